This is an optimization exercise on Yosys and OpenROAD, whose aim is small area, not a production implementation.
Where RTL was checked, it was by simulation tests only, not by an equivalence proof against the original.
Runs are listed by start time; runs that overlapped did not see each other's results, and the first one shown may already differ from the original design.
Some runs may be left out. An edit can pass the tests and still lose a function that they never use.
Only the layout flow was run in runs 4 to 8; the RTL was not checked for function there.
In runs 25 to 34 the design's own scripts or RTL, not TritonCTS, make the clock network.
The clock port is modelled as an ideal driver, which makes a skipped or thinned clock tree look cheaper than it is; a real chip needs a root buffer or a tree.

--- flow/run.sh ---
#!/bin/bash
# synth_recipe.tcl (not shown) runs the flow's synth.tcl, then flattens the netlist and writes it again
# the make line also repeats each setting of config.mk as NAME=value (left out here)
make -C /OpenROAD-flow-scripts/flow DESIGN_CONFIG=/design/flow/config.mk WORK_HOME=/design/flow/orfs CLKGATE_MAP_FILE= SYNTH_SCRIPT=/design/flow/synth_recipe.tcl finish
--- flow/config.mk ---
export PLATFORM = sky130hd
export DESIGN_NAME = TopModule
export DESIGN_NICKNAME = TopModule
export VERILOG_FILES = /design/flow/design.v
export SDC_FILE = /design/flow/constraint.sdc
export NUM_CORES = 4
export LEC_CHECK = 0
export CAP_MARGIN = 20
export CORE_MARGIN = 2
export CORE_UTILIZATION = 40
export SLEW_MARGIN = 20
--- flow/design.v ---
`timescale 1ns / 1ps
module ClockDivider(
    input clk,
    input reset,
    output reg clk_1Hz,
    output reg clk_2Hz,
	output reg clk_4Hz,
    output reg clk_50Hz,
    output reg clk_500Hz,
    output wire rise_2Hz,
    output wire rise_4Hz,
    output wire rise_500Hz
);
    localparam TH_1HZ   = 20_000;
    localparam TH_2HZ   = 10_000;
    localparam TH_4HZ   = 5_000;
    localparam TH_50HZ  = 400;
    localparam TH_500HZ = 40;
    reg [25:0] counter_1Hz;
	reg [25:0] counter_2Hz;
	reg [25:0] counter_4Hz;
    reg [25:0] counter_50Hz;
    reg [25:0] counter_500Hz;
	  always @(posedge clk or posedge reset) begin
        if (reset) begin
            counter_1Hz <= 0;
            counter_2Hz <= 0;
			counter_4Hz <= 0;
            counter_50Hz <= 0;
            counter_500Hz <= 0;
            clk_1Hz <= 0;
            clk_2Hz <= 0;
            clk_4Hz <= 0;
            clk_50Hz <= 0;
            clk_500Hz <= 0;
        end else begin
            if (counter_1Hz >= TH_1HZ) begin
                clk_1Hz <= ~clk_1Hz;
                counter_1Hz <= 0;
            end else begin
				counter_1Hz <= counter_1Hz + 1;
            end
            if (counter_2Hz >= TH_2HZ) begin
                clk_2Hz <= ~clk_2Hz;
                counter_2Hz <= 0;
            end else begin
                counter_2Hz <= counter_2Hz + 1;
            end
				if (counter_4Hz >= TH_4HZ) begin
					clk_4Hz <= ~clk_4Hz;
					counter_4Hz <= 0;
				end else begin
					counter_4Hz <= counter_4Hz + 1;
					end
            if (counter_50Hz >= TH_50HZ) begin
                clk_50Hz <= ~clk_50Hz;
                counter_50Hz <= 0;
				end else begin
                counter_50Hz <= counter_50Hz + 1;
            end
            if (counter_500Hz >= TH_500HZ) begin
                clk_500Hz <= ~clk_500Hz;
                counter_500Hz <= 0;
            end else begin
                counter_500Hz <= counter_500Hz + 1;
            end
        end
    end
    assign rise_2Hz   = (counter_2Hz   >= TH_2HZ)   & ~clk_2Hz;
    assign rise_4Hz   = (counter_4Hz   >= TH_4HZ)   & ~clk_4Hz;
    assign rise_500Hz = (counter_500Hz >= TH_500HZ) & ~clk_500Hz;
endmodule
`timescale 1ns / 1ps
module Debouncer(
	input clk,
	input reset_n,
	input button,
	output reg debounce
	);
	localparam COUNT_VALUE = 40_000 / 5;  
	reg [1:0] state;
	reg [25:0] count;
	reg button_sync, button_sync_prev;
	always @(posedge clk or negedge reset_n) begin
		if (!reset_n) begin
			state <= 0;
			debounce <= 0;
			count <= 0;
			button_sync <= 0;
			button_sync_prev <= 0;
		end else begin
			button_sync <= button;
			button_sync_prev <= button_sync;
			debounce <= 0;
	case (state)
		0: begin
			if (button_sync && !button_sync_prev) begin  
				state <= 1;
				count <= 0;
			end
		end
		1: begin
			if (count < COUNT_VALUE - 1) begin
				count <= count + 1;
			end else begin
				debounce <= 1;  
				state <= 0;
			end
		end
		endcase
	end
	end
endmodule
`timescale 1ns / 1ps
module refresher250ms (
    input clk,
    input rst,
    input en,
    output measure
);
    localparam PERIOD = 10_000;
    reg [23:0] count;
    always @(posedge clk or posedge rst) begin
        if (rst)
            count <= 24'd0;
        else if (en) begin
            if (count == PERIOD - 1)
                count <= 24'd0;
            else
                count <= count + 24'd1;
        end
    end
    assign measure = en & (count == PERIOD - 1);
endmodule
module UltraSonicSensor#(
    parameter ten_us = 10'd40,   
    parameter threshold_RAW = 22'd696   
)(
    input clk,  
    input rst,
    input measure,
    output reg [1:0] state,
    output ready,
    input echo,   
    output trig,  
    output reg [21:0] distanceRAW,
    output reg exit_car   
);
    localparam IDLE = 2'b00,
              TRIGGER = 2'b01,
              WAIT = 2'b11,
              COUNTECHO = 2'b10;
    wire inIDLE, inTRIGGER, inWAIT, inCOUNTECHO;
    reg [9:0] counter;
    wire trigcountDONE;
    assign ready = inIDLE;
    assign inIDLE = (state == IDLE);
    assign inTRIGGER = (state == TRIGGER);
    assign inWAIT = (state == WAIT);
    assign inCOUNTECHO = (state == COUNTECHO);
    always @(posedge clk or posedge rst)
        begin
            if (rst)
                begin
                    state <= IDLE;
                    exit_car <= 0;   
                end
            else
                begin
                    case (state)
                        IDLE:
                            begin
                                state <= (measure & ready) ? TRIGGER : state;
                            end
                        TRIGGER:
                            begin
                                state <= (trigcountDONE) ? WAIT : state;
                            end
                        WAIT:
                            begin
                                state <= (echo) ? COUNTECHO : state;
                            end
                        COUNTECHO:
                            begin
                                state <= (~echo) ? IDLE : state;
                            end
                    endcase
                    if (inIDLE && ready)
                        begin
                            if (distanceRAW < threshold_RAW)
                                exit_car <= 1;   
                            else
                                exit_car <= 0;   
                        end
                end
        end
    assign trig = (state == TRIGGER);
    always @(posedge clk or posedge rst)
        begin
            if (rst)
                counter <= 10'd0;
            else if (inIDLE)
                counter <= 10'd0;
            else
                counter <= counter + 1;
        end
    assign trigcountDONE = (counter == ten_us);
    always @(posedge clk or posedge rst)
        begin
            if (rst)
                distanceRAW <= 22'd0;
            else if (inWAIT)
                distanceRAW <= 22'd0;
            else if (inCOUNTECHO)
                distanceRAW <= distanceRAW + 1;
            else
                distanceRAW <= distanceRAW;
        end
endmodule
`timescale 1ns / 1ps
module ParkingFSM (
    input wire clk,
    input wire reset,
    input wire enable,
    input wire entry_sensor,
    input wire exit_sensor,
    input wire [1:0] exit_location,
    output reg door_open,
    output reg full_light,
    output reg [3:0] current_state,
    output reg [2:0] capacity,
    output reg [1:0] best_slot
);
    reg [3:0] next_state;
    reg is_valid_car_location;
    always @(*) begin
            case (current_state)
                4'b0000: best_slot = 2'b00;
                4'b0001: best_slot = 2'b01;
                4'b0011: best_slot = 2'b10;
                4'b0111: best_slot = 2'b11;
                default: begin
                    if (~current_state[0]) best_slot = 2'b00;
                    else if (~current_state[1]) best_slot = 2'b01;
                    else if (~current_state[2]) best_slot = 2'b10;
                    else if (~current_state[3]) best_slot = 2'b11;
                    else best_slot = 2'b00;  
                end
            endcase
            next_state = current_state;
            is_valid_car_location = 1'b0;
            if (exit_sensor) begin
                case (exit_location)
                    2'b00: is_valid_car_location = current_state[0];
                    2'b01: is_valid_car_location = current_state[1];
                    2'b10: is_valid_car_location = current_state[2];
                    2'b11: is_valid_car_location = current_state[3];
                    default: is_valid_car_location = 1'b0;
                endcase
                if (is_valid_car_location) begin
                    case (exit_location)
                        2'b00: next_state = current_state & ~4'b0001;
                        2'b01: next_state = current_state & ~4'b0010;
                        2'b10: next_state = current_state & ~4'b0100;
                        2'b11: next_state = current_state & ~4'b1000;
                    endcase
                end
            end
            else if (entry_sensor) begin
                if (current_state != 4'b1111) begin
                    case (best_slot)
                        2'b00: next_state = current_state | 4'b0001;
                        2'b01: next_state = current_state | 4'b0010;
                        2'b10: next_state = current_state | 4'b0100;
                        2'b11: next_state = current_state | 4'b1000;
                        default: next_state = current_state;  
                    endcase
                end
            end
            capacity = (current_state[0] ? 0 : 1) +
                       (current_state[1] ? 0 : 1) +
                       (current_state[2] ? 0 : 1) +
                       (current_state[3] ? 0 : 1);
    end
    always @(posedge clk or posedge reset) begin
        if (reset) begin
            current_state <= 4'b0000;
            door_open <= 1'b0;
            full_light <= 1'b0;
        end else if (enable) begin
            current_state <= next_state;
            door_open <= 1'b0;
            full_light <= 1'b0;
            if (exit_sensor && is_valid_car_location) begin
                door_open <= 1'b1;
            end else if (entry_sensor && current_state != 4'b1111) begin
                door_open <= 1'b1;
            end else if (entry_sensor && current_state == 4'b1111) begin
                full_light <= 1'b1;
            end
        end
    end
endmodule
module SevenSegmentDisplay (
    input clk,                       
    input reset,                     
    input tick,                      
    input [3:0] digit_0,             
    input [3:0] digit_1,             
    input [3:0] digit_2,             
    input [3:0] digit_3,             
    output reg [7:0] seg_out,        
    output reg [4:0] anode           
);
    reg [3:0] current_digit;         
    reg [1:0] mux_index;             
    function [7:0] seven_seg;
    input [3:0] num;
    begin
        case (num)
            4'h0: seven_seg = 8'b00111111;  
            4'h1: seven_seg = 8'b00000110;  
            4'h2: seven_seg = 8'b01011011;  
            4'h3: seven_seg = 8'b01001111;  
            4'h4: seven_seg = 8'b01100110;  
            default: seven_seg = 8'b01000000;  
        endcase
    end
endfunction
    always @(posedge clk or posedge reset) begin
        if (reset)
            mux_index <= 0;
        else if (!tick)
            mux_index <= mux_index;
        else if (mux_index < 2'b11) begin
            mux_index <= mux_index + 1;
		  end else begin
			   mux_index <= 2'b00;
		  end
    end
    always @(*) begin
        case (mux_index)
            2'b00: begin
                current_digit = digit_0;  
                anode = 5'b00001;         
            end
            2'b01: begin
                current_digit = digit_1;  
                anode = 5'b00010;         
            end
            2'b10: begin
                current_digit = digit_2;  
                anode = 5'b00100;         
            end
            2'b11: begin
                current_digit = digit_3;  
                anode = 5'b01000;         
            end
            default: begin
                current_digit = 4'b1111;
                anode = 5'b11111;  
            end
        endcase
        seg_out = seven_seg(current_digit);  
    end
endmodule
`timescale 1ns / 1ps
module TopModule(
    input wire clk,
    input wire reset,
    input wire entry_sensor,
    input wire exit_sensor,
    input wire [1:0] exit_location,  
    output reg door_status_light,    
    output reg lot_full_light,       
    output wire [3:0] parking_state,
    output wire [7:0] seg_out,      
    output wire [4:0] anode,         
	input wire echo,
	output trig
);
    wire debounced_entry_signal;
    wire debounced_exit_signal;
	wire door_open_signal;
    wire lot_full_signal;
	wire entry_ultra;
	wire exit_ultra;
	wire ready;
	wire [21:0] distanceRAW;
	wire ultra_exit;
    wire clk_1Hz;
    wire clk_2Hz;
	wire clk_4Hz;
    wire clk_50Hz;
  	wire clk_500Hz;
    wire rise_2Hz;
    wire rise_4Hz;
    wire rise_500Hz;
    wire [2:0] parking_capacity;
    wire [1:0] best_slot;
	ClockDivider clock_divider (
		.clk(clk),
      .reset(reset),
      .clk_1Hz(clk_1Hz),
      .clk_2Hz(clk_2Hz),
		.clk_4Hz(clk_4Hz),
      .clk_50Hz(clk_50Hz),
	   .clk_500Hz(clk_500Hz),
      .rise_2Hz(rise_2Hz),
      .rise_4Hz(rise_4Hz),
      .rise_500Hz(rise_500Hz)
  );
	Debouncer entry_debouncer (
        .clk(clk),
        .reset_n(~reset),
        .button(~entry_sensor),
        .debounce(debounced_entry_signal)
    );
	wire measure;
		refresher250ms refresher_inst (
        .clk(clk),
        .rst(reset),
        .en(1'b1),
        .measure(measure)
    );
		UltraSonicSensor #(
    .ten_us(10'd40)       
  ) sensor (
    .clk(clk),             
    .rst(reset),           
    .measure(measure),
    .state(),              
    .ready(ready),         
    .echo(echo),           
    .trig(trig),           
    .distanceRAW(distanceRAW),
    .exit_car(ultra_exit)    
  );
    ParkingFSM parking_fsm (
        .clk(clk),
        .reset(reset),
		  .enable(1'b1),
        .entry_sensor(debounced_entry_signal),
        .exit_sensor(ultra_exit),
        .exit_location(exit_location),
        .door_open(door_open_signal),
        .full_light(lot_full_signal),
        .current_state(parking_state),
        .capacity(parking_capacity),
        .best_slot(best_slot)
    );
    reg [5:0] door_open_timer;
    reg door_active;  
    always @(posedge clk or posedge reset) begin
        if (reset) begin
            door_open_timer <= 6'b000000;
            door_active <= 1'b0;
            door_status_light <= 1'b0;
        end else if (door_open_signal) begin
            door_open_timer <= 6'b000000;
            door_active <= 1'b1;
            door_status_light <= 1'b1;
        end else if (rise_4Hz) begin
          if (door_active && door_open_timer < 6'b100111) begin
            door_status_light <= ~door_status_light;
				 door_open_timer <= door_open_timer + 5'b00001;
          end else if (door_open_timer >= 6'b100111) begin
            door_active <= 1'b0;
            door_status_light <= 1'b0;
          end
        end
    end
	 reg [2:0] full_blink_counter;
    reg full_blink_active;
	 always @(posedge clk or posedge reset) begin
        if (reset) begin
            full_blink_counter <= 3'b000;
            full_blink_active <= 1'b0;
            lot_full_light <= 1'b0;
        end else if (lot_full_signal) begin
            full_blink_counter <= 3'b000;
            full_blink_active <= 1'b1;
            lot_full_light <= 1'b1;
        end else if (rise_2Hz) begin
          if (full_blink_active && full_blink_counter < 3'b101) begin
            lot_full_light <= ~lot_full_light;
				 full_blink_counter <= full_blink_counter + 3'b001;
          end else if (full_blink_counter >= 3'b101) begin
            full_blink_active <= 1'b0;
            lot_full_light <= 1'b0;
          end
        end
    end
    SevenSegmentDisplay seven_segment_display (
        .clk(clk),
        .reset(reset),
        .tick(rise_500Hz),
        .digit_0((parking_capacity == 3'b000) ? 4'b0101 : {2'b00,best_slot}),
        .digit_1((parking_capacity == 3'b000) ? 4'b0101 : 4'b0000),
        .digit_2({1'b0,parking_capacity}),
        .digit_3(4'b0000),
        .seg_out(seg_out),
        .anode(anode)
    );
endmodule
--- flow/constraint.sdc ---
create_clock -name core_clock -period 10.0 [get_ports {clk}]
set_input_delay 2.0000 -clock core_clock [delete_from_list [all_inputs] [get_ports {clk}]]
set_output_delay 2.0000 -clock core_clock [all_outputs]
set_load 0.01 [all_outputs]
==> run notes, run 1 <==
status finished clean; gr usage total 13.6%; first-pass GRT wire length roughly 25 mm; via count between 5k and 6k; synth cell count leaders dfrtp_1, nor2_1, nand3_1, xor2_1, inv_1; clock slew at reported path FFs roughly 70 ps; post-synthesis compound-gate area fraction approximately 6.4%; post-layout util between 40% and 50%; hold path start entry_debouncer.button_sync; max-slew headroom at the worst pin 30.2%; Routed WL per cell between 10 and 15 um; CTS Root Cell clkbuf_16; Async S/R FF share, synth 100%; RSZ-0062 raised after global routing false; max-cap violation count 0; Synth warnings 7; Tmin final 5670 ps; post-synthesis mux area share between 2 and 2.5%; layout cells sized above 1 6.53%; post-synthesis xor/xnor area fraction under 10%; Post-synth EDFFs 0; CP Launch Point parking_fsm.current_state[0]; cell family with the largest share of critical-path delay adder cells; cts hold-fix bufs 0; slowest stage delay, CP about 580 ps; I/O pin count 27; Syn Inst Count approximately 800; Critical Path Most Common Cell ha_1; Area Overhead vs Synth 14.6%; critical setup path kind register to output port; Final Cell Area approximately 0.0097 mm^2; Die Height roughly 150 um; CP Max Fanout 10; critical path arrival approximately 3700 ps; Sinks on Clock Net between 150 and 200; Final Cycle Share around 57%; routed vias/inst roughly 4.8; vias in the first global route ~5.3k; port bufs 23; WHS ~390 ps; n_diodes 0; worst-margin pin slew 1040 ps; Hold WC Path Type register to register; post-CTS setup buffer count 0; worst endpoint required time roughly 8000 ps; dominant cell by count in the synthesized netlist dfrtp_1; clock tree buffer depth 2; largest net degree at the start of global routing around 120; CTS Buf Count 17; Worst path slowest cell fa_1; Die X between 100 and 150 um; fmax ~180 MHz; Startpoint Class register; final hold viol count 0; Synth Cell Area around 0.0084 mm^2; Critical R2R Launch entry_debouncer.count[0]; Fin Setup TNS 0 ps; Site Rows 53; sequential fraction of the synthesis area ~57%; Post-layout nets about 880; Residual DRC 0; initial antenna violation count 0; GPL Wtd Cong between 0.7 and 0.8; Starting DRT DRC Count 258; Final ANT Viol Nets 0; Initial Util 40.4%; Cell Area, Placed a little over 0.009 mm^2; Post-Synth Simple-Gate Area between 20% and 30%; # fillers between 1.5k and 2k; gr ovfl total 0; Core ar. roughly 0.021 mm^2; number of gates resized after CTS 0; H-tree Lvls 4; CTS tree done; register area between 0.004 and 0.005 mm^2; 1st-pass router iterations 4; Worst-Skew Late Latency approximately 430 ps; largest family of logic cells by synthesized area simple AND/OR/NAND/NOR gates; Worst Skew around 12 ps; Synth area leader dfrtp_1; Yosys cell types between 50 and 60; HPWL reported at the end of detailed placement approximately 9 mm; crit path buf inv count 2; final WL about 14 mm; Worst setup EP type output port; Yosys reg bits around 190; mean post-synth cell area ~11 um^2; crit-path cells fa_1 -> inv_1 -> ha_1 -> ha_1 -> or3_1 -> a31oi_1 -> mux2i_1 -> clkdlybuf4s50_1; Slew Viols, Final 0; Adder-Cell Fraction of Synth Area under 10%; top-area cell type share of the netlist area a little under three fifths; synth top area cells dfrtp_1, nor2_1, xor2_1, ha_1, xnor2_1; main flop type after synthesis dfrtp_1; multi-input logic area 0.00360 mm^2; final setup vio count 0; die area about 0.022 mm^2
## registers in the layout (all words and copies together) (netlist names), 6 cells and up
name / cells
clock_divider.counter_2Hz: 26
clock_divider.counter_4Hz: 26
clock_divider.counter_500Hz: 26
door_open_timer: 6
entry_debouncer.count: 26
refresher_inst.count: 24
sensor.counter: 10
sensor.distanceRAW: 22
## per-stage QoR
step	cells	worst slack, ps
after CTS	1133	4290
after global placement	1102	4790
after global routing	1133	4120
final	1133	4330
after detailed placement	1102	4780
after floorplan	823	2800
## cells in the final DEF, fill, tap and decap left out, types with 4 or more instances in the layout
cell type,Yosys,routed
a21o_1,6,6
a21oi_1,15,15
a31oi_1,7,7
and2_1,16,16
and3_1,18,18
and4_1,10,10
clkbuf_16,0,17
clkdlybuf4s50_1,0,23
clkinv_4,0,4
conb_1,1,47
dfrtp_1,191,191
ha_1,27,27
inv_1,38,37
inv_6,0,5
mux2_2,8,8
mux2i_1,7,7
nand2_1,37,37
nand2b_1,5,5
nand3_1,44,44
nand4_1,17,17
nor2_1,102,101
nor2b_1,13,13
nor3_1,9,9
nor4_1,22,21
nor4b_1,4,4
o21ai_0,24,24
o22ai_1,5,5
or2_2,6,6
or3_1,9,9
xnor2_1,32,32
xor2_1,43,43
## layer usage
metal	wire length (um)	GRT usage [%]	vias to the layer above
li1	-	-	2763
met1	7060	19.0	2567
met2	6060	20.7	73
met3	407	3.64	8
met4	111	4.05	0
met5	0	0	-
## layout make-up
type / count / share of cell area, %
clock inverters: 12 / 1.04
repair buffers: 24 / 2.46
clock buffers: 19 / 4.68
multi-input cells: 574 / 37.3
inverters: 38 / 1.55
flip-flops and latches: 191 / 49.4
well taps: 275 / 3.56
## cell families after synthesis
kind of cell / count (synthesis)
DFF: 191
buffers and inverters: 58
xor gates and xnor gates: 75
other: 1
muxes: 16
adders and majority gates: 28
AOI/OAI and AO/OA: 82
and+or+nand+nor: 326
## path summary, 6_finish.rpt
kind,to,slack (ps),depth (start not counted)
max in group asynchronous,door_open_timer[2],6440,3
worst min register to register,entry_debouncer.button_sync_prev,390,0
worst min-delay path,entry_debouncer.button_sync_prev,390,0
worst max-delay path,seg_out[2],4330,8
min in group asynchronous,clock_divider.counter_2Hz[7],2120,2
worst max register to register,entry_debouncer.count[9],7490,6
Power of run 1 is not shown: the default activity estimate is doubtful for this run.
==> run 2: changes to the inputs <==
==> flow/design.v (replaced) <==
`timescale 1ns / 1ps
module ClockDivider(
    input clk,
    input reset,
    output wire rise_2Hz,
    output wire rise_4Hz,
    output wire rise_500Hz
);
    reg [14:0] f;
    reg [14:0] h;
    reg [6:0] q;
    assign rise_4Hz   = ((f ^ 15'b110011100110000) & 15'b111011110011110) == 0;
    assign rise_2Hz   = ((h ^ 15'b100111011100010) & 15'b111111100110111) == 0;
    assign rise_500Hz = ((q ^ 7'b0101101) & 7'b0011111) == 0;
    always @(posedge clk or posedge reset) begin
        if (reset) begin
            f <= 15'b001000011001000;
            h <= 15'b011010100110001;
            q <= 7'b0011001;
        end else begin
            f <= {f[13:0], f[14] ^ f[6] ^ rise_4Hz};
            h <= {h[13:0], h[14] ^ h[7] ^ rise_2Hz};
            q <= {q[5:0], ~(q[6] ^ q[3]) ^ rise_500Hz};
        end
    end
endmodule
`timescale 1ns / 1ps
module Debouncer(
    input clk,
    input reset,
    input button,
    output wire debounce
);
    reg button_sync;
    reg button_sync_prev;
    reg busy;
    reg c_top;
    reg [11:0] c_low;
    wire [12:0] c = {c_top, c_low};
    wire last = ((c ^ 13'b1100000000000) & 13'b1011111111111) == 0;
    assign debounce = ~busy & c_top;
    always @(posedge clk or posedge reset) begin
        if (reset) begin
            button_sync <= 1'b0;
            busy <= 1'b0;
            c_top <= 1'b0;
        end else begin
            button_sync <= button;
            busy <= busy ? ~last : (button_sync & ~button_sync_prev);
            c_top <= busy & c_low[11];
        end
    end
    always @(posedge clk) begin
        button_sync_prev <= button_sync;
        c_low <= busy ? {c_low[10:0], ~(c[12] ^ c[2])} : 12'd0;
    end
endmodule
`timescale 1ns / 1ps
module refresher250ms (
    input clk,
    input rst,
    output wire measure,
    output wire trig_done
);
    reg [13:0] r;
    assign measure   = ((r ^ 14'b00001010100000) & 14'b01101111111111) == 0;
    assign trig_done = ((r ^ 14'b00001111001110) & 14'b00010100000001) == 0;
    always @(posedge clk or posedge rst) begin
        if (rst)
            r <= 14'b00010101000000;
        else
            r <= {r[12:0], ~(r[13] ^ r[12]) ^ measure};
    end
endmodule
module UltraSonicSensor (
    input clk,
    input rst,
    input measure,
    input trig_done,
    input echo,
    output wire trig,
    output reg exit_car
);
    localparam IDLE = 2'b00, TRIGGER = 2'b01, WAIT = 2'b11, COUNTECHO = 2'b10;
    reg [1:0] state;
    reg below;
    reg [21:0] ecount;
    wire inIDLE = (state == IDLE);
    wire inCOUNT = (state == COUNTECHO);
    assign trig = (state == TRIGGER);
    wire zero21 = ~|ecount[20:0];
    wire wrap = ecount[21] & zero21;               
    wire at695 = ((ecount ^ 22'b1111111111000000000011) & 22'b0001001001100000000001) == 0;   
    always @(posedge clk or posedge rst) begin
        if (rst) begin
            state <= IDLE;
            exit_car <= 1'b0;
            below <= 1'b1;
        end else begin
            case (state)
                IDLE:      state <= measure ? TRIGGER : IDLE;
                TRIGGER:   state <= trig_done ? WAIT : TRIGGER;
                WAIT:      state <= echo ? COUNTECHO : WAIT;
                COUNTECHO: state <= echo ? COUNTECHO : IDLE;
            endcase
            if (inIDLE)
                exit_car <= below;
            if (inCOUNT)
                below <= (below & ~at695) | wrap;
            else if (state == WAIT)
                below <= 1'b1;
        end
    end
    always @(posedge clk)
        ecount <= {ecount[20:0], inCOUNT & (ecount[21] ^ ecount[20] ^ zero21)};
endmodule
`timescale 1ns / 1ps
module ParkingFSM (
    input wire clk,
    input wire reset,
    input wire entry_sensor,
    input wire exit_sensor,
    input wire [1:0] exit_location,
    output reg door_open,
    output reg full_light,
    output reg [3:0] current_state
);
    wire [3:0] loc_bit = 4'b0001 << exit_location;
    wire full = &current_state;
    wire leave = exit_sensor & |(current_state & loc_bit);
    wire [3:0] free = ~current_state;
    wire [3:0] take = free & ~{free[2:0], 1'b0} & ~{free[1:0], 2'b0} & ~{free[0], 3'b0};
    always @(posedge clk or posedge reset) begin
        if (reset) begin
            current_state <= 4'b0000;
            door_open <= 1'b0;
            full_light <= 1'b0;
        end else begin
            if (exit_sensor)
                current_state <= current_state & ~loc_bit;
            else if (entry_sensor)
                current_state <= current_state | take;
            door_open <= leave | (entry_sensor & ~full);
            full_light <= ~leave & entry_sensor & full;
        end
    end
endmodule
module SevenSegmentDisplay (
    input clk,
    input reset,
    input tick,
    input [3:0] slots,
    output reg [7:0] seg_out,
    output reg [4:0] anode
);
    reg [1:0] mux_index;
    function [7:0] seven_seg;
        input [2:0] num;
        begin
            case (num)
                3'd0: seven_seg = 8'b00111111;
                3'd1: seven_seg = 8'b00000110;
                3'd2: seven_seg = 8'b01011011;
                3'd3: seven_seg = 8'b01001111;
                3'd4: seven_seg = 8'b01100110;
                default: seven_seg = 8'b01000000;
            endcase
        end
    endfunction
    always @(posedge clk or posedge reset) begin
        if (reset)
            mux_index <= 2'b00;
        else if (tick)
            mux_index <= mux_index + 2'b01;
    end
    wire full = &slots;
    wire [2:0] nfree = {2'b00, ~slots[0]} + {2'b00, ~slots[1]} + {2'b00, ~slots[2]} + {2'b00, ~slots[3]};
    wire [1:0] best = ~slots[0] ? 2'd0 : ~slots[1] ? 2'd1 : ~slots[2] ? 2'd2 : 2'd3;
    reg [2:0] digit;
    always @(*) begin
        case (mux_index)
            2'b00: begin digit = full ? 3'd5 : {1'b0, best}; anode = 5'b00001; end
            2'b01: begin digit = full ? 3'd5 : 3'd0;         anode = 5'b00010; end
            2'b10: begin digit = nfree;                       anode = 5'b00100; end
            default: begin digit = 3'd0;                      anode = 5'b01000; end
        endcase
        seg_out = seven_seg(digit);
    end
endmodule
`timescale 1ns / 1ps
module TopModule(
    input wire clk,
    input wire reset,
    input wire entry_sensor,
    input wire exit_sensor,
    input wire [1:0] exit_location,  
    output reg door_status_light,    
    output reg lot_full_light,       
    output wire [3:0] parking_state,
    output wire [7:0] seg_out,
    output wire [4:0] anode,
    input wire echo,
    output trig
);
    wire rise_2Hz, rise_4Hz, rise_500Hz;
    wire measure, trig_done;
    wire entry_pulse;
    wire exit_car;
    wire door_open, full_light;
    ClockDivider clock_divider (
        .clk(clk), .reset(reset),
        .rise_2Hz(rise_2Hz), .rise_4Hz(rise_4Hz), .rise_500Hz(rise_500Hz)
    );
    Debouncer entry_debouncer (
        .clk(clk), .reset(reset), .button(~entry_sensor), .debounce(entry_pulse)
    );
    refresher250ms refresher_inst (
        .clk(clk), .rst(reset), .measure(measure), .trig_done(trig_done)
    );
    UltraSonicSensor sensor (
        .clk(clk), .rst(reset), .measure(measure), .trig_done(trig_done),
        .echo(echo), .trig(trig), .exit_car(exit_car)
    );
    ParkingFSM parking_fsm (
        .clk(clk), .reset(reset),
        .entry_sensor(entry_pulse), .exit_sensor(exit_car), .exit_location(exit_location),
        .door_open(door_open), .full_light(full_light), .current_state(parking_state)
    );
    reg [4:0] door_left;
    always @(posedge clk or posedge reset) begin
        if (reset) begin
            door_status_light <= 1'b0;
            door_left <= 5'd0;
        end else if (door_open) begin
            door_status_light <= 1'b1;
            door_left <= 5'd19;
        end else if (rise_4Hz && (door_status_light || door_left != 5'd0)) begin
            door_status_light <= ~door_status_light;
            if (!door_status_light)
                door_left <= door_left - 5'd1;
        end
    end
    reg [1:0] full_left;
    always @(posedge clk or posedge reset) begin
        if (reset) begin
            lot_full_light <= 1'b0;
            full_left <= 2'd0;
        end else if (full_light) begin
            lot_full_light <= 1'b1;
            full_left <= 2'd2;
        end else if (rise_2Hz && (lot_full_light || full_left != 2'd0)) begin
            lot_full_light <= ~lot_full_light;
            if (!lot_full_light)
                full_left <= full_left - 2'd1;
        end
    end
    SevenSegmentDisplay seven_segment_display (
        .clk(clk), .reset(reset), .tick(rise_500Hz), .slots(parking_state),
        .seg_out(seg_out), .anode(anode)
    );
endmodule
==> run 2 against run 1 <==
Effect of this change:
- highest routed layer unchanged
- hold slack worse by 45 ps
- routed wire length is 56% lower
- first-iteration DRC count is 79% lower
- global-route usage is 0.90 points lower
- cell count is 60% lower
- still clean
==> run notes, run 2 <==
status finished clean; Site Rows 35 (-34%); CP Max Fanout 8 (-2); final setup vio count 0 (unchanged); Residual DRC 0 (unchanged); critical setup path kind register to output port; fmax 196 MHz (+11%); Biggest register sensor.ecount; Worst Setup EP seg_out[3]; Yosys reg bits 110 (-42%); port bufs 23 (unchanged); initial antenna violation count 0 (unchanged); clock slew at reported path FFs 110 ps (+40 ps); Worst-Skew Late Latency 370 ps (-60 ps); CTS tree done; routed vias/inst 4.73 (-1.0%); n_diodes 0 (unchanged); Die X 102 um (-32%); Routed WL per cell 13.3 um (+10%); Die Height 102 um (-32%); Startpoint Class register; sequential fraction of the synthesis area 68.3% (+12 points); top flop regs sensor.ecount x22, clock_divider.f x15, clock_divider.h x15; Cell Area, Placed 0.00417 mm^2 (-54%); r2r setup slk 8270 ps (+780 ps); Synth Cell Area 0.00380 mm^2 (-55%); commonest non-fill, non-tap cell in the layout dfrtp_1; CP Launch Point parking_fsm.current_state[0]; CTS Root Cell clkbuf_8; max-cap violation count 0 (unchanged); Fin Setup TNS 0 ps (unchanged); Async S/R FF share, synth 68.2% (-32 points); Worst Skew 14.4 ps (+2.39 ps); Worst setup EP type output port; clock tree buffer depth 2 (unchanged); Slew Viols, Final 0 (unchanged); dominant cell by count in the synthesized netlist dfrtp_1; die area 0.0103 mm^2 (-54%); Tmin final 5100 ps (-571 ps); top-area cell type share of the netlist area 37.5% (-19 points); final hold viol count 0 (unchanged); Starting DRT DRC Count 55 (-79%); CTS Buf Count 9 (-8); Final Cell Area 0.00437 mm^2 (-55%); layout cells sized above 1 13.8% (+7.3 points); R2R Path End full_left[1]; max reg flops 22; Post-layout nets 333 (-62%); Sinks on Clock Net 110 (-42%); Syn Inst Count 284 (-63%); Critical R2R Launch clock_divider.h[5]; worst-margin pin slew 898 ps (-145 ps); main flop type after synthesis dfrtp_1; I/O pin count 27 (unchanged); synth top area cells dfrtp_1, dfxtp_1, dfstp_2, ha_1, and2_1; final WL 5.94 mm (-56%); Core ar. 0.00924 mm^2 (-56%); Final Cycle Share 51.0% (-5.7 points); GPL Wtd Cong 0.778 (+0.17%); most frequent cells in the layout dfrtp_1, dfxtp_1, clkdlybuf4s50_1; vias in the first global route 2098 (-60%); Yosys cell types 57 (unchanged); R2R depth 4 (-2); Initial Util 41.2% (+0.81 points); max-slew headroom at the worst pin 40.2% (+10 points); cts hold-fix bufs 0 (unchanged); Hold WC Path Type register to register; 1st-pass router iterations 4 (unchanged); worst endpoint required time 8000 ps (about the same); first-pass GRT wire length 9.93 mm (-60%); gr ovfl total 0 (unchanged); Post-synth EDFFs 0 (unchanged); number of gates resized after CTS 0 (unchanged); via count 2118 (-61%); Synth area leader dfrtp_1; HPWL reported at the end of detailed placement 4.01 mm (-55%); critical path arrival 3100 ps (-570 ps); Area Overhead vs Synth 15.0%; post-CTS setup buffer count 0 (unchanged); H-tree Lvls 3 (-1); synth cell count leaders dfrtp_1, dfxtp_1, inv_1, dfstp_2, nand2_1; Synth warnings 7 (unchanged); largest net degree at the start of global routing 76 (-35%); gr usage total 12.7% (-0.90 points); mean post-synth cell area 13.4 um^2 (+23%); RSZ-0062 raised after global routing false; Final ANT Viol Nets 0 (unchanged)
[run 2: cell count changes after synthesis, moves of 19 or more]
| cell | change |
|---|---|
| dfrtp_1 | -134 |
| nand2_1 | -23 |
| nor2_1 | -90 |
| inv_1 | -19 |
| xor2_1 | -40 |
| dfxtp_1 | +35 |
| nand3_1 | -39 |
| xnor2_1 | -26 |
[run 2: worst max-delay path: stages, from the launching register on]
cell and delay [ps]:
dfrtp_1 520, inv_1 80, ha_1 320, fa_1 360
ha_1 280, a32oi_1 270, a21oi_1 100, or2_2 300
clkdlybuf4s50_1 510
[run 2: layout make-up]
cell class | count | area (um^2)
sequential | 110 | 2600
fill | 810 | 4870
clock buffer | 10 | 128
inverter | 19 | 71.3
tap | 129 | 161
timing repair buffer | 24 | 238
clock inverter | 6 | 73.8
multi-input combinational | 150 | 1100
[run 2: kinds of logic after synthesis]
family          share of synthesized area, %
compound gates                          5.85
xor+xnor                                2.07
fa+ha+maj                               4.14
buf+inv                                 2.79
flops                                   68.3
mux                                     2.20
other cells                           0.0986
simple gates                            14.5
[run 2: worst min path at each step]
stage	startpoint	to	cells past startpoint
CTS	sensor.ecount[19]	sensor.ecount[20]	0
detailed placement	clock_divider.h[6]	clock_divider.h[7]	0
floorplan	sensor.ecount[13]	sensor.ecount[14]	0
global route	sensor.ecount[13]	sensor.ecount[14]	0
global placement	clock_divider.h[6]	clock_divider.h[7]	0
finish	sensor.ecount[13]	sensor.ecount[14]	0
[run 2: through the flow]
step                instances  setup slack (ps)  hold WS [ps]  utilization [%]
floorplan                 285              5790           331                -
global placement          432              5340           334             45.2
detailed placement        432              5300           338             45.2
CTS                       448              4850           353             47.3
global route              448              4700           363             47.3
finish                    448              4900           350             47.3
[run 2: layer usage]
layer	track usage, %	wire, um	up-vias	share of wire (%)
li1	-	-	1041	-
met1	17.2	2980	1037	50
met2	18.5	2650	32	45
met3	4.83	232	8	3.9
met4	4.78	73	0	1.2
met5	0	0	-	0
Power of run 2 is not shown: the default activity estimate is doubtful for this run.
==> run 3: changes to the inputs <==
--- a/flow/config.mk
+++ b/flow/config.mk
@@ -5,7 +5,8 @@
 export SDC_FILE = /design/flow/constraint.sdc
 export NUM_CORES = 4
 export LEC_CHECK = 0
+export ABC_AREA = 1
 export CAP_MARGIN = 20
 export CORE_MARGIN = 2
-export CORE_UTILIZATION = 40
+export CORE_UTILIZATION = 65
 export SLEW_MARGIN = 20
==> run 3 against run 2 <==
Effect of this change:
- clock skew down 3.9 ps
- highest routed layer unchanged
- non-clock buffer count unchanged
- global-route usage up 8.6 points
- register-to-register slack better by 340 ps
- synthesized area up 5.0%
- die area down 34%
==> run notes, run 3 <==
Yosys cell types 35 (-39%); first-pass GRT wire length 10.6 mm (+7.2%); Fin Setup TNS 0 ps (unchanged); Tmin final 4910 ps (-195 ps); I/O pin count 27 (unchanged); GPL Wtd Cong 0.757 (-2.8%); port bufs 23 (unchanged); Post-synth EDFFs 0 (unchanged); layout cells sized above 1 10.9% (-2.9 points); Startpoint Class register; Residual DRC 0 (unchanged); Site Rows 28 (-20%); r2r setup slk 8610 ps (+340 ps); critical setup path kind register to output port; largest net degree at the start of global routing 76 (unchanged); CP Max Fanout 6 (-2); routed vias/inst 5.02 (+6.1%); Sinks on Clock Net 110 (unchanged); CTS tree done; most frequent cells in the layout nand2_1, inv_1, dfrtp_1; Starting DRT DRC Count 104 (+89%); Biggest register sensor.ecount; vias in the first global route 2402 (+14%); Hold Crit Depth 0 (unchanged); post-CTS setup buffer count 0 (unchanged); worst endpoint required time 8000 ps (about the same); Final Cycle Share 49.1% (-2.0 points); Yosys reg bits 110 (unchanged); critical path arrival 2910 ps (-190 ps); Core ar. 0.00592 mm^2 (-36%); Slew Viols, Final 0 (unchanged); n_diodes 0 (unchanged); max reg flops 22 (unchanged); Async S/R FF share, synth 68.2% (unchanged); Worst-Skew Late Latency 360 ps (about the same); clock tree buffer depth 2 (unchanged); Hold WC Path Type register to register; dominant cell by count in the synthesized netlist nand2_1; die area 0.00679 mm^2 (-34%); final hold viol count 0 (unchanged); worst-margin pin slew 891 ps (-6.18 ps); RSZ-0062 raised after global routing false; Post-layout nets 445 (+34%); main flop type after synthesis dfrtp_1; synth cell count leaders nand2_1, inv_1, dfrtp_1, nor2_1, dfxtp_1; final WL 6.37 mm (+7.2%); max-slew headroom at the worst pin 40.6% (+0.41 points); Synth area leader dfrtp_1; initial antenna violation count 0 (unchanged); gr ovfl total 0 (unchanged); Syn Inst Count 394 (+39%); R2R depth 9 (+5); R2R Path End door_left[1]; mean post-synth cell area 10.1 um^2 (-24%); sequential fraction of the synthesis area 65.1% (-3.2 points); Die X 82.4 um (-19%); Final ANT Viol Nets 0 (unchanged); H-tree Lvls 3 (unchanged); top flop regs sensor.ecount x22, clock_divider.f x15, clock_divider.h x15; CTS Root Cell clkbuf_8; via count 2538 (+20%); 1st-pass router iterations 4 (unchanged); CTS Buf Count 9 (unchanged); Initial Util 67.5% (+26 points); Worst Hold End sensor.ecount[15]; max-cap violation count 0 (unchanged); Worst setup EP type output port; Area Overhead vs Synth 13.0%; Routed WL per cell 12.6 um (-5.1%); final setup vio count 0 (unchanged); Synth Cell Area 0.00399 mm^2 (+5.0%); Worst Skew 10.4 ps (-3.93 ps); status finished clean; synth top area cells dfrtp_1, dfxtp_1, dfstp_2, nand2_1, inv_1; HPWL reported at the end of detailed placement 4.26 mm (+6.1%); fmax 204 MHz (+4.0%); clock slew at reported path FFs 100 ps (about the same); top-area cell type share of the netlist area 35.7% (-1.8 points); gr usage total 21.2% (+8.6 points); cts hold-fix bufs 0 (unchanged); Critical R2R Launch door_left[0]; number of gates resized after CTS 0 (unchanged); Synth warnings 7 (unchanged); Die Height 82.4 um (-19%); commonest non-fill, non-tap cell in the layout nand2_1; hold path start sensor.ecount[14]
==> run 3: how the worst max path moves through the flow <==
| stage | start | endpoint | slack (ps) | depth (start not counted) |
|---|---|---|---|---|
| CTS | parking_fsm.current_state[0] | seg_out[3] | 5110 | 9 |
| global route | parking_fsm.current_state[1] | seg_out[0] | 4920 | 9 |
| floorplan | parking_fsm.current_state[0] | seg_out[3] | 5910 | 9 |
| finish | parking_fsm.current_state[0] | seg_out[3] | 5090 | 9 |
| detailed placement | parking_fsm.current_state[0] | seg_out[3] | 5550 | 9 |
| global placement | parking_fsm.current_state[0] | seg_out[0] | 5560 | 9 |
==> run 3: worst max-delay path, stage by stage, from the launching register on <==
cell and delay [ps]:
dfrtp_1 460, inv_1 90, ha_1 330, fa_1 380
ha_1 280, nand2_1 50, nand2_1 70, nand2_1 80
a31oi_1 220, clkdlybuf4s50_1 570
==> run 3: final cells by class <==
type,count,area (um^2)
Clock buffer,12,176
Clock inverter,4,35.0
Fill cell,398,1410
Inverter,62,233
Multi-Input combinational cell,219,1140
Sequential cell,110,2600
Tap cell,75,93.8
Timing Repair Buffer,24,238
==> run 3: per-stage QoR <==
step | area (um^2) | utilization, % | hold WS [ps] | std cells | setup slack, ps
final | 4510 | 76.2 | 349 | 506 | 5090
after global routing | 4510 | 76.2 | 359 | 506 | 4920
after detailed placement | 4300 | 72.7 | 335 | 490 | 5550
after floorplan | 4000 | - | 324 | 395 | 5910
after CTS | 4510 | 76.2 | 355 | 506 | 5110
after global placement | 4300 | 72.7 | 333 | 490 | 5560
==> run 3: per-layer routing <==
layer / routed length, um / part of all wire (%) / vias to the layer above / global-route usage [%]
met1: 2940 / 46 / 1230 / 26.4
li1: - / - / 1275 / -
met4: 76 / 1.2 / 0 / 7.67
met3: 188 / 3.0 / 6 / 6.85
met2: 3160 / 50 / 27 / 34.9
met5: 0 / 0 / - / 0
==> run 3: cells by family after synthesis <==
kind of cell / synth area share (%)
and+or+nand+nor: 19.4
DFF: 65.1
buffers and inverters: 6.48
AOI/OAI and AO/OA: 3.01
adders and majority gates: 3.95
xor gates and xnor gates: 1.97
other: 0.0939
Power of run 3 is not shown: the default activity estimate is doubtful for this run.
==> run 4: changes to the inputs <==
--- a/flow/design.v
+++ b/flow/design.v
@@ -33,27 +33,21 @@
 );
     reg button_sync;
     reg button_sync_prev;
-    reg busy;
-    reg c_top;
-    reg [11:0] c_low;
-    wire [12:0] c = {c_top, c_low};
-    wire last = ((c ^ 13'b1100000000000) & 13'b1011111111111) == 0;
-    assign debounce = ~busy & c_top;
+    reg [12:0] c;
+    wire waiting = ~|c[11:0];
+    assign debounce = waiting & c[12];
+    wire fb = waiting ? (button_sync & ~button_sync_prev) : (c[12] ^ c[2]);
     always @(posedge clk or posedge reset) begin
         if (reset) begin
             button_sync <= 1'b0;
-            busy <= 1'b0;
-            c_top <= 1'b0;
+            c <= 13'd0;
         end else begin
             button_sync <= button;
-            busy <= busy ? ~last : (button_sync & ~button_sync_prev);
-            c_top <= busy & c_low[11];
-        end
-    end
-    always @(posedge clk) begin
+            c <= {c[11:0], fb};
+        end
+    end
+    always @(posedge clk)
         button_sync_prev <= button_sync;
-        c_low <= busy ? {c_low[10:0], ~(c[12] ^ c[2])} : 12'd0;
-    end
 endmodule
 `timescale 1ns / 1ps
 module refresher250ms (
@@ -146,43 +140,41 @@
     end
 endmodule
 module SevenSegmentDisplay (
-    input clk,
-    input reset,
-    input tick,
-    input [3:0] slots,
-    output reg [7:0] seg_out,
-    output reg [4:0] anode
-);
+    input clk, input reset, input tick, input [3:0] slots,
+    output reg [7:0] seg_out, output wire [4:0] anode);
     reg [1:0] mux_index;
+    always @(posedge clk or posedge reset)
+        if (reset) mux_index <= 2'b00;
+        else if (tick) mux_index <= {mux_index[0], ~mux_index[1]};
+    assign anode = {1'b0, mux_index == 2'b10, mux_index == 2'b11, mux_index == 2'b01, mux_index == 2'b00};
     function [7:0] seven_seg;
         input [2:0] num;
-        begin
-            case (num)
-                3'd0: seven_seg = 8'b00111111;
-                3'd1: seven_seg = 8'b00000110;
-                3'd2: seven_seg = 8'b01011011;
-                3'd3: seven_seg = 8'b01001111;
-                3'd4: seven_seg = 8'b01100110;
-                default: seven_seg = 8'b01000000;
-            endcase
-        end
+        case (num)
+            3'd0: seven_seg = 8'b00111111;
+            3'd1: seven_seg = 8'b00000110;
+            3'd2: seven_seg = 8'b01011011;
+            3'd3: seven_seg = 8'b01001111;
+            3'd4: seven_seg = 8'b01100110;
+            default: seven_seg = 8'b01000000;
+        endcase
     endfunction
-    always @(posedge clk or posedge reset) begin
-        if (reset)
-            mux_index <= 2'b00;
-        else if (tick)
-            mux_index <= mux_index + 2'b01;
-    end
     wire full = &slots;
-    wire [2:0] nfree = {2'b00, ~slots[0]} + {2'b00, ~slots[1]} + {2'b00, ~slots[2]} + {2'b00, ~slots[3]};
+    reg [2:0] nfree;
+    always @(*) case (slots)
+        4'b0000: nfree = 3'd4;
+        4'b0001, 4'b0010, 4'b0100, 4'b1000: nfree = 3'd3;
+        4'b0011, 4'b0101, 4'b0110, 4'b1001, 4'b1010, 4'b1100: nfree = 3'd2;
+        4'b1111: nfree = 3'd0;
+        default: nfree = 3'd1;
+    endcase
     wire [1:0] best = ~slots[0] ? 2'd0 : ~slots[1] ? 2'd1 : ~slots[2] ? 2'd2 : 2'd3;
     reg [2:0] digit;
     always @(*) begin
         case (mux_index)
-            2'b00: begin digit = full ? 3'd5 : {1'b0, best}; anode = 5'b00001; end
-            2'b01: begin digit = full ? 3'd5 : 3'd0;         anode = 5'b00010; end
-            2'b10: begin digit = nfree;                       anode = 5'b00100; end
-            default: begin digit = 3'd0;                      anode = 5'b01000; end
+            2'b00: digit = full ? 3'd5 : {1'b0, best};
+            2'b01: digit = full ? 3'd5 : 3'd0;
+            2'b11: digit = nfree;
+            default: digit = 3'd0;
         endcase
         seg_out = seven_seg(digit);
     end
--- a/flow/config.mk
+++ b/flow/config.mk
@@ -5,8 +5,8 @@
 export SDC_FILE = /design/flow/constraint.sdc
 export NUM_CORES = 4
 export LEC_CHECK = 0
-export ABC_AREA = 1
 export CAP_MARGIN = 20
 export CORE_MARGIN = 2
-export CORE_UTILIZATION = 65
+export CORE_UTILIZATION = 40
+export CTS_BUF_LIST = sky130_fd_sc_hd__clkbuf_8
 export SLEW_MARGIN = 20
==> run 4 against run 3 <==
Effect of this change:
- still clean
- flip-flop and latch count shrank 1
- via count down 19%
- die area is 49% higher
- non-clock buffer count unchanged
- critical path depth down 2
- clock skew grew 3.1 ps
- cell count shrank 18%
- fmax grew 3.7%
- synthesized cell count fell by 31%
- global-route usage down 9.6 points
- clock-buffer cell count down 3
- critical path type unchanged
==> run notes, run 4 <==
status finished clean; Syn Inst Count 272 (-31%); top-area cell type share of the netlist area 45.5% (+9.8 points); Area Overhead vs Synth 14.6%; via count 2049 (-19%); multi-input logic area 0.00101 mm^2 (-11%); sequential fraction of the synthesis area 70.4% (+5.3 points); worst endpoint required time 8000 ps (about the same); gr ovfl total 0 (unchanged); crit-path cells inv_1 -> ha_1 -> nor2b_1 -> a2111oi_0 -> nor3_1 -> a21oi_1 -> clkdlybuf4s50_1; n_diodes 0 (unchanged); final non-filler cell total 417 (-18%); Yosys reg bits 109 (-0.91%); Routed WL per cell 13.2 um (+4.5%); GPL Wtd Cong 0.753 (-0.41%); gr usage total 11.6% (-9.6 points); main flop type after synthesis dfrtp_1; Fin Setup TNS 0 ps (unchanged); Biggest register sensor.ecount; max-cap violation count 0 (unchanged); most frequent cells in the layout dfrtp_1, dfxtp_1, clkdlybuf4s50_1; initial antenna violation count 0 (unchanged); slowest stage delay, CP 570 ps (about the same); max reg flops 22 (unchanged); critical setup path kind register to output port; dominant cell by count in the synthesized netlist dfrtp_1; Die X 101 um (+22%); Worst setup EP type output port; Tmin final 4730 ps (-177 ps); Synth warnings 7 (unchanged); Synth area leader dfrtp_1; critical path arrival 2730 ps (-180 ps); number of gates resized after CTS 0 (unchanged); # placed instances 401 (-18%); Synth Cell Area 0.00374 mm^2 (-6.3%); Slew Viols, Final 0 (unchanged); Starting DRT DRC Count 73 (-30%); Residual DRC 0 (unchanged); final setup vio count 0 (unchanged); first-pass GRT wire length 9.33 mm (-12%); commonest non-fill, non-tap cell in the layout dfrtp_1; Async S/R FF share, synth 78.9% (+11 points); fmax 211 MHz (+3.7%); Yosys cell types 52 (+49%); vias in the first global route 2030 (-15%); Post-layout nets 315 (-29%); # fillers 840 (+110%); Sinks on Clock Net 109 (-0.91%); Worst-Skew Late Latency 360 ps (about the same); final hold viol count 0 (unchanged); Worst path slowest cell clkdlybuf4s50_1; port bufs 23 (unchanged); CTS Buf Count 9 (unchanged); final WL 5.49 mm (-14%); CP Launch Point parking_fsm.current_state[0]; Site Rows 35 (+25%); post-CTS setup buffer count 0 (unchanged); synth cell count leaders dfrtp_1, dfxtp_1, dfstp_2, nor2_1, inv_1; clock tree buffer depth 2 (unchanged); cell family with the largest share of critical-path delay buffers and inverters; Hold WC Path Type register to register; mean post-synth cell area 13.8 um^2 (+36%); Post-synth EDFFs 0 (unchanged); top flop regs sensor.ecount x22, clock_divider.f x15, clock_divider.h x15; Worst Skew 13.6 ps (+3.14 ps); register area 0.00264 mm^2 (+1.3%); RSZ-0062 raised after global routing false; CP Max Fanout 8 (+2); cts hold-fix bufs 0 (unchanged); 1st-pass router iterations 4 (unchanged); Critical R2R Launch clock_divider.f[2]; crit path buf inv count 2 (unchanged); max-slew headroom at the worst pin 50.8% (+10 points); die area 0.0101 mm^2 (+49%); layout cells sized above 1 14.1% (+3.1 points); H-tree Lvls 3 (unchanged); CTS tree done; clock slew at reported path FFs 110 ps (about the same); Final ANT Viol Nets 0 (unchanged); largest net degree at the start of global routing 87 (+14%); Core ar. 0.00915 mm^2 (+55%); routed vias/inst 4.91 (-2.0%); CTS Root Cell clkbuf_8; Die Height 101 um (+22%); Final Cycle Share 47.3% (-1.8 points); hold path start sensor.ecount[6]; synth top area cells dfrtp_1, dfstp_2, dfxtp_1, ha_1, nor2_1; worst-margin pin slew 738 ps (-154 ps); Startpoint Class register; HPWL reported at the end of detailed placement 3.55 mm (-17%); Initial Util 40.9% (-27 points); I/O pin count 27 (unchanged)
run 4: cell count changes after synthesis, sizes merged, moves of 5 or more:
cell,change
nand2,-70
inv,-45
nor2,-28
nand3,-23
dfxtp,-12
dfrtp,+11
nor4,+7
mux2i,+6
nor4bb,+6
xnor2,+6
nor2b,+5
o21ai,-5
run 4: area by class of cell:
type	instances	area share, %
Multi-Input combinational cell	141	23.5
Timing Repair Buffer	24	5.63
Clock inverter	7	1.87
Tap cell	111	3.24
Sequential cell	109	61.4
Clock buffer	9	2.89
Inverter	16	1.43
run 4: metal layers:
metal / track usage [%] / routed length, um / vias up
met4: 3.48 / 52 / 0
li1: - / - / 994
met5: 0 / 0 / -
met1: 15.5 / 2690 / 1033
met3: 3.95 / 142 / 7
met2: 17.9 / 2600 / 15
run 4: per-stage QoR:
step / setup WS (ps) / hold WS [ps] / util, % / cell area, um^2
global route: 5080 / 358 / 46.9 / 4290
finish: 5270 / 344 / 46.9 / 4290
CTS: 5250 / 349 / 46.8 / 4290
detailed placement: 5680 / 338 / 44.6 / 4080
global placement: 5700 / 334 / 44.6 / 4080
floorplan: 5810 / 331 / - / 3750
run 4: final timing paths:
| kind | endpoint | slack, ps | cells past startpoint |
|---|---|---|---|
| setup / recovery | seg_out[0] | 5270 | 7 |
| hold reg to reg | sensor.ecount[7] | 340 | 0 |
| hold / removal | sensor.ecount[7] | 340 | 0 |
| setup reg to reg | door_left[3] | 7710 | 4 |
| max in group asynchronous | door_left[2] | 7350 | 3 |
| min in group asynchronous | clock_divider.q[1] | 2120 | 3 |
run 4: kinds of logic after synthesis:
| group | Yosys count | share of synthesized area (%) |
|---|---|---|
| adders and majority gates | 7 | 2.34 |
| buffers and inverters | 23 | 2.71 |
| and+or+nand+nor | 81 | 13.3 |
| other | 1 | 0.100 |
| xor gates and xnor gates | 12 | 2.81 |
| DFF | 109 | 70.4 |
| AOI/OAI and AO/OA | 29 | 5.22 |
| muxes | 10 | 3.11 |
Power of run 4 is not shown: the default activity estimate is doubtful for this run.
==> run 5: changes to the inputs <==
--- a/flow/design.v
+++ b/flow/design.v
@@ -2,25 +2,31 @@
 module ClockDivider(
     input clk,
     input reset,
+    output reg [3:0] b,
     output wire rise_2Hz,
     output wire rise_4Hz,
     output wire rise_500Hz
 );
-    reg [14:0] f;
-    reg [14:0] h;
-    reg [6:0] q;
-    assign rise_4Hz   = ((f ^ 15'b110011100110000) & 15'b111011110011110) == 0;
-    assign rise_2Hz   = ((h ^ 15'b100111011100010) & 15'b111111100110111) == 0;
-    assign rise_500Hz = ((q ^ 7'b0101101) & 7'b0011111) == 0;
-    always @(posedge clk or posedge reset) begin
-        if (reset) begin
-            f <= 15'b001000011001000;
-            h <= 15'b011010100110001;
-            q <= 7'b0011001;
-        end else begin
-            f <= {f[13:0], f[14] ^ f[6] ^ rise_4Hz};
-            h <= {h[13:0], h[14] ^ h[7] ^ rise_2Hz};
-            q <= {q[5:0], ~(q[6] ^ q[3]) ^ rise_500Hz};
+    reg [12:0] f;
+    reg [13:0] h;
+    reg [5:0] q;
+    wire f_end = ((f ^ 13'b1000011001111) & 13'b0101111111101) == 0;
+    wire h_end = ((h ^ 14'b10010001000110) & 14'b01101111111111) == 0;
+    wire q_end = ((q ^ 6'b110100) & 6'b010111) == 0;
+    assign rise_4Hz   = f_end & ~b[0];
+    assign rise_2Hz   = h_end & ~b[0];
+    assign rise_500Hz = q_end & ~b[0];
+    always @(posedge clk or posedge reset) begin
+        if (reset) begin
+            b <= 4'd0;
+            f <= 13'b0000110011110;
+            h <= 14'b00100010001100;
+            q <= 6'b101000;
+        end else begin
+            b <= b + 4'd1;
+            f <= {f[11:0], ~(f[12] ^ f[0]) ^ f_end};
+            h <= {h[12:0], h[13] ^ h[12] ^ h_end};
+            q <= {q[4:0], q[5] ^ q[0] ^ q_end};
         end
     end
 endmodule
@@ -53,17 +59,19 @@
 module refresher250ms (
     input clk,
     input rst,
+    input [3:0] b,
     output wire measure,
     output wire trig_done
 );
-    reg [13:0] r;
-    assign measure   = ((r ^ 14'b00001010100000) & 14'b01101111111111) == 0;
-    assign trig_done = ((r ^ 14'b00001111001110) & 14'b00010100000001) == 0;
+    reg [9:0] r;
+    wire r_end = ((r ^ 10'b0000011010) & 10'b0111110111) == 0;
+    assign measure   = r_end & (&b);
+    assign trig_done = (({b, r} ^ 14'b10001000101110) & 14'b00000000111100) == 0;
     always @(posedge clk or posedge rst) begin
         if (rst)
-            r <= 14'b00010101000000;
+            r <= 10'b0000110100;
         else
-            r <= {r[12:0], ~(r[13] ^ r[12]) ^ measure};
+            r <= {r[8:0], ~(r[9] ^ r[2]) ^ r_end};
     end
 endmodule
 module UltraSonicSensor (
@@ -199,15 +207,16 @@
     wire entry_pulse;
     wire exit_car;
     wire door_open, full_light;
+    wire [3:0] n16;
     ClockDivider clock_divider (
-        .clk(clk), .reset(reset),
+        .clk(clk), .reset(reset), .b(n16),
         .rise_2Hz(rise_2Hz), .rise_4Hz(rise_4Hz), .rise_500Hz(rise_500Hz)
     );
     Debouncer entry_debouncer (
         .clk(clk), .reset(reset), .button(~entry_sensor), .debounce(entry_pulse)
     );
     refresher250ms refresher_inst (
-        .clk(clk), .rst(reset), .measure(measure), .trig_done(trig_done)
+        .clk(clk), .rst(reset), .b(n16), .measure(measure), .trig_done(trig_done)
     );
     UltraSonicSensor sensor (
         .clk(clk), .rst(reset), .measure(measure), .trig_done(trig_done),
==> flow/flow/run.sh (new file) <==
#!/bin/bash
set -euo pipefail
export BUFFER_PORTS_ARGS="-buffer_cell sky130_fd_sc_hd__buf_1"
export CTS_ARGS="-sink_clustering_enable -repair_clock_nets -dont_use_dummy_load"
bash standard.sh finish > standard_flow.log 2>&1
==> flow/standard.sh (new file) <==
#!/bin/bash
# synth_recipe.tcl (not shown) runs the flow's synth.tcl, then flattens the netlist and writes it again
# the make line also repeats each setting of config.mk as NAME=value (left out here)
make -C /OpenROAD-flow-scripts/flow DESIGN_CONFIG=/design/flow/config.mk WORK_HOME=/design/flow/orfs CLKGATE_MAP_FILE= SYNTH_SCRIPT=/design/flow/synth_recipe.tcl "${@:-finish}"
--- a/flow/config.mk
+++ b/flow/config.mk
@@ -8,5 +8,4 @@
 export CAP_MARGIN = 20
 export CORE_MARGIN = 2
 export CORE_UTILIZATION = 40
-export CTS_BUF_LIST = sky130_fd_sc_hd__clkbuf_8
 export SLEW_MARGIN = 20
removed: flow/run.sh
==> run 5 against run 4 <==
Effect of this change:
- routed wire length shrank 3.9%
- sequential share of layout area grew 2.1 points
- global-route usage grew 0.23 points
- hold slack lost 12 ps
- setup slack gained 400 ps
- largest cell class unchanged
==> run notes, run 5 <==
via count 2062 (+0.63%); critical setup path kind register to output port; Yosys cell types 57 (+9.6%); R2R depth 6 (+2); worst slack, placed 6070 ps (+395 ps); Fin Setup TNS 0 ps (unchanged); Starting DRT DRC Count 93 (+27%); vias in the first global route 2064 (+1.7%); Worst-Skew Late Latency 360 ps (about the same); RSZ-0062 raised after global routing false; Slew Viols, Final 0 (unchanged); Async S/R FF share, synth 78.1% (-0.80 points); mean post-synth cell area 13.3 um^2 (-3.4%); top flop regs sensor.ecount x22, clock_divider.h x14; WP depth 7 (unchanged); cell family with the largest share of critical-path delay compound AO/OA/AOI/OAI gates; most frequent cells in the layout dfrtp_1, dfxtp_1, buf_1; I/O pin count 27 (unchanged); CTS Root Cell clkbuf_8; routed vias/inst 5.02 (+2.1%); first-pass GRT wire length 9.38 mm (+0.60%); Core ar. 0.00881 mm^2 (-3.8%); max-slew headroom at the worst pin 36.5% (-14 points); Sinks on Clock Net 105 (-3.7%); Area Overhead vs Synth 8.59%; clock slew at reported path FFs 100 ps (about the same); Residual DRC 0 (unchanged); slowest stage delay, CP 500 ps (-70 ps); Worst Skew 32.8 ps (+19.3 ps); fmax 231 MHz (+9.1%); port bufs 23 (unchanged); Synth Cell Area 0.00367 mm^2 (-1.9%); cts hold-fix bufs 0 (unchanged); sequential fraction of the synthesis area 69.0% (-1.4 points); Final Cycle Share 43.3% (-4.0 points); n_diodes 0 (unchanged); Initial Util 41.7% (+0.79 points); 1st-pass router iterations 4 (unchanged); Synth area leader dfrtp_1; max-cap violation count 0 (unchanged); Biggest register sensor.ecount; gr ovfl total 0 (unchanged); Syn Inst Count 276 (+1.5%); Final ANT Viol Nets 0 (unchanged); Startpoint Class register; synth top area cells dfrtp_1, dfxtp_1, dfstp_2, ha_1, xnor2_1; Synth warnings 7 (unchanged); commonest non-fill, non-tap cell in the layout dfrtp_1; clock tree buffer depth 2 (unchanged); crit path buf inv count 2 (unchanged); CTS Buf Count 9 (unchanged); Worst setup EP type output port; largest net degree at the start of global routing 83 (-4.6%); critical path arrival 2330 ps (-400 ps); number of gates resized after CTS 0 (unchanged); die area 0.00996 mm^2 (-1.9%); synth cell count leaders dfrtp_1, dfxtp_1, inv_1, nor2_1, dfstp_2; final hold viol count 0 (unchanged); Routed WL per cell 12.8 um (-2.5%); r2r setup slk 8190 ps (+480 ps); Worst path slowest cell dfrtp_1; CTS tree done; dominant cell by count in the synthesized netlist dfrtp_1; Post-layout nets 320 (+1.6%); H-tree Lvls 3 (unchanged); final setup vio count 0 (unchanged); HPWL reported at the end of detailed placement 3.58 mm (+0.82%); GPL Wtd Cong 0.788 (+4.6%); gr usage total 11.8% (+0.23 points); initial antenna violation count 0 (unchanged); fin worst setup slack 5670 ps (+396 ps); top-area cell type share of the netlist area 45.0% (-0.46 points); worst-margin pin slew 953 ps (+215 ps); post-CTS setup buffer count 0 (unchanged); Post-synth EDFFs 0 (unchanged); # fillers 819 (-2.5%); Site Rows 34 (-2.9%); Hold Crit Depth 0 (unchanged); main flop type after synthesis dfrtp_1; Tmin final 4330 ps (-396 ps); Die Height 99.8 um (-0.93%); Yosys reg bits 105 (-3.7%); max reg flops 22 (unchanged); status finished clean; Die X 99.8 um (-0.93%); CP Max Fanout 8 (unchanged); final WL 5.28 mm (-3.9%); layout cells sized above 1 10.9% (-3.2 points); crit-path cells inv_1 -> ha_1 -> nor2b_1 -> a2111oi_0 -> or3_1 -> o21ai_0 -> buf_1; Hold WC Path Type register to register; worst endpoint required time 8000 ps (about the same)
run 5: changes by cell type in the layout (fill, tap and decap cells not counted), moves of 3 or more:
cell             before  now
mux2i_1               6    2
inv_6                 3    0
nand3_1               5    8
clkdlybuf4s50_1      23    0
nor4bb_1              6    3
buf_1                 0   23
run 5: layout make-up:
cell class / instances / area (um^2) / share of cell area [%]
Sequential cell: 105 / 2530 / 63.5
Inverter: 18 / 68.8 / 1.73
Tap cell: 108 / 135 / 3.39
Multi-Input combinational cell: 147 / 1030 / 25.9
Clock buffer: 9 / 124 / 3.11
Timing Repair Buffer: 24 / 93.8 / 2.35
run 5: cell families (layout without fill, tap and decap cells):
logic type / Yosys count / in the layout / synth area share, %
other cells: 1 / 2 / 0.102
fa+ha+maj: 8 / 8 / 2.73
flops: 105 / 105 / 69.0
buf+inv: 25 / 51 / 3.00
xor+xnor: 13 / 13 / 3.10
compound gates: 35 / 35 / 6.55
mux: 4 / 4 / 1.57
simple gates: 85 / 85 / 13.9
run 5: stage by stage:
stage          cell area, um^2  std cells  util, %  hold WS (ps)
3_5_place_dp              3860        402     43.8           336
2_1_floorplan             3670        277        -           331
5_1_grt                   3990        411     45.3           340
6_report                  3990        411     45.3           332
4_1_cts                   3990        411     45.3           327
3_3_place_gp              3860        402     43.8           338
run 5: worst paths after layout:
path                                              start               endpoint
setup / recovery           parking_fsm.current_state[0]             seg_out[1]
hold reg to reg                       sensor.ecount[17]      sensor.ecount[18]
min in group asynchronous                         reset     clock_divider.h[1]
setup reg to reg                           door_left[0]           door_left[3]
hold / removal                        sensor.ecount[17]      sensor.ecount[18]
max in group asynchronous                         reset  entry_debouncer.c[11]
run 5: layer usage:
metal,routed length (um),vias to the layer above,global-route usage [%]
met2,2460,16,18.0
met3,131,10,3.97
met1,2600,1021,16.0
met5,0,-,0
met4,85,0,4.11
li1,-,1015,-
run 5: worst register-to-register path, stage by stage (launching register included):
cell,delay (ps)
dfrtp_1,400
inv_1,120
ha_1,170
or4b_1,460
nand4_2,200
nor4_2,70
mux2_4,290
Power of run 5 is not shown: the default activity estimate is doubtful for this run.
==> run 6: changes to the inputs <==
==> flow/run.sh (new file) <==
#!/bin/bash
# synth_recipe.tcl (not shown) runs the flow's synth.tcl, then flattens the netlist and writes it again
# the make line also repeats each setting of config.mk as NAME=value (left out here)
make -C /OpenROAD-flow-scripts/flow DESIGN_CONFIG=/design/flow/config.mk WORK_HOME=/design/flow/orfs CLKGATE_MAP_FILE= SYNTH_SCRIPT=/design/flow/synth_recipe.tcl finish
removed: flow/flow/run.sh
removed: flow/standard.sh
==> run 6 against run 5 <==
Effect of this change:
- global-route usage increased by 0.51 points
- hold slack improved by 20 ps
- setup slack got worse by 320 ps
- cell area increased by 6.1%
- synthesized area unchanged
- largest cell class unchanged
==> run notes, run 6 <==
status finished clean; Worst setup EP type output port; max-slew headroom at the worst pin 65.8% (+29 points); Final ANT Viol Nets 0 (unchanged); cts hold-fix bufs 0 (unchanged); number of gates resized after CTS 0 (unchanged); Worst Skew 17.2 ps (-15.6 ps); R2R Path End door_left[3]; RSZ-0062 raised after global routing false; 1st-pass router iterations 4 (unchanged); Core ar. 0.00881 mm^2 (unchanged); R2R depth 6 (unchanged); dominant cell by count in the synthesized netlist dfrtp_1; I/O pin count 27 (unchanged); first-pass GRT wire length 9.78 mm (+4.3%); multi-input logic area 0.00103 mm^2 (unchanged); largest net degree at the start of global routing 83 (unchanged); Post-layout nets 321 (+0.31%); CTS tree done; sequential fraction of the synthesis area 69.0% (unchanged); CTS Buf Count 9 (unchanged); Hold Crit Depth 0 (unchanged); post-layout util 48.0% (+2.8 points); most used routing layer in global routing met2; Fin Setup TNS 0 ps (unchanged); CP Max Fanout 8 (unchanged); H-tree Lvls 3 (unchanged); WHS 352 ps (+19.9 ps); vias in the first global route 2053 (-0.53%); Site Rows 34 (unchanged); gr usage total 12.3% (+0.51 points); Critical R2R Launch door_left[0]; mean post-synth cell area 13.3 um^2 (unchanged); worst slack, placed 5740 ps (-330 ps); Initial Util 41.7% (unchanged); layout cells sized above 1 13.2% (+2.3 points); Synth warnings 7 (unchanged); Tmin final 4650 ps (+320 ps); Hold WC Path Type register to register; M1 GR Usage 17.5% (+1.4 points); cell family with the largest share of critical-path delay buffers and inverters; Die Height 99.8 um (unchanged); met2 Track Usage GR 18.3% (+0.31 points); max-cap violation count 0 (unchanged); Final Cycle Share 46.5% (+3.2 points); Starting DRT DRC Count 94 (+1.1%); top-area cell type share of the netlist area 45.0% (unchanged); hold path start sensor.ecount[10]; worst-margin pin slew 500 ps (-452 ps); register area 0.00253 mm^2 (unchanged); via count 2084 (+1.1%); Biggest register sensor.ecount; clock tree buffer depth 2 (unchanged); GPL Wtd Cong 0.817 (+3.6%); Die X 99.8 um (unchanged); critical setup path kind register to output port; critical path arrival 2650 ps (+320 ps); Residual DRC 0 (unchanged); main flop type after synthesis dfrtp_1; # fillers 806 (-1.6%); Worst-Skew Late Latency 360 ps (about the same); slowest stage delay, CP 530 ps (+30 ps); Area Overhead vs Synth 15.2%; Syn Inst Count 276 (unchanged); final hold viol count 0 (unchanged); Synth Cell Area 0.00367 mm^2 (unchanged); Post-synth EDFFs 0 (unchanged); die area 0.00996 mm^2 (unchanged); Worst Hold End sensor.ecount[11]; routed vias/inst 4.97 (-0.86%); crit path buf inv count 2 (unchanged); crit-path cells inv_1 -> ha_1 -> nor2b_1 -> a2111oi_0 -> or3_1 -> or2_1 -> clkdlybuf4s50_1; clock slew at reported path FFs 100 ps (about the same); CTS Root Cell clkbuf_8; fin worst setup slack 5350 ps (-320 ps); initial antenna violation count 0 (unchanged); Async S/R FF share, synth 78.1% (unchanged); Worst path slowest cell clkdlybuf4s50_1; fmax 215 MHz (-6.9%); worst endpoint required time 8000 ps (about the same); Synth area leader dfrtp_1; post-CTS setup buffer count 0 (unchanged); met3 Use GR 4.81% (+0.84 points); gr ovfl total 0 (unchanged); Routed WL per cell 13.2 um (+3.1%); max reg flops 22 (unchanged); HPWL reported at the end of detailed placement 3.74 mm (+4.4%); top flop regs sensor.ecount x22, clock_divider.h x14; Sinks on Clock Net 105 (unchanged); Yosys reg bits 105 (unchanged); final WL 5.55 mm (+5.1%); Startpoint Class register; port bufs 23 (unchanged); r2r setup slk 8170 ps (-20 ps); synth top area cells dfrtp_1, dfxtp_1, dfstp_2, ha_1, xnor2_1; commonest non-fill, non-tap cell in the layout dfrtp_1; final setup vio count 0 (unchanged); Yosys cell types 57 (unchanged); Slew Viols, Final 0 (unchanged); n_diodes 0 (unchanged); most frequent cells in the layout dfrtp_1, dfxtp_1, clkdlybuf4s50_1; synth cell count leaders dfrtp_1, dfxtp_1, inv_1, nor2_1, dfstp_2
-- run 6: cell counts after synthesis --
Identical to the previous run, type by type.
-- run 6: logic make-up (layout without fill, tap and decap cells) --
family	count (synthesis)	count (layout)	synth area share, %
DFF	105	105	69.0
and+or+nand+nor	85	85	13.9
AOI/OAI and AO/OA	35	35	6.55
buffers and inverters	25	59	3.00
xor gates and xnor gates	13	13	3.10
adders and majority gates	8	8	2.73
muxes	4	4	1.57
other	1	2	0.102
-- run 6: area by class of cell --
class                      count  share of cell area [%]
clock buffer                  10                    3.52
inverter                      18                    1.63
tap                          108                    3.20
multi-input combinational    147                    24.4
clock inverter                 6                    1.12
timing repair buffer          25                    6.27
sequential                   105                    59.9
-- run 6: how the worst max path moves through the flow --
| stage | from | end | slack [ps] | cells past startpoint |
|---|---|---|---|---|
| floorplan | reset | clock_divider.b[0] | 5920 | 1 |
| global placement | parking_fsm.current_state[0] | seg_out[6] | 5720 | 7 |
| detailed placement | parking_fsm.current_state[0] | seg_out[3] | 5740 | 7 |
| CTS | parking_fsm.current_state[0] | seg_out[3] | 5310 | 7 |
| global route | parking_fsm.current_state[0] | seg_out[3] | 5020 | 7 |
| finish | parking_fsm.current_state[0] | seg_out[6] | 5350 | 7 |
-- run 6: through the flow --
| step | cells | instance area (um^2) |
|---|---|---|
| 2_1_floorplan | 277 | 3670 |
| 3_3_place_gp | 402 | 4010 |
| 3_5_place_dp | 402 | 4010 |
| 4_1_cts | 418 | 4200 |
| 5_1_grt | 419 | 4230 |
| 6_report | 419 | 4230 |
-- run 6: layer usage --
metal  routed length (um)  share of wire, %  up-vias
li1                     -                 -     1026
met1                 2720                49     1034
met2                 2600                47       20
met3                  180               3.2        4
met4                   40              0.72        0
met5                    0                 0        -
Power of run 6 is not shown: the default activity estimate is doubtful for this run.
==> run 7: changes to the inputs <==
==> flow/flow/run.sh (new file) <==
#!/bin/bash
set -euo pipefail
export BUFFER_PORTS_ARGS="-buffer_cell sky130_fd_sc_hd__buf_1"
export CTS_ARGS="-sink_clustering_enable -repair_clock_nets -dont_use_dummy_load -buf_list sky130_fd_sc_hd__clkbuf_16 -sink_clustering_size 60 -sink_clustering_max_diameter 200"
bash standard.sh finish > standard_flow.log 2>&1
==> flow/standard.sh (new file) <==
#!/bin/bash
# synth_recipe.tcl (not shown) runs the flow's synth.tcl, then flattens the netlist and writes it again
# the make line also repeats each setting of config.mk as NAME=value (left out here)
make -C /OpenROAD-flow-scripts/flow DESIGN_CONFIG=/design/flow/config.mk WORK_HOME=/design/flow/orfs CLKGATE_MAP_FILE= SYNTH_SCRIPT=/design/flow/synth_recipe.tcl "${@:-finish}"
removed: flow/run.sh
==> run 7 against run 6 <==
Effect of this change:
- clock skew is 3.8 ps higher
- cell area is 3.4% lower
- still clean
- clock-buffer cell count is 1 lower
- die area stayed put
- critical path depth stayed put
- critical endpoint is now seg_out[1]
- routed wire length is 5.2% lower
==> run notes, run 7 <==
max reg flops 22 (unchanged); Die X 99.8 um (unchanged); CTS Buf Count 9 (unchanged); # fillers 808 (+0.25%); status finished clean; Biggest register sensor.ecount; Slew Viols, Final 0 (unchanged); Routed WL per cell 12.8 um (-3.3%); first-pass GRT wire length 9.35 mm (-4.4%); max-cap violation count 0 (unchanged); CTS tree done; initial antenna violation count 0 (unchanged); die area 0.00996 mm^2 (unchanged); RSZ-0062 raised after global routing false; Final ANT Viol Nets 0 (unchanged); final non-filler cell total 411 (-1.9%); 1st-pass router iterations 4 (unchanged); final setup vio count 0 (unchanged); Syn Inst Count 276 (unchanged); n_diodes 0 (unchanged); Synth warnings 7 (unchanged); top flop regs sensor.ecount x22, clock_divider.h x14; Residual DRC 0 (unchanged); Tmin final 4290 ps (-363 ps); CP Max Fanout 8 (unchanged); dominant cell by count in the synthesized netlist dfrtp_1; Post-layout nets 320 (-0.31%); Hold WC Path Type register to register; largest net degree at the start of global routing 83 (unchanged); worst-margin pin slew 953 ps (+453 ps); critical setup path kind register to output port; H-tree Lvls 3 (unchanged); mean post-synth cell area 13.3 um^2 (unchanged); register area 0.00253 mm^2 (unchanged); post-CTS setup buffer count 0 (unchanged); port bufs 23 (unchanged); worst endpoint required time 8000 ps (about the same); Startpoint Class register; Final Cycle Share 42.9% (-3.6 points); I/O pin count 27 (unchanged); final WL 5.26 mm (-5.2%); cts hold-fix bufs 0 (unchanged); clock tree buffer depth 2 (unchanged); fmax 233 MHz (+8.5%); Synth area leader dfrtp_1; vias in the first global route 2053 (unchanged); synth cell count leaders dfrtp_1, dfxtp_1, inv_1, nor2_1, dfstp_2; Starting DRT DRC Count 80 (-15%); Post-synth EDFFs 0 (unchanged); max-slew headroom at the worst pin 36.5% (-29 points); Worst Skew 21.0 ps (+3.76 ps); Yosys cell types 57 (unchanged); Initial Util 41.7% (unchanged); gr ovfl total 0 (unchanged); CTS Root Cell clkbuf_16; GPL Wtd Cong 0.788 (-3.5%); synth top area cells dfrtp_1, dfxtp_1, dfstp_2, ha_1, xnor2_1; gr usage total 11.8% (-0.51 points); Die Height 99.8 um (unchanged); Fin Setup TNS 0 ps (unchanged); Yosys reg bits 105 (unchanged); clock slew at reported path FFs 70 ps (-30 ps); final hold viol count 0 (unchanged); multi-input logic area 0.00103 mm^2 (unchanged); commonest non-fill, non-tap cell in the layout dfrtp_1; top-area cell type share of the netlist area 45.0% (unchanged); main flop type after synthesis dfrtp_1; layout cells sized above 1 10.9% (-2.3 points); critical path arrival 2290 ps (-360 ps); HPWL reported at the end of detailed placement 3.58 mm (-4.2%); Worst setup EP type output port; Core ar. 0.00881 mm^2 (unchanged); via count 2049 (-1.7%); Worst-Skew Late Latency 330 ps (-30 ps); # placed instances 402 (unchanged); Site Rows 34 (unchanged); number of gates resized after CTS 0 (unchanged); most frequent cells in the layout dfrtp_1, dfxtp_1, buf_1; sequential fraction of the synthesis area 69.0% (unchanged); WHS 338 ps (-14.4 ps); Area Overhead vs Synth 11.4%; Async S/R FF share, synth 78.1% (unchanged); Sinks on Clock Net 105 (unchanged); Synth Cell Area 0.00367 mm^2 (unchanged); routed vias/inst 4.99 (+0.23%)
-- run 7: through the flow --
| stage | instance area (um^2) | util, % | worst slack (ps) |
|---|---|---|---|
| 2_1_floorplan | 3670 | - | 5920 |
| 3_3_place_gp | 3860 | 43.8 | 6100 |
| 3_5_place_dp | 3860 | 43.8 | 6070 |
| 4_1_cts | 4090 | 46.4 | 5690 |
| 5_1_grt | 4090 | 46.4 | 5420 |
| 6_report | 4090 | 46.4 | 5710 |
-- run 7: layer usage --
metal	share of wire [%]	track usage [%]	wire length [um]	vias up
met5	0	0	0	-
met4	0.57	3.16	30	0
met3	1.9	4.60	102	4
met2	47	18.0	2490	11
met1	50	16.0	2640	1014
li1	-	-	-	1020
-- run 7: final cells by class --
| class | count | share of cell area [%] |
|---|---|---|
| sequential | 105 | 62.0 |
| clock buffer | 9 | 5.51 |
| tap | 108 | 3.31 |
| timing repair buffer | 24 | 2.30 |
| inverter | 18 | 1.68 |
| multi-input combinational | 147 | 25.2 |
-- run 7: cells by family after synthesis --
logic type	Yosys count	share of synthesized area (%)
xor gates and xnor gates	13	3.10
buffers and inverters	25	3.00
and+or+nand+nor	85	13.9
muxes	4	1.57
adders and majority gates	8	2.73
DFF	105	69.0
other	1	0.102
AOI/OAI and AO/OA	35	6.55
-- run 7: worst paths after layout --
path / start / to / slack (ps) / cells past startpoint
worst max-delay path: parking_fsm.current_state[0] / seg_out[1] / 5710 / 7
worst min-delay path: sensor.ecount[3] / sensor.ecount[4] / 340 / 0
worst max register to register: door_left[0] / door_left[3] / 8200 / 6
worst min register to register: sensor.ecount[3] / sensor.ecount[4] / 340 / 0
max in group asynchronous: reset / entry_debouncer.c[0] / 7440 / 3
min in group asynchronous: reset / clock_divider.h[1] / 1950 / 3
-- run 7: worst max-delay path, cell delays in order (launching register included) --
cell and delay, ps:
dfrtp_1 490, inv_1 120, ha_1 220, nor2b_1 120, a2111oi_0 500, or3_1 240
o21ai_0 90, buf_1 170
Power of run 7 is not shown: the default activity estimate is doubtful for this run.
==> run 8: changes to the inputs <==
==> flow/flow/run.sh (replaced) <==
#!/bin/bash
set -euo pipefail
export BUFFER_PORTS_ARGS="-buffer_cell sky130_fd_sc_hd__buf_1"
export CTS_ARGS="-sink_clustering_enable -repair_clock_nets -dont_use_dummy_load -buf_list \"sky130_fd_sc_hd__clkbuf_8 sky130_fd_sc_hd__clkbuf_16\" -sink_clustering_size 30 -sink_clustering_max_diameter 100"
bash standard.sh finish > standard_flow.log 2>&1
==> run 8 against run 7 <==
Effect of this change:
- setup slack got worse by 44 ps
- synthesized area stayed put
- cell count stayed put
- register-to-register slack about the same
- synthesized cell count unchanged
- routed wire length rose by 0.32%
==> run notes, run 8 <==
Yosys cell types 57 (unchanged); Area Overhead vs Synth 8.59%; layout cells sized above 1 10.9% (unchanged); Post-Synth Simple-Gate Area 13.9% (unchanged); WHS 332 ps (-5.50 ps); Worst Hold End sensor.ecount[18]; commonest non-fill, non-tap cell in the layout dfrtp_1; number of gates resized after CTS 0 (unchanged); Final ANT Viol Nets 0 (unchanged); most frequent cells in the layout dfrtp_1, dfxtp_1, buf_1; largest net degree at the start of global routing 83 (unchanged); largest family of logic cells by synthesized area simple AND/OR/NAND/NOR gates; Async S/R FF share, synth 78.1% (unchanged); Biggest register sensor.ecount; Post-layout nets 320 (unchanged); first-pass GRT wire length 9.38 mm (+0.37%); cell family with the largest share of critical-path delay compound AO/OA/AOI/OAI gates; crit-path cells inv_1 -> ha_1 -> nor2b_1 -> a2111oi_0 -> or3_1 -> o21ai_0 -> buf_1; Residual DRC 0 (unchanged); status finished clean; R2R Path End door_left[3]; mean post-synth cell area 13.3 um^2 (unchanged); Worst path slowest cell dfrtp_1; slowest stage delay, CP 500 ps (about the same); Adder-Cell Fraction of Synth Area 2.73% (unchanged); synth cell count leaders dfrtp_1, dfxtp_1, inv_1, nor2_1, dfstp_2; gr usage total 11.8% (unchanged); Final Cycle Share 43.3% (+0.44 points); CP Max Fanout 8 (unchanged); Core ar. 0.00881 mm^2 (unchanged); Syn Inst Count 276 (unchanged); Post-synth EDFFs 0 (unchanged); Critical R2R Launch door_left[0]; fmax 231 MHz (-1.0%); vias in the first global route 2064 (+0.54%); dominant cell by count in the synthesized netlist dfrtp_1; post-synthesis xor/xnor area fraction 3.10% (unchanged); hold path start sensor.ecount[17]; Synth warnings 7 (unchanged); CTS Root Cell clkbuf_8; # fillers 819 (+1.4%); routed vias/inst 5.02 (+0.63%); cts hold-fix bufs 0 (unchanged); worst endpoint required time 8000 ps (about the same); top flop regs sensor.ecount x22, clock_divider.h x14; via count 2062 (+0.63%); n_diodes 0 (unchanged); sequential fraction of the synthesis area 69.0% (unchanged); gr ovfl total 0 (unchanged); Sinks on Clock Net 105 (unchanged); max-cap violation count 0 (unchanged); main flop type after synthesis dfrtp_1; WP depth 7 (unchanged); I/O pin count 27 (unchanged); R2R depth 6 (unchanged); Worst Skew 32.8 ps (+11.9 ps); CTS tree done; final WL 5.28 mm (+0.32%); Site Rows 34 (unchanged); critical path arrival 2330 ps (+40 ps); Fin Setup TNS 0 ps (unchanged); Initial Util 41.7% (unchanged); die area 0.00996 mm^2 (unchanged); initial antenna violation count 0 (unchanged); HPWL reported at the end of detailed placement 3.58 mm (unchanged); Routed WL per cell 12.8 um (+0.32%); Synth area leader dfrtp_1; GPL Wtd Cong 0.788 (unchanged); H-tree Lvls 3 (unchanged); post-synthesis compound-gate area fraction 6.55% (unchanged); Hold Crit Depth 0 (unchanged); port bufs 23 (unchanged); clock slew at reported path FFs 100 ps (+30 ps); synth top area cells dfrtp_1, dfxtp_1, dfstp_2, ha_1, xnor2_1; post-CTS setup buffer count 0 (unchanged); Slew Viols, Final 0 (unchanged); 1st-pass router iterations 4 (unchanged); clock tree buffer depth 2 (unchanged); worst-margin pin slew 953 ps (-0.381 ps); top-area cell type share of the netlist area 45.0% (unchanged); RSZ-0062 raised after global routing false; Hold WC Path Type register to register; crit path buf inv count 2 (unchanged); Worst-Skew Late Latency 360 ps (+30 ps); Worst setup EP type output port; CTS Buf Count 9 (unchanged); Die Height 99.8 um (unchanged); Die X 99.8 um (unchanged); max reg flops 22 (unchanged); final setup vio count 0 (unchanged); Synth Cell Area 0.00367 mm^2 (unchanged); Yosys reg bits 105 (unchanged); post-synthesis mux area share 1.57% (unchanged); Startpoint Class register; final hold viol count 0 (unchanged); Starting DRT DRC Count 93 (+16%); critical setup path kind register to output port; r2r setup slk 8190 ps (about the same); Tmin final 4330 ps (+43.5 ps); max-slew headroom at the worst pin 36.5% (about the same)
[run 8: metrics by stage]
step	worst slack (ps)	instances	util (%)	area (um^2)
2_1_floorplan	5920	277	-	3670
3_3_place_gp	6100	402	43.8	3860
3_5_place_dp	6070	402	43.8	3860
4_1_cts	5640	411	45.3	3990
5_1_grt	5370	411	45.3	3990
6_report	5670	411	45.3	3990
[run 8: cells by family after synthesis]
group	Yosys count
buffers and inverters	25
AOI/OAI and AO/OA	35
other	1
muxes	4
DFF	105
adders and majority gates	8
and+or+nand+nor	85
xor gates and xnor gates	13
[run 8: worst max-delay path by stage]
stage	to	start	slack, ps
final	seg_out[1]	parking_fsm.current_state[0]	5670
after global routing	seg_out[1]	parking_fsm.current_state[0]	5370
after CTS	seg_out[6]	parking_fsm.current_state[0]	5640
after detailed placement	seg_out[6]	parking_fsm.current_state[0]	6070
after global placement	seg_out[6]	parking_fsm.current_state[0]	6100
after floorplan	clock_divider.b[0]	reset	5920
[run 8: area by class of cell]
| type | count | area [um^2] | share of cell area, % |
|---|---|---|---|
| clock buffers | 9 | 124 | 3.11 |
| well taps | 108 | 135 | 3.39 |
| multi-input cells | 147 | 1030 | 25.9 |
| inverters | 18 | 68.8 | 1.73 |
| flip-flops and latches | 105 | 2530 | 63.5 |
| repair buffers | 24 | 93.8 | 2.35 |
[run 8: worst register-to-register path, delay by kind of cell, from the launching register on]
| family | cells | cell delay (ps) |
|---|---|---|
| fa+ha+maj | 1 | 170 |
| buf+inv | 1 | 120 |
| flops | 1 | 400 |
| mux | 1 | 290 |
| simple gates | 3 | 730 |
[run 8: layer usage]
metal | vias to the layer above | wire length [um] | GRT usage [%]
li1 | 1015 | - | -
met4 | 0 | 85 | 4.11
met5 | - | 0 | 0
met1 | 1021 | 2600 | 16.0
met3 | 10 | 131 | 3.97
met2 | 16 | 2460 | 18.0
Power of run 8 is not shown: the default activity estimate is doubtful for this run.
==> run 9: changes to the inputs <==
--- a/flow/design.v
+++ b/flow/design.v
@@ -227,32 +227,33 @@
         .entry_sensor(entry_pulse), .exit_sensor(exit_car), .exit_location(exit_location),
         .door_open(door_open), .full_light(full_light), .current_state(parking_state)
     );
-    reg [4:0] door_left;
+    reg [4:0] door_step;
+    wire door_end = ~|(door_step & 5'b10110);
     always @(posedge clk or posedge reset) begin
         if (reset) begin
             door_status_light <= 1'b0;
-            door_left <= 5'd0;
+            door_step <= 5'b00000;
         end else if (door_open) begin
             door_status_light <= 1'b1;
-            door_left <= 5'd19;
-        end else if (rise_4Hz && (door_status_light || door_left != 5'd0)) begin
+            door_step <= 5'b00010;
+        end else if (rise_4Hz && (door_status_light || !door_end)) begin
             door_status_light <= ~door_status_light;
             if (!door_status_light)
-                door_left <= door_left - 5'd1;
-        end
-    end
-    reg [1:0] full_left;
+                door_step <= {door_step[3:0], ~(door_step[4] ^ door_step[0])};
+        end
+    end
+    reg [1:0] full_step;
     always @(posedge clk or posedge reset) begin
         if (reset) begin
             lot_full_light <= 1'b0;
-            full_left <= 2'd0;
+            full_step <= 2'b00;
         end else if (full_light) begin
             lot_full_light <= 1'b1;
-            full_left <= 2'd2;
-        end else if (rise_2Hz && (lot_full_light || full_left != 2'd0)) begin
+            full_step <= 2'b11;
+        end else if (rise_2Hz && (lot_full_light || full_step[1])) begin
             lot_full_light <= ~lot_full_light;
             if (!lot_full_light)
-                full_left <= full_left - 2'd1;
+                full_step <= {full_step[0], 1'b0};
         end
     end
     SevenSegmentDisplay seven_segment_display (
==> flow/flow/run.sh (replaced) <==
#!/bin/bash
set -euo pipefail
export BUFFER_PORTS_ARGS="-buffer_cell sky130_fd_sc_hd__buf_1"
export CTS_ARGS="-sink_clustering_enable -repair_clock_nets -dont_use_dummy_load"
bash standard.sh finish > standard_flow.log 2>&1
==> run 9 against run 8 <==
Effect of this change:
- synthesized area fell by 0.75%
- die area fell by 0.72%
- synthesized cell count fell by 4.3%
- critical endpoint is now seg_out[2]
- first-iteration DRC count fell by 16%
- critical path depth did not move
==> run notes, run 9 <==
status finished clean; Starting DRT DRC Count 78 (-16%); slowest stage delay, CP 480 ps (-20 ps); Worst-Skew Late Latency 360 ps (about the same); final non-filler cell total 398 (-3.2%); number of gates resized after CTS 0 (unchanged); Routed WL per cell 13.3 um (+3.2%); Startpoint Class register; Post-layout nets 304 (-5.0%); cell family with the largest share of critical-path delay flip-flops; top flop regs sensor.ecount x22, clock_divider.h x14; largest net degree at the start of global routing 83 (unchanged); I/O pin count 27 (unchanged); WP depth 7 (unchanged); Synth area leader dfrtp_1; routed vias/inst 4.89 (-2.5%); Final ANT Viol Nets 0 (unchanged); Synth warnings 7 (unchanged); Die X 99.4 um (-0.36%); vias in the first global route 1975 (-4.3%); clock tree buffer depth 2 (unchanged); Core ar. 0.00876 mm^2 (-0.48%); Worst Skew 32.8 ps (-0.0715 ps); CP Max Fanout 7 (-1); max reg flops 22 (unchanged); CTS Buf Count 9 (unchanged); most frequent cells in the layout dfrtp_1, dfxtp_1, buf_1; Synth Cell Area 0.00364 mm^2 (-0.75%); worst endpoint required time 8000 ps (about the same); critical setup path kind register to output port; worst slack, placed 6160 ps (+81.8 ps); Residual DRC 0 (unchanged); via count 1946 (-5.6%); final setup vio count 0 (unchanged); max-slew headroom at the worst pin 66.6% (+30 points); synth cell count leaders dfrtp_1, dfxtp_1, dfstp_2, inv_1, o21ai_0; fmax 237 MHz (+2.7%); max-cap violation count 0 (unchanged); Cell Area, Placed 0.00382 mm^2 (-0.94%); crit-path cells inv_1 -> ha_1 -> xnor2_1 -> xnor2_1 -> a31o_2 -> mux2i_1 -> buf_1; layout cells sized above 1 14.8% (+3.9 points); cts hold-fix bufs 0 (unchanged); sequential fraction of the synthesis area 69.5% (+0.52 points); Site Rows 34 (unchanged); worst-margin pin slew 500 ps (-452 ps); Sinks on Clock Net 105 (unchanged); gr ovfl total 0 (unchanged); Worst setup EP type output port; top-area cell type share of the netlist area 45.3% (+0.34 points); gr usage total 11.7% (-0.12 points); Hold WC Path Type register to register; initial antenna violation count 0 (unchanged); H-tree Lvls 3 (unchanged); Area Overhead vs Synth 9.17%; crit path buf inv count 2 (unchanged); n_diodes 0 (unchanged); CTS Root Cell clkbuf_8; Biggest register sensor.ecount; critical path arrival 2220 ps (-110 ps); die area 0.00989 mm^2 (-0.72%); Worst path slowest cell dfrtp_1; final hold viol count 0 (unchanged); CTS tree done; Final Cycle Share 42.2% (-1.2 points); Slew Viols, Final 0 (unchanged); Syn Inst Count 264 (-4.3%); Hold Crit Depth 0 (unchanged); Yosys cell types 61 (+7.0%); clock slew at reported path FFs 100 ps (about the same); dominant cell by count in the synthesized netlist dfrtp_1; 1st-pass router iterations 4 (unchanged); final WL 5.28 mm (about the same); Tmin final 4220 ps (-116 ps); Yosys reg bits 105 (unchanged); Fin Setup TNS 0 ps (unchanged); first-pass GRT wire length 9.23 mm (-1.6%); commonest non-fill, non-tap cell in the layout dfrtp_1; Initial Util 41.6% (-0.11 points); post-CTS setup buffer count 0 (unchanged); Critical Path Most Common Cell xnor2_1; Final Cell Area 0.00398 mm^2 (-0.22%); fin worst setup slack 5780 ps (+116 ps); Post-synth EDFFs 0 (unchanged); port bufs 23 (unchanged); Async S/R FF share, synth 78.1% (unchanged); # placed instances 388 (-3.5%); R2R depth 4 (-2); Die Height 99.4 um (-0.36%); synth top area cells dfrtp_1, dfxtp_1, dfstp_2, ha_1, xnor2_1; RSZ-0062 raised after global routing false; mean post-synth cell area 13.8 um^2 (+3.8%); HPWL reported at the end of detailed placement 3.43 mm (-4.3%); # fillers 809 (-1.2%); GPL Wtd Cong 0.749 (-4.9%); main flop type after synthesis dfrtp_1
==> run 9: metal layers <==
metal	global-route usage, %	up-vias	wire length, um
li1	-	973	-
met1	16.1	949	2780
met2	17.1	19	2290
met3	4.50	5	154
met4	4.11	0	53
met5	0	-	0
==> run 9: area by class of cell <==
type	count	area [um^2]	share of cell area (%)
timing repair buffer	25	121	3.05
tap	108	135	3.40
inverter	12	45.0	1.13
clock buffer	9	124	3.12
sequential	105	2530	63.7
multi-input combinational	139	1020	25.6
==> run 9: metrics by stage <==
stage	util, %	hold slack [ps]
after floorplan	-	323
after global placement	43.6	334
after detailed placement	43.6	332
after CTS	45.1	352
after global routing	45.4	355
final	45.4	350
==> run 9: final timing paths <==
path / startpoint / end / slack [ps]
worst min register to register: sensor.ecount[9] / sensor.ecount[10] / 350
worst max-delay path: parking_fsm.current_state[0] / seg_out[2] / 5780
worst max register to register: clock_divider.h[2] / full_step[0] / 8180
min in group asynchronous: reset / entry_debouncer.c[7] / 1620
worst min-delay path: sensor.ecount[9] / sensor.ecount[10] / 350
max in group asynchronous: reset / clock_divider.h[3] / 7710
==> run 9: kinds of logic after synthesis <==
family	after synthesis	synth area share, %
buffers and inverters	21	2.61
flip-flops	105	69.5
AND/OR/NAND/NOR	74	13.7
other	1	0.103
AO/OA/AOI/OAI	41	7.63
multiplexers	6	2.10
adder cells (fa/ha/maj)	5	1.72
XOR/XNOR	11	2.65
Power of run 9 is not shown: the default activity estimate is doubtful for this run.
==> run 10: changes to the inputs <==
==> flow/flow/run.sh (replaced) <==
#!/bin/bash
set -euo pipefail
export BUFFER_PORTS_ARGS="-buffer_cell sky130_fd_sc_hd__buf_1"
export CTS_ARGS="-sink_clustering_enable -repair_clock_nets -dont_use_dummy_load"
export POST_FLOORPLAN_TCL="$(pwd)/flow/downsize.tcl"
bash standard.sh finish > standard_flow.log 2>&1
==> flow/flow/downsize.tcl (new file) <==
# Swap every logic cell the synthesis sized up for its smallest drive-strength
# variant (same function and pins); the placement's repair_design sizes up
# again wherever slew, capacitance or timing needs it. Taps, fills and clock
# buffers are left alone.
set db [ord::get_db]
set block [[$db getChip] getBlock]
set dont_use [split $::env(DONT_USE_CELLS)]
set swapped 0
set saved 0
foreach inst [$block getInsts] {
  set m [$inst getMaster]
  set name [$m getName]
  if {![regexp {^(sky130_fd_sc_hd__[a-z0-9]+)_([0-9]+)$} $name -> base drv]} { continue }
  if {[regexp {tap|fill|decap|clkbuf|clkinv|clkdly|diode|conb} $base]} { continue }
  set best ""
  set bestw [$m getWidth]
  foreach d {0 1 2 4} {
    set cname ${base}_$d
    if {$cname eq $name} { continue }
    set cand [$db findMaster $cname]
    if {$cand eq "NULL" || $cand eq ""} { continue }
    set bad 0
    foreach pat $dont_use { if {$pat ne "" && [string match $pat $cname]} { set bad 1 } }
    if {$bad} { continue }
    if {[$cand getWidth] < $bestw} { set best $cand; set bestw [$cand getWidth] }
  }
  if {$best ne ""} {
    puts "downsize: [$inst getName] $name -> [$best getName]"
    incr saved [expr {[$m getWidth] - $bestw}]
    $inst swapMaster $best
    incr swapped
  }
}
puts "downsize: swapped $swapped cells, [expr {$saved / 1000.0}] um of row width saved"
--- a/flow/config.mk
+++ b/flow/config.mk
@@ -5,7 +5,7 @@
 export SDC_FILE = /design/flow/constraint.sdc
 export NUM_CORES = 4
 export LEC_CHECK = 0
-export CAP_MARGIN = 20
+export CAP_MARGIN = 5
 export CORE_MARGIN = 2
 export CORE_UTILIZATION = 40
-export SLEW_MARGIN = 20
+export SLEW_MARGIN = 5
==> run 10 against run 9 <==
Effect of this change:
- still clean on timing, DRC and antenna
- sequential share of layout area increased by 1.7 points
- synthesized area unchanged
- register-to-register slack got worse by 200 ps
- via count increased by 1.4%
- critical endpoint is now seg_out[0]
- largest cell class unchanged
- highest routed layer unchanged
==> run notes, run 10 <==
Async S/R FF share, synth 78.1% (unchanged); via count 1974 (+1.4%); post-synthesis mux area share 2.10% (unchanged); Residual DRC 0 (unchanged); worst-margin pin slew 981 ps (+481 ps); Core ar. 0.00876 mm^2 (unchanged); final non-filler cell total 397 (-0.25%); Final ANT Viol Nets 0 (unchanged); gr usage total 11.9% (+0.15 points); synth top area cells dfrtp_1, dfxtp_1, dfstp_2, ha_1, xnor2_1; commonest non-fill, non-tap cell in the layout dfrtp_1; worst endpoint required time 8000 ps (about the same); CTS Root Cell clkbuf_8; Initial Util 41.6% (unchanged); top flop regs sensor.ecount x22, clock_divider.h x14; Synth Cell Area 0.00364 mm^2 (unchanged); RSZ-0062 raised after global routing false; post-layout util 44.2% (-1.2 points); Synth warnings 7 (unchanged); initial antenna violation count 0 (unchanged); CP Max Fanout 7 (unchanged); Post-layout nets 303 (-0.33%); post-CTS setup buffer count 0 (unchanged); critical path arrival 2190 ps (-30 ps); Starting DRT DRC Count 73 (-6.4%); vias in the first global route 2015 (+2.0%); Tmin final 4190 ps (-26.1 ps); Area Overhead vs Synth 6.39%; H-tree Lvls 3 (unchanged); Slew Viols, Final 0 (unchanged); die area 0.00989 mm^2 (unchanged); Yosys reg bits 105 (unchanged); Routed WL per cell 13.1 um (-1.1%); I/O pin count 27 (unchanged); Worst Skew 19.1 ps (-13.7 ps); Startpoint Class register; Biggest register sensor.ecount; worst slack, placed 6180 ps (+19.4 ps); max reg flops 22 (unchanged); mean post-synth cell area 13.8 um^2 (unchanged); fmax 239 MHz (+0.62%); final hold viol count 0 (unchanged); post-synthesis compound-gate area fraction 7.63% (unchanged); CTS Buf Count 9 (unchanged); max-slew headroom at the worst pin 34.6% (-32 points); cts hold-fix bufs 0 (unchanged); clock tree buffer depth 2 (unchanged); Post-synth EDFFs 0 (unchanged); status finished clean; clock slew at reported path FFs 80 ps (-20 ps); sequential fraction of the synthesis area 69.5% (unchanged); routed vias/inst 4.97 (+1.7%); largest family of logic cells by synthesized area simple AND/OR/NAND/NOR gates; layout cells sized above 1 11.1% (-3.8 points); Die X 99.4 um (unchanged); R2R depth 4 (unchanged); Critical R2R Launch clock_divider.f[7]; Syn Inst Count 264 (unchanged); r2r setup slk 7980 ps (-200 ps); dominant cell by count in the synthesized netlist dfrtp_1; post-synthesis xor/xnor area fraction 2.65% (unchanged); fin worst setup slack 5810 ps (+26.1 ps); first-pass GRT wire length 9.34 mm (+1.2%); n_diodes 0 (unchanged); gr ovfl total 0 (unchanged); Synth area leader dfrtp_1; hold path start clock_divider.f[3]; Site Rows 34 (unchanged); Die Height 99.4 um (unchanged); CTS tree done; final setup vio count 0 (unchanged); Hold WC Path Type register to register; Final Cycle Share 41.9% (-0.26 points); final WL 5.20 mm (-1.4%); Fin Setup TNS 0 ps (unchanged); # placed instances 388 (unchanged); Sinks on Clock Net 105 (unchanged); Adder-Cell Fraction of Synth Area 1.72% (unchanged); synth cell count leaders dfrtp_1, dfxtp_1, dfstp_2, inv_1, o21ai_0; Worst Hold End clock_divider.f[4]; R2R Path End door_step[0]; Yosys cell types 61 (unchanged); largest net degree at the start of global routing 83 (unchanged); main flop type after synthesis dfrtp_1; Worst-Skew Late Latency 350 ps (about the same); top-area cell type share of the netlist area 45.3% (unchanged); critical setup path kind register to output port; Worst setup EP type output port; port bufs 23 (unchanged); 1st-pass router iterations 5 (+1); HPWL reported at the end of detailed placement 3.45 mm (+0.71%); Hold Crit Depth 0 (unchanged); Post-Synth Simple-Gate Area 13.7% (unchanged); number of gates resized after CTS 0 (unchanged); max-cap violation count 0 (unchanged); most frequent cells in the layout dfrtp_1, dfxtp_1, buf_1; GPL Wtd Cong 0.738 (-1.5%)
## run 10: worst max path at each step
stage               slack, ps                          from                 end  cells past startpoint
floorplan                5920                         reset  clock_divider.b[0]                      1
global placement         6190  parking_fsm.current_state[0]          seg_out[0]                      7
detailed placement       6180  parking_fsm.current_state[0]          seg_out[0]                      7
CTS                      5790  parking_fsm.current_state[0]          seg_out[0]                      7
global route             5610  parking_fsm.current_state[0]          seg_out[0]                      7
finish                   5810  parking_fsm.current_state[0]          seg_out[0]                      7
## run 10: metrics by stage
step                      hold WS [ps]  area, um^2
final                              346        3870
after global routing               355        3870
after CTS                          346        3870
after detailed placement           328        3750
after global placement             337        3750
after floorplan                    323        3650
## run 10: worst max-delay path: stages, from the launching register on
cell	delay (ps)
dfrtp_1	470
inv_1	130
ha_1	320
xnor2_1	140
xnor2_1	140
a31o_2	290
a21oi_1	170
buf_1	180
## run 10: layout make-up
class / count / area [um^2]
fill: 805 / 4890
tap: 108 / 135
inverter: 12 / 46.3
timing repair buffer: 24 / 93.8
clock buffer: 9 / 124
multi-input combinational: 139 / 943
sequential: 105 / 2530
## run 10: cells by family after synthesis
logic type | after synthesis
AOI/OAI and AO/OA | 41
xor gates and xnor gates | 11
adders and majority gates | 5
buffers and inverters | 21
DFF | 105
muxes | 6
other | 1
and+or+nand+nor | 74
## run 10: layer usage
layer	global-route usage [%]	part of all wire (%)	vias up	wire, um
met4	4.21	1.0	0	53
met2	17.7	46	17	2370
li1	-	-	973	-
met3	4.29	3.2	6	164
met5	0	0	-	0
met1	16.1	50	978	2610
Power of run 10 is not shown: the default activity estimate is doubtful for this run.
==> run 11: changes to the inputs <==
==> flow/config.mk (replaced) <==
export PLATFORM = sky130hd
export DESIGN_NAME = TopModule
export DESIGN_NICKNAME = TopModule
export VERILOG_FILES = /design/flow/design.v
export SDC_FILE = /design/flow/constraint.sdc
export NUM_CORES = 4
export LEC_CHECK = 0
export CAP_MARGIN = 20
export CORE_MARGIN = 2
export CORE_UTILIZATION = 60
export SLEW_MARGIN = 20
==> run 11 against run 10 <==
Effect of this change:
- synthesized area stayed put
- clock skew rose by 7.5 ps
- cell count down 8.3%
- hold slack lost 20 ps
- critical path depth stayed put
- critical endpoint unchanged
- clock-buffer cell count is the same
- fmax down 1.7%
- via count grew 1.7%
- first-iteration DRC count increased by 85%
- still clean
==> run notes, run 11 <==
Site Rows 28 (-18%); die area 0.00671 mm^2 (-32%); post-CTS setup buffer count 0 (unchanged); first-pass GRT wire length 9.00 mm (-3.7%); most frequent cells in the layout dfrtp_1, dfxtp_1, buf_1; Final Cell Area 0.00384 mm^2 (-0.97%); Area Overhead vs Synth 5.36%; 1st-pass router iterations 4 (-1); clock slew at reported path FFs 90 ps (about the same); worst slack, placed 6130 ps (-43.6 ps); Final Cycle Share 42.7% (+0.75 points); initial antenna violation count 0 (unchanged); critical path arrival 2270 ps (+80 ps); vias in the first global route 1915 (-5.0%); Worst Hold End clock_divider.f[11]; RSZ-0062 raised after global routing false; status finished clean; Async S/R FF share, synth 78.1% (unchanged); fin worst setup slack 5730 ps (-74.6 ps); Worst Skew 26.6 ps (+7.53 ps); R2R depth 4 (unchanged); dominant cell by count in the synthesized netlist dfrtp_1; max-slew headroom at the worst pin 53.8% (+19 points); final WL 5.42 mm (+4.2%); CTS Root Cell clkbuf_8; port bufs 23 (unchanged); max reg flops 22 (unchanged); mean post-synth cell area 13.8 um^2 (unchanged); synth top area cells dfrtp_1, dfxtp_1, dfstp_2, ha_1, xnor2_1; layout cells sized above 1 11.1% (unchanged); synth cell count leaders dfrtp_1, dfxtp_1, dfstp_2, inv_1, o21ai_0; n_diodes 0 (unchanged); clock tree buffer depth 2 (unchanged); max-cap violation count 0 (unchanged); Die X 81.9 um (-18%); top-area cell type share of the netlist area 45.3% (unchanged); cts hold-fix bufs 0 (unchanged); Critical R2R Launch clock_divider.f[7]; Post-synth EDFFs 0 (unchanged); CTS Buf Count 9 (unchanged); Worst-Skew Late Latency 350 ps (about the same); final hold viol count 0 (unchanged); Sinks on Clock Net 105 (unchanged); via count 2008 (+1.7%); H-tree Lvls 3 (unchanged); critical setup path kind register to output port; R2R Path End door_step[0]; Core ar. 0.00589 mm^2 (-33%); Final ANT Viol Nets 0 (unchanged); Synth Cell Area 0.00364 mm^2 (unchanged); Die Height 81.9 um (-18%); I/O pin count 27 (unchanged); Slew Viols, Final 0 (unchanged); Syn Inst Count 264 (unchanged); HPWL reported at the end of detailed placement 3.67 mm (+6.5%); main flop type after synthesis dfrtp_1; Startpoint Class register; number of gates resized after CTS 0 (unchanged); gr usage total 18.1% (+6.3 points); Hold WC Path Type register to register; top flop regs sensor.ecount x22, clock_divider.h x14; Initial Util 61.9% (+20 points); Routed WL per cell 14.9 um (+14%); CP Max Fanout 7 (unchanged); Residual DRC 0 (unchanged); Yosys cell types 61 (unchanged); Fin Setup TNS 0 ps (unchanged); Cell Area, Placed 0.00371 mm^2 (-1.1%); fmax 234 MHz (-1.7%); worst-margin pin slew 693 ps (-288 ps); Tmin final 4270 ps (+74.6 ps); largest net degree at the start of global routing 83 (unchanged); GPL Wtd Cong 0.834 (+13%); sequential fraction of the synthesis area 69.5% (unchanged); Synth warnings 7 (unchanged); worst endpoint required time 8000 ps (about the same); gr ovfl total 0 (unchanged); Starting DRT DRC Count 135 (+85%); # fillers 471 (-41%); Biggest register sensor.ecount; Yosys reg bits 105 (unchanged); Synth area leader dfrtp_1; commonest non-fill, non-tap cell in the layout dfrtp_1; WHS 325 ps (-20.4 ps); Post-layout nets 303 (unchanged); Hold Crit Depth 0 (unchanged); hold path start clock_divider.f[10]; r2r setup slk 7940 ps (-40 ps); CTS tree done; final setup vio count 0 (unchanged); routed vias/inst 5.52 (+11%); Worst setup EP type output port
## run 11: changes by cell type in the layout (fill, tap and decap cells not counted)
cell   previous run  this run
buf_6             0         1
buf_4             1         0
## run 11: worst max path at each step
stage	start	endpoint	slack [ps]	cells after the start
final	parking_fsm.current_state[0]	seg_out[0]	5730	7
after global routing	parking_fsm.current_state[0]	seg_out[0]	5580	7
after CTS	parking_fsm.current_state[0]	seg_out[0]	5750	7
after detailed placement	parking_fsm.current_state[0]	seg_out[3]	6130	7
after global placement	parking_fsm.current_state[0]	seg_out[0]	6190	7
after floorplan	reset	clock_divider.b[0]	5920	1
## run 11: worst max-delay path: stages, from the launching register on
cell	delay, ps
dfrtp_1	480
inv_1	130
ha_1	230
nor3b_1	140
a311oi_1	390
o22ai_1	190
a21oi_1	200
buf_1	170
## run 11: per-layer routing
metal	part of all wire, %	wire [um]	track usage, %
met4	1.1	57	7.50
met3	3.2	172	4.95
met2	46	2490	26.2
met5	0	0	0
met1	50	2700	26.1
## run 11: stage by stage
| stage | std cells | util [%] |
|---|---|---|
| 2_1_floorplan | 265 | - |
| 3_3_place_gp | 355 | 63.0 |
| 3_5_place_dp | 355 | 63.0 |
| 4_1_cts | 364 | 65.1 |
| 5_1_grt | 364 | 65.2 |
| 6_report | 364 | 65.2 |
## run 11: cell families (layout without fill, tap and decap cells)
logic type	count (synthesis)	in the layout	synth area share [%]
buffers and inverters	21	45	2.61
xor gates and xnor gates	11	11	2.65
and+or+nand+nor	74	74	13.7
muxes	6	6	2.10
other	1	2	0.103
DFF	105	105	69.5
AOI/OAI and AO/OA	41	41	7.63
adders and majority gates	5	5	1.72
## run 11: final cells by class
cell class                 count  area (um^2)  share of cell area (%)
clock buffer                   9          124                    3.23
multi-input combinational    139          943                    24.6
inverter                      12         46.3                    1.21
sequential                   105         2530                    66.0
tap                           75         93.8                    2.45
timing repair buffer          24         97.6                    2.54
Power of run 11 is not shown: the default activity estimate is doubtful for this run.
==> run 12: changes to the inputs <==
--- a/flow/design.v
+++ b/flow/design.v
@@ -149,43 +149,53 @@
 endmodule
 module SevenSegmentDisplay (
     input clk, input reset, input tick, input [3:0] slots,
-    output reg [7:0] seg_out, output wire [4:0] anode);
+    output wire [7:0] seg_out, output wire [4:0] anode);
     reg [1:0] mux_index;
     always @(posedge clk or posedge reset)
         if (reset) mux_index <= 2'b00;
         else if (tick) mux_index <= {mux_index[0], ~mux_index[1]};
-    assign anode = {1'b0, mux_index == 2'b10, mux_index == 2'b11, mux_index == 2'b01, mux_index == 2'b00};
-    function [7:0] seven_seg;
-        input [2:0] num;
-        case (num)
-            3'd0: seven_seg = 8'b00111111;
-            3'd1: seven_seg = 8'b00000110;
-            3'd2: seven_seg = 8'b01011011;
-            3'd3: seven_seg = 8'b01001111;
-            3'd4: seven_seg = 8'b01100110;
-            default: seven_seg = 8'b01000000;
-        endcase
-    endfunction
-    wire full = &slots;
-    reg [2:0] nfree;
-    always @(*) case (slots)
-        4'b0000: nfree = 3'd4;
-        4'b0001, 4'b0010, 4'b0100, 4'b1000: nfree = 3'd3;
-        4'b0011, 4'b0101, 4'b0110, 4'b1001, 4'b1010, 4'b1100: nfree = 3'd2;
-        4'b1111: nfree = 3'd0;
-        default: nfree = 3'd1;
-    endcase
-    wire [1:0] best = ~slots[0] ? 2'd0 : ~slots[1] ? 2'd1 : ~slots[2] ? 2'd2 : 2'd3;
-    reg [2:0] digit;
-    always @(*) begin
-        case (mux_index)
-            2'b00: digit = full ? 3'd5 : {1'b0, best};
-            2'b01: digit = full ? 3'd5 : 3'd0;
-            2'b11: digit = nfree;
-            default: digit = 3'd0;
-        endcase
-        seg_out = seven_seg(digit);
-    end
+    wire n00, n01, n02, n03, n04, n05, n06, n07, n08, n09, n10, n11, n12, n13, n14, n15, n16, n17, n18, n19, n20, n21, n22, n23, n24, n25, n26, n27, n28;
+    assign anode[0] = ~(mux_index[0] | mux_index[1]);
+    assign n00 = ~mux_index[0];
+    assign n01 = ~mux_index[1];
+    assign anode[2] = ~(n00 | n01);
+    assign anode[1] = ~(mux_index[1] | n00);
+    assign anode[3] = ~(mux_index[0] | n01);
+    assign n02 = ~(slots[1] | slots[0]);
+    assign n03 = ~slots[1];
+    assign n04 = ~slots[0];
+    assign n05 = ~(n03 | n04);
+    assign n06 = ~(n02 | n05);
+    assign n07 = ~(slots[2] | slots[3]);
+    assign n08 = ~slots[2];
+    assign n09 = ~slots[3];
+    assign n10 = ~(n08 | n09);
+    assign n11 = ~(n07 | n10);
+    assign n12 = n06 ^ n11;
+    assign n13 = ~(n12 & anode[2]);
+    assign n14 = ~((slots[2] | n03) & slots[0] & anode[0]);
+    assign n15 = ~n05;
+    assign n16 = ~n10;
+    assign n17 = ~(n15 | n16);
+    assign n18 = ~(n17 & anode[1]);
+    assign n19 = ~(n13 & n14 & n18);
+    assign n20 = ~n19;
+    assign n21 = ~(n02 & n07);
+    assign n22 = ~(n21 & anode[2]);
+    assign n23 = ~((n02 | n16) & (n15 | n07));
+    assign n24 = ~(n16 & anode[0] & n05);
+    assign n25 = (n22 | n23) & n24;
+    assign n26 = ~(n20 & n25);
+    assign seg_out[5] = ~n26;
+    assign seg_out[1] = ~(n17 & n01);
+    assign n27 = ~(anode[2] & n02 & n07);
+    assign seg_out[6] = ~(n25 & seg_out[1] & n27);
+    assign n28 = ~(seg_out[1] & n27);
+    assign seg_out[2] = ~((n20 | n28) & n26);
+    assign seg_out[4] = ~(n28 | n19);
+    assign seg_out[0] = ~((n28 | n19) & n25);
+    assign anode[4] = 1'h0;
+    assign { seg_out[7], seg_out[3] } = { 1'h0, seg_out[0] };
 endmodule
 `timescale 1ns / 1ps
 module TopModule(
--- a/flow/config.mk
+++ b/flow/config.mk
@@ -7,5 +7,5 @@
 export LEC_CHECK = 0
 export CAP_MARGIN = 20
 export CORE_MARGIN = 2
-export CORE_UTILIZATION = 60
+export CORE_UTILIZATION = 40
 export SLEW_MARGIN = 20
==> run 12 against run 11 <==
Effect of this change:
- still clean
- setup slack better by 170 ps
- clock skew is 4.6 ps higher
- via count is 3.0% lower
- routed wire length is 5.8% lower
- critical path type unchanged
- critical endpoint is now seg_out[2]
==> run notes, run 12 <==
main flop type after synthesis dfrtp_1; Routed WL per cell 12.9 um (-13%); Residual DRC 0 (unchanged); Syn Inst Count 257 (-2.7%); top-area cell type share of the netlist area 46.2% (+0.82 points); via count 1947 (-3.0%); post-layout util 45.1% (-20 points); I/O pin count 27 (unchanged); worst endpoint required time 8000 ps (about the same); Worst-Skew Late Latency 360 ps (about the same); Initial Util 41.2% (-21 points); CP Max Fanout 5 (-2); Synth Cell Area 0.00358 mm^2 (-1.8%); synth cell count leaders dfrtp_1, dfxtp_1, nor2_1, dfstp_2, inv_1; Final Cycle Share 41.0% (-1.7 points); WL met2 2.39 mm (-4.2%); final setup vio count 0 (unchanged); gr ovfl total 0 (unchanged); Worst Skew 31.2 ps (+4.58 ps); r2r setup slk 8150 ps (+210 ps); Area Overhead vs Synth 9.48%; max-cap violation count 0 (unchanged); clock tree buffer depth 2 (unchanged); final hold viol count 0 (unchanged); HPWL reported at the end of detailed placement 3.39 mm (-7.8%); Core ar. 0.00868 mm^2 (+47%); gr usage total 12.1% (-6.0 points); worst-margin pin slew 562 ps (-131 ps); final WL 5.11 mm (-5.8%); Post-synth EDFFs 0 (unchanged); CTS tree done; max reg flops 22 (unchanged); port bufs 23 (unchanged); top flop regs sensor.ecount x22, clock_divider.h x14; die area 0.00972 mm^2 (+45%); sequential fraction of the synthesis area 70.8% (+1.3 points); hold path start sensor.ecount[2]; Biggest register sensor.ecount; GPL Wtd Cong 0.709 (-15%); mean post-synth cell area 13.9 um^2 (+0.89%); Startpoint Class register; CTS Buf Count 9 (unchanged); Synth area leader dfrtp_1; DR WL met3 169 um (-1.7%); most frequent cells in the layout dfrtp_1, dfxtp_1, buf_1; Hold Crit Depth 0 (unchanged); routed vias/inst 4.93 (-11%); R2R Path End full_step[0]; first-pass GRT wire length 9.48 mm (+5.4%); Tmin final 4100 ps (-169 ps); # fillers 791 (+68%); vias in the first global route 2058 (+7.5%); R2R depth 4 (unchanged); critical path arrival 2100 ps (-170 ps); H-tree Lvls 3 (unchanged); critical setup path kind register to output port; initial antenna violation count 0 (unchanged); # placed instances 385 (+8.5%); M1 WL 2.50 mm (-7.3%); Die X 98.6 um (+20%); Slew Viols, Final 0 (unchanged); Starting DRT DRC Count 79 (-41%); Hold WC Path Type register to register; 1st-pass router iterations 4 (unchanged); dominant cell by count in the synthesized netlist dfrtp_1; post-CTS setup buffer count 0 (unchanged); RSZ-0062 raised after global routing false; final non-filler cell total 395 (+8.5%); Final ANT Viol Nets 0 (unchanged); DR top layer met4; clock slew at reported path FFs 100 ps (about the same); Worst setup EP type output port; Sinks on Clock Net 105 (unchanged); Worst Hold End sensor.ecount[3]; Site Rows 34 (+21%); Fin Setup TNS 0 ps (unchanged); commonest non-fill, non-tap cell in the layout dfrtp_1; n_diodes 0 (unchanged); Die Height 98.6 um (+20%); Async S/R FF share, synth 78.1% (unchanged); fmax 244 MHz (+4.1%); Synth warnings 7 (unchanged); Yosys cell types 53 (-13%); layout cells sized above 1 12.2% (+1.1 points); max-slew headroom at the worst pin 62.0% (+8.2 points); status finished clean; number of gates resized after CTS 0 (unchanged); Yosys reg bits 105 (unchanged); synth top area cells dfrtp_1, dfxtp_1, dfstp_2, ha_1, nor2_1; largest net degree at the start of global routing 83 (unchanged); Post-layout nets 304 (+0.33%); Critical R2R Launch clock_divider.h[2]; cts hold-fix bufs 0 (unchanged); CTS Root Cell clkbuf_8
==> run 12: changes by cell type after synthesis, sizes merged, moves of 4 or more <==
cell,change
a21oi,-8
nor2,+8
buf,-5
o21ai,-5
nand3,-4
nor3,-4
==> run 12: worst max-delay path by stage <==
stage                     slack [ps]                          from                 end  cells past startpoint
after detailed placement        6300  parking_fsm.current_state[0]          seg_out[2]                      7
after floorplan                 5920                         reset  clock_divider.b[0]                      1
after CTS                       5870  parking_fsm.current_state[0]          seg_out[2]                      7
after global placement          6320  parking_fsm.current_state[0]          seg_out[2]                      7
final                           5900  parking_fsm.current_state[0]          seg_out[2]                      7
after global routing            5690  parking_fsm.current_state[0]          seg_out[2]                      7
==> run 12: kinds of logic (layout without fill, tap and decap cells) <==
logic type / Yosys count / count (layout) / share of synthesized area (%)
DFF: 105 / 105 / 70.8
and+or+nand+nor: 78 / 78 / 13.2
AOI/OAI and AO/OA: 28 / 28 / 5.46
buffers and inverters: 18 / 47 / 2.20
xor gates and xnor gates: 10 / 10 / 2.45
muxes: 9 / 9 / 2.97
adders and majority gates: 8 / 8 / 2.80
other: 1 / 2 / 0.105
==> run 12: area by class of cell <==
type                            count  area, um^2  share of cell area (%)
Inverter                           12        46.3                    1.18
Clock buffer                        9         124                    3.16
Tap cell                          108         135                    3.45
Sequential cell                   105        2530                    64.7
Timing Repair Buffer               26         129                    3.29
Multi-Input combinational cell    135         950                    24.2
==> run 12: per-stage QoR <==
stage / hold slack (ps) / instance area [um^2] / setup slack [ps]
after floorplan: 331 / 3580 / 5920
after global placement: 334 / 3760 / 6320
after detailed placement: 337 / 3760 / 6300
after CTS: 341 / 3890 / 5870
after global routing: 342 / 3920 / 5690
final: 341 / 3920 / 5900
==> run 12: routing by layer <==
layer | vias up | track usage, %
li1 | 945 | -
met1 | 978 | 16.3
met2 | 17 | 18.7
met3 | 7 | 4.33
met4 | 0 | 3.79
met5 | - | 0
==> run 12: critical path, stage by stage (launching register included) <==
cell,delay [ps]
dfrtp_1,430
inv_1,120
ha_1,320
xnor2_1,130
o21ai_0,150
a21o_1,210
mux2i_1,210
buf_1,160
Power of run 12 is not shown: the default activity estimate is doubtful for this run.
==> run 13: changes to the inputs <==
==> flow/design.v: back to that of run 9 <==
==> run 13 against run 12 <==
Effect of this change:
- synthesized area rose by 1.8%
- non-clock buffer count shrank 2
- cell count rose by 0.51%
- via count up 1.4%
- still clean on timing, DRC and antenna
- register-to-register slack lost 170 ps
- cell area fell by 0.96%
- routed wire length grew 1.9%
- first-iteration DRC count is 7.6% lower
- largest cell class unchanged
==> run notes, run 13 <==
Die Height 99.4 um (+0.87%); Post-synth EDFFs 0 (unchanged); CTS Buf Count 9 (unchanged); critical setup path kind register to output port; Starting DRT DRC Count 73 (-7.6%); sequential fraction of the synthesis area 69.5% (-1.3 points); main flop type after synthesis dfrtp_1; max-slew headroom at the worst pin 52.9% (-9.1 points); post-CTS setup buffer count 0 (unchanged); Worst Skew 19.1 ps (-12.1 ps); max-cap violation count 0 (unchanged); Synth area leader dfrtp_1; most used routing layer in global routing met2; met3 Use GR 4.29% (-0.040 points); Yosys cell types 61 (+15%); first-pass GRT wire length 9.34 mm (-1.5%); most frequent cells in the layout dfrtp_1, dfxtp_1, buf_1; max reg flops 22 (unchanged); vias in the first global route 2015 (-2.1%); Worst path slowest cell dfrtp_1; Biggest register sensor.ecount; cts hold-fix bufs 0 (unchanged); 1st-pass router iterations 5 (+1); Sinks on Clock Net 105 (unchanged); crit-path cells inv_1 -> ha_1 -> xnor2_1 -> xnor2_1 -> a31o_2 -> a21oi_1 -> buf_1; Initial Util 41.6% (+0.34 points); Worst setup EP type output port; clock slew at reported path FFs 80 ps (-20 ps); largest net degree at the start of global routing 83 (unchanged); I/O pin count 27 (unchanged); critical path arrival 2190 ps (+90 ps); Startpoint Class register; via count 1974 (+1.4%); slowest stage delay, CP 470 ps (+40 ps); M1 GR Usage 16.1% (-0.23 points); synth cell count leaders dfrtp_1, dfxtp_1, dfstp_2, inv_1, o21ai_0; n_diodes 0 (unchanged); worst endpoint required time 8000 ps (about the same); Final Cycle Share 41.9% (+0.94 points); gr usage total 11.9% (-0.28 points); CP Max Fanout 7 (+2); Synth warnings 7 (unchanged); Area Overhead vs Synth 6.49%; routed vias/inst 4.97 (+0.88%); Final ANT Viol Nets 0 (unchanged); CTS tree done; mean post-synth cell area 13.8 um^2 (-0.88%); synth top area cells dfrtp_1, dfxtp_1, dfstp_2, ha_1, xnor2_1; Residual DRC 0 (unchanged); Syn Inst Count 264 (+2.7%); dominant cell by count in the synthesized netlist dfrtp_1; Synth Cell Area 0.00364 mm^2 (+1.8%); gr ovfl total 0 (unchanged); Critical Path Most Common Cell xnor2_1; fmax 239 MHz (-2.2%); top flop regs sensor.ecount x22, clock_divider.h x14; die area 0.00989 mm^2 (+1.8%); layout cells sized above 1 11.1% (-1.1 points); Site Rows 34 (unchanged); Yosys reg bits 105 (unchanged); status finished clean; Hold WC Path Type register to register; worst-margin pin slew 706 ps (+144 ps); RSZ-0062 raised after global routing false; final hold viol count 0 (unchanged); cell family with the largest share of critical-path delay flip-flops; port bufs 23 (unchanged); GPL Wtd Cong 0.738 (+4.1%); Tmin final 4190 ps (+94.2 ps); crit path buf inv count 2 (unchanged); initial antenna violation count 0 (unchanged); final setup vio count 0 (unchanged); CTS Root Cell clkbuf_8; Die X 99.4 um (+0.87%); top-area cell type share of the netlist area 45.3% (-0.82 points); Slew Viols, Final 0 (unchanged); H-tree Lvls 3 (unchanged); Routed WL per cell 13.1 um (+1.4%); met2 Track Usage GR 17.7% (-0.96 points); Core ar. 0.00876 mm^2 (+0.98%); # fillers 803 (+1.5%); commonest non-fill, non-tap cell in the layout dfrtp_1; number of gates resized after CTS 0 (unchanged); Post-layout nets 303 (-0.33%); clock tree buffer depth 2 (unchanged); final WL 5.20 mm (+1.9%); Async S/R FF share, synth 78.1% (unchanged); HPWL reported at the end of detailed placement 3.45 mm (+1.9%); Worst-Skew Late Latency 350 ps (about the same); Fin Setup TNS 0 ps (unchanged)
## run 13: cell types whose count changed in the layout (fill, tap and decap cells not counted), sizes merged, moves of 3 or more
| cell | delta |
|---|---|
| a21oi | +8 |
| and4 | +3 |
| ha | -3 |
| mux2i | -3 |
| nand3 | +4 |
| nor2 | -8 |
| nor3 | +4 |
| nor4 | -3 |
| o21ai | +5 |
## run 13: cells by family (layout without fill, tap and decap cells)
kind of cell	Yosys count	after routing	share of synthesized area [%]
muxes	6	6	2.10
and+or+nand+nor	74	74	13.7
adders and majority gates	5	5	1.72
other	1	2	0.103
buffers and inverters	21	45	2.61
AOI/OAI and AO/OA	41	41	7.63
xor gates and xnor gates	11	11	2.65
DFF	105	105	69.5
## run 13: through the flow
stage | setup WS, ps | instances | hold WS, ps | cell area, um^2 | util, %
global placement | 6190 | 388 | 337 | 3750 | 42.8
finish | 5810 | 397 | 346 | 3880 | 44.3
global route | 5610 | 397 | 355 | 3880 | 44.3
floorplan | 5920 | 265 | 323 | 3650 | -
CTS | 5790 | 397 | 346 | 3870 | 44.2
detailed placement | 6180 | 388 | 328 | 3750 | 42.8
## run 13: worst paths after layout
| check | slack, ps | depth (start not counted) | from | end |
|---|---|---|---|---|
| max in group asynchronous | 7690 | 3 | reset | seven_segment_display.mux_index[1] |
| hold / removal | 350 | 0 | clock_divider.f[3] | clock_divider.f[4] |
| setup / recovery | 5810 | 7 | parking_fsm.current_state[0] | seg_out[0] |
| hold reg to reg | 350 | 0 | clock_divider.f[3] | clock_divider.f[4] |
| setup reg to reg | 7980 | 4 | clock_divider.f[7] | door_step[0] |
| min in group asynchronous | 1810 | 3 | reset | clock_divider.h[5] |
## run 13: final cells by class
class                   count  area (um^2)  area share (%)
clock buffers               9          124            3.19
multi-input cells         139          943            24.3
well taps                 108          135            3.48
inverters                  12         46.3            1.19
flip-flops and latches    105         2530            65.3
repair buffers             24         97.6            2.52
## run 13: layer usage
| layer | wire, um | vias to the layer above | share of wire [%] |
|---|---|---|---|
| met5 | 0 | - | 0 |
| met4 | 53 | 0 | 1.0 |
| met3 | 164 | 6 | 3.2 |
| met2 | 2370 | 17 | 46 |
| met1 | 2610 | 978 | 50 |
| li1 | - | 973 | - |
Power of run 13 is not shown: the default activity estimate is doubtful for this run.
==> run 14: changes to the inputs <==
==> flow/design.v: back to that of run 12 <==
--- a/flow/config.mk
+++ b/flow/config.mk
@@ -5,7 +5,7 @@
 export SDC_FILE = /design/flow/constraint.sdc
 export NUM_CORES = 4
 export LEC_CHECK = 0
-export CAP_MARGIN = 20
+export CAP_MARGIN = 0
 export CORE_MARGIN = 2
 export CORE_UTILIZATION = 40
-export SLEW_MARGIN = 20
+export SLEW_MARGIN = 0
==> run 14 against run 13 <==
Effect of this change:
- first-iteration DRC count rose by 5.5%
- largest cell class unchanged
- still clean on timing, DRC and antenna
- clock skew rose by 12 ps
- cell count shrank 0.76%
- critical path type unchanged
- synthesized cell count is 2.7% lower
==> run notes, run 14 <==
status finished clean; Site Rows 34 (unchanged); final hold viol count 0 (unchanged); worst endpoint required time 8000 ps (about the same); final non-filler cell total 394 (-0.76%); fmax 244 MHz (+2.3%); Worst-Skew Late Latency 360 ps (about the same); CTS Buf Count 9 (unchanged); via count 1942 (-1.6%); top-area cell type share of the netlist area 46.2% (+0.82 points); dominant cell by count in the synthesized netlist dfrtp_1; Area Overhead vs Synth 8.71%; HPWL reported at the end of detailed placement 3.39 mm (-1.8%); CTS tree done; max-cap violation count 0 (unchanged); Sinks on Clock Net 105 (unchanged); I/O pin count 27 (unchanged); gr ovfl total 0 (unchanged); slowest stage delay, CP 430 ps (-40 ps); Yosys cell types 53 (-13%); Worst path slowest cell dfrtp_1; main flop type after synthesis dfrtp_1; fin worst setup slack 5900 ps (+93.0 ps); die area 0.00972 mm^2 (-1.7%); Die Height 98.6 um (-0.86%); clock tree buffer depth 2 (unchanged); Hold WC Path Type register to register; WHS 341 ps (-4.63 ps); routed vias/inst 4.93 (-0.87%); largest net degree at the start of global routing 83 (unchanged); Biggest register sensor.ecount; Synth Cell Area 0.00358 mm^2 (-1.8%); # fillers 794 (-1.1%); Slew Viols, Final 0 (unchanged); Final Cycle Share 41.0% (-0.93 points); 1st-pass router iterations 3 (-2); max-slew headroom at the worst pin 34.9% (-18 points); critical setup path kind register to output port; crit path buf inv count 2 (unchanged); CTS Root Cell clkbuf_8; Synth warnings 7 (unchanged); Initial Util 41.2% (-0.34 points); critical path arrival 2100 ps (-90 ps); post-CTS setup buffer count 0 (unchanged); Post-layout nets 303 (unchanged); Syn Inst Count 257 (-2.7%); synth cell count leaders dfrtp_1, dfxtp_1, nor2_1, dfstp_2, inv_1; Synth area leader dfrtp_1; gr usage total 12.1% (+0.28 points); cts hold-fix bufs 0 (unchanged); Tmin final 4100 ps (-93.0 ps); synth top area cells dfrtp_1, dfxtp_1, dfstp_2, ha_1, nor2_1; mean post-synth cell area 13.9 um^2 (+0.89%); Core ar. 0.00868 mm^2 (-0.97%); crit-path cells inv_1 -> ha_1 -> xnor2_1 -> o21ai_0 -> a21o_1 -> mux2i_1 -> buf_1; n_diodes 0 (unchanged); GPL Wtd Cong 0.709 (-3.9%); Final ANT Viol Nets 0 (unchanged); top flop regs sensor.ecount x22, clock_divider.h x14; most frequent cells in the layout dfrtp_1, dfxtp_1, buf_1; Fin Setup TNS 0 ps (unchanged); vias in the first global route 2058 (+2.1%); cell family with the largest share of critical-path delay flip-flops; max reg flops 22 (unchanged); H-tree Lvls 3 (unchanged); # placed instances 385 (-0.77%); Residual DRC 0 (unchanged); worst-margin pin slew 976 ps (+270 ps); port bufs 23 (unchanged); Die X 98.6 um (-0.86%); worst slack, placed 6300 ps (+128 ps); CP Max Fanout 5 (-2); Routed WL per cell 12.9 um (-1.5%); commonest non-fill, non-tap cell in the layout dfrtp_1; number of gates resized after CTS 0 (unchanged); initial antenna violation count 0 (unchanged); Yosys reg bits 105 (unchanged); Worst setup EP type output port; Post-synth EDFFs 0 (unchanged); Async S/R FF share, synth 78.1% (unchanged); final setup vio count 0 (unchanged); first-pass GRT wire length 9.48 mm (+1.5%); sequential fraction of the synthesis area 70.8% (+1.3 points); RSZ-0062 raised after global routing false; Startpoint Class register; final WL 5.08 mm (-2.3%); layout cells sized above 1 11.9% (+0.82 points); clock slew at reported path FFs 100 ps (+20 ps); Starting DRT DRC Count 77 (+5.5%); Worst Skew 31.5 ps (+12.4 ps)
==> run 14: worst paths after layout <==
check	end	slack (ps)	cells after the start	startpoint
max in group asynchronous	clock_divider.f[6]	7440	3	reset
setup reg to reg	full_step[0]	8150	4	clock_divider.h[2]
hold reg to reg	sensor.ecount[3]	340	0	sensor.ecount[2]
hold / removal	sensor.ecount[3]	340	0	sensor.ecount[2]
setup / recovery	seg_out[2]	5900	7	parking_fsm.current_state[0]
min in group asynchronous	entry_debouncer.c[5]	1930	3	reset
==> run 14: metrics by stage <==
step | util (%) | area (um^2)
3_3_place_gp | 43.4 | 3760
5_1_grt | 44.8 | 3890
2_1_floorplan | - | 3580
4_1_cts | 44.8 | 3890
3_5_place_dp | 43.4 | 3760
6_report | 44.8 | 3890
==> run 14: layout make-up <==
class | count | area, um^2 | area share, %
clock buffer | 9 | 124 | 3.19
inverter | 12 | 46.3 | 1.19
multi-input combinational | 135 | 950 | 24.4
sequential | 105 | 2530 | 65.1
tap | 108 | 135 | 3.47
timing repair buffer | 25 | 101 | 2.61
==> run 14: cells by family after synthesis <==
group	count (synthesis)	share of synthesized area, %
xor gates and xnor gates	10	2.45
adders and majority gates	8	2.80
other	1	0.105
muxes	9	2.97
and+or+nand+nor	78	13.2
DFF	105	70.8
AOI/OAI and AO/OA	28	5.46
buffers and inverters	18	2.20
==> run 14: routing by layer <==
layer / routed length (um) / up-vias / global-route usage, %
li1: - / 944 / -
met1: 2440 / 976 / 16.3
met2: 2430 / 15 / 18.7
met3: 165 / 7 / 4.33
met4: 48 / 0 / 3.79
met5: 0 / - / 0
==> run 14: worst register-to-register path, cell delays in order (launching register included) <==
cell and delay [ps]:
dfstp_2 530, nor4bb_1 290, nand3_1 190, or4b_1 520, a21o_1 190
Power of run 14 is not shown: the default activity estimate is doubtful for this run.
==> run 15: changes to the inputs <==
==> flow/design.v: back to that of run 9 <==
==> run 15 against run 14 <==
Effect of this change:
- fmax shrank 2.2%
- utilization shrank 0.59 points
- via count grew 1.6%
- synthesized cell count increased by 2.7%
- critical path type unchanged
- clock-buffer cell count unchanged
==> run notes, run 15 <==
status finished clean; Synth warnings 7 (unchanged); Slew Viols, Final 0 (unchanged); mean post-synth cell area 13.8 um^2 (-0.88%); Worst-Skew Late Latency 350 ps (about the same); Yosys reg bits 105 (unchanged); slowest stage delay, CP 470 ps (+40 ps); Worst setup EP type output port; fmax 239 MHz (-2.2%); 1st-pass router iterations 5 (+2); Async S/R FF share, synth 78.1% (unchanged); Startpoint Class register; final setup vio count 0 (unchanged); Critical Path Most Common Cell xnor2_1; first-pass GRT wire length 9.34 mm (-1.5%); final WL 5.20 mm (+2.3%); clock slew at reported path FFs 80 ps (-20 ps); CTS tree done; commonest non-fill, non-tap cell in the layout dfrtp_1; Post-synth EDFFs 0 (unchanged); clock tree buffer depth 2 (unchanged); Site Rows 34 (unchanged); die area 0.00989 mm^2 (+1.8%); Routed WL per cell 13.1 um (+1.6%); Yosys cell types 61 (+15%); routed vias/inst 4.97 (+0.88%); initial antenna violation count 0 (unchanged); dominant cell by count in the synthesized netlist dfrtp_1; post-CTS setup buffer count 0 (unchanged); most frequent cells in the layout dfrtp_1, dfxtp_1, buf_1; Sinks on Clock Net 105 (unchanged); Die X 99.4 um (+0.87%); Die Height 99.4 um (+0.87%); Final ANT Viol Nets 0 (unchanged); Syn Inst Count 264 (+2.7%); worst-margin pin slew 981 ps (+4.68 ps); cts hold-fix bufs 0 (unchanged); Tmin final 4190 ps (+92.9 ps); Worst Skew 19.1 ps (-12.4 ps); max-slew headroom at the worst pin 34.6% (-0.31 points); RSZ-0062 raised after global routing false; final hold viol count 0 (unchanged); top-area cell type share of the netlist area 45.3% (-0.82 points); critical path arrival 2190 ps (+90 ps); synth top area cells dfrtp_1, dfxtp_1, dfstp_2, ha_1, xnor2_1; Synth area leader dfrtp_1; crit path buf inv count 2 (unchanged); via count 1974 (+1.6%); Final Cycle Share 41.9% (+0.93 points); Biggest register sensor.ecount; HPWL reported at the end of detailed placement 3.45 mm (+1.9%); critical setup path kind register to output port; Fin Setup TNS 0 ps (unchanged); GPL Wtd Cong 0.738 (+4.1%); gr ovfl total 0 (unchanged); max-cap violation count 0 (unchanged); crit-path cells inv_1 -> ha_1 -> xnor2_1 -> xnor2_1 -> a31o_2 -> a21oi_1 -> buf_1; Worst path slowest cell dfrtp_1; Initial Util 41.6% (+0.34 points); worst endpoint required time 8000 ps (about the same); Synth Cell Area 0.00364 mm^2 (+1.8%); gr usage total 11.9% (-0.28 points); cell family with the largest share of critical-path delay flip-flops; Hold WC Path Type register to register; n_diodes 0 (unchanged); H-tree Lvls 3 (unchanged); Starting DRT DRC Count 73 (-5.2%); Residual DRC 0 (unchanged); Core ar. 0.00876 mm^2 (+0.98%); largest net degree at the start of global routing 83 (unchanged); Post-layout nets 303 (unchanged); Cell Area, Placed 0.00375 mm^2 (-0.37%); Area Overhead vs Synth 6.39%; synth cell count leaders dfrtp_1, dfxtp_1, dfstp_2, inv_1, o21ai_0; sequential fraction of the synthesis area 69.5% (-1.3 points); Final Cell Area 0.00387 mm^2 (-0.35%); CTS Buf Count 9 (unchanged); CTS Root Cell clkbuf_8; max reg flops 22 (unchanged); top flop regs sensor.ecount x22, clock_divider.h x14; CP Max Fanout 7 (+2); layout cells sized above 1 11.1% (-0.82 points); main flop type after synthesis dfrtp_1; I/O pin count 27 (unchanged); number of gates resized after CTS 0 (unchanged); port bufs 23 (unchanged); vias in the first global route 2015 (-2.1%)
[run 15: cells by family (layout without fill, tap and decap cells)]
| family | Yosys count | in the layout | synth area share, % |
|---|---|---|---|
| XOR/XNOR | 11 | 11 | 2.65 |
| AO/OA/AOI/OAI | 41 | 41 | 7.63 |
| multiplexers | 6 | 6 | 2.10 |
| adder cells (fa/ha/maj) | 5 | 5 | 1.72 |
| other | 1 | 2 | 0.103 |
| AND/OR/NAND/NOR | 74 | 74 | 13.7 |
| buffers and inverters | 21 | 45 | 2.61 |
| flip-flops | 105 | 105 | 69.5 |
[run 15: worst paths after layout]
kind                                              startpoint                            endpoint  slack (ps)  cells after the start
worst max-delay path            parking_fsm.current_state[0]                          seg_out[0]        5810                      7
worst min-delay path                      clock_divider.f[3]                  clock_divider.f[4]         350                      0
worst max register to register            clock_divider.f[7]                        door_step[0]        7980                      4
worst min register to register            clock_divider.f[3]                  clock_divider.f[4]         350                      0
max in group asynchronous                              reset  seven_segment_display.mux_index[1]        7420                      3
min in group asynchronous                              reset                  clock_divider.h[5]        1930                      3
[run 15: final cells by class]
type,instances,area [um^2]
Multi-Input combinational cell,139,943
Sequential cell,105,2530
Inverter,12,46.3
Tap cell,108,135
Timing Repair Buffer,24,93.8
Fill cell,805,4890
Clock buffer,9,124
[run 15: per-layer routing]
layer,up-vias,global-route usage (%),part of all wire (%)
met2,17,17.7,46
met5,-,0,0
met4,0,4.21,1.0
met1,978,16.1,50
li1,973,-,-
met3,6,4.29,3.2
[run 15: stage by stage]
step / setup WS [ps] / hold WS (ps) / util (%) / instances
global placement: 6190 / 337 / 42.8 / 388
CTS: 5790 / 346 / 44.2 / 397
floorplan: 5920 / 323 / - / 265
global route: 5610 / 355 / 44.2 / 397
detailed placement: 6180 / 328 / 42.8 / 388
finish: 5810 / 346 / 44.2 / 397
Power of run 15 is not shown: the default activity estimate is doubtful for this run.
==> run 16: changes to the inputs <==
--- a/flow/design.v
+++ b/flow/design.v
@@ -74,47 +74,134 @@
             r <= {r[8:0], ~(r[9] ^ r[2]) ^ r_end};
     end
 endmodule
-module UltraSonicSensor (
-    input clk,
-    input rst,
-    input measure,
-    input trig_done,
-    input echo,
-    output wire trig,
-    output reg exit_car
-);
-    localparam IDLE = 2'b00, TRIGGER = 2'b01, WAIT = 2'b11, COUNTECHO = 2'b10;
-    reg [1:0] state;
-    reg below;
-    reg [21:0] ecount;
-    wire inIDLE = (state == IDLE);
-    wire inCOUNT = (state == COUNTECHO);
-    assign trig = (state == TRIGGER);
-    wire zero21 = ~|ecount[20:0];
-    wire wrap = ecount[21] & zero21;               
-    wire at695 = ((ecount ^ 22'b1111111111000000000011) & 22'b0001001001100000000001) == 0;   
-    always @(posedge clk or posedge rst) begin
-        if (rst) begin
-            state <= IDLE;
-            exit_car <= 1'b0;
-            below <= 1'b1;
-        end else begin
-            case (state)
-                IDLE:      state <= measure ? TRIGGER : IDLE;
-                TRIGGER:   state <= trig_done ? WAIT : TRIGGER;
-                WAIT:      state <= echo ? COUNTECHO : WAIT;
-                COUNTECHO: state <= echo ? COUNTECHO : IDLE;
-            endcase
-            if (inIDLE)
-                exit_car <= below;
-            if (inCOUNT)
-                below <= (below & ~at695) | wrap;
-            else if (state == WAIT)
-                below <= 1'b1;
-        end
-    end
-    always @(posedge clk)
-        ecount <= {ecount[20:0], inCOUNT & (ecount[21] ^ ecount[20] ^ zero21)};
+`timescale 1ns / 1ps
+module UltraSonicSensor(clk, rst, measure, trig_done, echo, trig, exit_car);
+  input clk;
+  wire clk;
+  input rst;
+  wire rst;
+  input measure;
+  wire measure;
+  input trig_done;
+  wire trig_done;
+  input echo;
+  wire echo;
+  output trig;
+  wire trig;
+  output exit_car;
+  reg exit_car;
+  wire _00_;
+  wire [21:0] _01_;
+  wire _02_;
+  wire _03_;
+  wire _04_;
+  wire _05_;
+  wire _06_;
+  wire _07_;
+  wire _08_;
+  wire _09_;
+  wire _10_;
+  wire _11_;
+  wire _12_;
+  wire _13_;
+  wire _14_;
+  wire _15_;
+  wire _16_;
+  wire _17_;
+  wire _18_;
+  wire _19_;
+  wire _20_;
+  wire _21_;
+  wire _22_;
+  wire _23_;
+  wire [1:0] _24_;
+  reg below;
+  reg [21:0] ecount;
+  reg [1:0] state;
+  always @(posedge clk, posedge rst)
+    if (rst) exit_car <= 1'h0;
+    else if (!_03_) exit_car <= below;
+  always @(posedge clk, posedge rst)
+    if (rst) below <= 1'h1;
+    else if (_02_) below <= _00_;
+  always @(posedge clk)
+    ecount[0] <= _01_[0];
+  always @(posedge clk)
+    ecount[1] <= ecount[0];
+  always @(posedge clk)
+    ecount[2] <= ecount[1];
+  always @(posedge clk)
+    ecount[3] <= ecount[2];
+  always @(posedge clk)
+    ecount[4] <= ecount[3];
+  always @(posedge clk)
+    ecount[5] <= ecount[4];
+  always @(posedge clk)
+    ecount[6] <= ecount[5];
+  always @(posedge clk)
+    ecount[7] <= ecount[6];
+  always @(posedge clk)
+    ecount[8] <= ecount[7];
+  always @(posedge clk)
+    ecount[9] <= ecount[8];
+  always @(posedge clk)
+    ecount[10] <= ecount[9];
+  always @(posedge clk)
+    ecount[11] <= ecount[10];
+  always @(posedge clk)
+    ecount[12] <= ecount[11];
+  always @(posedge clk)
+    ecount[13] <= ecount[12];
+  always @(posedge clk)
+    ecount[14] <= ecount[13];
+  always @(posedge clk)
+    ecount[15] <= ecount[14];
+  always @(posedge clk)
+    ecount[16] <= ecount[15];
+  always @(posedge clk)
+    ecount[17] <= ecount[16];
+  always @(posedge clk)
+    ecount[18] <= ecount[17];
+  always @(posedge clk)
+    ecount[19] <= ecount[18];
+  always @(posedge clk)
+    ecount[20] <= ecount[19];
+  always @(posedge clk)
+    ecount[21] <= ecount[20];
+  always @(posedge clk, posedge rst)
+    if (rst) state[0] <= 1'h0;
+    else state[0] <= _24_[0];
+  always @(posedge clk, posedge rst)
+    if (rst) state[1] <= 1'h0;
+    else state[1] <= _24_[1];
+    assign _04_ = (~(state[1]));
+    assign _05_ = (~(state[0]));
+    assign _03_ = (~(_04_)) | (~(_05_));
+    assign trig = (~(state[1])&~(_05_));
+    assign _06_ = (~(state[1])) | (~(echo));
+    assign _07_ = (~(state[0])&~(measure)) | (~(_06_));
+    assign _08_ = (~(state[0])&~(_04_));
+    assign _24_[0] = (~(_07_)&~(_08_));
+    assign _09_ = (~(state[1])&~(trig_done)) | (~(state[0]));
+    assign _24_[1] = (~(_09_)) | (~(_06_));
+    assign _02_ = ((state[1]));
+    assign _10_ = ((ecount[21])&~(ecount[20])) | (~(ecount[21])&(ecount[20]));
+    assign _11_ = ((ecount[4])) | ((ecount[9])) | ((ecount[10])) | ((ecount[11]));
+    assign _12_ = (~(ecount[15])&~(ecount[14])&~(ecount[19])&~(_11_));
+    assign _13_ = (~(ecount[7])&~(ecount[6])&~(ecount[8])&~(ecount[13]));
+    assign _14_ = (~(ecount[12])&~(ecount[17])&~(ecount[16])&~(ecount[18]));
+    assign _15_ = ((_13_)&(_14_));
+    assign _16_ = ((ecount[0])) | ((ecount[3])) | ((ecount[2])) | ((ecount[5]));
+    assign _17_ = (~(ecount[20])&~(ecount[1])&~(_16_));
+    assign _18_ = (~(_12_)) | (~(_15_)) | (~(_17_));
+    assign _19_ = ((_10_)&~(_18_)) | (~(_10_)&(_18_));
+    assign _01_[0] = (~(_04_)&~(state[0])&~(_19_));
+    assign _20_ = (~(_12_)) | (~(ecount[21])) | (~(_17_)) | (~(_15_));
+    assign _21_ = (~(ecount[0]));
+    assign _22_ = (~(ecount[12])) | (~(ecount[15])) | (~(ecount[18]));
+    assign _23_ = (~(ecount[11])&~(_21_)&~(_22_)) | (~(below));
+    assign _00_ = (~(_20_)) | (~(_08_)) | (~(_23_));
+    assign _01_[21:1] = ecount[20:0];
 endmodule
 `timescale 1ns / 1ps
 module ParkingFSM (
@@ -149,43 +236,53 @@
 endmodule
 module SevenSegmentDisplay (
     input clk, input reset, input tick, input [3:0] slots,
-    output reg [7:0] seg_out, output wire [4:0] anode);
+    output wire [7:0] seg_out, output wire [4:0] anode);
     reg [1:0] mux_index;
     always @(posedge clk or posedge reset)
         if (reset) mux_index <= 2'b00;
         else if (tick) mux_index <= {mux_index[0], ~mux_index[1]};
-    assign anode = {1'b0, mux_index == 2'b10, mux_index == 2'b11, mux_index == 2'b01, mux_index == 2'b00};
-    function [7:0] seven_seg;
-        input [2:0] num;
-        case (num)
-            3'd0: seven_seg = 8'b00111111;
-            3'd1: seven_seg = 8'b00000110;
-            3'd2: seven_seg = 8'b01011011;
-            3'd3: seven_seg = 8'b01001111;
-            3'd4: seven_seg = 8'b01100110;
-            default: seven_seg = 8'b01000000;
-        endcase
-    endfunction
-    wire full = &slots;
-    reg [2:0] nfree;
-    always @(*) case (slots)
-        4'b0000: nfree = 3'd4;
-        4'b0001, 4'b0010, 4'b0100, 4'b1000: nfree = 3'd3;
-        4'b0011, 4'b0101, 4'b0110, 4'b1001, 4'b1010, 4'b1100: nfree = 3'd2;
-        4'b1111: nfree = 3'd0;
-        default: nfree = 3'd1;
-    endcase
-    wire [1:0] best = ~slots[0] ? 2'd0 : ~slots[1] ? 2'd1 : ~slots[2] ? 2'd2 : 2'd3;
-    reg [2:0] digit;
-    always @(*) begin
-        case (mux_index)
-            2'b00: digit = full ? 3'd5 : {1'b0, best};
-            2'b01: digit = full ? 3'd5 : 3'd0;
-            2'b11: digit = nfree;
-            default: digit = 3'd0;
-        endcase
-        seg_out = seven_seg(digit);
-    end
+    wire n00, n01, n02, n03, n04, n05, n06, n07, n08, n09, n10, n11, n12, n13, n14, n15, n16, n17, n18, n19, n20, n21, n22, n23, n24, n25, n26, n27, n28;
+    assign anode[0] = ~(mux_index[0] | mux_index[1]);
+    assign n00 = ~mux_index[0];
+    assign n01 = ~mux_index[1];
+    assign anode[2] = ~(n00 | n01);
+    assign anode[1] = ~(mux_index[1] | n00);
+    assign anode[3] = ~(mux_index[0] | n01);
+    assign n02 = ~(slots[1] | slots[0]);
+    assign n03 = ~slots[1];
+    assign n04 = ~slots[0];
+    assign n05 = ~(n03 | n04);
+    assign n06 = ~(n02 | n05);
+    assign n07 = ~(slots[2] | slots[3]);
+    assign n08 = ~slots[2];
+    assign n09 = ~slots[3];
+    assign n10 = ~(n08 | n09);
+    assign n11 = ~(n07 | n10);
+    assign n12 = n06 ^ n11;
+    assign n13 = ~(n12 & anode[2]);
+    assign n14 = ~((slots[2] | n03) & slots[0] & anode[0]);
+    assign n15 = ~n05;
+    assign n16 = ~n10;
+    assign n17 = ~(n15 | n16);
+    assign n18 = ~(n17 & anode[1]);
+    assign n19 = ~(n13 & n14 & n18);
+    assign n20 = ~n19;
+    assign n21 = ~(n02 & n07);
+    assign n22 = ~(n21 & anode[2]);
+    assign n23 = ~((n02 | n16) & (n15 | n07));
+    assign n24 = ~(n16 & anode[0] & n05);
+    assign n25 = (n22 | n23) & n24;
+    assign n26 = ~(n20 & n25);
+    assign seg_out[5] = ~n26;
+    assign seg_out[1] = ~(n17 & n01);
+    assign n27 = ~(anode[2] & n02 & n07);
+    assign seg_out[6] = ~(n25 & seg_out[1] & n27);
+    assign n28 = ~(seg_out[1] & n27);
+    assign seg_out[2] = ~((n20 | n28) & n26);
+    assign seg_out[4] = ~(n28 | n19);
+    assign seg_out[0] = ~((n28 | n19) & n25);
+    assign anode[4] = 1'h0;
+    assign { seg_out[7], seg_out[3] } = { 1'h0, seg_out[0] };
 endmodule
 `timescale 1ns / 1ps
 module TopModule(
--- a/flow/config.mk
+++ b/flow/config.mk
@@ -8,4 +8,5 @@
 export CAP_MARGIN = 0
 export CORE_MARGIN = 2
 export CORE_UTILIZATION = 40
+export PLACE_DENSITY = 0.8
 export SLEW_MARGIN = 0
==> run 16 against run 15 <==
Effect of this change:
- still clean
- non-clock buffer count is 1 higher
- register-to-register slack better by 110 ps
- die area is 2.8% lower
- sequential share of layout area increased by 0.38 points
- clock skew is 12 ps higher
- via count down 1.1%
- routed wire length is 0.23% higher
- critical path depth unchanged
- cell count fell by 1.8%
- critical path type unchanged
- highest routed layer unchanged
==> run notes, run 16 <==
Critical R2R Launch clock_divider.b[0]; via count 1952 (-1.1%); die area 0.00961 mm^2 (-2.8%); final WL 5.21 mm (+0.23%); Synth warnings 7 (unchanged); Post-synth EDFFs 0 (unchanged); Cell Area, Placed 0.00373 mm^2 (-0.60%); GPL Wtd Cong 0.852 (+15%); worst endpoint required time 8000 ps (about the same); Worst Hold End sensor.ecount[14]; Final Cell Area 0.00385 mm^2 (-0.58%); Die X 98.0 um (-1.4%); mean post-synth cell area 14.0 um^2 (+1.7%); Starting DRT DRC Count 90 (+23%); Syn Inst Count 252 (-4.5%); Worst-Skew Late Latency 360 ps (about the same); hold path start sensor.ecount[13]; number of gates resized after CTS 0 (unchanged); cts hold-fix bufs 0 (unchanged); critical setup path kind register to output port; 1st-pass router iterations 4 (-1); Biggest register sensor.ecount; largest net degree at the start of global routing 83 (unchanged); final hold viol count 0 (unchanged); I/O pin count 27 (unchanged); Routed WL per cell 13.4 um (+2.0%); r2r setup slk 8090 ps (+110 ps); Final ANT Viol Nets 0 (unchanged); main flop type after synthesis dfrtp_1; Slew Viols, Final 0 (unchanged); top flop regs sensor.ecount x22, clock_divider.h x14; routed vias/inst 5.01 (+0.66%); Startpoint Class register; CTS tree done; Hold WC Path Type register to register; clock slew at reported path FFs 100 ps (+20 ps); Site Rows 34 (unchanged); max reg flops 22 (unchanged); Hold Crit Depth 0 (unchanged); Sinks on Clock Net 105 (unchanged); Final Cycle Share 41.1% (-0.77 points); max-slew headroom at the worst pin 35.7% (+1.1 points); # fillers 799 (-0.75%); HPWL reported at the end of detailed placement 3.51 mm (+1.7%); synth top area cells dfrtp_1, dfxtp_1, dfstp_2, ha_1, nor4_1; RSZ-0062 raised after global routing false; final setup vio count 0 (unchanged); vias in the first global route 1993 (-1.1%); status finished clean; Yosys reg bits 105 (unchanged); Core ar. 0.00864 mm^2 (-1.5%); Area Overhead vs Synth 8.91%; layout cells sized above 1 12.1% (+0.98 points); R2R Path End door_step[3]; final non-filler cell total 390 (-1.8%); top-area cell type share of the netlist area 46.7% (+1.3 points); CTS Buf Count 9 (unchanged); initial antenna violation count 0 (unchanged); Die Height 98.0 um (-1.4%); sequential fraction of the synthesis area 71.6% (+2.1 points); Yosys cell types 46 (-25%); # placed instances 381 (-1.8%); Post-layout nets 298 (-1.7%); synth cell count leaders dfrtp_1, dfxtp_1, dfstp_2, nor2_1, inv_1; clock tree buffer depth 2 (unchanged); fmax 243 MHz (+1.9%); R2R depth 5 (+1); CP Max Fanout 5 (-2); Worst setup EP type output port; Synth Cell Area 0.00354 mm^2 (-2.9%); Tmin final 4110 ps (-76.8 ps); Initial Util 41.0% (-0.60 points); n_diodes 0 (unchanged); post-CTS setup buffer count 0 (unchanged); gr usage total 12.3% (+0.44 points); commonest non-fill, non-tap cell in the layout dfrtp_1; critical path arrival 2110 ps (-80 ps); max-cap violation count 0 (unchanged); worst-margin pin slew 964 ps (-16.8 ps); Fin Setup TNS 0 ps (unchanged); port bufs 23 (unchanged); gr ovfl total 0 (unchanged); H-tree Lvls 3 (unchanged); post-layout util 44.6% (+0.39 points); Async S/R FF share, synth 78.1% (unchanged); Synth area leader dfrtp_1; CTS Root Cell clkbuf_8; most frequent cells in the layout dfrtp_1, dfxtp_1, buf_1; first-pass GRT wire length 9.48 mm (+1.5%); Residual DRC 0 (unchanged); dominant cell by count in the synthesized netlist dfrtp_1; Worst Skew 31.1 ps (+12.0 ps)
-- run 16: cell count changes in the layout (fill, tap and decap cells not counted), moves of 3 or more --
cell     change
mux2i_1      +3
and4_1       -3
nor2_1       +5
nand3_1      -4
a21oi_1      -3
o21ai_0      -3
nor4_1       +3
-- run 16: worst max-delay path by stage --
| stage | startpoint | endpoint | slack, ps | depth (start not counted) |
|---|---|---|---|---|
| after floorplan | reset | clock_divider.b[0] | 5920 | 1 |
| after global placement | parking_fsm.current_state[0] | seg_out[2] | 6280 | 7 |
| after detailed placement | parking_fsm.current_state[0] | seg_out[2] | 6250 | 7 |
| after CTS | parking_fsm.current_state[0] | seg_out[2] | 5850 | 7 |
| after global routing | parking_fsm.current_state[0] | seg_out[2] | 5760 | 7 |
| final | parking_fsm.current_state[0] | seg_out[2] | 5890 | 7 |
-- run 16: layout make-up --
class | instances | area, um^2 | share of cell area (%)
sequential | 105 | 2530 | 65.7
multi-input combinational | 132 | 918 | 23.8
tap | 108 | 135 | 3.51
clock buffer | 9 | 124 | 3.22
timing repair buffer | 25 | 101 | 2.63
inverter | 11 | 41.3 | 1.07
-- run 16: worst max-delay path, stage by stage, from the launching register on --
cell	delay, ps
dfrtp_1	440
inv_1	130
ha_1	320
xnor2_1	130
a21oi_1	140
o2bb2ai_1	220
mux2i_1	220
buf_1	170
-- run 16: cell families after synthesis --
family	after synthesis	share of synthesized area, %
AO/OA/AOI/OAI	27	4.99
XOR/XNOR	11	2.72
adder cells (fa/ha/maj)	7	2.48
buffers and inverters	16	2.02
flip-flops	105	71.6
multiplexers	9	3.01
other	1	0.106
AND/OR/NAND/NOR	76	13.1
-- run 16: per-layer routing --
| layer | global-route usage (%) | vias up | share of wire (%) |
|---|---|---|---|
| met5 | 0 | - | 0 |
| met3 | 4.08 | 6 | 4.1 |
| li1 | - | 928 | - |
| met1 | 16.1 | 986 | 46 |
| met2 | 19.1 | 32 | 49 |
| met4 | 4.81 | 0 | 1.4 |
-- run 16: through the flow --
| step | hold WS [ps] | setup WS [ps] |
|---|---|---|
| final | 345 | 5890 |
| after detailed placement | 339 | 6250 |
| after CTS | 353 | 5850 |
| after global placement | 333 | 6280 |
| after floorplan | 331 | 5920 |
| after global routing | 362 | 5760 |
Power of run 16 is not shown: the default activity estimate is doubtful for this run.
==> run 17: changes to the inputs <==
--- a/flow/config.mk
+++ b/flow/config.mk
@@ -8,5 +8,4 @@
 export CAP_MARGIN = 0
 export CORE_MARGIN = 2
 export CORE_UTILIZATION = 40
-export PLACE_DENSITY = 0.8
 export SLEW_MARGIN = 0
==> run 17 against run 16 <==
Effect of this change:
- setup slack improved by 48 ps
- critical path depth unchanged
- hold slack lost 10 ps
- via count shrank 3.4%
- die area is the same
- non-clock buffer count unchanged
- fmax up 1.2%
- routed wire length fell by 3.0%
- utilization about the same
- cell count unchanged
- critical path type unchanged
==> run notes, run 17 <==
Worst Skew 34.0 ps (+2.90 ps); status finished clean; Core ar. 0.00864 mm^2 (unchanged); synth top area cells dfrtp_1, dfxtp_1, dfstp_2, ha_1, nor4_1; DR top layer met4; CP Max Fanout 5 (unchanged); Syn Inst Count 252 (unchanged); Async S/R FF share, synth 78.1% (unchanged); Routed WL per cell 13.0 um (-3.0%); Post-synth EDFFs 0 (unchanged); worst endpoint required time 8000 ps (about the same); Startpoint Class register; max-cap violation count 0 (unchanged); slowest stage delay, CP 420 ps (-20 ps); 1st-pass router iterations 7 (+3); R2R depth 4 (-1); Die Height 98.0 um (unchanged); synth cell count leaders dfrtp_1, dfxtp_1, dfstp_2, nor2_1, inv_1; number of gates resized after CTS 0 (unchanged); cts hold-fix bufs 0 (unchanged); post-CTS setup buffer count 0 (unchanged); Tmin final 4070 ps (-48.4 ps); critical path arrival 2070 ps (-40 ps); mean post-synth cell area 14.0 um^2 (unchanged); Final Cycle Share 40.7% (-0.48 points); Post-layout nets 298 (unchanged); RSZ-0062 raised after global routing false; crit-path cells inv_1 -> ha_1 -> xnor2_1 -> a21oi_1 -> o2bb2ai_1 -> mux2i_1 -> buf_1; Hold WC Path Type register to register; routed vias/inst 4.84 (-3.4%); Starting DRT DRC Count 24 (-73%); Residual DRC 0 (unchanged); I/O pin count 27 (unchanged); top flop regs sensor.ecount x22, clock_divider.h x14; Synth Cell Area 0.00354 mm^2 (unchanged); clock tree buffer depth 2 (unchanged); Final ANT Viol Nets 0 (unchanged); initial antenna violation count 0 (unchanged); main flop type after synthesis dfrtp_1; Fin Setup TNS 0 ps (unchanged); first-pass GRT wire length 8.76 mm (-7.6%); max-slew headroom at the worst pin 34.7% (-1.0 points); Yosys cell types 46 (unchanged); Hold Crit Depth 0 (unchanged); worst-margin pin slew 979 ps (+15.0 ps); via count 1886 (-3.4%); commonest non-fill, non-tap cell in the layout dfrtp_1; gr ovfl total 0 (unchanged); Area Overhead vs Synth 8.95% (about the same); final setup vio count 0 (unchanged); sequential fraction of the synthesis area 71.6% (unchanged); CTS Root Cell clkbuf_8; GPL Wtd Cong 0.752 (-12%); # fillers 803 (+0.50%); Worst-Skew Late Latency 350 ps (about the same); n_diodes 0 (unchanged); Worst path slowest cell dfrtp_1; CTS Buf Count 9 (unchanged); Worst setup EP type output port; DR WL met3 173 um (-19%); HPWL reported at the end of detailed placement 3.39 mm (-3.5%); dominant cell by count in the synthesized netlist dfrtp_1; Site Rows 34 (unchanged); max reg flops 22 (unchanged); gr usage total 11.3% (-1.0 points); clock slew at reported path FFs 100 ps (about the same); largest net degree at the start of global routing 83 (unchanged); M1 WL 2.56 mm (+7.3%); final WL 5.06 mm (-3.0%); most frequent cells in the layout dfrtp_1, dfxtp_1, buf_1; Synth area leader dfrtp_1; port bufs 23 (unchanged); fmax 246 MHz (+1.2%); vias in the first global route 1858 (-6.8%); Biggest register sensor.ecount; WL met2 2.32 mm (-8.8%); H-tree Lvls 3 (unchanged); die area 0.00961 mm^2 (unchanged); Sinks on Clock Net 105 (unchanged); layout cells sized above 1 12.1% (unchanged); critical setup path kind register to output port; top-area cell type share of the netlist area 46.7% (unchanged); final hold viol count 0 (unchanged); Synth warnings 7 (unchanged); Slew Viols, Final 0 (unchanged); Initial Util 41.0% (unchanged); Yosys reg bits 105 (unchanged); Die X 98.0 um (unchanged); CTS tree done
[run 17: changes by cell type in the layout (fill, tap and decap cells not counted)]
cell / change
inv_2: -1
clkinv_2: +1
[run 17: area by class of cell]
| cell class | count | area [um^2] | area share (%) |
|---|---|---|---|
| Clock buffer | 9 | 124 | 3.21 |
| Inverter | 11 | 42.5 | 1.10 |
| Multi-Input combinational cell | 132 | 918 | 23.8 |
| Sequential cell | 105 | 2530 | 65.7 |
| Tap cell | 108 | 135 | 3.51 |
| Timing Repair Buffer | 25 | 101 | 2.63 |
[run 17: logic make-up (layout without fill, tap and decap cells)]
| group | after synthesis | in the layout | synth area share, % |
|---|---|---|---|
| xor gates and xnor gates | 11 | 11 | 2.72 |
| other | 1 | 2 | 0.106 |
| and+or+nand+nor | 76 | 76 | 13.1 |
| muxes | 9 | 9 | 3.01 |
| AOI/OAI and AO/OA | 27 | 27 | 4.99 |
| adders and majority gates | 7 | 7 | 2.48 |
| DFF | 105 | 105 | 71.6 |
| buffers and inverters | 16 | 45 | 2.02 |
[run 17: per-layer routing]
layer  up-vias  track usage, %
met1       929            16.5
met2        26            16.3
li1        929               -
met4         0            2.56
met5         -               0
met3         2            4.08
[run 17: per-stage QoR]
stage          setup WS, ps  util [%]  std cells  hold slack [ps]  cell area, um^2
2_1_floorplan          5920         -        253              331             3540
6_report               5930      44.6        390              335             3850
3_3_place_gp           6300      43.2        381              334             3730
3_5_place_dp           6280      43.2        381              341             3730
4_1_cts                5880      44.6        390              335             3850
5_1_grt                5720      44.6        390              346             3850
[run 17: final timing paths]
check                                                  start                    end  slack [ps]
worst max-delay path            parking_fsm.current_state[0]             seg_out[2]        5930
worst min register to register              sensor.ecount[3]       sensor.ecount[4]         330
worst max register to register            clock_divider.h[2]           full_step[0]        8080
worst min-delay path                        sensor.ecount[3]       sensor.ecount[4]         330
max in group asynchronous                              reset  parking_fsm.door_open        7420
min in group asynchronous                              reset     clock_divider.h[6]        1930
[run 17: worst max-delay path, delay by kind of cell, from the launching register on]
kind	cells	cell delay, ps
buffers and inverters	2	290
DFF	1	420
adders and majority gates	1	320
xor gates and xnor gates	1	130
AOI/OAI and AO/OA	2	350
muxes	1	220
Power of run 17 is not shown: the default activity estimate is doubtful for this run.
==> run 18: changes to the inputs <==
==> flow/flow/run.sh (replaced) <==
#!/bin/bash
set -euo pipefail
export BUFFER_PORTS_ARGS="-buffer_cell sky130_fd_sc_hd__buf_1"
export CTS_ARGS="-sink_clustering_enable -repair_clock_nets -dont_use_dummy_load -buf_list sky130_fd_sc_hd__clkbuf_8 -sink_buffer_max_cap_derate 2.0"
export POST_FLOORPLAN_TCL="$(pwd)/flow/downsize.tcl"
bash standard.sh finish > standard_flow.log 2>&1
==> run 18 against run 17 <==
Effect of this change:
- the run now fails in 4_1_cts
- synthesized area unchanged
- synthesized cell count did not move
==> run notes, run 18 <==
main flop type after synthesis dfrtp_1; synth top area cells dfrtp_1, dfxtp_1, dfstp_2, ha_1, nor4_1; status did not finish; HPWL reported at the end of detailed placement 3.39 mm (unchanged); Synth warnings 7 (unchanged); Yosys cell types 46 (unchanged); Post-synth EDFFs 0 (unchanged); mean post-synth cell area 14.0 um^2 (unchanged); Initial Util 41.0% (unchanged); Async S/R FF share, synth 78.1% (unchanged); # placed instances 381 (unchanged); synth cell count leaders dfrtp_1, dfxtp_1, dfstp_2, nor2_1, inv_1; Die Height 98.0 um (unchanged); dominant cell by count in the synthesized netlist dfrtp_1; sequential fraction of the synthesis area 71.6% (unchanged); GPL Wtd Cong 0.752 (unchanged); Cell Area, Placed 0.00373 mm^2 (unchanged); I/O pin count 27 (unchanged); Log Error [ERROR CTS-0109] sink_buffer_max_cap_derate needs to be between 0 and 1.0.; top-area cell type share of the netlist area 46.7% (unchanged); halt point of the flow 4_1_cts; Synth area leader dfrtp_1; Yosys reg bits 105 (unchanged); port bufs 23 (unchanged); Die X 98.0 um (unchanged); Syn Inst Count 252 (unchanged); Synth Cell Area 0.00354 mm^2 (unchanged); Site Rows 34 (unchanged)
run 18: stage by stage:
| step | worst slack (ps) | hold slack, ps | utilization, % |
|---|---|---|---|
| floorplan | 5920 | 331 | - |
| global placement | 6300 | 334 | 43.2 |
| detailed placement | 6280 | 341 | 43.2 |
run 18: how the worst max path moves through the flow:
stage	start	endpoint	slack, ps	depth (start not counted)
after floorplan	reset	clock_divider.b[0]	5920	1
after global placement	parking_fsm.current_state[0]	seg_out[2]	6300	7
after detailed placement	parking_fsm.current_state[0]	seg_out[2]	6280	7
run 18: cell families after synthesis:
logic type / synth area share, %
AND/OR/NAND/NOR: 13.1
other: 0.106
multiplexers: 3.01
flip-flops: 71.6
buffers and inverters: 2.02
AO/OA/AOI/OAI: 4.99
XOR/XNOR: 2.72
adder cells (fa/ha/maj): 2.48
==> run 19: changes to the inputs <==
==> flow/flow/run.sh (replaced) <==
#!/bin/bash
set -euo pipefail
export BUFFER_PORTS_ARGS="-buffer_cell sky130_fd_sc_hd__buf_1"
export CTS_ARGS="-sink_clustering_enable -repair_clock_nets -dont_use_dummy_load -buf_list sky130_fd_sc_hd__clkbuf_8 -sink_buffer_max_cap_derate 1.0"
export POST_FLOORPLAN_TCL="$(pwd)/flow/downsize.tcl"
bash standard.sh finish > standard_flow.log 2>&1
==> run 19 against run 18 <==
Effect of this change:
- synthesized cell count unchanged
- the run now finishes clean
- synthesized area stayed put
==> run notes, run 19 <==
Final Cycle Share between 40% and 50%; main flop type after synthesis dfrtp_1; commonest non-fill, non-tap cell in the layout dfrtp_1; dominant cell by count in the synthesized netlist dfrtp_1; Syn Inst Count 252 (unchanged); most frequent cells in the layout dfrtp_1, dfxtp_1, buf_1; Worst path slowest cell dfrtp_1; critical setup path kind register to output port; max-cap violation count 0; post-layout util between 40% and 50%; layout cells sized above 1 about an eighth; Sinks on Clock Net about 110; Slew Viols, Final 0; post-CTS setup buffer count 0; max reg flops 22; HPWL reported at the end of detailed placement 3.39 mm (unchanged); 1st-pass router iterations 7; sequential fraction of the synthesis area 71.6% (unchanged); # fillers 803; gr usage total a little under an eighth; Fin Setup TNS 0 ps; WL met2 between 2 and 2.5 mm; Yosys reg bits 105 (unchanged); Post-synth EDFFs 0 (unchanged); Worst Skew ~34 ps; routed vias/inst 4.84; synth cell count leaders dfrtp_1, dfxtp_1, dfstp_2, nor2_1, inv_1; Post-layout nets 298; worst-margin pin slew approximately 980 ps; Final ANT Viol Nets 0; multi-input logic area 918 um^2; WHS around 330 ps; cell family with the largest share of critical-path delay flip-flops; critical path arrival between 2000 and 2500 ps; Synth area leader dfrtp_1; Die X 98.0 um (unchanged); CTS tree done; n_diodes 0; DR WL met3 between 150 and 200 um; top flop regs sensor.ecount x22, clock_divider.h x14; Residual DRC 0; Biggest register sensor.ecount; final WL between 5 and 6 mm; Cell Area, Placed 0.00373 mm^2 (unchanged); gr ovfl total 0; CTS Root Cell clkbuf_8; GPL Wtd Cong 0.752 (unchanged); clock slew at reported path FFs about 100 ps; Startpoint Class register; Async S/R FF share, synth 78.1% (unchanged); number of gates resized after CTS 0; Die Height 98.0 um (unchanged); clock tree buffer depth 2; final hold viol count 0; worst endpoint required time about 8000 ps; Starting DRT DRC Count 24; final setup vio count 0; via count ~1.9k; Initial Util 41.0% (unchanged); initial antenna violation count 0; Hold WC Path Type register to register; Final Cell Area just under 0.004 mm^2; DR top layer met4; Core ar. roughly 0.0086 mm^2; vias in the first global route about 1.9k; CP Max Fanout 5; Site Rows 34 (unchanged); status finished clean; register area 0.00253 mm^2; top-area cell type share of the netlist area 46.7% (unchanged); first-pass GRT wire length roughly 8.8 mm; cts hold-fix bufs 0; M1 WL 2.56 mm; mean post-synth cell area 14.0 um^2 (unchanged); Yosys cell types 46 (unchanged); Area Overhead vs Synth 8.95%; Worst setup EP type output port; I/O pin count 27 (unchanged); synth top area cells dfrtp_1, dfxtp_1, dfstp_2, ha_1, nor4_1; largest net degree at the start of global routing 83; Tmin final between 4000 and 5000 ps; Synth warnings 7 (unchanged); max-slew headroom at the worst pin a little over a third; Synth Cell Area 0.00354 mm^2 (unchanged); CTS Buf Count 9; crit-path cells inv_1 -> ha_1 -> xnor2_1 -> a21oi_1 -> o2bb2ai_1 -> mux2i_1 -> buf_1; Worst-Skew Late Latency roughly 350 ps; port bufs 23 (unchanged); crit path buf inv count 2; die area approximately 0.0096 mm^2; H-tree Lvls 3; fmax around 250 MHz; RSZ-0062 raised after global routing false; slowest stage delay, CP 420 ps; Routed WL per cell ~13 um
run 19: cell counts after synthesis:
No cell type changed its count.
run 19: kinds of logic (layout without fill, tap and decap cells):
| kind of cell | count (synthesis) | in the layout | share of synthesized area [%] |
|---|---|---|---|
| xor+xnor | 11 | 11 | 2.72 |
| compound gates | 27 | 27 | 4.99 |
| flops | 105 | 105 | 71.6 |
| fa+ha+maj | 7 | 7 | 2.48 |
| simple gates | 76 | 76 | 13.1 |
| mux | 9 | 9 | 3.01 |
| buf+inv | 16 | 45 | 2.02 |
| other cells | 1 | 2 | 0.106 |
run 19: routing by layer:
| layer | vias up | GRT usage [%] |
|---|---|---|
| met4 | 0 | 2.56 |
| met3 | 2 | 4.08 |
| met2 | 26 | 16.3 |
| met5 | - | 0 |
| li1 | 929 | - |
| met1 | 929 | 16.5 |
run 19: worst paths after layout:
path | depth (start not counted) | startpoint | endpoint | slack [ps]
max | 7 | parking_fsm.current_state[0] | seg_out[2] | 5930
max reg2reg | 4 | clock_divider.h[2] | full_step[0] | 8080
min | 0 | sensor.ecount[3] | sensor.ecount[4] | 330
max in group asynchronous | 3 | reset | parking_fsm.door_open | 7420
min in group asynchronous | 3 | reset | clock_divider.h[6] | 1930
min reg2reg | 0 | sensor.ecount[3] | sensor.ecount[4] | 330
run 19: stage by stage:
| stage | cells | worst slack [ps] |
|---|---|---|
| 5_1_grt | 390 | 5720 |
| 4_1_cts | 390 | 5880 |
| 6_report | 390 | 5930 |
| 2_1_floorplan | 253 | 5920 |
| 3_5_place_dp | 381 | 6280 |
| 3_3_place_gp | 381 | 6300 |
run 19: cell type report:
cell class	count	area share, %
clock buffer	9	3.21
inverter	11	1.10
multi-input combinational	132	23.8
sequential	105	65.7
tap	108	3.51
timing repair buffer	25	2.63
Power of run 19 is not shown: the default activity estimate is doubtful for this run.
==> run 20: changes to the inputs <==
==> flow/flow/run.sh (replaced) <==
#!/bin/bash
set -euo pipefail
export BUFFER_PORTS_ARGS="-buffer_cell sky130_fd_sc_hd__buf_1"
export CTS_ARGS="-sink_clustering_enable -repair_clock_nets -dont_use_dummy_load"
export POST_FLOORPLAN_TCL="$(pwd)/flow/downsize.tcl"
bash standard.sh finish > standard_flow.log 2>&1
--- a/flow/flow/downsize.tcl
+++ b/flow/flow/downsize.tcl
@@ -32,3 +32,36 @@
   }
 }
 puts "downsize: swapped $swapped cells, [expr {$saved / 1000.0}] um of row width saved"
+
+# A half adder whose SUM output drives nothing computes only COUT = A & B:
+# replace it with an and2 (and one whose COUT drives nothing with an xor2).
+proc my_net_unused {net} {
+  if {$net eq "NULL" || $net eq ""} { return 1 }
+  return [expr {[llength [$net getITerms]] <= 1 && [llength [$net getBTerms]] == 0}]
+}
+set and2 [$db findMaster sky130_fd_sc_hd__and2_1]
+set xor2 [$db findMaster sky130_fd_sc_hd__xor2_1]
+set nha 0
+foreach inst [$block getInsts] {
+  if {[[$inst getMaster] getName] ne "sky130_fd_sc_hd__ha_1"} { continue }
+  set a [[$inst findITerm A] getNet]
+  set b [[$inst findITerm B] getNet]
+  set s [[$inst findITerm SUM] getNet]
+  set c [[$inst findITerm COUT] getNet]
+  if {[my_net_unused $s]} {
+    set out $c; set m $and2
+  } elseif {[my_net_unused $c]} {
+    set out $s; set m $xor2
+  } else { continue }
+  set name [$inst getName]
+  foreach t [$inst getITerms] { if {[$t getNet] ne "NULL"} { $t disconnect } }
+  foreach n [list $s $c] { if {$n ne "NULL" && $n ne "" && $n ne $out && [llength [$n getITerms]] == 0 && [llength [$n getBTerms]] == 0} { odb::dbNet_destroy $n } }
+  odb::dbInst_destroy $inst
+  set new [odb::dbInst_create $block $m $name]
+  [$new findITerm A] connect $a
+  [$new findITerm B] connect $b
+  [$new findITerm X] connect $out
+  puts "downsize: half adder $name -> [$m getName]"
+  incr nha
+}
+puts "downsize: replaced $nha half adders"
==> run 20 against run 19 <==
Effect of this change:
- sequential share of layout area rose by 0.43 points
- fmax shrank 0.25%
- first-iteration DRC count grew to 2.7 times the previous value
- clock skew up 3.0 ps
- clock-buffer cell count is the same
- synthesized cell count stayed put
- synthesized area stayed put
- critical endpoint unchanged
- hold slack better by 17 ps
- setup slack lost 10 ps
- cell area decreased by 0.65%
- highest routed layer unchanged
- cell count did not move
- utilization shrank 0.29 points
==> run notes, run 20 <==
status finished clean; crit-path cells inv_1 -> ha_1 -> xnor2_1 -> a21oi_1 -> o2bb2ai_1 -> mux2i_1 -> buf_1; max-cap violation count 0 (unchanged); first-pass GRT wire length 8.87 mm (+1.2%); slowest stage delay, CP 420 ps (about the same); CTS Root Cell clkbuf_8; clock tree buffer depth 2 (unchanged); die area 0.00961 mm^2 (unchanged); top flop regs sensor.ecount x22, clock_divider.h x14; largest net degree at the start of global routing 83 (unchanged); Final Cycle Share 40.8% (+0.10 points); synth cell count leaders dfrtp_1, dfxtp_1, dfstp_2, nor2_1, inv_1; CP Launch Point parking_fsm.current_state[1]; Biggest register sensor.ecount; final WL 5.16 mm (+2.1%); routed vias/inst 4.88 (+0.95%); Post-layout nets 294 (-1.3%); cts hold-fix bufs 0 (unchanged); CTS tree done; RSZ-0062 raised after global routing false; via count 1904 (+0.95%); R2R depth 4 (unchanged); R2R Path End full_step[0]; Core ar. 0.00864 mm^2 (unchanged); worst endpoint required time 8000 ps (about the same); H-tree Lvls 3 (unchanged); Area Overhead vs Synth 8.24%; HPWL reported at the end of detailed placement 3.44 mm (+1.6%); Sinks on Clock Net 105 (unchanged); WP depth 7 (unchanged); gr ovfl total 0 (unchanged); clock slew at reported path FFs 80 ps (-20 ps); commonest non-fill, non-tap cell in the layout dfrtp_1; cell family with the largest share of critical-path delay flip-flops; final setup vio count 0 (unchanged); initial antenna violation count 0 (unchanged); n_diodes 0 (unchanged); synth top area cells dfrtp_1, dfxtp_1, dfstp_2, ha_1, nor4_1; I/O pin count 27 (unchanged); post-CTS setup buffer count 0 (unchanged); Synth Cell Area 0.00354 mm^2 (unchanged); Tmin final 4080 ps (+10.2 ps); Startpoint Class register; CTS Buf Count 9 (unchanged); Die X 98.0 um (unchanged); Worst setup EP type output port; port bufs 23 (unchanged); final hold viol count 0 (unchanged); Async S/R FF share, synth 78.1% (unchanged); Critical R2R Launch clock_divider.h[2]; max-slew headroom at the worst pin 33.9% (-0.77 points); Final ANT Viol Nets 0 (unchanged); dominant cell by count in the synthesized netlist dfrtp_1; critical path arrival 2080 ps (about the same); fmax 245 MHz (-0.25%); Residual DRC 0 (unchanged); Worst-Skew Late Latency 360 ps (about the same); main flop type after synthesis dfrtp_1; Syn Inst Count 252 (unchanged); Starting DRT DRC Count 64 (+170%); Routed WL per cell 13.2 um (+2.1%); 1st-pass router iterations 4 (-3); mean post-synth cell area 14.0 um^2 (unchanged); crit path buf inv count 2 (unchanged); Yosys reg bits 105 (unchanged); Worst Skew 37.0 ps (+2.99 ps); Initial Util 41.0% (unchanged); r2r setup slk 8150 ps (+70 ps); gr usage total 11.6% (+0.28 points); CP Max Fanout 5 (unchanged); top-area cell type share of the netlist area 46.7% (unchanged); Synth warnings 7 (unchanged); Die Height 98.0 um (unchanged); Hold WC Path Type register to register; Synth area leader dfrtp_1; max reg flops 22 (unchanged); most frequent cells in the layout dfrtp_1, dfxtp_1, buf_1; Yosys cell types 46 (unchanged); sequential fraction of the synthesis area 71.6% (unchanged); Site Rows 34 (unchanged); worst-margin pin slew 991 ps (+11.5 ps); Fin Setup TNS 0 ps (unchanged); GPL Wtd Cong 0.801 (+6.5%); vias in the first global route 1876 (+0.97%); Worst Setup EP seg_out[2]; Slew Viols, Final 0 (unchanged); Post-synth EDFFs 0 (unchanged); critical setup path kind register to output port; number of gates resized after CTS 0 (unchanged); layout cells sized above 1 12.1% (unchanged); Worst path slowest cell dfrtp_1
run 20: cell count changes in the layout (fill, tap and decap cells not counted), sizes merged:
cell,before,now
and2,1,5
ha,7,3
run 20: layout make-up:
cell class / instances / area (um^2)
Tap cell: 108 / 135
Sequential cell: 105 / 2530
Clock buffer: 9 / 124
Fill cell: 802 / 4810
Multi-Input combinational cell: 132 / 893
Timing Repair Buffer: 25 / 101
Inverter: 11 / 42.5
run 20: kinds of logic (layout without fill, tap and decap cells):
| logic type | Yosys count | in the layout | share of synthesized area (%) |
|---|---|---|---|
| AO/OA/AOI/OAI | 27 | 27 | 4.99 |
| other | 1 | 2 | 0.106 |
| flip-flops | 105 | 105 | 71.6 |
| adder cells (fa/ha/maj) | 7 | 3 | 2.48 |
| buffers and inverters | 16 | 45 | 2.02 |
| XOR/XNOR | 11 | 11 | 2.72 |
| multiplexers | 9 | 9 | 3.01 |
| AND/OR/NAND/NOR | 76 | 80 | 13.1 |
run 20: worst min path at each step:
stage	from	slack, ps	to	depth (start not counted)
after global placement	sensor.ecount[14]	330	sensor.ecount[15]	0
after global routing	sensor.ecount[8]	350	sensor.ecount[9]	0
after CTS	clock_divider.h[2]	350	clock_divider.h[3]	0
final	clock_divider.h[2]	350	clock_divider.h[3]	0
after floorplan	sensor.ecount[4]	330	sensor.ecount[5]	0
after detailed placement	sensor.ecount[7]	340	sensor.ecount[8]	0
run 20: stage by stage:
| stage | cells | hold WS (ps) | instance area (um^2) | setup slack, ps | util [%] |
|---|---|---|---|---|---|
| after global placement | 381 | 335 | 3700 | 6320 | 42.9 |
| after CTS | 390 | 351 | 3830 | 5890 | 44.3 |
| final | 390 | 351 | 3830 | 5920 | 44.3 |
| after global routing | 390 | 352 | 3830 | 5720 | 44.3 |
| after detailed placement | 381 | 338 | 3700 | 6280 | 42.9 |
| after floorplan | 253 | 331 | 3540 | 5920 | - |
run 20: routing by layer:
| layer | share of wire (%) | global-route usage (%) | vias to the layer above | wire [um] |
|---|---|---|---|---|
| met5 | 0 | 0 | - | 0 |
| met4 | 1.2 | 3.85 | 0 | 63 |
| met3 | 3.1 | 4.15 | 6 | 159 |
| met2 | 45 | 17.3 | 15 | 2350 |
| met1 | 50 | 15.8 | 956 | 2600 |
| li1 | - | - | 927 | - |
Power of run 20 is not shown: the default activity estimate is doubtful for this run.
==> run 21: changes to the inputs <==
==> flow/flow/run.sh (replaced) <==
#!/bin/bash
set -euo pipefail
export BUFFER_PORTS_ARGS="-buffer_cell sky130_fd_sc_hd__buf_1"
export CTS_ARGS="-sink_clustering_enable -repair_clock_nets -dont_use_dummy_load"
export POST_FLOORPLAN_TCL="$(pwd)/flow/downsize.tcl"
export RECOVER_POWER=100
bash standard.sh finish > standard_flow.log 2>&1
==> run 21 against run 20 <==
Effect of this change:
- now fails the layout checks on capacitance limit, slew limit
- first-iteration DRC count is 25% higher
- utilization fell by 0.087 points
- die area unchanged
- flip-flop and latch count unchanged
- clock skew barely moved
- largest cell class unchanged
==> run notes, run 21 <==
vias in the first global route 1876 (unchanged); 1st-pass router iterations 3 (-1); Startpoint Class input pin; clock slew at reported path FFs 100 ps (+20 ps); n_diodes 0 (unchanged); DR top layer met4; cell family with the largest share of critical-path delay buffers and inverters; WL met2 2.37 mm (+1.0%); Starting DRT DRC Count 80 (+25%); layout cells sized above 1 9.22% (-2.8 points); M1 WL 2.54 mm (-2.2%); die area 0.00961 mm^2 (unchanged); Site Rows 34 (unchanged); port bufs 23 (unchanged); Yosys cell types 46 (unchanged); Initial Util 41.0% (unchanged); max-slew headroom at the worst pin -174% (-210 points); Area Overhead vs Synth 8.03%; critical setup path kind input pin to asynchronous set/reset pin; Worst path slowest cell clkbuf_1; CP Max Fanout 82 (+77); worst-margin pin slew 4110 ps (+3120 ps); status complete, but fails checks; Fin Setup TNS 0 ps (unchanged); slowest stage delay, CP 2860 ps (+2440 ps); hold path start sensor.ecount[8]; CTS Buf Count 9 (unchanged); max reg flops 22 (unchanged); via count 1898 (-0.32%); final hold viol count 0 (unchanged); Synth warnings 7 (unchanged); CTS Root Cell clkbuf_8; Post-synth EDFFs 0 (unchanged); clock tree buffer depth 2 (unchanged); Hold WC Path Type register to register; worst endpoint required time 9470 ps (+1470 ps); most frequent cells in the layout dfrtp_1, dfxtp_1, buf_1; fmax 179 MHz (-27%); crit-path cells buf_1 -> clkinvlp_2 -> clkbuf_1; H-tree Lvls 3 (unchanged); largest net degree at the start of global routing 83 (unchanged); crit path buf inv count 3 (+1); HPWL reported at the end of detailed placement 3.44 mm (unchanged); Core ar. 0.00864 mm^2 (unchanged); Die Height 98.0 um (unchanged); # fillers 800 (-0.25%); Worst-Skew Late Latency 360 ps (about the same); Async S/R FF share, synth 78.1% (unchanged); register area 0.00253 mm^2 (unchanged); mean post-synth cell area 14.0 um^2 (unchanged); I/O pin count 27 (unchanged); final setup vio count 0 (unchanged); Die X 98.0 um (unchanged); RSZ-0062 raised after global routing false; Biggest register sensor.ecount; top-area cell type share of the netlist area 46.7% (unchanged); Synth area leader dfrtp_1; routed vias/inst 4.87 (-0.32%); final WL 5.13 mm (-0.66%); Final ANT Viol Nets 0 (unchanged); Yosys reg bits 105 (unchanged); violated checks capacitance limit, slew limit; CTS tree done; number of gates resized after CTS 0 (unchanged); dominant cell by count in the synthesized netlist dfrtp_1; Slew Viols, Final 83 (+83); Critical R2R Launch clock_divider.b[0]; Residual DRC 0 (unchanged); Worst Skew 37.0 ps (+0.0123 ps); top flop regs sensor.ecount x22, clock_divider.h x14; DR WL met3 159 um (unchanged); Tmin final 5580 ps (+1500 ps); Post-layout nets 294 (unchanged); synth cell count leaders dfrtp_1, dfxtp_1, dfstp_2, nor2_1, inv_1; multi-input logic area 893 um^2 (unchanged); first-pass GRT wire length 8.87 mm (unchanged); Worst setup EP type asynchronous set/reset pin; Routed WL per cell 13.2 um (-0.66%); gr usage total 11.6% (unchanged); cts hold-fix bufs 0 (unchanged); critical path arrival 5050 ps (+2970 ps); Final Cycle Share 55.8% (+15 points); Sinks on Clock Net 105 (unchanged); max-cap violation count 1 (+1); GPL Wtd Cong 0.801 (unchanged); sequential fraction of the synthesis area 71.6% (unchanged); synth top area cells dfrtp_1, dfxtp_1, dfstp_2, ha_1, nor4_1; CP Launch Point reset; initial antenna violation count 0 (unchanged); Syn Inst Count 252 (unchanged); gr ovfl total 0 (unchanged); Synth Cell Area 0.00354 mm^2 (unchanged); post-CTS setup buffer count 0 (unchanged); commonest non-fill, non-tap cell in the layout dfrtp_1; main flop type after synthesis dfrtp_1
==> run 21: worst paths after layout <==
check / slack (ps) / cells after the start / end
worst min register to register: 350 / 0 / sensor.ecount[9]
worst max-delay path: 4420 / 3 / entry_debouncer.c[4]
worst min-delay path: 350 / 0 / sensor.ecount[9]
min in group asynchronous: 3240 / 3 / clock_divider.h[6]
max in group core_clock: 5920 / 7 / seg_out[2]
worst max register to register: 8060 / 5 / door_step[0]
==> run 21: area by class of cell <==
cell class	instances	share of cell area, %
inverters	11	1.11
flip-flops and latches	105	66.3
well taps	108	3.54
repair buffers	25	2.46
multi-input cells	132	23.4
clock buffers	9	3.24
==> run 21: worst reg2reg max path, delay by kind of cell (launching register included) <==
| family | cells | cell delay (ps) |
|---|---|---|
| buf+inv | 1 | 340 |
| simple gates | 2 | 720 |
| compound gates | 2 | 310 |
| flops | 1 | 480 |
==> run 21: logic make-up after synthesis <==
logic type	Yosys count	synth area share, %
buffers and inverters	16	2.02
flip-flops	105	71.6
adder cells (fa/ha/maj)	7	2.48
XOR/XNOR	11	2.72
other	1	0.106
AND/OR/NAND/NOR	76	13.1
multiplexers	9	3.01
AO/OA/AOI/OAI	27	4.99
==> run 21: metal layers <==
layer / vias to the layer above / GRT usage (%)
met1: 949 / 15.8
li1: 928 / -
met2: 15 / 17.3
met5: - / 0
met3: 6 / 4.15
met4: 0 / 3.85
==> run 21: metrics by stage <==
| stage | hold slack (ps) | setup WS [ps] | utilization, % | cell area [um^2] | std cells |
|---|---|---|---|---|---|
| floorplan | 331 | 5920 | - | 3540 | 253 |
| global placement | 335 | 6320 | 42.9 | 3700 | 381 |
| detailed placement | 338 | 6280 | 42.9 | 3700 | 381 |
| CTS | 351 | 5890 | 44.3 | 3830 | 390 |
| global route | 352 | 3370 | 44.2 | 3820 | 390 |
| finish | 351 | 4420 | 44.2 | 3820 | 390 |
Power of run 21 is not shown: the default activity estimate is doubtful for this run.
==> run 22: changes to the inputs <==
==> flow/flow/run.sh (replaced) <==
#!/bin/bash
set -euo pipefail
export BUFFER_PORTS_ARGS="-buffer_cell sky130_fd_sc_hd__buf_1"
export CTS_ARGS="-sink_clustering_enable -repair_clock_nets -dont_use_dummy_load"
export POST_FLOORPLAN_TCL="$(pwd)/flow/restructure.tcl"
bash standard.sh finish > standard_flow.log 2>&1
==> flow/flow/libfilter.py (new file) <==
# libfilter.py IN.lib OUT.lib PATTERN... : copy a liberty file without the cells
# whose names match any of the (glob) patterns.
import sys, re, fnmatch
src, dst, pats = sys.argv[1], sys.argv[2], sys.argv[3:]
text = open(src).read()
starts = [m.start() for m in re.finditer(r'^    cell \(', text, re.M)]
end = text.rstrip().rfind('}')          # the library group's closing brace
out = [text[:starts[0]]]
bounds = starts + [end]
dropped = 0
for a, b in zip(bounds, bounds[1:]):
    name = re.match(r'    cell \("?([^")]+)"?\)', text[a:]).group(1)
    if any(fnmatch.fnmatch(name, p) for p in pats):
        dropped += 1
        continue
    out.append(text[a:b])
out.append(text[end:])
open(dst, 'w').write(''.join(out))
print('libfilter: dropped %d cells' % dropped)
==> flow/flow/restructure.tcl (new file) <==
# Re-map the combinational logic for area with OpenROAD's ABC-based restructure,
# on a copy of the liberty file without the platform's don't-use cells, then
# run downsize.tcl.
set here [file dirname [info script]]
set lib [lindex $::env(LIB_FILES) 0]
set wd $::env(OBJECTS_DIR)/restructure
file mkdir $wd
set flib $wd/restructure.lib
exec python3 $here/libfilter.py $lib $flib {*}$::env(DONT_USE_CELLS) >@ stdout
set lo [join $::env(TIELO_CELL_AND_PORT) "/"]
set hi [join $::env(TIEHI_CELL_AND_PORT) "/"]
set_dont_use $::env(DONT_USE_CELLS)
log_cmd restructure -target area -liberty_file $flib -tielo_port $lo -tiehi_port $hi -work_dir $wd -abc_logfile $wd/abc.log
source $here/downsize.tcl
==> run 22 against run 21 <==
Effect of this change:
- the run now finishes clean
- critical path depth rose by 7
- synthesized cell count stayed put
- clock skew fell by 6.2 ps
- global-route usage increased by 0.72 points
- first-iteration DRC count decreased by 7.5%
- flip-flop and latch count is the same
- non-clock buffer count fell by 1
- register-to-register slack worse by 630 ps
- utilization shrank 0.41 points
- critical endpoint is now seg_out[3]
==> run notes, run 22 <==
Yosys cell types 46 (unchanged); Synth warnings 7 (unchanged); gr ovfl total 0 (unchanged); Yosys reg bits 105 (unchanged); Sinks on Clock Net 105 (unchanged); critical path arrival 2480 ps (-2570 ps); synth cell count leaders dfrtp_1, dfxtp_1, dfstp_2, nor2_1, inv_1; largest net degree at the start of global routing 83 (unchanged); top flop regs sensor.ecount x22, clock_divider.h x14; post-synthesis compound-gate area fraction 4.99% (unchanged); Post-layout nets 306 (+4.1%); GPL Wtd Cong 0.830 (+3.7%); Die X 98.0 um (unchanged); Startpoint Class register; first-pass GRT wire length 9.49 mm (+7.1%); routed vias/inst 4.86 (-0.20%); I/O pin count 27 (unchanged); CP Max Fanout 5 (-94%); max-slew headroom at the worst pin 34.2% (+210 points); Routed WL per cell 13.0 um (-1.5%); post-synthesis xor/xnor area fraction 2.72% (unchanged); fmax 223 MHz (+25%); max-cap violation count 0 (-1); via count 1967 (+3.6%); Fin Setup TNS 0 ps (unchanged); # fillers 816 (+2.0%); number of gates resized after CTS 0 (unchanged); worst-margin pin slew 987 ps (-3120 ps); initial antenna violation count 0 (unchanged); Synth area leader dfrtp_1; Slew Viols, Final 0 (-100%); Synth Cell Area 0.00354 mm^2 (unchanged); final setup vio count 0 (unchanged); Async S/R FF share, synth 78.1% (unchanged); synth top area cells dfrtp_1, dfxtp_1, dfstp_2, ha_1, nor4_1; post-synthesis mux area share 3.01% (unchanged); vias in the first global route 1921 (+2.4%); CTS Buf Count 9 (unchanged); Residual DRC 0 (unchanged); Initial Util 41.0% (unchanged); dominant cell by count in the synthesized netlist dfrtp_1; max reg flops 22 (unchanged); post-CTS setup buffer count 0 (unchanged); multi-input logic area 769 um^2 (-14%); RSZ-0062 raised after global routing false; Hold WC Path Type register to register; layout cells sized above 1 9.09% (-0.13 points); Worst Skew 30.9 ps (-6.15 ps); top-area cell type share of the netlist area 46.7% (unchanged); Site Rows 34 (unchanged); final WL 5.25 mm (+2.3%); register area 0.00253 mm^2 (unchanged); Post-Synth Simple-Gate Area 13.1% (unchanged); Worst-Skew Late Latency 360 ps (about the same); cts hold-fix bufs 0 (unchanged); critical setup path kind register to output port; Core ar. 0.00864 mm^2 (unchanged); sequential fraction of the synthesis area 71.6% (unchanged); clock slew at reported path FFs 90 ps (about the same); Starting DRT DRC Count 74 (-7.5%); Post-synth EDFFs 0 (unchanged); clock tree buffer depth 2 (unchanged); mean post-synth cell area 14.0 um^2 (unchanged); H-tree Lvls 3 (unchanged); Biggest register sensor.ecount; 1st-pass router iterations 4 (+1); Adder-Cell Fraction of Synth Area 2.48% (unchanged); worst slack, placed 5900 ps (-379 ps); CTS tree done; status finished clean; Syn Inst Count 252 (unchanged); Area Overhead vs Synth 7.04%; Tmin final 4480 ps (-1100 ps); Die Height 98.0 um (unchanged); Worst setup EP type output port; main flop type after synthesis dfrtp_1; largest family of logic cells by synthesized area simple AND/OR/NAND/NOR gates; Final Cycle Share 44.8% (-11 points); final hold viol count 0 (unchanged); commonest non-fill, non-tap cell in the layout dfrtp_1; gr usage total 12.3% (+0.72 points); most frequent cells in the layout dfrtp_1, clkinv_1, dfxtp_1, buf_1, nor2_1; n_diodes 0 (unchanged); fin worst setup slack 5520 ps (+1100 ps); HPWL reported at the end of detailed placement 3.42 mm (-0.65%); Final ANT Viol Nets 0 (unchanged); die area 0.00961 mm^2 (unchanged); CTS Root Cell clkbuf_8; port bufs 23 (unchanged); worst endpoint required time 8000 ps (-1470 ps)
## run 22: cell types whose count changed in the layout (fill, tap and decap cells not counted), moves of 4 or more
cell,change
nand2_1,-4
nor4_1,-6
nand2b_1,-6
dfstp_1,-6
or4_1,+6
dfstp_2,+6
nor2_1,+8
clkinv_1,+34
mux2i_1,-4
inv_1,-10
## run 22: cell type report
| type | count | share of cell area (%) |
|---|---|---|
| sequential | 105 | 66.9 |
| multi-input combinational | 124 | 20.3 |
| tap | 108 | 3.57 |
| inverter | 35 | 3.47 |
| clock buffer | 9 | 3.27 |
| timing repair buffer | 24 | 2.48 |
## run 22: metrics by stage
step / hold WS (ps) / util (%) / cells / cell area, um^2
after detailed placement: 330 / 42.4 / 396 / 3660
after floorplan: 331 / - / 253 / 3540
after global placement: 330 / 42.4 / 396 / 3660
after global routing: 335 / 43.8 / 405 / 3790
after CTS: 329 / 43.8 / 405 / 3790
final: 331 / 43.8 / 405 / 3790
## run 22: kinds of logic (layout without fill, tap and decap cells)
family	count (synthesis)	after routing
AOI/OAI and AO/OA	27	42
xor gates and xnor gates	11	7
adders and majority gates	7	0
buffers and inverters	16	68
DFF	105	105
muxes	9	1
other	1	4
and+or+nand+nor	76	70
## run 22: path summary, 6_finish.rpt
| path | startpoint | to | slack, ps | cells past startpoint |
|---|---|---|---|---|
| worst max register to register | clock_divider.f[3] | door_step[0] | 7430 | 6 |
| worst min register to register | clock_divider.f[10] | clock_divider.f[11] | 330 | 0 |
| worst max-delay path | parking_fsm.current_state[0] | seg_out[3] | 5520 | 10 |
| max in group asynchronous | reset | entry_debouncer.c[0] | 7420 | 3 |
| worst min-delay path | clock_divider.f[10] | clock_divider.f[11] | 330 | 0 |
| min in group asynchronous | reset | sensor.state[0] | 1930 | 3 |
## run 22: layer usage
metal / up-vias / global-route usage [%] / wire length, um
met5: - / 0 / 0
met4: 0 / 3.85 / 70
met3: 7 / 5.15 / 225
met2: 29 / 16.9 / 2230
met1: 962 / 17.8 / 2730
li1: 969 / - / -
## run 22: critical path, cell delays in order (launching register included)
cell and delay [ps]:
dfrtp_1 430, clkinv_1 180, nor2_1 190, clkinv_1 170, o21ai_0 150, clkinv_1 100, a221oi_1 260, o32ai_1 190
nor2_1 150, or2_0 160, buf_1 170
Power of run 22 is not shown: the default activity estimate is doubtful for this run.
==> run 23: changes to the inputs <==
==> flow/design.v: back to that of run 9 <==
==> flow/flow/run.sh (replaced) <==
#!/bin/bash
set -euo pipefail
export BUFFER_PORTS_ARGS="-buffer_cell sky130_fd_sc_hd__buf_1"
export CTS_ARGS="-sink_clustering_enable -repair_clock_nets -dont_use_dummy_load"
export PRE_CTS_TCL="$(pwd)/flow/clocktree.tcl"
export FLOW_CLK_GROUPS=2
export POST_FLOORPLAN_TCL="$(pwd)/flow/restructure.tcl"
bash standard.sh finish > standard_flow.log 2>&1
==> flow/flow/clocktree.tcl (new file) <==
# Clock distribution: split the register clock pins on the clock port's net
# into FLOW_CLK_GROUPS groups by position and drive each group from its own
# clkbuf_16 placed at the group's centre; the clock port then feeds only these
# buffers. Clock tree synthesis runs afterwards on what is left.
set db [ord::get_db]
set block [[$db getChip] getBlock]
set k $::env(FLOW_CLK_GROUPS)
set net [$block findNet clk]
set master [$db findMaster sky130_fd_sc_hd__clkbuf_16]
set sinks {}
foreach it [$net getITerms] {
  set loc [[$it getInst] getLocation]
  lappend sinks [list [lindex $loc 0] [lindex $loc 1] $it]
}
puts "clocktree: [llength $sinks] sinks on clk"
# split into k groups along x, then each group is one cluster
set sorted [lsort -integer -index 0 $sinks]
set n [llength $sorted]
for {set g 0} {$g < $k} {incr g} {
  set lo [expr {$g * $n / $k}]
  set hi [expr {($g + 1) * $n / $k - 1}]
  set grp [lrange $sorted $lo $hi]
  set sx 0; set sy 0
  foreach s $grp { incr sx [lindex $s 0]; incr sy [lindex $s 1] }
  set cx [expr {$sx / [llength $grp]}]; set cy [expr {$sy / [llength $grp]}]
  set bnet [odb::dbNet_create $block "clk_grp$g"]
  $bnet setSigType CLOCK
  set buf [odb::dbInst_create $block $master "clkbuf_grp$g"]
  $buf setLocation $cx $cy
  $buf setPlacementStatus PLACED
  foreach s $grp { set it [lindex $s 2]; $it disconnect; $it connect $bnet }
  [$buf findITerm A] connect $net
  [$buf findITerm X] connect $bnet
  puts "clocktree: group $g, [llength $grp] sinks, buffer at $cx $cy"
}
==> run 23 against run 22 <==
Effect of this change:
- hold slack got worse by 7.4 ps
- via count increased by 1.7%
- first-iteration DRC count increased by 14%
- global-route usage decreased by 1.2 points
- routed wire length decreased by 2.8%
- utilization increased by 0.48 points
- highest routed layer unchanged
- clock skew increased by 3.7 ps
- sequential share of layout area decreased by 1.7 points
- setup slack got worse by 430 ps
- cell area increased by 2.6%
- critical endpoint is now seg_out[2]
- die area increased by 2.9%
- cell count increased by 2.5%
- critical path type unchanged
==> run notes, run 23 <==
CP Launch Point parking_fsm.current_state[0]; critical path arrival 2910 ps (+430 ps); Starting DRT DRC Count 84 (+14%); dominant cell by count in the synthesized netlist dfrtp_1; I/O pin count 27 (unchanged); Post-layout nets 316 (+3.3%); max-slew headroom at the worst pin 34.4% (+0.12 points); R2R Path End sensor.ecount[0]; number of gates resized after CTS 0 (unchanged); RSZ-0062 raised after global routing false; Async S/R FF share, synth 78.1% (unchanged); post-CTS setup buffer count 0 (unchanged); routed vias/inst 4.82 (-0.72%); Die Height 99.4 um (+1.4%); Cell Area, Placed 0.00365 mm^2 (-0.20%); vias in the first global route 2070 (+7.8%); Synth warnings 7 (unchanged); critical setup path kind register to output port; via count 2001 (+1.7%); initial antenna violation count 0 (unchanged); CTS tree done; r2r setup slk 7850 ps (+420 ps); Fin Setup TNS 0 ps (unchanged); HPWL reported at the end of detailed placement 3.45 mm (+0.97%); layout cells sized above 1 10.7% (+1.7 points); clock slew at reported path FFs 100 ps (about the same); fmax 204 MHz (-8.8%); Routed WL per cell 12.3 um (-5.2%); Slew Viols, Final 0 (unchanged); Post-synth EDFFs 0 (unchanged); Die X 99.4 um (+1.4%); Worst-Skew Late Latency 640 ps (+280 ps); max-cap violation count 0 (unchanged); final hold viol count 0 (unchanged); Synth Cell Area 0.00364 mm^2 (+3.0%); Critical R2R Launch sensor.ecount[19]; max reg flops 22 (unchanged); first-pass GRT wire length 9.05 mm (-4.7%); Worst Setup EP seg_out[2]; largest net degree at the start of global routing 83 (unchanged); Worst Skew 34.6 ps (+3.68 ps); GPL Wtd Cong 0.799 (-3.7%); Worst setup EP type output port; worst-margin pin slew 972 ps (-14.2 ps); Site Rows 34 (unchanged); Synth area leader dfrtp_1; 1st-pass router iterations 4 (unchanged); Hold Crit Depth 0 (unchanged); status finished clean; Final Cycle Share 49.1% (+4.3 points); Residual DRC 0 (unchanged); synth top area cells dfrtp_1, dfxtp_1, dfstp_2, ha_1, xnor2_1; Biggest register sensor.ecount; Final Cell Area 0.00388 mm^2 (+2.6%); Hold WC Path Type register to register; Initial Util 41.6% (+0.60 points); gr usage total 11.1% (-1.2 points); final WL 5.10 mm (-2.8%); sequential fraction of the synthesis area 69.5% (-2.1 points); Syn Inst Count 264 (+4.8%); n_diodes 0 (unchanged); Final ANT Viol Nets 0 (unchanged); top-area cell type share of the netlist area 45.3% (-1.3 points); Startpoint Class register; mean post-synth cell area 13.8 um^2 (-1.7%); worst endpoint required time 8000 ps (about the same); final setup vio count 0 (unchanged); top flop regs sensor.ecount x22, clock_divider.h x14; port bufs 23 (unchanged); Tmin final 4910 ps (+431 ps); most frequent cells in the layout dfrtp_1, clkinv_1, dfxtp_1, buf_1, nor2_1; synth cell count leaders dfrtp_1, dfxtp_1, dfstp_2, inv_1, o21ai_0; cts hold-fix bufs 0 (unchanged); Area Overhead vs Synth 6.63%; die area 0.00989 mm^2 (+2.9%); main flop type after synthesis dfrtp_1; R2R depth 5 (-1); commonest non-fill, non-tap cell in the layout dfrtp_1; Yosys cell types 61 (+33%); Yosys reg bits 105 (unchanged); CP Max Fanout 7 (+2); Core ar. 0.00876 mm^2 (+1.5%); gr ovfl total 0 (unchanged)
==> run 23: changes by cell type after synthesis, sizes merged, moves of 2 or more <==
cell,before,now
a211o,0,2
a21oi,6,9
and4,0,3
buf,3,8
ha,7,5
mux2i,5,2
nand2b,8,6
nand3,6,10
nor2,14,9
nor3b,0,2
nor4,11,8
o21ai,9,13
o31ai,0,2
or2,2,0
==> run 23: critical path, cell delays in order, from the launching register on <==
cell	delay, ps
dfrtp_1	470
clkinv_1	170
nor2_1	200
clkinv_1	170
nor3_1	410
a21oi_1	80
o22ai_1	310
clkinv_1	150
o22ai_1	150
buf_1	170
==> run 23: layout make-up, without the clock buffers <==
type / count / area [um^2]
buffer: 2 / 50.0
fill: 815 / 4880
inverter: 35 / 133
multi-input combinational: 128 / 761
sequential: 105 / 2530
tap: 108 / 135
timing repair buffer: 24 / 93.8
==> run 23: how the worst min path moves through the flow <==
stage / from / end / slack (ps)
after floorplan: sensor.ecount[9] / sensor.ecount[10] / 320
after global placement: sensor.ecount[19] / sensor.ecount[20] / 330
after detailed placement: sensor.ecount[2] / sensor.ecount[3] / 330
after CTS: refresher_inst.r[4] / refresher_inst.r[5] / 330
after global routing: refresher_inst.r[4] / refresher_inst.r[5] / 320
final: refresher_inst.r[4] / refresher_inst.r[5] / 320
==> run 23: cell families after synthesis <==
group | after synthesis | share of synthesized area (%)
flops | 105 | 69.5
simple gates | 74 | 13.7
compound gates | 41 | 7.63
buf+inv | 21 | 2.61
xor+xnor | 11 | 2.65
mux | 6 | 2.10
fa+ha+maj | 5 | 1.72
other cells | 1 | 0.103
==> run 23: per-stage QoR <==
step                      setup slack, ps  utilization (%)  hold slack, ps  std cells
after global placement               5920             41.7             328        400
final                                5090             44.3             323        415
after global routing                 4730             44.3             322        415
after CTS                            5110             44.3             327        415
after detailed placement             5780             41.7             332        400
after floorplan                      5920                -             323        265
==> run 23: metal layers <==
layer  global-route usage, %  part of all wire (%)
met5                       0                     0
met4                    3.58                   1.5
met3                    3.16                   3.7
met2                    16.8                    45
met1                    15.6                    50
Power of run 23 is not shown: the default activity estimate is doubtful for this run.
==> run 24: changes to the inputs <==
==> flow/flow/run.sh (replaced) <==
#!/bin/bash
set -euo pipefail
export BUFFER_PORTS_ARGS="-buffer_cell sky130_fd_sc_hd__buf_1"
export CTS_ARGS="-sink_clustering_enable -repair_clock_nets -dont_use_dummy_load"
export POST_FLOORPLAN_TCL="$(pwd)/flow/restructure.tcl"
bash standard.sh finish > standard_flow.log 2>&1
removed: flow/flow/clocktree.tcl
==> run 24 against run 23 <==
Effect of this change:
- register-to-register slack is essentially flat
- sequential share of layout area grew 1.8 points
- still clean on timing, DRC and antenna
- utilization shrank 1.2 points
- critical path depth is the same
- via count shrank 0.40%
==> run notes, run 24 <==
Residual DRC 0 (unchanged); Final Cycle Share 46.3% (-2.8 points); Biggest register sensor.ecount; Die X 99.4 um (unchanged); Worst Skew 32.6 ps (-2.01 ps); Async S/R FF share, synth 78.1% (unchanged); Tmin final 4630 ps (-277 ps); main flop type after synthesis dfrtp_1; M1 WL 2.51 mm (-1.7%); post-CTS setup buffer count 0 (unchanged); clock tree buffer depth 2; top flop regs sensor.ecount x22, clock_divider.h x14; DR WL met3 178 um (-4.8%); Hold WC Path Type register to register; Routed WL per cell 12.4 um (+0.61%); Synth Cell Area 0.00364 mm^2 (unchanged); WL met2 2.34 mm (+2.4%); number of gates resized after CTS 0 (unchanged); vias in the first global route 2031 (-1.9%); largest net degree at the start of global routing 83 (unchanged); max reg flops 22 (unchanged); Startpoint Class register; worst slack, placed 5780 ps (unchanged); max-slew headroom at the worst pin 33.9% (-0.49 points); Yosys reg bits 105 (unchanged); Synth area leader dfrtp_1; Post-synth EDFFs 0 (unchanged); critical setup path kind register to output port; via count 1993 (-0.40%); synth cell count leaders dfrtp_1, dfxtp_1, dfstp_2, inv_1, o21ai_0; mean post-synth cell area 13.8 um^2 (unchanged); RSZ-0062 raised after global routing false; commonest non-fill, non-tap cell in the layout dfrtp_1; fin worst setup slack 5370 ps (+277 ps); CP Max Fanout 7 (unchanged); die area 0.00989 mm^2 (unchanged); cts hold-fix bufs 0 (unchanged); Die Height 99.4 um (unchanged); final hold viol count 0 (unchanged); I/O pin count 27 (unchanged); layout cells sized above 1 8.97% (-1.8 points); Initial Util 41.6% (unchanged); Yosys cell types 61 (unchanged); top-area cell type share of the netlist area 45.3% (unchanged); Final ANT Viol Nets 0 (unchanged); CTS Root Cell clkbuf_8; gr usage total 11.4% (+0.33 points); worst endpoint required time 8000 ps (about the same); Worst setup EP type output port; Fin Setup TNS 0 ps (unchanged); max-cap violation count 0 (unchanged); n_diodes 0 (unchanged); CTS tree done; Synth warnings 7 (unchanged); Worst-Skew Late Latency 350 ps (-290 ps); 1st-pass router iterations 4 (unchanged); first-pass GRT wire length 8.98 mm (-0.76%); Post-layout nets 310 (-1.9%); Core ar. 0.00876 mm^2 (unchanged); Slew Viols, Final 0 (unchanged); GPL Wtd Cong 0.799 (unchanged); dominant cell by count in the synthesized netlist dfrtp_1; most frequent cells in the layout dfrtp_1, clkinv_1, dfxtp_1, buf_1, nor2_1; initial antenna violation count 0 (unchanged); H-tree Lvls 3; Starting DRT DRC Count 92 (+9.5%); CTS Buf Count 9; critical path arrival 2630 ps (-280 ps); final setup vio count 0 (unchanged); synth top area cells dfrtp_1, dfxtp_1, dfstp_2, ha_1, xnor2_1; DR top layer met4; Site Rows 34 (unchanged); routed vias/inst 4.87 (+1.1%); Sinks on Clock Net roughly 110; Syn Inst Count 264 (unchanged); HPWL reported at the end of detailed placement 3.45 mm (unchanged); worst-margin pin slew 980 ps (+7.28 ps); Area Overhead vs Synth 3.74%; clock slew at reported path FFs 80 ps (-20 ps); status finished clean; gr ovfl total 0 (unchanged); sequential fraction of the synthesis area 69.5% (unchanged); fmax 216 MHz (+6.0%); port bufs 23 (unchanged); final WL 5.06 mm (-0.84%)
-- run 24: final timing paths --
kind	from	end	slack (ps)	cells past startpoint
max in group asynchronous	reset	parking_fsm.current_state[0]	7430	3
worst min register to register	clock_divider.h[10]	clock_divider.h[11]	330	0
worst max register to register	sensor.ecount[19]	sensor.ecount[0]	7850	5
worst max-delay path	parking_fsm.current_state[0]	seg_out[2]	5370	9
worst min-delay path	clock_divider.h[10]	clock_divider.h[11]	330	0
min in group asynchronous	reset	clock_divider.h[12]	1920	3
-- run 24: layout make-up --
cell class	count	area, um^2
multi-input combinational	128	761
tap	108	135
timing repair buffer	24	93.8
inverter	35	133
sequential	105	2530
fill	833	4980
clock buffer	9	124
-- run 24: logic make-up after synthesis --
kind of cell,share of synthesized area (%)
xor gates and xnor gates,2.65
AOI/OAI and AO/OA,7.63
DFF,69.5
and+or+nand+nor,13.7
buffers and inverters,2.61
muxes,2.10
other,0.103
adders and majority gates,1.72
-- run 24: worst max-delay path, stage by stage (launching register included) --
cell and delay [ps]:
dfrtp_1 470, clkinv_1 170, nor2_1 210, clkinv_1 170, nor3_1 410, a21oi_1 80, o22ai_1 330, clkinv_1 150
o22ai_1 140, buf_1 170
-- run 24: metrics by stage --
step           cells  instance area, um^2  utilization (%)  hold slack, ps
2_1_floorplan    265                 3650                -             323
5_1_grt          409                 3780             43.1             357
4_1_cts          409                 3780             43.1             337
3_3_place_gp     400                 3650             41.7             328
3_5_place_dp     400                 3650             41.7             332
6_report         409                 3780             43.1             334
-- run 24: routing by layer --
layer  track usage, %  vias to the layer above
met1             15.2                      967
met2             17.3                       38
met3             3.65                        4
li1                 -                      984
met5                0                        -
met4             5.06                        0
Power of run 24 is not shown: the default activity estimate is doubtful for this run.
==> run 25: changes to the inputs <==
==> flow/flow/run.sh (replaced) <==
#!/bin/bash
set -euo pipefail
export BUFFER_PORTS_ARGS="-buffer_cell sky130_fd_sc_hd__buf_1"
export CTS_ARGS="-sink_clustering_enable -repair_clock_nets -dont_use_dummy_load"
export POST_CTS_TCL="$(pwd)/flow/clocktree.tcl"
export FLOW_CLK_GROUPS=3
export POST_FLOORPLAN_TCL="$(pwd)/flow/restructure.tcl"
bash standard.sh finish > standard_flow.log 2>&1
==> flow/flow/clocktree.tcl (new file) <==
# Replace the clock tree that clock tree synthesis built with a flatter one:
# the register clock pins are split by position into FLOW_CLK_GROUPS groups,
# each driven by one clkbuf_16 placed at the group's centre; the clock port
# feeds only these buffers. Every register keeps the same buffer depth (one),
# so no register's clock is delayed on purpose against the others.
set db [ord::get_db]
set block [[$db getChip] getBlock]
set k $::env(FLOW_CLK_GROUPS)
set clk [$block findNet clk]
set master [$db findMaster sky130_fd_sc_hd__clkbuf_16]
# the buffers and nets clock tree synthesis made
set cts_insts {}
foreach inst [$block getInsts] {
  if {[regexp {^clkbuf_[0-9]+_[0-9_]*(_f_)?clk$} [$inst getName]]} { lappend cts_insts $inst }
}
set nets [list $clk]
foreach n [$block getNets] { if {[string match clknet_* [$n getName]]} { lappend nets $n } }
set sinks {}
foreach n $nets {
  foreach it [$n getITerms] {
    set inst [$it getInst]
    if {[lsearch -exact $cts_insts $inst] >= 0} { continue }
    set loc [$inst getLocation]
    lappend sinks [list [lindex $loc 0] [lindex $loc 1] $it]
  }
}
puts "clocktree: removing [llength $cts_insts] clock tree buffers, [llength $sinks] sinks"
foreach inst $cts_insts {
  foreach it [$inst getITerms] { if {[$it getNet] ne "NULL"} { $it disconnect } }
  odb::dbInst_destroy $inst
}
foreach s $sinks { [lindex $s 2] disconnect }
foreach n $nets { if {$n ne $clk} { odb::dbNet_destroy $n } }
set sorted [lsort -integer -index 0 $sinks]
set n [llength $sorted]
for {set g 0} {$g < $k} {incr g} {
  set grp [lrange $sorted [expr {$g * $n / $k}] [expr {($g + 1) * $n / $k - 1}]]
  set sx 0; set sy 0
  foreach s $grp { incr sx [lindex $s 0]; incr sy [lindex $s 1] }
  set cx [expr {$sx / [llength $grp]}]; set cy [expr {$sy / [llength $grp]}]
  set bnet [odb::dbNet_create $block "clknet_grp$g"]
  $bnet setSigType CLOCK
  set buf [odb::dbInst_create $block $master "clkbuf_grp$g"]
  $buf setLocation $cx $cy
  $buf setPlacementStatus PLACED
  [$buf findITerm A] connect $clk
  [$buf findITerm X] connect $bnet
  foreach s $grp { [lindex $s 2] connect $bnet }
  puts "clocktree: group $g, [llength $grp] sinks, buffer at $cx $cy"
}
detailed_placement
check_placement -verbose
estimate_parasitics -placement
report_clock_skew
report_check_types -max_slew -max_capacitance -violators
==> run 25 against run 24 <==
Effect of this change:
- clock skew down 25 ps
- utilization down 0.56 points
- cell area down 1.3%
- synthesized area unchanged
- cell count down 1.5%
- routed wire length down 4.4%
- first-iteration DRC count down 17%
- via count down 2.7%
- sequential share of layout area up 0.88 points
- highest routed layer unchanged
==> run notes, run 25 <==
final setup vio count 0 (unchanged); critical path arrival 2490 ps (-140 ps); clock slew at reported path FFs 120 ps (+40 ps); first-pass GRT wire length 8.74 mm (-2.7%); HPWL reported at the end of detailed placement 3.45 mm (unchanged); R2R depth 5 (unchanged); Tmin final 4490 ps (-137 ps); post-synthesis mux area share 2.10% (unchanged); cell family with the largest share of critical-path delay buffers and inverters; Async S/R FF share, synth 78.1% (unchanged); Synth warnings 7 (unchanged); post-synthesis xor/xnor area fraction 2.65% (unchanged); Critical Path Most Common Cell clkinv_1; synth top area cells dfrtp_1, dfxtp_1, dfstp_2, ha_1, xnor2_1; Worst path slowest cell dfrtp_1; Slew Viols, Final 0 (unchanged); commonest non-fill, non-tap cell in the layout dfrtp_1; Startpoint Class register; n_diodes 0 (unchanged); largest family of logic cells by synthesized area simple AND/OR/NAND/NOR gates; Residual DRC 0 (unchanged); Die Height 99.4 um (unchanged); synth cell count leaders dfrtp_1, dfxtp_1, dfstp_2, inv_1, o21ai_0; # fillers 835 (+0.24%); crit-path cells clkinv_1 -> nor2_1 -> clkinv_1 -> nor3_1 -> a21oi_1 -> o22ai_1 -> clkinv_1 -> o22ai_1 -> buf_1; slowest stage delay, CP 490 ps (+20 ps); Worst Skew 7.78 ps (-24.8 ps); Core ar. 0.00876 mm^2 (unchanged); post-synthesis compound-gate area fraction 7.63% (unchanged); critical setup path kind register to output port; r2r setup slk 7850 ps (about the same); crit path buf inv count 4 (unchanged); Area Overhead vs Synth 2.40%; GPL Wtd Cong 0.799 (unchanged); initial antenna violation count 0 (unchanged); most frequent cells in the layout dfrtp_1, clkinv_1, dfxtp_1, buf_1, nor2_1; Fin Setup TNS 0 ps (unchanged); Starting DRT DRC Count 76 (-17%); Yosys reg bits 105 (unchanged); via count 1940 (-2.7%); Synth area leader dfrtp_1; Post-layout nets 304 (-1.9%); status finished clean; dominant cell by count in the synthesized netlist dfrtp_1; final hold viol count 0 (unchanged); largest net degree at the start of global routing 83 (unchanged); Worst setup EP type output port; Adder-Cell Fraction of Synth Area 1.72% (unchanged); Final ANT Viol Nets 0 (unchanged); port bufs 23 (unchanged); main flop type after synthesis dfrtp_1; die area 0.00989 mm^2 (unchanged); WP depth 9 (unchanged); gr ovfl total 0 (unchanged); vias in the first global route 1987 (-2.2%); fmax 223 MHz (+3.1%); Biggest register sensor.ecount; multi-input logic area 761 um^2 (unchanged); max reg flops 22 (unchanged); Die X 99.4 um (unchanged); 1st-pass router iterations 4 (unchanged); Worst-Skew Late Latency 170 ps (-180 ps); final WL 4.83 mm (-4.4%); top-area cell type share of the netlist area 45.3% (unchanged); Final Cycle Share 44.9% (-1.4 points); I/O pin count 27 (unchanged); Hold WC Path Type register to register; Syn Inst Count 264 (unchanged); Hold Crit Depth 0 (unchanged); routed vias/inst 4.81 (-1.2%); mean post-synth cell area 13.8 um^2 (unchanged); RSZ-0062 raised after global routing false; register area 0.00253 mm^2 (unchanged); CP Max Fanout 7 (unchanged); Yosys cell types 61 (unchanged); Sinks on Clock Net 105 (unchanged); worst-margin pin slew 990 ps (+10.7 ps); Post-Synth Simple-Gate Area 13.7% (unchanged); sequential fraction of the synthesis area 69.5% (unchanged); gr usage total 10.6% (-0.86 points); Synth Cell Area 0.00364 mm^2 (unchanged); Initial Util 41.6% (unchanged); Routed WL per cell 12.0 um (-3.0%); Site Rows 34 (unchanged); Post-synth EDFFs 0 (unchanged); top flop regs sensor.ecount x22, clock_divider.h x14; max-slew headroom at the worst pin 33.1% (-0.72 points); max-cap violation count 0 (unchanged); worst endpoint required time 8000 ps (about the same); layout cells sized above 1 7.12% (-1.9 points)
-- run 25: cell counts after synthesis --
Identical to the previous run, type by type.
-- run 25: stage by stage --
step / setup WS (ps) / instance area, um^2 / std cells / hold slack, ps / utilization (%)
detailed placement: 5780 / 3650 / 400 / 332 / 41.7
global placement: 5920 / 3650 / 400 / 328 / 41.7
finish: 5510 / 3730 / 403 / 353 / 42.6
global route: 5180 / 3730 / 403 / 361 / 42.6
floorplan: 5920 / 3650 / 265 / 323 / -
-- run 25: cells by family (layout without fill, tap and decap cells) --
kind of cell	after synthesis	after routing
compound gates	41	48
xor+xnor	11	7
fa+ha+maj	5	0
buf+inv	21	62
flops	105	105
mux	6	0
other cells	1	4
simple gates	74	69
-- run 25: cell type report --
cell class                      count  share of cell area [%]
Sequential cell                   105                    67.9
Multi-Input combinational cell    128                    20.4
Tap cell                          108                    3.62
Inverter                           35                    3.56
Timing Repair Buffer               24                    2.52
Buffer                              3                    2.01
-- run 25: worst reg2reg max path, cell delays in order (launching register included) --
cell and delay [ps]:
dfxtp_1 320, or4_1 520, or4_1 530, nor4_1 380, nor3_1 100, nor4_1 230
-- run 25: metal layers --
layer | global-route usage (%) | up-vias | wire length, um
met5 | 0 | - | 0
li1 | - | 980 | -
met1 | 14.8 | 936 | 2450
met4 | 1.90 | 0 | 30
met3 | 1.97 | 4 | 120
met2 | 17.6 | 20 | 2230
-- run 25: final timing paths --
| kind | startpoint | endpoint |
|---|---|---|
| hold reg to reg | sensor.ecount[19] | sensor.ecount[20] |
| setup reg to reg | sensor.ecount[19] | sensor.ecount[0] |
| max in group asynchronous | reset | entry_debouncer.c[1] |
| hold / removal | sensor.ecount[19] | sensor.ecount[20] |
| setup / recovery | parking_fsm.current_state[0] | seg_out[2] |
| min in group asynchronous | reset | clock_divider.h[12] |
Power of run 25 is not shown: the default activity estimate is doubtful for this run.
==> run 26: changes to the inputs <==
==> flow/flow/run.sh (replaced) <==
#!/bin/bash
set -euo pipefail
export BUFFER_PORTS_ARGS="-buffer_cell sky130_fd_sc_hd__buf_1"
export CTS_ARGS="-sink_clustering_enable -repair_clock_nets -dont_use_dummy_load"
export POST_CTS_TCL="$(pwd)/flow/clocktree.tcl"
export FLOW_CLK_GROUPS=4
export POST_FLOORPLAN_TCL="$(pwd)/flow/restructure.tcl"
bash standard.sh finish > standard_flow.log 2>&1
--- a/flow/flow/clocktree.tcl
+++ b/flow/flow/clocktree.tcl
@@ -31,10 +31,18 @@
 }
 foreach s $sinks { [lindex $s 2] disconnect }
 foreach n $nets { if {$n ne $clk} { odb::dbNet_destroy $n } }
-set sorted [lsort -integer -index 0 $sinks]
-set n [llength $sorted]
-for {set g 0} {$g < $k} {incr g} {
-  set grp [lrange $sorted [expr {$g * $n / $k}] [expr {($g + 1) * $n / $k - 1}]]
+# recursive bisection of the sinks, alternately by x and by y, into k groups
+proc my_bisect {items k axis} {
+  if {$k <= 1} { return [list $items] }
+  set sorted [lsort -integer -index $axis $items]
+  set k1 [expr {$k / 2}]
+  set cut [expr {[llength $sorted] * $k1 / $k}]
+  set other [expr {1 - $axis}]
+  return [concat [my_bisect [lrange $sorted 0 [expr {$cut - 1}]] $k1 $other] \
+                 [my_bisect [lrange $sorted $cut end] [expr {$k - $k1}] $other]]
+}
+set g 0
+foreach grp [my_bisect $sinks $k 0] {
   set sx 0; set sy 0
   foreach s $grp { incr sx [lindex $s 0]; incr sy [lindex $s 1] }
   set cx [expr {$sx / [llength $grp]}]; set cy [expr {$sy / [llength $grp]}]
@@ -47,6 +55,7 @@
   [$buf findITerm X] connect $bnet
   foreach s $grp { [lindex $s 2] connect $bnet }
   puts "clocktree: group $g, [llength $grp] sinks, buffer at $cx $cy"
+  incr g
 }
 detailed_placement
 check_placement -verbose
==> run 26 against run 25 <==
Effect of this change:
- still clean
- sequential share of layout area fell by 0.45 points
- cell count rose by 0.25%
- flip-flop and latch count did not move
- synthesized cell count did not move
- global-route usage rose by 0.27 points
- fmax rose by 0.78%
- routed wire length rose by 1.6%
- critical path depth did not move
- utilization rose by 0.29 points
- cell area rose by 0.67%
- hold slack got worse by 8.1 ps
- synthesized area did not move
- critical endpoint unchanged
==> run notes, run 26 <==
status finished clean; Initial Util 41.6% (unchanged); critical path arrival 2460 ps (-30 ps); final non-filler cell total 404 (+0.25%); vias in the first global route 1968 (-0.96%); register area 0.00253 mm^2 (unchanged); Area Overhead vs Synth 3.09%; most frequent cells in the layout dfrtp_1, clkinv_1, dfxtp_1, buf_1, nor2_1; worst endpoint required time 8000 ps (about the same); port bufs 23 (unchanged); n_diodes 0 (unchanged); Adder-Cell Fraction of Synth Area 1.72% (unchanged); Worst-Skew Late Latency 160 ps (about the same); die area 0.00989 mm^2 (unchanged); fmax 224 MHz (+0.78%); layout cells sized above 1 7.43% (+0.31 points); Startpoint Class register; multi-input logic area 761 um^2 (unchanged); final WL 4.91 mm (+1.6%); post-synthesis xor/xnor area fraction 2.65% (unchanged); Core ar. 0.00876 mm^2 (unchanged); Final ANT Viol Nets 0 (unchanged); post-synthesis mux area share 2.10% (unchanged); worst slack, placed 5780 ps (unchanged); mean post-synth cell area 13.8 um^2 (unchanged); first-pass GRT wire length 8.78 mm (+0.47%); top flop regs sensor.ecount x22, clock_divider.h x14; Post-layout nets 305 (+0.33%); Tmin final 4460 ps (-34.9 ps); R2R depth 5 (unchanged); Die X 99.4 um (unchanged); Sinks on Clock Net 105 (unchanged); Slew Viols, Final 0 (unchanged); final hold viol count 0 (unchanged); dominant cell by count in the synthesized netlist dfrtp_1; synth cell count leaders dfrtp_1, dfxtp_1, dfstp_2, inv_1, o21ai_0; # placed instances 400 (unchanged); # fillers 829 (-0.72%); gr ovfl total 0 (unchanged); Post-Synth Simple-Gate Area 13.7% (unchanged); GPL Wtd Cong 0.799 (unchanged); Synth warnings 7 (unchanged); Yosys reg bits 105 (unchanged); fin worst setup slack 5540 ps (+34.9 ps); Die Height 99.4 um (unchanged); critical setup path kind register to output port; Site Rows 34 (unchanged); largest family of logic cells by synthesized area simple AND/OR/NAND/NOR gates; Biggest register sensor.ecount; Worst Skew 7.88 ps (+0.103 ps); Starting DRT DRC Count 78 (+2.6%); Residual DRC 0 (unchanged); routed vias/inst 4.81 (about the same); max-cap violation count 0 (unchanged); Hold WC Path Type register to register; Fin Setup TNS 0 ps (unchanged); gr usage total 10.8% (+0.27 points); Synth area leader dfrtp_1; worst-margin pin slew 972 ps (-18.2 ps); initial antenna violation count 0 (unchanged); clock slew at reported path FFs 90 ps (-30 ps); top-area cell type share of the netlist area 45.3% (unchanged); Synth Cell Area 0.00364 mm^2 (unchanged); sequential fraction of the synthesis area 69.5% (unchanged); Final Cycle Share 44.6% (-0.35 points); HPWL reported at the end of detailed placement 3.45 mm (unchanged); max reg flops 22 (unchanged); main flop type after synthesis dfrtp_1; CP Max Fanout 7 (unchanged); commonest non-fill, non-tap cell in the layout dfrtp_1; post-synthesis compound-gate area fraction 7.63% (unchanged); Routed WL per cell 12.2 um (+1.4%); Syn Inst Count 264 (unchanged); 1st-pass router iterations 4 (unchanged); RSZ-0062 raised after global routing false; synth top area cells dfrtp_1, dfxtp_1, dfstp_2, ha_1, xnor2_1; Worst setup EP type output port; Hold Crit Depth 0 (unchanged); final setup vio count 0 (unchanged); Yosys cell types 61 (unchanged); largest net degree at the start of global routing 83 (unchanged); max-slew headroom at the worst pin 34.4% (+1.2 points); Post-synth EDFFs 0 (unchanged); Async S/R FF share, synth 78.1% (unchanged); I/O pin count 27 (unchanged); via count 1943 (+0.15%)
[run 26: critical path, stage by stage, from the launching register on]
cell      delay (ps)
dfrtp_1          480
clkinv_1         170
nor2_1           210
clkinv_1         170
nor3_1           400
a21oi_1           80
o22ai_1          320
clkinv_1         150
o22ai_1          150
buf_1            170
[run 26: worst paths after layout]
check                                            to                          from  slack [ps]
worst min register to register    sensor.ecount[14]             sensor.ecount[13]         350
max in group asynchronous       refresher_inst.r[6]                         reset        7280
min in group asynchronous       clock_divider.h[12]                         reset        2100
worst min-delay path              sensor.ecount[14]             sensor.ecount[13]         350
worst max-delay path                     seg_out[2]  parking_fsm.current_state[0]        5540
worst max register to register     sensor.ecount[0]             sensor.ecount[19]        7860
[run 26: cells by family (layout without fill, tap and decap cells)]
| group | count (synthesis) | after routing |
|---|---|---|
| AOI/OAI and AO/OA | 41 | 48 |
| xor gates and xnor gates | 11 | 7 |
| adders and majority gates | 5 | 0 |
| buffers and inverters | 21 | 63 |
| DFF | 105 | 105 |
| muxes | 6 | 0 |
| other | 1 | 4 |
| and+or+nand+nor | 74 | 69 |
[run 26: final cells by class]
type                    count  share of cell area, %
plain buffers               4                   2.67
inverters                  35                   3.53
multi-input cells         128                   20.3
flip-flops and latches    105                   67.4
well taps                 108                   3.60
repair buffers             24                   2.50
[run 26: through the flow]
stage                     utilization, %  hold WS [ps]  cell area (um^2)
after floorplan                        -           323              3650
after global placement              41.7           328              3650
after detailed placement            41.7           332              3650
after global routing                42.8           357              3750
final                               42.8           345              3750
[run 26: per-layer routing]
layer / share of wire, % / vias up / track usage, % / routed length [um]
met4: 1.3 / 0 / 3.79 / 65
met5: 0 / - / 0 / 0
met3: 2.2 / 7 / 1.76 / 107
met2: 46 / 24 / 16.9 / 2240
met1: 51 / 930 / 15.5 / 2500
li1: - / 982 / - / -
Power of run 26 is not shown: the default activity estimate is doubtful for this run.
==> run 27: changes to the inputs <==
==> flow/flow/run.sh (replaced) <==
#!/bin/bash
set -euo pipefail
export BUFFER_PORTS_ARGS="-buffer_cell sky130_fd_sc_hd__buf_1"
export CTS_ARGS="-sink_clustering_enable -repair_clock_nets -dont_use_dummy_load"
export POST_CTS_TCL="$(pwd)/flow/clocktree.tcl"
export FLOW_CLK_GROUPS=3
export POST_FLOORPLAN_TCL="$(pwd)/flow/restructure.tcl"
bash standard.sh finish > standard_flow.log 2>&1
==> run 27 against run 26 <==
Effect of this change:
- still clean on timing, DRC and antenna
- critical path depth stayed put
- clock skew shrank 1.3 ps
- global-route usage shrank 0.10 points
- hold slack better by 8.2 ps
- via count rose by 0.51%
- first-iteration DRC count rose by 3.8%
- die area is the same
- largest cell class unchanged
- fmax fell by 0.19%
- cell count fell by 0.25%
- critical endpoint unchanged
- synthesized area is the same
==> run notes, run 27 <==
status finished clean; Synth area leader dfrtp_1; 1st-pass router iterations 4 (unchanged); Starting DRT DRC Count 81 (+3.8%); R2R Path End sensor.ecount[0]; top-area cell type share of the netlist area 45.3% (unchanged); vias in the first global route 1979 (+0.56%); Yosys reg bits 105 (unchanged); Syn Inst Count 264 (unchanged); CP Max Fanout 7 (unchanged); critical setup path kind register to output port; mean post-synth cell area 13.8 um^2 (unchanged); dominant cell by count in the synthesized netlist dfrtp_1; Yosys cell types 61 (unchanged); Post-layout nets 304 (-0.33%); Startpoint Class register; routed vias/inst 4.85 (+0.76%); Area Overhead vs Synth 2.40%; Core ar. 0.00876 mm^2 (unchanged); Final Cycle Share 44.7% (+0.083 points); commonest non-fill, non-tap cell in the layout dfrtp_1; critical path arrival 2470 ps (about the same); Hold WC Path Type register to register; Async S/R FF share, synth 78.1% (unchanged); Die X 99.4 um (unchanged); gr ovfl total 0 (unchanged); port bufs 23 (unchanged); Worst Skew 6.55 ps (-1.33 ps); final WL 4.88 mm (-0.69%); fmax 224 MHz (-0.19%); slowest stage delay, CP 490 ps (about the same); GPL Wtd Cong 0.799 (unchanged); final setup vio count 0 (unchanged); HPWL reported at the end of detailed placement 3.45 mm (unchanged); Worst-Skew Late Latency 170 ps (about the same); initial antenna violation count 0 (unchanged); Final ANT Viol Nets 0 (unchanged); Die Height 99.4 um (unchanged); first-pass GRT wire length 8.74 mm (-0.39%); worst-margin pin slew 972 ps (+0.203 ps); Slew Viols, Final 0 (unchanged); crit-path cells clkinv_1 -> nor2_1 -> clkinv_1 -> nor3_1 -> a21oi_1 -> o22ai_1 -> clkinv_1 -> o22ai_1 -> buf_1; Biggest register sensor.ecount; Fin Setup TNS 0 ps (unchanged); synth cell count leaders dfrtp_1, dfxtp_1, dfstp_2, inv_1, o21ai_0; Worst path slowest cell dfrtp_1; synth top area cells dfrtp_1, dfxtp_1, dfstp_2, ha_1, xnor2_1; r2r setup slk 7840 ps (-20 ps); layout cells sized above 1 7.12% (-0.31 points); I/O pin count 27 (unchanged); top flop regs sensor.ecount x22, clock_divider.h x14; R2R depth 5 (unchanged); via count 1953 (+0.51%); Residual DRC 0 (unchanged); Post-synth EDFFs 0 (unchanged); Worst Setup EP seg_out[2]; Site Rows 34 (unchanged); main flop type after synthesis dfrtp_1; Initial Util 41.6% (unchanged); Synth Cell Area 0.00364 mm^2 (unchanged); Critical R2R Launch sensor.ecount[15]; most frequent cells in the layout dfrtp_1, clkinv_1, dfxtp_1, buf_1, nor2_1; gr usage total 10.7% (-0.10 points); max-cap violation count 0 (unchanged); Critical Path Most Common Cell clkinv_1; Tmin final 4470 ps (+8.32 ps); die area 0.00989 mm^2 (unchanged); largest net degree at the start of global routing 83 (unchanged); CP Launch Point parking_fsm.current_state[0]; sequential fraction of the synthesis area 69.5% (unchanged); final hold viol count 0 (unchanged); Synth warnings 7 (unchanged); max reg flops 22 (unchanged); worst endpoint required time 8000 ps (about the same); Routed WL per cell 12.1 um (-0.45%); Worst setup EP type output port; n_diodes 0 (unchanged); clock slew at reported path FFs 110 ps (+20 ps); Sinks on Clock Net 105 (unchanged); RSZ-0062 raised after global routing false; max-slew headroom at the worst pin 34.4% (about the same)
-- run 27: cell counts after synthesis --
Identical to the previous run, type by type.
-- run 27: worst min-delay path by stage --
stage,depth (start not counted),start,to
after floorplan,0,sensor.ecount[9],sensor.ecount[10]
after global placement,0,sensor.ecount[19],sensor.ecount[20]
after detailed placement,0,sensor.ecount[2],sensor.ecount[3]
after global routing,0,sensor.ecount[6],sensor.ecount[7]
final,0,sensor.ecount[19],sensor.ecount[20]
-- run 27: worst max-delay path: cells and delay by family (launching register included) --
| family | cells | cell delay [ps] |
|---|---|---|
| buffers and inverters | 4 | 670 |
| AOI/OAI and AO/OA | 3 | 540 |
| and+or+nand+nor | 2 | 600 |
| DFF | 1 | 490 |
-- run 27: layer usage --
metal | routed length [um] | global-route usage, %
met1 | 2440 | 15.0
met2 | 2240 | 17.4
met3 | 125 | 1.76
met4 | 65 | 3.48
met5 | 0 | 0
-- run 27: cell type report --
type | count | area [um^2]
fillers | 838 | 5030
multi-input cells | 128 | 761
plain buffers | 3 | 75.1
repair buffers | 24 | 93.8
well taps | 108 | 135
flip-flops and latches | 105 | 2530
inverters | 35 | 133
-- run 27: logic make-up (layout without fill, tap and decap cells) --
kind of cell / Yosys count / count (layout) / share of synthesized area [%]
buf+inv: 21 / 62 / 2.61
mux: 6 / 0 / 2.10
xor+xnor: 11 / 7 / 2.65
compound gates: 41 / 48 / 7.63
flops: 105 / 105 / 69.5
other cells: 1 / 4 / 0.103
fa+ha+maj: 5 / 0 / 1.72
simple gates: 74 / 69 / 13.7
-- run 27: stage by stage --
step,area [um^2],hold slack [ps],utilization [%],setup slack [ps],cells
floorplan,3650,323,-,5920,265
global placement,3650,328,41.7,5920,400
detailed placement,3650,332,41.7,5780,400
global route,3730,361,42.6,5180,403
finish,3730,353,42.6,5530,403
Power of run 27 is not shown: the default activity estimate is doubtful for this run.
==> run 28: changes to the inputs <==
--- a/flow/flow/clocktree.tcl
+++ b/flow/flow/clocktree.tcl
@@ -7,7 +7,7 @@
 set block [[$db getChip] getBlock]
 set k $::env(FLOW_CLK_GROUPS)
 set clk [$block findNet clk]
-set master [$db findMaster sky130_fd_sc_hd__clkbuf_16]
+set master [$db findMaster [expr {[info exists ::env(FLOW_CLK_CELL)] ? $::env(FLOW_CLK_CELL) : "sky130_fd_sc_hd__clkbuf_16"}]]
 # the buffers and nets clock tree synthesis made
 set cts_insts {}
 foreach inst [$block getInsts] {
--- a/flow/flow/downsize.tcl
+++ b/flow/flow/downsize.tcl
@@ -65,3 +65,41 @@
   incr nha
 }
 puts "downsize: replaced $nha half adders"
+
+# Tie cells: constant nets that drive no port share one conb_1; the other
+# tie cells feeding only such nets are removed.
+proc my_tie_internal {t} {
+  foreach it [$t getITerms] {
+    set n [$it getNet]
+    if {$n ne "NULL" && $n ne "" && [llength [$n getBTerms]] > 0} { return 0 }
+  }
+  return 1
+}
+set ties {}
+foreach inst [$block getInsts] {
+  if {[[$inst getMaster] getName] eq "sky130_fd_sc_hd__conb_1" && [my_tie_internal $inst]} { lappend ties $inst }
+}
+if {[llength $ties] > 1} {
+  set keep [lindex $ties 0]
+  foreach port {LO HI} {
+    set kt [$keep findITerm $port]
+    foreach t [lrange $ties 1 end] {
+      set net [[$t findITerm $port] getNet]
+      if {$net eq "NULL" || $net eq ""} { continue }
+      set knet [$kt getNet]
+      if {$knet eq "NULL" || $knet eq ""} {
+        [$t findITerm $port] disconnect
+        $kt connect $net
+        continue
+      }
+      foreach it [$net getITerms] { if {[$it getInst] ne $t} { $it disconnect; $it connect $knet } }
+      [$t findITerm $port] disconnect
+      odb::dbNet_destroy $net
+    }
+  }
+  foreach t [lrange $ties 1 end] {
+    foreach it [$t getITerms] { if {[$it getNet] ne "NULL"} { $it disconnect } }
+    odb::dbInst_destroy $t
+  }
+  puts "downsize: merged [llength $ties] internal tie cells into one"
+}
==> run 28 against run 27 <==
Effect of this change:
- sequential share of layout area is 0.069 points higher
- synthesized cell count stayed put
- still clean on timing, DRC and antenna
- fmax up 0.22%
- critical path depth unchanged
- cell area is 0.10% lower
- via count is 0.26% higher
==> run notes, run 28 <==
n_diodes 0 (unchanged); critical path arrival 2460 ps (about the same); via count 1958 (+0.26%); top-area cell type share of the netlist area 45.3% (unchanged); Initial Util 41.6% (unchanged); Synth Cell Area 0.00364 mm^2 (unchanged); final hold viol count 0 (unchanged); Die X 99.4 um (unchanged); Hold Crit Depth 0 (unchanged); critical setup path kind register to output port; Hold WC Path Type register to register; final WL 4.89 mm (+0.21%); Fin Setup TNS 0 ps (unchanged); max-slew headroom at the worst pin 29.2% (-5.2 points); fmax 224 MHz (+0.22%); Final Cycle Share 44.6% (-0.097 points); Area Overhead vs Synth 2.30%; largest net degree at the start of global routing 83 (unchanged); gr ovfl total 0 (unchanged); register area 0.00253 mm^2 (unchanged); clock slew at reported path FFs 120 ps (about the same); layout cells sized above 1 7.14% (+0.024 points); port bufs 23 (unchanged); Async S/R FF share, synth 78.1% (unchanged); RSZ-0062 raised after global routing false; die area 0.00989 mm^2 (unchanged); 1st-pass router iterations 4 (unchanged); multi-input logic area 757 um^2 (-0.49%); worst-margin pin slew 1050 ps (+76.9 ps); I/O pin count 27 (unchanged); CP Max Fanout 7 (unchanged); Die Height 99.4 um (unchanged); mean post-synth cell area 13.8 um^2 (unchanged); hold path start sensor.ecount[7]; Yosys cell types 61 (unchanged); vias in the first global route 1905 (-3.7%); main flop type after synthesis dfrtp_1; Syn Inst Count 264 (unchanged); synth top area cells dfrtp_1, dfxtp_1, dfstp_2, ha_1, xnor2_1; Critical R2R Launch sensor.ecount[15]; routed vias/inst 4.87 (+0.51%); top flop regs sensor.ecount x22, clock_divider.h x14; Post-synth EDFFs 0 (unchanged); Tmin final 4460 ps (-9.68 ps); dominant cell by count in the synthesized netlist dfrtp_1; sequential fraction of the synthesis area 69.5% (unchanged); HPWL reported at the end of detailed placement 3.38 mm (-2.2%); initial antenna violation count 0 (unchanged); r2r setup slk 7860 ps (+20 ps); GPL Wtd Cong 0.819 (+2.4%); Worst Skew 9.30 ps (+2.75 ps); Worst setup EP type output port; Startpoint Class register; Synth warnings 7 (unchanged); # fillers 808 (-3.6%); Starting DRT DRC Count 76 (-6.2%); CP Launch Point parking_fsm.current_state[0]; most frequent cells in the layout dfrtp_1, clkinv_1, dfxtp_1, buf_1, nor2_1; worst endpoint required time 8000 ps (about the same); Worst-Skew Late Latency 180 ps (about the same); Biggest register sensor.ecount; status finished clean; Routed WL per cell 12.2 um (+0.45%); Sinks on Clock Net 105 (unchanged); max-cap violation count 0 (unchanged); Worst Hold End sensor.ecount[8]; gr usage total 10.6% (-0.18 points); Residual DRC 0 (unchanged); Core ar. 0.00876 mm^2 (unchanged); Slew Viols, Final 0 (unchanged); commonest non-fill, non-tap cell in the layout dfrtp_1; Post-layout nets 303 (-0.33%); first-pass GRT wire length 8.77 mm (+0.31%); Final ANT Viol Nets 0 (unchanged); final setup vio count 0 (unchanged); Yosys reg bits 105 (unchanged); Synth area leader dfrtp_1; R2R Path End sensor.ecount[0]; WHS 352 ps (-1.54 ps); Site Rows 34 (unchanged); R2R depth 5 (unchanged); max reg flops 22 (unchanged); synth cell count leaders dfrtp_1, dfxtp_1, dfstp_2, inv_1, o21ai_0
run 28: critical path: stages, from the launching register on:
cell,delay [ps]
dfrtp_1,490
clkinv_1,150
nor2_1,170
clkinv_1,160
nor3_1,420
a21oi_1,90
o22ai_1,320
clkinv_1,150
o22ai_1,160
buf_1,170
run 28: worst max path at each step:
stage | cells past startpoint | to
after floorplan | 1 | clock_divider.b[0]
after global placement | 9 | seg_out[2]
after detailed placement | 9 | seg_out[2]
after global routing | 9 | seg_out[2]
final | 9 | seg_out[2]
run 28: logic make-up (layout without fill, tap and decap cells):
kind of cell / after synthesis / count (layout) / synth area share (%)
DFF: 105 / 105 / 69.5
AOI/OAI and AO/OA: 41 / 48 / 7.63
and+or+nand+nor: 74 / 69 / 13.7
xor gates and xnor gates: 11 / 7 / 2.65
muxes: 6 / 0 / 2.10
other: 1 / 3 / 0.103
buffers and inverters: 21 / 62 / 2.61
adders and majority gates: 5 / 0 / 1.72
run 28: metal layers:
| metal | wire, um | global-route usage [%] |
|---|---|---|
| met1 | 2520 | 16.2 |
| met3 | 151 | 1.69 |
| met4 | 24 | 2.00 |
| met5 | 0 | 0 |
| met2 | 2200 | 16.1 |
run 28: final cells by class:
| type | instances | share of cell area (%) |
|---|---|---|
| buffer | 3 | 2.01 |
| inverter | 35 | 3.56 |
| multi-input combinational | 127 | 20.3 |
| sequential | 105 | 68.0 |
| tap | 108 | 3.63 |
| timing repair buffer | 24 | 2.52 |
run 28: metrics by stage:
stage | instances | setup slack [ps] | instance area [um^2] | util [%]
after floorplan | 265 | 5920 | 3650 | -
after global placement | 399 | 5880 | 3650 | 41.7
after detailed placement | 399 | 5820 | 3650 | 41.7
after global routing | 402 | 5300 | 3730 | 42.5
final | 402 | 5540 | 3730 | 42.5
Power of run 28 is not shown: the default activity estimate is doubtful for this run.
==> run 29: changes to the inputs <==
--- a/flow/config.mk
+++ b/flow/config.mk
@@ -5,6 +5,7 @@
 export SDC_FILE = /design/flow/constraint.sdc
 export NUM_CORES = 4
 export LEC_CHECK = 0
+export ABC_AREA = 1
 export CAP_MARGIN = 0
 export CORE_MARGIN = 2
 export CORE_UTILIZATION = 40
==> run 29 against run 28 <==
Effect of this change:
- still clean
- flip-flop and latch count unchanged
- routed wire length increased by 10%
- setup slack improved by 140 ps
- cell count increased by 3.5%
- register-to-register slack got worse by 400 ps
- via count unchanged
- critical path depth increased by 1
- first-iteration DRC count increased by 32%
- critical path type unchanged
==> run notes, run 29 <==
Synth warnings 7 (unchanged); multi-input logic area 719 um^2 (-5.0%); final hold viol count 0 (unchanged); clock slew at reported path FFs 120 ps (about the same); Initial Util 41.3% (-0.26 points); register area 0.00253 mm^2 (unchanged); Starting DRT DRC Count 100 (+32%); top-area cell type share of the netlist area 43.3% (-2.1 points); final WL 5.40 mm (+10%); port bufs 23 (unchanged); gr usage total 11.2% (+0.64 points); main flop type after synthesis dfrtp_1; Cell Area, Placed 0.00364 mm^2 (-0.21%); fmax 232 MHz (+3.4%); Worst Skew 13.1 ps (+3.84 ps); Hold WC Path Type register to register; status finished clean; max-cap violation count 0 (unchanged); synth cell count leaders nand2_1, dfrtp_1, nor2_1, inv_1, nand3_1; M1 GR Usage 16.0% (-0.14 points); Worst setup EP type output port; met3 Use GR 2.21% (+0.52 points); die area 0.0103 mm^2 (+4.6%); Die X 102 um (+2.3%); via count 1958 (unchanged); most frequent cells in the layout dfrtp_1, clkinv_1, dfxtp_1, buf_1, nor2_1; sequential fraction of the synthesis area 66.4% (-3.2 points); worst endpoint required time 8000 ps (about the same); Die Height 102 um (+2.3%); Fin Setup TNS 0 ps (unchanged); I/O pin count 27 (unchanged); top flop regs sensor.ecount x22, clock_divider.h x14; Tmin final 4310 ps (-145 ps); layout cells sized above 1 7.32% (+0.17 points); mean post-synth cell area 10.1 um^2 (-27%); Final Cell Area 0.00372 mm^2 (-0.20%); Synth area leader dfrtp_1; max reg flops 22 (unchanged); largest net degree at the start of global routing 83 (unchanged); Slew Viols, Final 0 (unchanged); Final ANT Viol Nets 0 (unchanged); vias in the first global route 1970 (+3.4%); Routed WL per cell 13.0 um (+6.7%); gr ovfl total 0 (unchanged); first-pass GRT wire length 9.34 mm (+6.5%); Yosys cell types 29 (-52%); Sinks on Clock Net 105 (unchanged); final setup vio count 0 (unchanged); met2 Track Usage GR 17.5% (+1.4 points); GPL Wtd Cong 0.800 (-2.2%); Post-layout nets 296 (-2.3%); critical path arrival 2310 ps (-150 ps); Residual DRC 0 (unchanged); initial antenna violation count 0 (unchanged); worst-margin pin slew 1000 ps (-48.1 ps); WHS 354 ps (+2.49 ps); Post-synth EDFFs 0 (unchanged); critical setup path kind register to output port; RSZ-0062 raised after global routing false; Final Cycle Share 43.1% (-1.4 points); synth top area cells dfrtp_1, dfxtp_1, dfstp_2, nand2_1, nor2_1; Syn Inst Count 377 (+43%); Core ar. 0.00924 mm^2 (+5.4%); Worst-Skew Late Latency 180 ps (about the same); Async S/R FF share, synth 78.1% (unchanged); 1st-pass router iterations 5 (+1); CP Max Fanout 5 (-2); Synth Cell Area 0.00382 mm^2 (+4.8%); # fillers 885 (+9.5%); most used routing layer in global routing met2; Area Overhead vs Synth -2.56%; max-slew headroom at the worst pin 32.6% (+3.5 points); n_diodes 0 (unchanged); routed vias/inst 4.71 (-3.4%); Yosys reg bits 105 (unchanged); dominant cell by count in the synthesized netlist nand2_1; Biggest register sensor.ecount; commonest non-fill, non-tap cell in the layout dfrtp_1; HPWL reported at the end of detailed placement 3.74 mm (+11%); Startpoint Class register; Site Rows 35 (+2.9%)
## run 29: changes by cell type in the layout (fill, tap and decap cells not counted), sizes merged, moves of 4 or more
cell   previous run  this run
nand2             9         5
nor4              5         9
xnor2             5         1
or4              10         5
nand3             3         9
a22oi             4         0
## run 29: routing by layer
metal,vias to the layer above,wire length [um]
met5,-,0
met4,0,44
met3,3,142
met2,31,2520
met1,966,2690
li1,958,-
## run 29: worst paths after layout
kind,slack (ps),start,cells after the start,end
setup / recovery,5690,parking_fsm.current_state[0],10,seg_out[2]
min in group asynchronous,2110,reset,3,clock_divider.h[6]
setup reg to reg,7460,clock_divider.f[3],6,door_step[4]
hold reg to reg,350,sensor.ecount[14],0,sensor.ecount[15]
hold / removal,350,sensor.ecount[14],0,sensor.ecount[15]
max in group asynchronous,7280,reset,3,parking_fsm.full_light
## run 29: critical path, cell delays in order (launching register included)
cell and delay (ps):
dfrtp_1 460, clkinv_1 190, nor2_1 190, clkinv_1 120
nor2_1 220, nand2_1 110, clkinv_1 70, nand2_1 110
o221ai_1 330, o21a_1 190, buf_1 150
## run 29: layout make-up
cell class	instances	share of cell area (%)
multi-input combinational	119	19.3
inverter	36	3.67
sequential	105	68.1
timing repair buffer	24	2.52
tap	129	4.34
buffer	3	2.02
## run 29: metrics by stage
| step | cells | setup slack [ps] | util [%] |
|---|---|---|---|
| 2_1_floorplan | 378 | 5920 | - |
| 3_3_place_gp | 413 | 6020 | 39.4 |
| 3_5_place_dp | 413 | 5890 | 39.4 |
| 5_1_grt | 416 | 5450 | 40.2 |
| 6_report | 416 | 5690 | 40.2 |
## run 29: cell families after synthesis
group | Yosys count | synth area share [%]
flops | 105 | 66.4
fa+ha+maj | 5 | 1.64
other cells | 1 | 0.0983
simple gates | 178 | 20.2
compound gates | 27 | 3.80
buf+inv | 50 | 5.34
xor+xnor | 11 | 2.52
Power of run 29 is not shown: the default activity estimate is doubtful for this run.
==> run 30: changes to the inputs <==
==> flow/design.v: back to that of run 16 <==
==> run 30 against run 29 <==
Effect of this change:
- hold slack improved by 3.3 ps
- flip-flop and latch count did not move
- setup slack improved by 100 ps
- first-iteration DRC count rose by 48%
- clock skew fell by 4.4 ps
- synthesized area fell by 2.0%
- critical path depth fell by 1
- cell count fell by 2.4%
- fmax rose by 2.5%
- register-to-register slack improved by 830 ps
- critical endpoint is now seg_out[3]
==> run notes, run 30 <==
Yosys cell types 32 (+10%); Final Cycle Share 42.1% (-1.0 points); Post-layout nets 304 (+2.7%); layout cells sized above 1 7.12% (-0.20 points); synth top area cells dfrtp_1, dfxtp_1, dfstp_2, nand2_1, inv_1; vias in the first global route 1933 (-1.9%); Hold WC Path Type register to register; die area 0.0101 mm^2 (-1.9%); Area Overhead vs Synth -0.903%; critical path arrival 2210 ps (-100 ps); HPWL reported at the end of detailed placement 3.54 mm (-5.2%); Post-synth EDFFs 0 (unchanged); dominant cell by count in the synthesized netlist dfrtp_1; worst slack, placed 6010 ps (+115 ps); via count 1943 (-0.77%); Synth warnings 7 (unchanged); most frequent cells in the layout dfrtp_1, clkinv_1, dfxtp_1, buf_1, nor2_1; Site Rows 35 (unchanged); Die Height 101 um (-0.95%); Sinks on Clock Net 105 (unchanged); Final ANT Viol Nets 0 (unchanged); n_diodes 0 (unchanged); gr ovfl total 0 (unchanged); Syn Inst Count 347 (-8.0%); main flop type after synthesis dfrtp_1; Starting DRT DRC Count 148 (+48%); sequential fraction of the synthesis area 67.7% (+1.3 points); final hold viol count 0 (unchanged); Slew Viols, Final 0 (unchanged); slowest stage delay, CP 420 ps (-40 ps); worst-margin pin slew 697 ps (-304 ps); worst endpoint required time 8000 ps (about the same); Critical Path Most Common Cell nor2_1; Async S/R FF share, synth 78.1% (unchanged); Die X 101 um (-0.95%); Residual DRC 0 (unchanged); fmax 238 MHz (+2.5%); R2R depth 10 (+4); RSZ-0062 raised after global routing false; gr usage total 10.6% (-0.64 points); critical setup path kind register to output port; GPL Wtd Cong 0.803 (+0.35%); status finished clean; top-area cell type share of the netlist area 44.1% (+0.87 points); synth cell count leaders dfrtp_1, nand2_1, inv_1, nor2_1, dfxtp_1; crit-path cells clkinv_1 -> nor2_1 -> clkinv_1 -> nor2_1 -> nand2_1 -> o221ai_1 -> nor2_1 -> or2_0 -> buf_1; WP depth 9 (-1); Worst path slowest cell dfrtp_1; Hold Crit Depth 0 (unchanged); port bufs 23 (unchanged); largest net degree at the start of global routing 60 (-28%); max-slew headroom at the worst pin 53.5% (+21 points); Tmin final 4210 ps (-104 ps); # fillers 870 (-1.7%); cell family with the largest share of critical-path delay simple AND/OR/NAND/NOR gates; max reg flops 22 (unchanged); Yosys reg bits 105 (unchanged); commonest non-fill, non-tap cell in the layout dfrtp_1; Startpoint Class register; Biggest register sensor.ecount; initial antenna violation count 0 (unchanged); Worst-Skew Late Latency 180 ps (about the same); mean post-synth cell area 10.8 um^2 (+6.5%); Synth area leader dfrtp_1; Synth Cell Area 0.00374 mm^2 (-2.0%); routed vias/inst 4.79 (+1.7%); first-pass GRT wire length 8.80 mm (-5.8%); 1st-pass router iterations 4 (-1); top flop regs sensor.ecount x22, clock_divider.h x14; CP Max Fanout 6 (+1); I/O pin count 27 (unchanged); Core ar. 0.00915 mm^2 (-0.95%); final setup vio count 0 (unchanged); max-cap violation count 0 (unchanged); final WL 5.06 mm (-6.3%); Worst setup EP type output port; Initial Util 40.9% (-0.43 points); Routed WL per cell 12.5 um (-4.0%); clock slew at reported path FFs 120 ps (about the same); fin worst setup slack 5790 ps (+104 ps); Worst Skew 8.75 ps (-4.39 ps); crit path buf inv count 3 (-1); Fin Setup TNS 0 ps (unchanged)
-- run 30: cell types whose count changed in the layout (fill, tap and decap cells not counted), moves of 4 or more --
cell / before / now
nand2_1: 5 / 11
a21oi_1: 4 / 8
o22ai_1: 6 / 10
or4_1: 5 / 1
-- run 30: cell type report --
type	instances	area (um^2)	share of cell area, %
buffer	3	75.1	2.02
inverter	37	140	3.78
multi-input combinational	126	727	19.6
sequential	105	2530	68.3
tap	111	139	3.75
timing repair buffer	24	93.8	2.53
-- run 30: path summary, 6_finish.rpt --
path | start | endpoint | slack, ps
min in group asynchronous | reset | clock_divider.h[9] | 1760
min reg2reg | sensor.ecount[19] | sensor.ecount[20] | 360
min | sensor.ecount[19] | sensor.ecount[20] | 360
max | parking_fsm.current_state[0] | seg_out[3] | 5790
max in group asynchronous | reset | entry_debouncer.c[9] | 7220
max reg2reg | clock_divider.f[4] | door_step[0] | 8290
-- run 30: worst register-to-register path, cell delays in order (launching register included) --
cell	delay, ps
dfstp_2	540
nor2_1	40
nand3_1	90
nor3_1	50
nand4_1	120
nor3_1	70
nand2_1	120
clkinv_1	140
nor2_1	170
clkinv_1	130
o22ai_1	170
-- run 30: cells by family (layout without fill, tap and decap cells) --
group	after synthesis	after routing	synth area share [%]
XOR/XNOR	12	5	2.81
buffers and inverters	47	64	5.05
flip-flops	105	105	67.7
other	1	3	0.100
adder cells (fa/ha/maj)	7	0	2.34
AND/OR/NAND/NOR	145	70	17.5
AO/OA/AOI/OAI	30	48	4.52
-- run 30: through the flow --
step	cell area (um^2)	hold WS, ps	cells	util, %
2_1_floorplan	3740	324	348	-
3_3_place_gp	3630	333	403	39.7
3_5_place_dp	3630	337	403	39.7
5_1_grt	3710	368	406	40.5
6_report	3710	357	406	40.5
-- run 30: metal layers --
| layer | GRT usage, % | share of wire (%) | up-vias |
|---|---|---|---|
| li1 | - | - | 976 |
| met1 | 14.8 | 49 | 944 |
| met2 | 17.4 | 48 | 19 |
| met3 | 1.87 | 2.0 | 4 |
| met4 | 1.90 | 0.61 | 0 |
| met5 | 0 | 0 | - |
Power of run 30 is not shown: the default activity estimate is doubtful for this run.
==> run 31: changes to the inputs <==
==> flow/design.v: back to that of run 9 <==
--- a/flow/config.mk
+++ b/flow/config.mk
@@ -8,5 +8,6 @@
 export ABC_AREA = 1
 export CAP_MARGIN = 0
 export CORE_MARGIN = 2
-export CORE_UTILIZATION = 40
+export CORE_UTILIZATION = 70
+export PLACE_DENSITY = 0.9
 export SLEW_MARGIN = 0
==> run 31 against run 30 <==
Effect of this change:
- global-route usage rose by 8.7 points
- still clean on timing, DRC and antenna
- hold slack got worse by 11 ps
- synthesized cell count rose by 8.6%
- critical endpoint is now seg_out[2]
- critical path type unchanged
- register-to-register slack got worse by 870 ps
- largest cell class unchanged
==> run notes, run 31 <==
Post-layout nets 296 (-2.6%); largest family of logic cells by synthesized area simple AND/OR/NAND/NOR gates; Startpoint Class register; Worst Skew 14.0 ps (+5.28 ps); Post-synth EDFFs 0 (unchanged); status finished clean; post-synthesis compound-gate area fraction 3.80% (-0.71 points); gr usage total 19.3% (+8.7 points); Synth area leader dfrtp_1; I/O pin count 27 (unchanged); final WL 5.30 mm (+4.9%); Die Height 77.8 um (-23%); synth cell count leaders nand2_1, dfrtp_1, nor2_1, inv_1, nand3_1; Synth Cell Area 0.00382 mm^2 (+2.0%); Biggest register sensor.ecount; Synth warnings 7 (unchanged); top-area cell type share of the netlist area 43.3% (-0.87 points); Worst-Skew Late Latency 170 ps (about the same); Starting DRT DRC Count 89 (-40%); Initial Util 73.8% (+33 points); commonest non-fill, non-tap cell in the layout dfrtp_1; main flop type after synthesis dfrtp_1; Core ar. 0.00517 mm^2 (-43%); Syn Inst Count 377 (+8.6%); top flop regs sensor.ecount x22, clock_divider.h x14; Sinks on Clock Net 105 (unchanged); Adder-Cell Fraction of Synth Area 1.64% (-0.70 points); worst slack, placed 5990 ps (-19.9 ps); max-cap violation count 0 (unchanged); Yosys reg bits 105 (unchanged); layout cells sized above 1 7.32% (+0.20 points); first-pass GRT wire length 9.27 mm (+5.4%); via count 2003 (+3.1%); sequential fraction of the synthesis area 66.4% (-1.3 points); Yosys cell types 29 (-9.4%); most frequent cells in the layout dfrtp_1, clkinv_1, dfxtp_1, buf_1, nor2_1; mean post-synth cell area 10.1 um^2 (-6.1%); Worst setup EP type output port; worst-margin pin slew 956 ps (+259 ps); Area Overhead vs Synth -4.52%; 1st-pass router iterations 4 (unchanged); fin worst setup slack 5660 ps (-134 ps); Async S/R FF share, synth 78.1% (unchanged); final hold viol count 0 (unchanged); RSZ-0062 raised after global routing false; fmax 230 MHz (-3.1%); Routed WL per cell 14.9 um (+19%); routed vias/inst 5.61 (+17%); critical setup path kind register to output port; post-synthesis mux area share 0% (unchanged); Die X 77.8 um (-23%); die area 0.00606 mm^2 (-40%); synth top area cells dfrtp_1, dfxtp_1, dfstp_2, nand2_1, nor2_1; initial antenna violation count 0 (unchanged); largest net degree at the start of global routing 83 (+38%); HPWL reported at the end of detailed placement 3.77 mm (+6.3%); Fin Setup TNS 0 ps (unchanged); WHS 347 ps (-10.8 ps); Tmin final 4340 ps (+134 ps); post-synthesis xor/xnor area fraction 2.52% (-0.28 points); n_diodes 0 (unchanged); gr ovfl total 0 (unchanged); post-layout util 70.4% (+30 points); Final Cycle Share 43.4% (+1.3 points); Slew Viols, Final 0 (unchanged); port bufs 23 (unchanged); vias in the first global route 2046 (+5.8%); Hold WC Path Type register to register; GPL Wtd Cong 0.772 (-3.8%); max-slew headroom at the worst pin 35.6% (-18 points); Site Rows 26 (-26%); max reg flops 22 (unchanged); CP Max Fanout 5 (-1); clock slew at reported path FFs 120 ps (about the same); worst endpoint required time 8000 ps (about the same); dominant cell by count in the synthesized netlist nand2_1; final setup vio count 0 (unchanged); Post-Synth Simple-Gate Area 20.2% (+2.7 points); critical path arrival 2340 ps (+130 ps); Final ANT Viol Nets 0 (unchanged); Residual DRC 0 (unchanged)
run 31: changes by cell type after synthesis, sizes merged, moves of 3 or more:
| cell | change |
|---|---|
| a21oi | -3 |
| nand2 | +17 |
| nand3 | +9 |
| nor2 | +5 |
| o21ai | +3 |
run 31: layout make-up:
cell class / instances / area, um^2
Buffer: 3 / 75.1
Fill cell: 345 / 1530
Inverter: 36 / 135
Multi-Input combinational cell: 119 / 719
Sequential cell: 105 / 2530
Tap cell: 70 / 87.6
Timing Repair Buffer: 24 / 93.8
run 31: critical path, stage by stage (launching register included):
cell	delay, ps
dfrtp_1	430
clkinv_1	180
nor2_1	220
clkinv_1	140
nor2_1	220
nand2_1	130
clkinv_1	90
nand2_1	100
o221ai_1	320
o21a_1	190
buf_1	160
run 31: path summary, 6_finish.rpt:
kind	end	depth (start not counted)	startpoint	slack (ps)
hold / removal	sensor.ecount[3]	0	sensor.ecount[2]	350
setup / recovery	seg_out[2]	10	parking_fsm.current_state[0]	5660
hold reg to reg	sensor.ecount[3]	0	sensor.ecount[2]	350
min in group asynchronous	clock_divider.h[9]	3	reset	2090
setup reg to reg	door_step[4]	6	clock_divider.f[2]	7420
max in group asynchronous	clock_divider.f[6]	3	reset	7310
run 31: stage by stage:
step,instances,instance area (um^2)
after floorplan,378,3820
after global placement,354,3570
after detailed placement,354,3570
after global routing,357,3640
final,357,3640
run 31: logic make-up after synthesis:
| family | after synthesis |
|---|---|
| AO/OA/AOI/OAI | 27 |
| XOR/XNOR | 11 |
| adder cells (fa/ha/maj) | 5 |
| AND/OR/NAND/NOR | 178 |
| flip-flops | 105 |
| other | 1 |
| buffers and inverters | 50 |
run 31: metal layers:
layer	wire length [um]	global-route usage (%)	part of all wire, %
met2	2730	34.0	52
met1	2340	24.4	44
met4	104	7.50	2.0
met3	127	2.44	2.4
met5	0	0	0
Power of run 31 is not shown: the default activity estimate is doubtful for this run.
==> run 32: changes to the inputs <==
--- a/flow/flow/restructure.tcl
+++ b/flow/flow/restructure.tcl
@@ -10,5 +10,5 @@
 set lo [join $::env(TIELO_CELL_AND_PORT) "/"]
 set hi [join $::env(TIEHI_CELL_AND_PORT) "/"]
 set_dont_use $::env(DONT_USE_CELLS)
-log_cmd restructure -target area -liberty_file $flib -tielo_port $lo -tiehi_port $hi -work_dir $wd -abc_logfile $wd/abc.log
+log_cmd restructure -target area -depth_threshold 4 -liberty_file $flib -tielo_port $lo -tiehi_port $hi -work_dir $wd -abc_logfile $wd/abc.log
 source $here/downsize.tcl
--- a/flow/config.mk
+++ b/flow/config.mk
@@ -8,6 +8,5 @@
 export ABC_AREA = 1
 export CAP_MARGIN = 0
 export CORE_MARGIN = 2
-export CORE_UTILIZATION = 70
-export PLACE_DENSITY = 0.9
+export CORE_UTILIZATION = 40
 export SLEW_MARGIN = 0
==> run 32 against run 31 <==
Effect of this change:
- largest cell class unchanged
- clock skew down 0.89 ps
- via count down 2.2%
- synthesized area unchanged
- first-iteration DRC count up 12%
- critical path type unchanged
- hold slack better by 7.5 ps
- utilization down 30 points
- sequential share of layout area down 1.4 points
- cell count up 17%
- register-to-register slack better by 40 ps
- critical path depth unchanged
- fmax up 0.70%
- die area up 71%
==> run notes, run 32 <==
status finished clean; gr ovfl total 0 (unchanged); DR top layer met4; routed vias/inst 4.71 (-16%); port bufs 23 (unchanged); Starting DRT DRC Count 100 (+12%); n_diodes 0 (unchanged); Slew Viols, Final 0 (unchanged); Site Rows 35 (+35%); worst endpoint required time 8000 ps (about the same); Yosys reg bits 105 (unchanged); first-pass GRT wire length 9.34 mm (+0.67%); Residual DRC 0 (unchanged); top-area cell type share of the netlist area 43.3% (unchanged); Worst setup EP type output port; synth top area cells dfrtp_1, dfxtp_1, dfstp_2, nand2_1, nor2_1; mean post-synth cell area 10.1 um^2 (unchanged); dominant cell by count in the synthesized netlist nand2_1; I/O pin count 27 (unchanged); RSZ-0062 raised after global routing false; fin worst setup slack 5690 ps (+30.3 ps); 1st-pass router iterations 5 (+1); Sinks on Clock Net 105 (unchanged); commonest non-fill, non-tap cell in the layout dfrtp_1; GPL Wtd Cong 0.800 (+3.6%); layout cells sized above 1 7.32% (unchanged); Startpoint Class register; main flop type after synthesis dfrtp_1; largest net degree at the start of global routing 83 (unchanged); Worst-Skew Late Latency 180 ps (about the same); sequential fraction of the synthesis area 66.4% (unchanged); Area Overhead vs Synth -2.56%; Hold WC Path Type register to register; Core ar. 0.00924 mm^2 (+79%); Final Cycle Share 43.1% (-0.30 points); Tmin final 4310 ps (-30.3 ps); Synth area leader dfrtp_1; Yosys cell types 29 (unchanged); final hold viol count 0 (unchanged); fmax 232 MHz (+0.70%); die area 0.0103 mm^2 (+71%); M1 WL 2.69 mm (+15%); final WL 5.40 mm (+1.8%); Initial Util 41.3% (-32 points); final setup vio count 0 (unchanged); Syn Inst Count 377 (unchanged); max-cap violation count 0 (unchanged); clock slew at reported path FFs 120 ps (about the same); Fin Setup TNS 0 ps (unchanged); critical setup path kind register to output port; Die X 102 um (+31%); Async S/R FF share, synth 78.1% (unchanged); gr usage total 11.2% (-8.1 points); Post-synth EDFFs 0 (unchanged); vias in the first global route 1970 (-3.7%); Die Height 102 um (+31%); Routed WL per cell 13.0 um (-13%); Worst Skew 13.1 ps (-0.888 ps); critical path arrival 2310 ps (-30 ps); Biggest register sensor.ecount; worst slack, placed 5890 ps (-95.4 ps); Synth warnings 7 (unchanged); via count 1958 (-2.2%); max reg flops 22 (unchanged); DR WL met3 142 um (+12%); synth cell count leaders nand2_1, dfrtp_1, nor2_1, inv_1, nand3_1; Post-layout nets 296 (unchanged); top flop regs sensor.ecount x22, clock_divider.h x14; Synth Cell Area 0.00382 mm^2 (unchanged); initial antenna violation count 0 (unchanged); HPWL reported at the end of detailed placement 3.74 mm (-0.80%); worst-margin pin slew 1000 ps (+44.7 ps); CP Max Fanout 5 (unchanged); max-slew headroom at the worst pin 32.6% (-3.0 points); WL met2 2.52 mm (-7.7%); Final ANT Viol Nets 0 (unchanged); most frequent cells in the layout dfrtp_1, clkinv_1, dfxtp_1, buf_1, nor2_1
[run 32: cell counts after synthesis]
Identical to the previous run, type by type.
[run 32: area by class of cell]
type / count / area, um^2
Buffer: 3 / 75.1
Timing Repair Buffer: 24 / 93.8
Sequential cell: 105 / 2530
Inverter: 36 / 136
Fill cell: 885 / 5520
Tap cell: 129 / 161
Multi-Input combinational cell: 119 / 719
[run 32: cells by family after synthesis]
| group | synth area share (%) |
|---|---|
| DFF | 66.4 |
| AOI/OAI and AO/OA | 3.80 |
| other | 0.0983 |
| and+or+nand+nor | 20.2 |
| xor gates and xnor gates | 2.52 |
| buffers and inverters | 5.34 |
| adders and majority gates | 1.64 |
[run 32: worst max-delay path, cell delays in order, from the launching register on]
cell and delay (ps):
dfrtp_1 460, clkinv_1 190, nor2_1 190, clkinv_1 120, nor2_1 220, nand2_1 110
clkinv_1 70, nand2_1 110, o221ai_1 330, o21a_1 190, buf_1 150
[run 32: per-layer routing]
layer,GRT usage (%),vias to the layer above
li1,-,958
met1,16.0,966
met2,17.5,31
met3,2.21,3
met4,2.91,0
met5,0,-
[run 32: per-stage QoR]
stage               area (um^2)  instances  utilization, %  hold slack, ps
global route               3720        416            40.2             365
finish                     3720        416            40.2             354
global placement           3640        413            39.4             328
floorplan                  3820        378               -             323
detailed placement         3640        413            39.4             331
[run 32: worst paths after layout]
| kind | startpoint | endpoint | slack [ps] | cells after the start |
|---|---|---|---|---|
| min in group asynchronous | reset | clock_divider.h[6] | 2110 | 3 |
| max in group asynchronous | reset | parking_fsm.full_light | 7280 | 3 |
| max reg2reg | clock_divider.f[3] | door_step[4] | 7460 | 6 |
| min | sensor.ecount[14] | sensor.ecount[15] | 350 | 0 |
| max | parking_fsm.current_state[0] | seg_out[2] | 5690 | 10 |
| min reg2reg | sensor.ecount[14] | sensor.ecount[15] | 350 | 0 |
Power of run 32 is not shown: the default activity estimate is doubtful for this run.
==> run 33: changes to the inputs <==
--- a/flow/flow/restructure.tcl
+++ b/flow/flow/restructure.tcl
@@ -10,5 +10,5 @@
 set lo [join $::env(TIELO_CELL_AND_PORT) "/"]
 set hi [join $::env(TIEHI_CELL_AND_PORT) "/"]
 set_dont_use $::env(DONT_USE_CELLS)
-log_cmd restructure -target area -depth_threshold 4 -liberty_file $flib -tielo_port $lo -tiehi_port $hi -work_dir $wd -abc_logfile $wd/abc.log
+log_cmd restructure -target area -depth_threshold 64 -liberty_file $flib -tielo_port $lo -tiehi_port $hi -work_dir $wd -abc_logfile $wd/abc.log
 source $here/downsize.tcl
==> run 33 against run 32 <==
Effect of this change:
- still clean
- hold slack unchanged
- fmax unchanged
- die area unchanged
- clock skew unchanged
- register-to-register slack about the same
- setup slack unchanged
- critical path type unchanged
- highest routed layer unchanged
==> run notes, run 33 <==
Worst setup EP type output port; via count 1958 (unchanged); top-area cell type share of the netlist area 43.3% (unchanged); dominant cell by count in the synthesized netlist nand2_1; max-cap violation count 0 (unchanged); Core ar. 0.00924 mm^2 (unchanged); hold path start sensor.ecount[14]; Starting DRT DRC Count 100 (unchanged); GPL Wtd Cong 0.800 (unchanged); final hold viol count 0 (unchanged); most frequent cells in the layout dfrtp_1, clkinv_1, dfxtp_1, buf_1, nor2_1; Initial Util 41.3% (unchanged); Residual DRC 0 (unchanged); 1st-pass router iterations 5 (unchanged); largest net degree at the start of global routing 83 (unchanged); initial antenna violation count 0 (unchanged); Hold WC Path Type register to register; mean post-synth cell area 10.1 um^2 (unchanged); critical setup path kind register to output port; Site Rows 35 (unchanged); synth cell count leaders nand2_1, dfrtp_1, nor2_1, inv_1, nand3_1; commonest non-fill, non-tap cell in the layout dfrtp_1; Slew Viols, Final 0 (unchanged); Fin Setup TNS 0 ps (unchanged); Synth warnings 7 (unchanged); I/O pin count 27 (unchanged); max reg flops 22 (unchanged); clock slew at reported path FFs 120 ps (about the same); die area 0.0103 mm^2 (unchanged); max-slew headroom at the worst pin 32.6% (unchanged); worst endpoint required time 8000 ps (about the same); Area Overhead vs Synth -2.56% (unchanged); Syn Inst Count 377 (unchanged); crit path buf inv count 4 (unchanged); Worst-Skew Late Latency 180 ps (about the same); port bufs 23 (unchanged); Synth area leader dfrtp_1; final setup vio count 0 (unchanged); first-pass GRT wire length 9.34 mm (unchanged); crit-path cells clkinv_1 -> nor2_1 -> clkinv_1 -> nor2_1 -> nand2_1 -> clkinv_1 -> nand2_1 -> o221ai_1 -> o21a_1 -> buf_1; Async S/R FF share, synth 78.1% (unchanged); Sinks on Clock Net 105 (unchanged); sequential fraction of the synthesis area 66.4% (unchanged); final WL 5.40 mm (unchanged); Worst path slowest cell dfrtp_1; critical path arrival 2310 ps (about the same); Startpoint Class register; Post-layout nets 296 (unchanged); Die Height 102 um (unchanged); worst-margin pin slew 1000 ps (unchanged); slowest stage delay, CP 460 ps (about the same); Yosys reg bits 105 (unchanged); CP Max Fanout 5 (unchanged); n_diodes 0 (unchanged); Biggest register sensor.ecount; status finished clean; Final Cycle Share 43.1% (unchanged); Die X 102 um (unchanged); Synth Cell Area 0.00382 mm^2 (unchanged); gr ovfl total 0 (unchanged); Post-synth EDFFs 0 (unchanged); routed vias/inst 4.71 (unchanged); CP Launch Point parking_fsm.current_state[0]; layout cells sized above 1 7.32% (unchanged); fmax 232 MHz (unchanged); Routed WL per cell 13.0 um (unchanged); Critical Path Most Common Cell clkinv_1; gr usage total 11.2% (unchanged); vias in the first global route 1970 (unchanged); synth top area cells dfrtp_1, dfxtp_1, dfstp_2, nand2_1, nor2_1; Worst Skew 13.1 ps (unchanged); cell family with the largest share of critical-path delay simple AND/OR/NAND/NOR gates; Critical R2R Launch clock_divider.f[3]; top flop regs sensor.ecount x22, clock_divider.h x14; Final ANT Viol Nets 0 (unchanged); main flop type after synthesis dfrtp_1; Tmin final 4310 ps (unchanged); RSZ-0062 raised after global routing false; HPWL reported at the end of detailed placement 3.74 mm (unchanged); Yosys cell types 29 (unchanged)
## run 33: final timing paths
kind / endpoint / slack (ps) / depth (start not counted)
setup / recovery: seg_out[2] / 5690 / 10
hold / removal: sensor.ecount[15] / 350 / 0
setup reg to reg: door_step[4] / 7460 / 6
hold reg to reg: sensor.ecount[15] / 350 / 0
max in group asynchronous: parking_fsm.full_light / 7280 / 3
min in group asynchronous: clock_divider.h[6] / 2110 / 3
## run 33: metal layers
metal / wire length [um] / GRT usage [%] / part of all wire (%)
met1: 2690 / 16.0 / 50
met4: 44 / 2.91 / 0.81
met3: 142 / 2.21 / 2.6
met5: 0 / 0 / 0
met2: 2520 / 17.5 / 47
## run 33: logic make-up (layout without fill, tap and decap cells)
| kind of cell | Yosys count | in the layout | synth area share [%] |
|---|---|---|---|
| AND/OR/NAND/NOR | 178 | 64 | 20.2 |
| flip-flops | 105 | 105 | 66.4 |
| buffers and inverters | 50 | 63 | 5.34 |
| AO/OA/AOI/OAI | 27 | 47 | 3.80 |
| XOR/XNOR | 11 | 5 | 2.52 |
| adder cells (fa/ha/maj) | 5 | 0 | 1.64 |
| other | 1 | 3 | 0.0983 |
## run 33: cell type report
cell class / count / area (um^2)
Sequential cell: 105 / 2530
Multi-Input combinational cell: 119 / 719
Fill cell: 885 / 5520
Inverter: 36 / 136
Tap cell: 129 / 161
Buffer: 3 / 75.1
Timing Repair Buffer: 24 / 93.8
## run 33: per-stage QoR
step / cell area (um^2) / util, % / hold WS (ps) / setup WS, ps / cells
final: 3720 / 40.2 / 354 / 5690 / 416
after global routing: 3720 / 40.2 / 365 / 5450 / 416
after detailed placement: 3640 / 39.4 / 331 / 5890 / 413
after global placement: 3640 / 39.4 / 328 / 6020 / 413
after floorplan: 3820 / - / 323 / 5920 / 378
Power of run 33 is not shown: the default activity estimate is doubtful for this run.
==> run 34: changes to the inputs <==
==> flow/design.v: back to that of run 12 <==
--- a/flow/flow/restructure.tcl
+++ b/flow/flow/restructure.tcl
@@ -10,5 +10,5 @@
 set lo [join $::env(TIELO_CELL_AND_PORT) "/"]
 set hi [join $::env(TIEHI_CELL_AND_PORT) "/"]
 set_dont_use $::env(DONT_USE_CELLS)
-log_cmd restructure -target area -depth_threshold 64 -liberty_file $flib -tielo_port $lo -tiehi_port $hi -work_dir $wd -abc_logfile $wd/abc.log
+log_cmd restructure -target area -liberty_file $flib -tielo_port $lo -tiehi_port $hi -work_dir $wd -abc_logfile $wd/abc.log
 source $here/downsize.tcl
==> run 34 against run 33 <==
Effect of this change:
- routed wire length decreased by 12%
- first-iteration DRC count increased by 19%
- die area decreased by 0.16%
- still clean on timing, DRC and antenna
==> run notes, run 34 <==
commonest non-fill, non-tap cell in the layout dfrtp_1; mean post-synth cell area 10.6 um^2 (+4.8%); port bufs 23 (unchanged); Fin Setup TNS 0 ps (unchanged); Sinks on Clock Net 105 (unchanged); worst-margin pin slew 952 ps (-48.9 ps); n_diodes 0 (unchanged); CP Max Fanout 6 (+1); M1 WL 2.36 mm (-12%); DR WL met3 123 um (-13%); dominant cell by count in the synthesized netlist dfrtp_1; worst endpoint required time 8000 ps (about the same); Hold WC Path Type register to register; Worst setup EP type output port; largest net degree at the start of global routing 83 (unchanged); routed vias/inst 4.65 (-1.2%); Worst Skew 14.3 ps (+1.15 ps); fmax 244 MHz (+5.1%); Starting DRT DRC Count 119 (+19%); Startpoint Class register; Biggest register sensor.ecount; RSZ-0062 raised after global routing false; Post-synth EDFFs 0 (unchanged); vias in the first global route 1888 (-4.2%); most frequent cells in the layout dfrtp_1, clkinv_1, dfxtp_1, buf_1; final hold viol count 0 (unchanged); Worst-Skew Late Latency 180 ps (about the same); synth top area cells dfrtp_1, dfxtp_1, dfstp_2, nand2_1, nor2_1; via count 1954 (-0.20%); Final Cell Area 0.00376 mm^2 (+1.1%); critical setup path kind register to output port; Final Cycle Share 41.0% (-2.1 points); main flop type after synthesis dfrtp_1; status finished clean; max-cap violation count 0 (unchanged); synth cell count leaders dfrtp_1, nand2_1, nor2_1, inv_1, dfxtp_1; r2r setup slk 7770 ps (+310 ps); first-pass GRT wire length 8.49 mm (-9.0%); Synth Cell Area 0.00381 mm^2 (-0.16%); Synth warnings 7 (unchanged); max-slew headroom at the worst pin 36.5% (+3.9 points); clock slew at reported path FFs 120 ps (about the same); Residual DRC 0 (unchanged); Area Overhead vs Synth -1.28%; Slew Viols, Final 0 (unchanged); Cell Area, Placed 0.00369 mm^2 (+1.2%); Post-layout nets 300 (+1.4%); top flop regs sensor.ecount x22, clock_divider.h x14; layout cells sized above 1 7.22% (-0.10 points); initial antenna violation count 0 (unchanged); GPL Wtd Cong 0.846 (+5.8%); critical path arrival 2100 ps (-210 ps); Core ar. 0.00924 mm^2 (unchanged); Die X 102 um (about the same); sequential fraction of the synthesis area 66.5% (+0.11 points); gr ovfl total 0 (unchanged); Tmin final 4100 ps (-210 ps); WL met2 2.24 mm (-11%); gr usage total 9.90% (-1.3 points); 1st-pass router iterations 4 (-1); max reg flops 22 (unchanged); Async S/R FF share, synth 78.1% (unchanged); Initial Util 41.2% (-0.068 points); final setup vio count 0 (unchanged); Final ANT Viol Nets 0 (unchanged); I/O pin count 27 (unchanged); Routed WL per cell 11.3 um (-13%); Yosys cell types 31 (+6.9%); Site Rows 35 (unchanged); HPWL reported at the end of detailed placement 3.39 mm (-9.3%); die area 0.0103 mm^2 (-0.16%); DR top layer met4; Syn Inst Count 359 (-4.8%); final WL 4.75 mm (-12%); post-layout util 40.7% (+0.46 points); Die Height 102 um (about the same); Synth area leader dfrtp_1; Yosys reg bits 105 (unchanged); top-area cell type share of the netlist area 43.3% (+0.071 points)
## run 34: cell families after synthesis
logic type,Yosys count,share of synthesized area [%]
simple gates,153,18.4
flops,105,66.5
buf+inv,49,5.12
compound gates,32,4.73
xor+xnor,11,2.53
fa+ha+maj,8,2.63
other cells,1,0.0984
## run 34: layout make-up
cell class | instances | area [um^2]
inverters | 38 | 144
plain buffers | 3 | 75.1
repair buffers | 24 | 93.8
fillers | 904 | 5480
well taps | 129 | 161
flip-flops and latches | 105 | 2530
multi-input cells | 121 | 754
## run 34: worst max-delay path, cell delays in order (launching register included)
cell      delay, ps
dfrtp_1         400
clkinv_1        170
nor2_1          180
clkinv_1        110
nor2_1          160
nand2_1         120
o211ai_1        300
nor2_1          100
or2_0           240
buf_1           130
## run 34: routing by layer
metal / vias to the layer above / track usage, %
li1: 965 / -
met1: 970 / 14.2
met2: 17 / 15.9
met3: 2 / 1.79
met4: 0 / 1.98
met5: - / 0
## run 34: final timing paths
kind,from,end,cells past startpoint
worst max-delay path,parking_fsm.current_state[2],seg_out[0],9
worst min-delay path,sensor.ecount[13],sensor.ecount[14],0
worst max register to register,sensor.ecount[19],sensor.ecount[0],4
worst min register to register,sensor.ecount[13],sensor.ecount[14],0
max in group asynchronous,reset,entry_debouncer.button_sync,3
min in group asynchronous,reset,clock_divider.h[4],3
## run 34: through the flow
| step | hold WS [ps] | instances | worst slack [ps] |
|---|---|---|---|
| global placement | 330 | 417 | 6140 |
| floorplan | 331 | 360 | 5920 |
| finish | 353 | 420 | 5900 |
| global route | 360 | 420 | 5600 |
| detailed placement | 334 | 417 | 6130 |
Power of run 34 is not shown: the default activity estimate is doubtful for this run.

## re-timing with driven ports
Ports are ideal in the flow. The routed layouts listed here were re-timed in OpenROAD. Step 1: set_driving_cell puts a clkbuf_16 on clk and a buf_2 on each other input, an assumption about the parent block. Step 2, shift: input delay + t, output delay - t, t = (earliest + latest rising clock arrival at the registers) / 2. This alone moves slack from input paths to output paths. Slacks: ideal / step 1 / step 2; pairs: ideal / step 1.
run	shift t [ns]	setup slack, ns	worst setup path after step 2	cell pins on the clock port's net
run 1	0.465	4.328 / 4.284 / 4.749	register to output	1
run 2	0.393	4.899 / 4.867 / 5.259	register to output	1
run 3	0.391	5.094 / 5.062 / 5.453	register to output	1
run 4	0.383	5.270 / 5.240 / 5.623	register to output	1
run 5	0.373	5.666 / 5.637 / 6.010	register to output	1
run 6	0.382	5.347 / 5.318 / 5.699	register to output	1
run 7	0.355	5.710 / 5.676 / 6.031	register to output	1
run 8	0.373	5.666 / 5.637 / 6.010	register to output	1
run 9	0.370	5.782 / 5.752 / 6.123	register to output	1
run 10	0.368	5.808 / 5.777 / 6.145	register to output	1
run 11	0.365	5.734 / 5.707 / 6.072	register to output	1
run 12	0.373	5.902 / 5.874 / 6.247	register to output	1
run 13	0.368	5.808 / 5.777 / 6.145	register to output	1
run 14	0.373	5.901 / 5.873 / 6.246	register to output	1
run 15	0.368	5.808 / 5.777 / 6.145	register to output	1
run 16	0.368	5.885 / 5.856 / 6.224	register to output	1
run 17	0.362	5.934 / 5.908 / 6.270	register to output	1
run 19	0.362	5.934 / 5.908 / 6.270	register to output	1
run 20	0.369	5.923 / 5.893 / 6.262	register to output	1
run 21	0.369	4.423 / 4.434 / 4.065	input, reset recovery	1
run 22	0.377	5.524 / 5.493 / 5.870	register to output	1
run 23	0.647	5.093 / 5.067 / 5.715	register to output	1
run 24	0.368	5.370 / 5.341 / 5.709	register to output	1
run 25	0.226	5.507 / 5.451 / 5.676	register to output	3
run 26	0.222	5.542 / 5.472 / 5.694	register to output	4
run 27	0.230	5.533 / 5.474 / 5.704	register to output	3
run 28	0.229	5.543 / 5.486 / 5.714	register to output	3
run 29	0.236	5.688 / 5.627 / 5.863	register to output	3
run 30	0.230	5.791 / 5.735 / 5.966	register to output	3
run 31	0.231	5.657 / 5.594 / 5.826	register to output	3
run 32	0.236	5.688 / 5.627 / 5.863	register to output	3
run 33	0.236	5.688 / 5.627 / 5.863	register to output	3
run 34	0.228	5.898 / 5.841 / 6.069	register to output	3
For run 21, which loses most, drivers alone change the setup slack by +0.011 ns; drivers and shift together by -0.358 ns. The worst setup slack also covers recovery checks on asynchronous resets.
